From an optimization exercise on the open Yosys and OpenROAD flow, aimed at small area and a short achievable clock period; shortcuts taken in it are not production practice. RTL that was checked went through simulation tests only; none was proved equivalent to the original. Order is by start time. A run may have started before the one above it ended, and the first run may already hold edits. The series may have gaps, and a smaller design here may also do less where the tests do not look. Only the layout flow was run in runs 2 to 4, 11, 12, 18 to 21, 23 and 25; the RTL was not checked for function there. No driver is modelled on the clock port, so clocking that relies on it looks cheaper here than on a real chip.

File: design/flow/config.mk
export PLATFORM = sky130hd
export DESIGN_NAME = sync_fifo
export DESIGN_NICKNAME = sync_fifo
export VERILOG_FILES = /design/flow/design.v
export SDC_FILE = /design/flow/constraint.sdc
export NUM_CORES = 4
export LEC_CHECK = 0
export CAP_MARGIN = 20
export CORE_MARGIN = 2
export CORE_UTILIZATION = 40
export SLEW_MARGIN = 20
File: design/flow/constraint.sdc
create_clock -name core_clock -period 4.2 [get_ports {clk}]
set_input_delay 0.8400 -clock core_clock [delete_from_list [all_inputs] [get_ports {clk}]]
set_output_delay 0.8400 -clock core_clock [all_outputs]
set_load 0.01 [all_outputs]
File: design/flow/design.v
module sync_fifo #(
    parameter DATA_WIDTH = 32,
    parameter ADDR_WIDTH = 4,    
    parameter FIFO_DEPTH = 16
) (
    input wire clk,
    input wire rst_n,
    input wire wr_en,
    input wire [DATA_WIDTH-1:0] data_in,
    output wire full,
    input wire rd_en,
    output wire [DATA_WIDTH-1:0] data_out,
    output wire empty
);
  reg [DATA_WIDTH-1:0] mem[0:FIFO_DEPTH-1];
  reg [ADDR_WIDTH:0] wr_ptr;   
  reg [ADDR_WIDTH:0] rd_ptr;
  wire [ADDR_WIDTH:0] wr_ptr_gray;
  wire [ADDR_WIDTH:0] rd_ptr_gray;
  assign empty = (wr_ptr == rd_ptr);
  assign full = ((wr_ptr[ADDR_WIDTH-1:0] == rd_ptr[ADDR_WIDTH-1:0]) &&
                   (wr_ptr[ADDR_WIDTH] != rd_ptr[ADDR_WIDTH]));
  assign data_out = mem[rd_ptr[ADDR_WIDTH-1:0]];
  always_ff @(posedge clk or negedge rst_n) begin
    if (!rst_n) begin
      wr_ptr <= 0;
    end else if (wr_en && !full) begin
      mem[wr_ptr[ADDR_WIDTH-1:0]] <= data_in;
      wr_ptr <= wr_ptr + 1;
    end
  end
  always_ff @(posedge clk or negedge rst_n) begin
    if (!rst_n) begin
      rd_ptr <= 0;
    end else if (rd_en && !empty) begin
      rd_ptr <= rd_ptr + 1;
    end
  end
  function [ADDR_WIDTH:0] binary_to_gray(input [ADDR_WIDTH:0] bin);
    binary_to_gray = bin ^ (bin >> 1);
  endfunction
  assign wr_ptr_gray = binary_to_gray(wr_ptr);
  assign rd_ptr_gray = binary_to_gray(rd_ptr);
endmodule
File: design/flow/run.sh
#!/bin/bash
# synth_recipe.tcl (not shown) runs the flow's synth.tcl, then flattens the netlist and writes it again
# the make line also repeats each setting of config.mk as NAME=value (left out here)
make -C /OpenROAD-flow-scripts/flow DESIGN_CONFIG=/design/flow/config.mk WORK_HOME=/design/flow/orfs CLKGATE_MAP_FILE= SYNTH_SCRIPT=/design/flow/synth_recipe.tcl finish
==> run_results.csv, run 1 <==
group,metric,value,unit
setup_path,cpMaxStageDelayCell,"dfrtp_4",
floorplan,die-area,52800,um2
floorplan,coreArea,50300,um2
sta,drv_slew,0,
layout,ff_latch_area,15600,um2
floorplan,io_pins,70,
layout,nets,1374,
cts,cts_tree,"built",
cts,path_clk_slew,0.06,ns
run_status,status,"finished clean",
setup_path,max_stage_delay,0.60,ns
global_route,grt_pass1_vias,12200,
worst_hold_path,hp-class,"reg -> reg",
setup_path,critPathMaxFanout,33,
cts,h-tree-depth,2,
setup_path,required,3.36,ns
yosys,synth_edf_count,512,
global_route,grt_max_degree,64,
floorplan,start_util,40.6,%
detailed_routing,drc,0,
global_route,grtUsageTotal,20.8,%
detailed_routing,num_vias,12100,
floorplan,chipWidth,230,um
yosys,yosysSeqAreaShare,76.6,%
setup_path,cp.buffers_inverters,4,
yosys,syn_area,20400,um2
yosys,syn_inst,1232,
detailed_routing,wl,55300,um
yosys,synth-seq-cells,522,
place,port_buffers,69,
layout,drive_gt1_share,14.5,%
yosys,synth.distinct_cells,65,
layout,layout_commonest_cell,"edfxtp_1",
sta,hold_viol,0,
setup_path,path_class,"reg -> out",
layout,n_antenna_cell,0,
setup_path,cp-start-kind,"flop",
layout,layout_common_cells,"edfxtp_1 (512), a22oi_1 (73), clkdlybuf4s50_1 (67)",
cts,cts_inserted_buffers,53,
setup_path,arrival,3.23,ns
sta,max_slew_margin,45.3,%
layout,fillers,4314,
sta,finalSetupViolations,0,
floorplan,rows,82,
yosys,async_flop_share,1.92,%
detailed_routing,first_pass_iters,5,
cts,cts_root_buffer,"clkbuf_16",
setup_path,end_kind,"output pin",
detailed_routing,ant_nets,0,
setup_path,path_cells,"buf_6 -> nor2_1 -> buf_4 -> nand2_2 -> buf_12 -> nand4_1 -> o32a_1 -> clkdlybuf4s50_1",
setup_path,cpLargestDelayFamily,"buffers and inverters",
global_route,grt.overflow.total,0,
sta,tightest_slew,0.821,ns
global_route,grt_pass1_wl,81400,um
sta,fmax,246,MHz
sta,finalSetupTns,0,ns
cts,cts_buffer_depth,3,
detailed_routing,routed_via_density,5.91,
sta,skew,0.0223,ns
cts,clk_latency,0.60,ns
place,gp_congestion,0.761,
detailed_routing,wire_per_inst,27.0,um
layout,multi_input_area,4360,um2
cts,cts_num_sinks,522,
flow_run,cap_violations,0,
yosys,synth_warnings,2,
global_route,antenna_found_initial,0,
place,dpl.hpwl,28100,um
sta,post-route-period-util,96.9,%
detailed_routing,drt_iter0_drc,1284,
yosys,syn_nets,1276,
sta,finalCriticalPeriod,4.07,ns
yosys,ys.flop_type,"edfxtp_1",
layout,area_delta_synth_final,17.5,%
floorplan,die_h,230,um
yosys,synth_area_per_cell,16.6,um2
per-stage QoR:
step | hold slack (ns) | instance area (um2) | setup slack (ns) | util, % | instances
after floorplan | 0.502 | 20400 | -0.386 | - | 1232
after global placement | 0.518 | 22100 | 0.394 | 44.0 | 1936
after detailed placement | 0.525 | 22100 | 0.430 | 44.0 | 1936
after CTS | 0.538 | 23900 | -0.00406 | 47.5 | 2042
after global routing | 0.564 | 24000 | -0.00154 | 47.7 | 2046
final | 0.534 | 24000 | 0.129 | 47.7 | 2046
worst paths after layout:
check / start / to / slack, ns / cells after the start
setup / recovery: rd_ptr[3] / data_out[20] / 0.13 / 8
hold / removal: wr_ptr[4] / wr_ptr[4] / 0.53 / 1
setup reg to reg: rd_ptr[3] / mem[14][0] / 1.40 / 6
hold reg to reg: wr_ptr[4] / wr_ptr[4] / 0.53 / 1
max in group asynchronous: rst_n / rd_ptr[2] / 3.43 / 2
min in group asynchronous: rst_n / wr_ptr[4] / 0.56 / 2
flip-flops by register name, indices dropped and copies added (netlist names):
register	count
mem	512
rd_ptr	5
wr_ptr	5
kinds of logic after synthesis:
kind of cell | after synthesis | share of synthesized area [%]
adder cells (fa/ha/maj) | 8 | 0.491
XOR/XNOR | 14 | 0.674
flip-flops | 522 | 76.6
multiplexers | 34 | 1.85
AND/OR/NAND/NOR | 212 | 5.11
buffers and inverters | 105 | 2.93
AO/OA/AOI/OAI | 337 | 12.4
Yosys cell counts (all sizes together) (4+ instances only):
library cell | number | area, um2
ha | 8 | 100
nor2b | 4 | 25.0
and3 | 6 | 37.5
nand3b | 9 | 67.6
a31oi | 28 | 175
mux2i | 23 | 230
o32a | 5 | 50.1
dfrtp | 10 | 250
mux2 | 9 | 101
a32o | 7 | 70.1
a221oi | 39 | 342
o211ai | 7 | 52.6
edfxtp | 512 | 15400
xnor2 | 13 | 129
buf | 86 | 526
nor3 | 19 | 111
a222oi | 24 | 240
nand3 | 55 | 275
a211oi | 13 | 97.6
nand4 | 4 | 40.0
clkbuf | 11 | 42.5
a21oi | 47 | 235
nand2b | 6 | 37.5
nor4 | 5 | 31.3
o21ai | 29 | 156
nor2 | 37 | 139
o22ai | 8 | 50.1
a22o | 12 | 105
a221o | 6 | 60.1
inv | 8 | 30.0
a22oi | 73 | 548
a311oi | 10 | 87.6
nand2 | 59 | 221
a32oi | 6 | 52.6
final cells by class:
| class | instances | share of cell area [%] |
|---|---|---|
| clock buffers | 72 | 6.09 |
| clock inverters | 27 | 0.757 |
| inverters | 8 | 0.125 |
| multi-input cells | 605 | 18.2 |
| flip-flops and latches | 522 | 65.2 |
| well taps | 672 | 3.51 |
| repair buffers | 140 | 6.07 |
routing by layer:
metal | wire, um | up-vias | GRT usage (%) | part of all wire (%)
li1 | - | 5269 | - | -
met1 | 22700 | 6239 | 27.5 | 41
met2 | 27400 | 495 | 35.2 | 50
met3 | 3760 | 87 | 2.99 | 6.8
met4 | 1400 | 0 | 7.14 | 2.5
met5 | 0 | - | 0 | 0
worst reg2reg max path, cell delays in order (launching register included):
cell and delay (ns):
dfrtp_4 0.60, buf_4 0.35, xnor2_2 0.18, nand4_4 0.22, o21ai_4 0.61, nor3_2 0.11
buf_4 0.39
timing repair:
action	CTS	global route
pin swaps	3	2
cloned	0	1
hold buffers	0	0
gates resized for setup	13	7
endpoints found under the setup margin	28	19
buffers inserted	7	3
Power of run 1 is not shown: the default activity estimate is doubtful for this run.
==> inputs of run 2 (changes only) <==
==> design/flow/design.v (replaced) <==
module sync_fifo (
    input wire clk,
    input wire rst_n,
    input wire wr_en,
    input wire [31:0] data_in,
    output wire full,
    input wire rd_en,
    output wire [31:0] data_out,
    output wire empty
);
  reg [31:0] mem[0:14];    
  reg [31:0] head;         
  reg [3:0] wp;            
  reg [3:0] rp;            
  reg [4:0] n;             
  reg empty_r;             
  reg full_r;              
  reg le1_r;               
  assign empty = empty_r;
  assign full = full_r;
  assign data_out = head;
  wire is1 = (n == 5'd1);
  wire is2 = (n == 5'd2);
  wire is15 = (n == 5'd15);
  wire do_w = wr_en & ~full_r;
  wire do_r = rd_en & ~empty_r;
  wire mem_we = wr_en & ~full_r & ~empty_r;
  wire wp_adv = mem_we & ~(rd_en & is1);
  wire rp_adv = rd_en & ~le1_r;
  wire [3:0] wp_inc = (wp == 4'd14) ? 4'd0 : wp + 4'd1;
  wire [3:0] rp_inc = (rp == 4'd14) ? 4'd0 : rp + 4'd1;
  wire [4:0] n_inc = n + 5'd1;
  wire [4:0] n_dec = n - 5'd1;
  wire [4:0] n_next = (do_w & ~do_r) ? n_inc : (do_r & ~do_w) ? n_dec : n;
  always_ff @(posedge clk or negedge rst_n) begin
    if (!rst_n) begin
      wp <= 4'd0;
      rp <= 4'd0;
      n <= 5'd0;
      empty_r <= 1'b1;
      full_r <= 1'b0;
      le1_r <= 1'b1;
    end else begin
      if (wp_adv) wp <= wp_inc;
      if (rp_adv) rp <= rp_inc;
      n <= n_next;
      empty_r <= empty_r ? ~wr_en : (is1 & rd_en & ~wr_en);
      full_r <= full_r ? ~rd_en : (is15 & wr_en & ~rd_en);
      le1_r <= empty_r | (is1 & ~(wr_en & ~rd_en)) | (is2 & rd_en & ~wr_en);
    end
  end
  always_ff @(posedge clk) begin
    if (mem_we) mem[wp] <= data_in;
  end
  always_ff @(posedge clk) begin
    if (empty_r | rd_en) head <= le1_r ? data_in : mem[rp];
  end
endmodule
==> run_results.csv, run 2 <==
group,metric,value,unit
detailed_routing,ant_nets,0,
global_route,grt.overflow.total,0,
detailed_routing,first_pass_iters,5,
global_route,grtUsageTotal,16.4,%
yosys,synthTopCellsByArea,"edfxtp_1 (74%), mux4_2 (8.4%), mux2i_1 (2.2%), dfrtp_1 (1.7%), mux2_2 (1.4%)",
detailed_routing,highest_layer,"met4",
layout,postLayoutCellArea,24200,um2
sta,tightest_slew,0.900,ns
global_route,antenna_found_initial,0,
place,gp_congestion,0.730,
run_status,status,"finished clean",
yosys,yosysSeqAreaShare,76.2,%
detailed_routing,wire_per_inst,22.9,um
global_route,grt_pass1_wl,65300,um
setup_path,regToRegStartpoint,"rp[0]",
yosys,synth.largest_area_cell,"edfxtp_1",
yosys,synth_top_family_by_area,"multiplexers",
setup_path,path_class,"in -> reg",
layout,largest_register_ffs,480,
layout,n_antenna_cell,0,
sta,finalCriticalPeriod,2.90,ns
place,dpl.hpwl,25800,um
yosys,synth_mux_area_share,12.8,%
global_route,grt_max_degree,65,
sta,post-route-period-util,69.0,%
yosys,synth_warnings,1,
yosys,synth-seq-cells,528,
yosys,synth_most_common_cell,"edfxtp_1",
floorplan,chipWidth,232,um
detailed_routing,num_vias,10100,
sta,skew,0.0279,ns
setup_path,critPathMaxFanout,16,
yosys,synth_top_area_share,74.2,%
setup_path,cp-start-kind,"input port",
detailed_routing,wl_met1,19000,um
layout,area_delta_synth_final,16.6,%
detailed_routing,met3_length,2190,um
detailed_routing,wl,43200,um
yosys,yosys.area_share.simple,3.53,%
sta,rsz0062_at_grt,"false",
yosys,async_flop_share,3.03,%
floorplan,coreArea,51200,um2
floorplan,die-area,53600,um2
place,place_inst,1782,
place,dpl-instance-area,22400,um2
sta,hold_viol,0,
floorplan,rows,83,
sta,fmax,345,MHz
detailed_routing,drc,0,
yosys,synth_area_per_cell,19.7,um2
sta,finalSetupTns,0,ns
floorplan,io_pins,70,
sta,drv_slew,0,
cts,h-tree-depth,2,
layout,layout_commonest_cell,"edfxtp_1",
cts,cts_root_buffer,"clkbuf_16",
yosys,synth_adder_area_share,0.363,%
detailed_routing,drt_iter0_drc,724,
floorplan,die_h,232,um
sta,max_slew_margin,40.0,%
worst_hold_path,hp-class,"reg -> reg",
sta,finalSetupViolations,0,
worst_hold_path,holdCritStartpoint,"n[3]",
setup_path,end_kind,"flop",
cts,cts_num_sinks,528,
yosys,yosys.area_share.xor_xnor,0.169,%
yosys,synth_common_cells,"edfxtp_1 (512), mux4_2 (77), nand2_1 (48), mux2i_1 (45), nor2_1 (39)",
detailed_routing,routed_via_density,5.37,
yosys,syn_nets,1095,
layout,instances_no_fill,1881,
yosys,syn_area,20700,um2
yosys,synth.distinct_cells,53,
detailed_routing,route.met2.wl,21100,um
cts,cts_inserted_buffers,54,
yosys,synth-compound-area-share,4.82,%
setup_path,arrival,3.18,ns
layout,layout_common_cells,"edfxtp_1 (512), mux4_2 (77), clkdlybuf4s50_1 (69)",
layout,drive_gt1_share,19.9,%
floorplan,start_util,40.4,%
cts,cts_setup_buffers,0,
layout,nets,1201,
place,port_buffers,69,
cts,cts_buffer_depth,3,
flow_run,cap_violations,0,
setup_path,cp-startpoint,"wr_en",
cts,cts_resized,0,
cts,clk_latency,0.60,ns
yosys,ys.flop_type,"edfxtp_1",
cts,path_clk_slew,0.06,ns
setup_path,required,4.48,ns
yosys,syn_inst,1053,
sta,whs,0.510,ns
cts,cts_hold_buffers,0,
yosys,synth_edf_count,512,
global_route,grt_pass1_vias,10500,
cts,cts_tree,"built",
## run 2: changes by cell type in the layout (fill, tap and decap cells not counted), sizes merged, moves of 24 or more
cell	before	now
a21oi	47	9
nand3	55	5
mux4	2	84
a22oi	73	7
buf	70	39
a222oi	24	0
a31oi	28	2
a221oi	39	0
## run 2: final cells by class
type | count | area, um2
timing repair buffer | 108 | 1100
tap | 680 | 851
clock buffer | 70 | 1410
fill | 4302 | 27000
inverter | 14 | 52.6
sequential | 528 | 15800
clock inverter | 28 | 344
multi-input combinational | 453 | 4600
## run 2: metrics by stage
| stage | worst slack [ns] | util, % |
|---|---|---|
| detailed placement | 0.647 | 43.7 |
| finish | 1.30 | 47.2 |
| CTS | 1.19 | 47.1 |
| floorplan | 0.166 | - |
| global placement | 0.662 | 43.7 |
| global route | 1.14 | 47.2 |
## run 2: worst max-delay path: stages
cell,delay (ns)
clkdlybuf4s50_1,0.53
nor2b_1,0.24
and2_1,0.28
nand3b_1,0.34
nor2_4,0.61
buf_4,0.33
## run 2: cell families (layout without fill, tap and decap cells)
kind of cell | Yosys count | in the layout
buffers and inverters | 72 | 220
xor gates and xnor gates | 4 | 4
and+or+nand+nor | 154 | 154
AOI/OAI and AO/OA | 135 | 135
DFF | 528 | 528
muxes | 154 | 154
adders and majority gates | 6 | 6
## run 2: metal layers
layer | GRT usage (%) | vias to the layer above
li1 | - | 4531
met1 | 22.1 | 5245
met2 | 27.4 | 250
met3 | 2.88 | 66
met4 | 4.82 | 0
met5 | 0 | -
## run 2: path summary, 6_finish.rpt
path,endpoint,slack [ns],cells after the start
max in group asynchronous,rp[1],2.80,1
min in group asynchronous,full_r,0.76,1
min reg2reg,n[3],0.51,1
min,n[3],0.51,1
max,mem[7][12],1.30,6
max reg2reg,head[13],1.48,6
Power of run 2 is not shown: the default activity estimate is doubtful for this run.
==> inputs of run 3 (changes only) <==
--- a/design/flow/config.mk
+++ b/design/flow/config.mk
@@ -8,4 +8,5 @@
 export CAP_MARGIN = 20
 export CORE_MARGIN = 2
 export CORE_UTILIZATION = 40
+export SETUP_SLACK_MARGIN = 2.3
 export SLEW_MARGIN = 20
==> run_results.csv, run 3 <==
group,metric,value,unit
run_status,status,"finished clean",
flow_run,cap_violations,0,
layout,area_delta_synth_final,32.1,%
worst_hold_path,holdCritStartpoint,"n[3]",
cts,h-tree-depth,2,
sta,skew,0.0286,ns
cts,clk_latency,0.62,ns
layout,layout_common_cells,"edfxtp_1 (512), mux4_2 (82), clkbuf_16 (77)",
global_route,grt_max_degree,28,
layout,largest_register_ffs,480,
global_route,grt_pass1_vias,11300,
cts,cts_tree,"built",
detailed_routing,drt_iter0_drc,1330,
cts,cts_buffer_depth,3,
yosys,synth-seq-cells,528,
place,dpl-instance-area,22400,um2
sta,tightest_slew,0.815,ns
global_route,antenna_found_initial,1,
yosys,syn_inst,1053,
detailed_routing,ant_nets,0,
yosys,synthTopCellsByArea,"edfxtp_1 (74%), mux4_2 (8.4%), mux2i_1 (2.2%), dfrtp_1 (1.7%), mux2_2 (1.4%)",
detailed_routing,first_pass_iters,5,
yosys,syn_nets,1095,
yosys,synth_most_common_cell,"edfxtp_1",
setup_path,critPathMaxFanout,5,
sta,finalSetupTns,0,ns
detailed_routing,routed_via_density,5.73,
yosys,synth_top_area_share,74.2,%
yosys,synth_warnings,1,
floorplan,die_h,232,um
global_route,grt.overflow.total,0,
sta,max_slew_margin,45.5,%
detailed_routing,num_vias,11700,
layout,drive_gt1_share,36.6,%
setup_path,ff2ff_setup_slack,1.99,ns
global_route,grtUsageTotal,20.4,%
cts,cts_root_buffer,"clkbuf_16",
floorplan,io_pins,70,
setup_path,end_kind,"flop",
sta,rsz0062_at_grt,"true",
yosys,synth.distinct_cells,53,
floorplan,chipWidth,232,um
yosys,synth_common_cells,"edfxtp_1 (512), mux4_2 (77), nand2_1 (48), mux2i_1 (45), nor2_1 (39)",
detailed_routing,drc,0,
worst_hold_path,worst_hold_path.endpoint,"n[3]",
layout,layout_commonest_cell,"edfxtp_1",
setup_path,regToRegStartpoint,"full_r",
cts,cts_hold_buffers,0,
setup_path,required,4.52,ns
setup_path,r2r_end,"mem[5][21]",
layout,nets,1360,
yosys,async_flop_share,3.03,%
cts,cts_num_sinks,528,
yosys,yosysSeqAreaShare,76.2,%
setup_path,arrival,2.54,ns
cts,cts_inserted_buffers,53,
place,gp_congestion,0.743,
setup_path,r2r_cells,10,
yosys,synth.largest_area_cell,"edfxtp_1",
yosys,ys.flop_type,"edfxtp_1",
floorplan,start_util,40.4,%
global_route,grt_pass1_wl,79100,um
floorplan,die-area,53600,um2
detailed_routing,wire_per_inst,29.2,um
yosys,synth_edf_count,512,
sta,drv_slew,0,
place,dpl.hpwl,27000,um
setup_path,path_class,"in -> reg",
sta,finalCriticalPeriod,2.23,ns
cts,path_clk_slew,0.06,ns
layout,n_antenna_cell,0,
sta,fmax,449,MHz
sta,hold_viol,0,
detailed_routing,wl,59700,um
floorplan,rows,83,
layout,fillers,3840,
worst_hold_path,hold_path_depth,1,
yosys,syn_area,20700,um2
layout,utilization,53.4,%
yosys,synth_area_per_cell,19.7,um2
layout,postLayoutCellArea,27400,um2
worst_hold_path,hp-class,"reg -> reg",
place,port_buffers,69,
sta,post-route-period-util,53.0,%
sta,finalSetupViolations,0,
floorplan,coreArea,51200,um2
setup_path,cp-start-kind,"input port",
==> run 3: per-stage QoR <==
step | instances | worst slack, ns | hold WS (ns)
6_report | 2042 | 1.97 | 0.503
5_1_grt | 2042 | 1.94 | 0.523
4_1_cts | 1988 | 2.05 | 0.505
3_5_place_dp | 1782 | 0.871 | 0.495
3_3_place_gp | 1782 | 0.880 | 0.495
2_1_floorplan | 1053 | 1.36 | 0.464
==> run 3: critical path: stages <==
cell,delay (ns)
clkdlybuf4s15_1,0.24
nor2b_4,0.19
and2_4,0.15
buf_6,0.10
buf_6,0.09
nand3b_1,0.18
buf_6,0.22
nor2_4,0.21
buf_6,0.17
clkbuf_16,0.15
==> run 3: how the worst max path moves through the flow <==
stage / from / to / slack, ns / cells after the start
after floorplan: wr_en / mem[0][0] / 1.36 / 4
after global placement: wr_en / mem[4][21] / 0.88 / 6
after detailed placement: wr_en / mem[4][21] / 0.87 / 6
after CTS: empty_r / empty / 2.05 / 1
after global routing: full_r / mem[5][30] / 1.94 / 10
final: wr_en / mem[5][21] / 1.97 / 10
==> run 3: per-layer routing <==
metal | up-vias | part of all wire (%) | track usage, % | wire length (um)
li1 | 4863 | - | - | -
met1 | 6148 | 40 | 28.2 | 23900
met2 | 577 | 49 | 33.4 | 29200
met3 | 117 | 7.8 | 3.57 | 4690
met4 | 2 | 3.2 | 5.71 | 1910
met5 | - | 0.022 | 0 | 13
==> run 3: cell type report <==
class,count,area [um2],share of cell area [%]
multi-input combinational,453,4950,18.1
tap,680,851,3.11
sequential,528,15800,57.7
inverter,14,55.1,0.201
clock buffer,61,1360,4.96
clock inverter,38,350,1.28
timing repair buffer,268,3990,14.6
==> run 3: timing repair <==
item                                   CTS  global route
pin swaps                               23            29
setup endpoints to repair              573           545
endpoints found under the hold margin    0             0
cloned                                  27            29
buffers inserted                        80            25
gates resized for setup                296            84
==> run 3: logic make-up (layout without fill, tap and decap cells) <==
logic type                 after synthesis  count (layout)  share of synthesized area [%]
AOI/OAI and AO/OA                      135             135                           4.82
xor gates and xnor gates                 4               4                          0.169
DFF                                    528             528                           76.2
adders and majority gates                6               6                          0.363
muxes                                  154             154                           12.8
and+or+nand+nor                        154             154                           3.53
buffers and inverters                   72             381                           2.12
Power of run 3 is not shown: the default activity estimate is doubtful for this run.
==> inputs of run 4 (changes only) <==
--- a/design/flow/config.mk
+++ b/design/flow/config.mk
@@ -7,6 +7,6 @@
 export LEC_CHECK = 0
 export CAP_MARGIN = 20
 export CORE_MARGIN = 2
-export CORE_UTILIZATION = 40
+export CORE_UTILIZATION = 65
 export SETUP_SLACK_MARGIN = 2.3
 export SLEW_MARGIN = 20
==> run_results.csv, run 4 <==
group,metric,value,unit
run_status,status,"finished clean",
place,dpl.hpwl,24300,um
cts,cts_tree,"built",
yosys,synth.distinct_cells,53,
yosys,yosysSeqAreaShare,76.2,%
layout,layout_commonest_cell,"edfxtp_1",
sta,finalCriticalPeriod,2.19,ns
detailed_routing,first_pass_iters,5,
yosys,syn_inst,1053,
yosys,synth_top_area_share,74.2,%
yosys,synth_area_per_cell,19.7,um2
cts,cts_root_buffer,"clkbuf_16",
sta,rsz0062_at_grt,"true",
global_route,grt_pass1_wl,73700,um
setup_path,critPathMaxFanout,8,
layout,instances_no_fill,1701,
place,gp_congestion,0.762,
setup_path,arrival,2.50,ns
setup_path,r2r_end,"head[19]",
detailed_routing,num_vias,11400,
detailed_routing,drt_iter0_drc,1624,
yosys,synth_most_common_cell,"edfxtp_1",
layout,drive_gt1_share,33.8,%
detailed_routing,wire_per_inst,30.9,um
worst_hold_path,hp-class,"in -> reg",
yosys,synth-seq-cells,528,
cts,path_clk_slew,0.06,ns
yosys,synth.largest_area_cell,"edfxtp_1",
floorplan,rows,65,
detailed_routing,routed_via_density,6.70,
floorplan,die-area,33300,um2
sta,skew,0.0171,ns
layout,nets,1302,
yosys,synthTopCellsByArea,"edfxtp_1 (74%), mux4_2 (8.4%), mux2i_1 (2.2%), dfrtp_1 (1.7%), mux2_2 (1.4%)",
setup_path,path_cells,"buf_6 -> buf_16 -> mux4_2 -> mux2_4 -> o22ai_2 -> nor2_1",
sta,tightest_slew,0.975,ns
layout,area_delta_synth_final,23.7,%
yosys,synth_edf_count,512,
setup_path,required,4.51,ns
setup_path,end_kind,"flop",
yosys,syn_nets,1095,
layout,layout_common_cells,"edfxtp_1 (512), mux4_2 (81), clkbuf_16 (59)",
setup_path,r2r_cells,6,
flow_run,cap_violations,0,
floorplan,chipWidth,182,um
place,place_inst,1498,
setup_path,regToRegStartpoint,"rp[0]",
cts,cts_hold_buffers,0,
cts,clk_latency,0.57,ns
floorplan,start_util,65.8,%
yosys,synth_warnings,1,
detailed_routing,wl,52600,um
layout,largest_register_ffs,480,
yosys,synth_common_cells,"edfxtp_1 (512), mux4_2 (77), nand2_1 (48), mux2i_1 (45), nor2_1 (39)",
global_route,antenna_found_initial,0,
sta,finalSetupViolations,0,
setup_path,cp-start-kind,"flop",
place,port_buffers,69,
global_route,grtUsageTotal,30.8,%
setup_path,ff2ff_setup_slack,2.01,ns
sta,hold_viol,0,
floorplan,die_h,182,um
floorplan,coreArea,31500,um2
global_route,grt.overflow.total,0,
layout,fillers,1508,
setup_path,max_stage_delay,0.55,ns
cts,cts_num_sinks,528,
detailed_routing,drc,0,
setup_path,cp-startpoint,"rp[0]",
setup_path,cpMaxStageDelayCell,"dfrtp_4",
sta,fmax,456,MHz
layout,n_antenna_cell,0,
global_route,grt_max_degree,55,
yosys,syn_area,20700,um2
setup_path,path_class,"reg -> reg",
cts,h-tree-depth,2,
floorplan,io_pins,70,
cts,cts_inserted_buffers,51,
yosys,ys.flop_type,"edfxtp_1",
sta,drv_slew,0,
sta,finalSetupTns,0,ns
setup_path,cpLargestDelayFamily,"multiplexers",
sta,max_slew_margin,34.8,%
cts,cts_buffer_depth,3,
global_route,grt_pass1_vias,11100,
setup_path,critical_path.endpoint,"head[19]",
detailed_routing,ant_nets,0,
yosys,async_flop_share,3.03,%
setup_path,cp.depth,6,
sta,post-route-period-util,52.2,%
setup_path,cp.buffers_inverters,2,
[run 4: cell counts after synthesis]
No cell type changed its count.
[run 4: final cells by class]
| type | instances | area, um2 | area share (%) |
|---|---|---|---|
| inverters | 14 | 55.1 | 0.215 |
| flip-flops and latches | 528 | 15800 | 61.7 |
| repair buffers | 212 | 2690 | 10.5 |
| clock buffers | 65 | 1380 | 5.39 |
| well taps | 402 | 503 | 1.96 |
| clock inverters | 27 | 208 | 0.811 |
| multi-input cells | 453 | 4980 | 19.5 |
[run 4: worst reg2reg max path, delay by kind of cell, from the launching register on]
family / cells / cell delay (ns)
mux: 2 / 0.87
flops: 1 / 0.55
buf+inv: 2 / 0.33
compound gates: 1 / 0.12
simple gates: 1 / 0.07
[run 4: worst min-delay path by stage]
stage	end	cells past startpoint	startpoint
global placement	n[3]	1	n[3]
finish	empty_r	2	wr_en
floorplan	n[3]	1	n[3]
CTS	empty_r	2	wr_en
detailed placement	n[3]	1	n[3]
global route	empty_r	2	wr_en
[run 4: cell families (layout without fill, tap and decap cells)]
group	count (synthesis)	count (layout)	share of synthesized area [%]
xor+xnor	4	4	0.169
compound gates	135	135	4.82
mux	154	154	12.8
flops	528	528	76.2
fa+ha+maj	6	6	0.363
buf+inv	72	318	2.12
simple gates	154	154	3.53
[run 4: timing repair]
action                     in CTS  in global routing
buffers inserted               69                 18
resized for setup             279                 51
pin swaps                      37                 16
cloned                         16                  8
setup endpoints to repair     584                384
[run 4: per-stage QoR]
stage	setup WS, ns	hold WS, ns	instance area (um2)	util, %
floorplan	1.36	0.464	20800	-
global placement	0.965	0.502	22000	69.9
detailed placement	0.920	0.511	22000	69.9
CTS	2.08	0.438	25100	79.7
global route	1.99	0.446	25600	81.4
finish	2.01	0.445	25600	81.4
[run 4: layer usage]
layer / part of all wire, % / vias to the layer above / global-route usage, % / routed length [um]
li1: - / 4737 / - / -
met1: 39 / 5954 / 45.2 / 20200
met2: 51 / 635 / 51.0 / 26800
met3: 8.6 / 65 / 3.85 / 4500
met4: 1.9 / 0 / 7.06 / 986
met5: 0 / - / 0 / 0
Power of run 4 is not shown: the default activity estimate is doubtful for this run.
==> inputs of run 5 (changes only) <==
==> design/flow/design.v (replaced) <==
module sync_fifo (
    input wire clk,
    input wire rst_n,
    input wire wr_en,
    input wire [31:0] data_in,
    output wire full,
    input wire rd_en,
    output wire [31:0] data_out,
    output wire empty
);
  reg [31:0] chain[0:14];  
  reg [31:0] head;         
  reg [15:0] pos;          
  reg empty_r;             
  assign empty = empty_r;
  assign full = pos[15];
  assign data_out = head;
  wire do_w = wr_en & ~pos[15];
  wire m_up = do_w & ~empty_r & ~rd_en;
  wire m_down = rd_en & ~pos[0] & ~do_w;
  always_ff @(posedge clk or negedge rst_n) begin
    if (!rst_n) begin
      pos <= 16'd1;
      empty_r <= 1'b1;
    end else begin
      if (m_up) pos <= {pos[14:0], 1'b0};
      else if (m_down) pos <= {1'b0, pos[15:1]};
      empty_r <= empty_r ? ~wr_en : (pos[0] & rd_en & ~wr_en);
    end
  end
  integer i;
  always_ff @(posedge clk) begin
    if (do_w) begin
      chain[0] <= data_in;
      for (i = 1; i < 15; i = i + 1) chain[i] <= chain[i-1];
    end
  end
  reg [31:0] next_head;
  always @* begin
    next_head = data_in & {32{pos[0]}};
    for (i = 0; i < 15; i = i + 1)
      next_head = next_head | (chain[i] & {32{pos[i+1]}});
  end
  always_ff @(posedge clk) begin
    if (empty_r | rd_en) head <= next_head;
  end
endmodule
--- a/design/flow/config.mk
+++ b/design/flow/config.mk
@@ -8,5 +8,7 @@
 export CAP_MARGIN = 20
 export CORE_MARGIN = 2
 export CORE_UTILIZATION = 65
+export CTS_CLUSTER_DIAMETER = 80
+export CTS_CLUSTER_SIZE = 30
 export SETUP_SLACK_MARGIN = 2.3
 export SLEW_MARGIN = 20
==> run_results.csv, run 5 <==
group,metric,value,unit
layout,drive_gt1_share,14.3,%
sta,post-route-period-util,49.0,%
cts,cts_inserted_buffers,21,
yosys,synth_warnings,2,
global_route,grt_pass1_vias,10200,
worst_hold_path,hp-class,"reg -> reg",
sta,hold_viol,0,
setup_path,path_cells,"buf_6",
detailed_routing,wire_per_inst,31.0,um
sta,finalCriticalPeriod,2.06,ns
yosys,ys.flop_type,"edfxtp_1",
floorplan,chipWidth,175,um
yosys,syn_area,18900,um2
setup_path,critPathMaxFanout,2,
yosys,synth_edf_count,512,
detailed_routing,drc,0,
yosys,syn_inst,934,
floorplan,rows,62,
cts,clk_latency,0.56,ns
cts,cts_tree,"built",
global_route,antenna_found_initial,0,
worst_hold_path,worst_hold_path.endpoint,"chain[14][8]",
floorplan,start_util,65.9,%
place,gp_congestion,0.797,
place,port_buffers,69,
layout,utilization,73.1,%
floorplan,die-area,30500,um2
sta,max_slew_margin,20.8,%
yosys,yosysSeqAreaShare,83.5,%
setup_path,cp-start-kind,"flop",
yosys,synth_top_area_share,81.3,%
worst_hold_path,hold_path_depth,0,
setup_path,required,3.36,ns
setup_path,r2r_end,"head[19]",
setup_path,ff2ff_setup_slack,2.32,ns
yosys,synth_most_common_cell,"edfxtp_1",
layout,postLayoutCellArea,21000,um2
setup_path,end_kind,"output pin",
setup_path,regToRegStartpoint,"pos[1]",
place,dpl-instance-area,20100,um2
layout,fillers,1676,
global_route,grt_max_degree,103,
layout,largest_register_ffs,480,
detailed_routing,ant_nets,0,
setup_path,cp.buffers_inverters,1,
layout,layout_commonest_cell,"edfxtp_1",
layout,layout_common_cells,"edfxtp_1 (512), a22o_1 (128), a221oi_1 (121)",
global_route,grt_pass1_wl,64100,um
detailed_routing,drt_iter0_drc,1387,
setup_path,arrival,1.22,ns
setup_path,cpMaxStageDelayCell,"dfstp_2",
sta,rsz0062_at_grt,"true",
cts,path_clk_slew,0.11,ns
yosys,syn_nets,970,
sta,skew,0.0206,ns
flow_run,cap_violations,0,
detailed_routing,first_pass_iters,5,
yosys,synth.distinct_cells,28,
global_route,grtUsageTotal,28.6,%
cts,h-tree-depth,1,
global_route,grt.overflow.total,0,
cts,cts_root_buffer,"clkbuf_16",
yosys,synth_common_cells,"edfxtp_1 (512), a22o_1 (129), a221oi_1 (128), clkbuf_1 (54), nand4_1 (32)",
run_status,status,"finished clean",
place,dpl.hpwl,21300,um
sta,fmax,486,MHz
detailed_routing,routed_via_density,7.21,
sta,drv_slew,0,
yosys,synth.largest_area_cell,"edfxtp_1",
yosys,synth-seq-cells,529,
yosys,async_flop_share,3.21,%
detailed_routing,wl,43100,um
sta,finalSetupTns,0,ns
layout,nets,1035,
yosys,synth_area_per_cell,20.3,um2
layout,n_antenna_cell,0,
setup_path,cpLargestDelayFamily,"flip-flops",
sta,finalSetupViolations,0,
sta,tightest_slew,1.19,ns
setup_path,max_stage_delay,0.57,ns
cts,cts_num_sinks,529,
cts,cts_buffer_depth,3,
setup_path,r2r_cells,4,
detailed_routing,num_vias,10000,
worst_hold_path,holdCritStartpoint,"chain[13][8]",
floorplan,io_pins,70,
floorplan,coreArea,28700,um2
floorplan,die_h,175,um
yosys,synthTopCellsByArea,"edfxtp_1 (81%), a22o_1 (6.0%), a221oi_1 (5.9%), dfrtp_1 (2.0%), clkbuf_1 (1.1%)",
setup_path,path_class,"reg -> out",
layout,area_delta_synth_final,10.9,%
[run 5: changes by cell type in the layout (fill, tap and decap cells not counted), moves of 31 or more]
| cell | previous run | this run |
|---|---|---|
| buf_6 | 38 | 7 |
| clkbuf_16 | 59 | 22 |
| mux4_2 | 81 | 0 |
| nand2_1 | 46 | 0 |
| nand4_1 | 1 | 32 |
| a221oi_1 | 0 | 121 |
| mux2i_1 | 41 | 1 |
| a22o_1 | 0 | 128 |
[run 5: metrics by stage]
step / std cells / setup slack [ns] / hold WS (ns)
after floorplan: 934 / 1.57 / 0.427
after global placement: 1335 / 1.07 / 0.429
after detailed placement: 1335 / 0.946 / 0.435
after CTS: 1383 / 2.13 / 0.461
after global routing: 1391 / 2.11 / 0.470
final: 1391 / 2.14 / 0.456
[run 5: cells by family after synthesis]
family / synth area share [%]
muxes: 0.0529
DFF: 83.5
buffers and inverters: 1.51
and+or+nand+nor: 1.89
AOI/OAI and AO/OA: 13.0
[run 5: what timing repair did]
| action | in CTS | in global routing |
|---|---|---|
| cloned | 6 | 1 |
| setup endpoints to repair | 576 | 50 |
| buffers inserted | 11 | 7 |
| hold buffers | 0 | 0 |
| resized for setup | 165 | 11 |
| pin swaps | 3 | 1 |
[run 5: how the worst max path moves through the flow]
| stage | to | cells past startpoint | start | slack (ns) |
|---|---|---|---|---|
| floorplan | pos[13] | 5 | wr_en | 1.57 |
| global placement | chain[0][29] | 4 | wr_en | 1.07 |
| detailed placement | chain[1][14] | 4 | wr_en | 0.95 |
| CTS | empty | 1 | empty_r | 2.13 |
| global route | empty | 1 | empty_r | 2.11 |
| finish | empty | 1 | empty_r | 2.14 |
[run 5: layout make-up]
class,instances,area (um2),area share (%)
clock buffer,27,548,2.61
clock inverter,4,25.0,0.119
inverter,2,33.8,0.161
multi-input combinational,335,2980,14.2
sequential,529,15800,75.5
tap,384,480,2.29
timing repair buffer,107,1030,4.89
timing repair inverter,3,48.8,0.233
[run 5: per-layer routing]
metal  up-vias  GRT usage [%]  wire, um
met5         -              0         0
met1      5230           41.3     17100
li1       4169              -         -
met3        67           4.66      3950
met4         0           9.20       901
met2       565           45.8     21200
Power of run 5 is not shown: the default activity estimate is doubtful for this run.
==> inputs of run 6 (changes only) <==
--- a/design/flow/design.v
+++ b/design/flow/design.v
@@ -11,21 +11,21 @@
   reg [31:0] chain[0:14];  
   reg [31:0] head;         
   reg [15:0] pos;          
-  reg empty_r;             
-  assign empty = empty_r;
+  reg ne_r;                
+  assign empty = ~ne_r;
   assign full = pos[15];
   assign data_out = head;
   wire do_w = wr_en & ~pos[15];
-  wire m_up = do_w & ~empty_r & ~rd_en;
+  wire m_up = do_w & ne_r & ~rd_en;
   wire m_down = rd_en & ~pos[0] & ~do_w;
   always_ff @(posedge clk or negedge rst_n) begin
     if (!rst_n) begin
       pos <= 16'd1;
-      empty_r <= 1'b1;
+      ne_r <= 1'b0;
     end else begin
       if (m_up) pos <= {pos[14:0], 1'b0};
       else if (m_down) pos <= {1'b0, pos[15:1]};
-      empty_r <= empty_r ? ~wr_en : (pos[0] & rd_en & ~wr_en);
+      ne_r <= ne_r ? ~(pos[0] & rd_en & ~wr_en) : wr_en;
     end
   end
   integer i;
@@ -42,6 +42,6 @@
       next_head = next_head | (chain[i] & {32{pos[i+1]}});
   end
   always_ff @(posedge clk) begin
-    if (empty_r | rd_en) head <= next_head;
+    if (~ne_r | rd_en) head <= next_head;
   end
 endmodule
==> run_results.csv, run 6 <==
group,metric,value,unit
run_status,status,"finished clean",
yosys,synth_warnings,2,
setup_path,cpMaxStageDelayCell,"dfrtp_4",
setup_path,cp.buffers_inverters,1,
floorplan,chipWidth,175,um
global_route,met2_usage,42.9,%
yosys,synth-seq-cells,529,
layout,nets,1038,
setup_path,path_class,"reg -> out",
cts,cts_buffer_depth,3,
layout,utilization,72.6,%
setup_path,cp-startpoint,"pos[15]",
yosys,synth_most_common_cell,"edfxtp_1",
setup_path,cp-start-kind,"flop",
yosys,synth_edf_count,512,
yosys,synth_common_cells,"edfxtp_1 (512), a22o_1 (129), a221oi_1 (128), nand4_1 (32), buf_2 (31)",
yosys,synthTopCellsByArea,"edfxtp_1 (81%), a22o_1 (5.9%), a221oi_1 (5.9%), dfrtp_1 (2.1%), nand4_1 (1.1%)",
layout,layout_commonest_cell,"edfxtp_1",
setup_path,r2r_end,"head[9]",
setup_path,required,3.36,ns
detailed_routing,num_vias,10200,
global_route,use_met1,43.7,%
floorplan,io_pins,70,
layout,n_antenna_cell,0,
sta,rsz0062_at_grt,"true",
detailed_routing,ant_nets,0,
global_route,grtUsageTotal,28.3,%
setup_path,critPathMaxFanout,2,
global_route,grt_use_met3,4.77,%
yosys,synth.distinct_cells,31,
setup_path,cpLargestDelayFamily,"flip-flops",
setup_path,path_cells,"buf_6",
yosys,ys.flop_type,"edfxtp_1",
sta,hold_viol,0,
setup_path,end_kind,"output pin",
worst_hold_path,hold_path_depth,0,
cts,cts_root_buffer,"clkbuf_16",
global_route,grt_pass1_vias,9924,
worst_hold_path,worst_hold_path.endpoint,"chain[6][25]",
place,dpl.hpwl,23000,um
cts,path_clk_slew,0.11,ns
detailed_routing,wire_per_inst,30.8,um
cts,cts_tree,"built",
setup_path,ff2ff_setup_slack,2.29,ns
sta,fmax,495,MHz
detailed_routing,routed_via_density,7.29,
yosys,syn_nets,971,
floorplan,start_util,66.0,%
floorplan,rows,62,
sta,finalCriticalPeriod,2.02,ns
detailed_routing,first_pass_iters,5,
floorplan,die-area,30600,um2
sta,drv_slew,0,
worst_hold_path,hp-class,"reg -> reg",
sta,tightest_slew,0.745,ns
cts,h-tree-depth,1,
setup_path,arrival,1.18,ns
global_route,grt.overflow.total,0,
sta,skew,0.0253,ns
worst_hold_path,holdCritStartpoint,"chain[5][25]",
yosys,synth.largest_area_cell,"edfxtp_1",
sta,finalSetupTns,0,ns
global_route,grt_pass1_wl,63500,um
global_route,antenna_found_initial,0,
flow_run,cap_violations,0,
floorplan,die_h,175,um
layout,drive_gt1_share,12.3,%
sta,finalSetupViolations,0,
yosys,async_flop_share,3.21,%
yosys,synth_area_per_cell,20.3,um2
setup_path,r2r_cells,4,
setup_path,max_stage_delay,0.50,ns
detailed_routing,drt_iter0_drc,1439,
floorplan,coreArea,28800,um2
yosys,syn_inst,935,
global_route,grt-busiest-layer,"met1",
place,port_buffers,69,
detailed_routing,wl,42900,um
cts,cts_num_sinks,529,
sta,max_slew_margin,50.2,%
layout,layout_common_cells,"edfxtp_1 (512), a22o_1 (129), a221oi_1 (125)",
sta,post-route-period-util,48.1,%
setup_path,regToRegStartpoint,"pos[0]",
layout,area_delta_synth_final,9.98,%
layout,largest_register_ffs,480,
yosys,syn_area,19000,um2
yosys,synth_top_area_share,80.9,%
global_route,grt_max_degree,75,
cts,clk_latency,0.56,ns
cts,cts_inserted_buffers,21,
place,gp_congestion,0.821,
yosys,yosysSeqAreaShare,83.2,%
detailed_routing,drc,0,
run 6: timing repair:
| action | 4_1_cts | 5_1_grt |
|---|---|---|
| hold buffers | 0 | 0 |
| buffers inserted | 5 | 7 |
| gates resized for setup | 169 | 21 |
| setup endpoints to repair | 594 | 56 |
| gates cloned | 6 | 0 |
| pin swaps | 1 | 0 |
| endpoints found under the hold margin | 0 | 0 |
run 6: area by class of cell:
| cell class | instances | area (um2) |
|---|---|---|
| Sequential cell | 529 | 15800 |
| Fill cell | 1711 | 7880 |
| Multi-Input combinational cell | 336 | 2880 |
| Timing Repair Buffer | 108 | 1040 |
| Clock buffer | 28 | 552 |
| Tap cell | 384 | 480 |
| Timing Repair inverter | 3 | 48.8 |
| Inverter | 3 | 37.5 |
| Clock inverter | 1 | 16.3 |
run 6: worst max path at each step:
| stage | to | slack [ns] | cells after the start |
|---|---|---|---|
| floorplan | pos[10] | 1.58 | 5 |
| global placement | chain[0][9] | 1.34 | 4 |
| detailed placement | chain[12][3] | 1.24 | 4 |
| CTS | data_out[12] | 2.16 | 1 |
| global route | data_out[12] | 2.16 | 1 |
| finish | full | 2.18 | 1 |
run 6: logic make-up (layout without fill, tap and decap cells):
group,Yosys count,count (layout),share of synthesized area [%]
muxes,1,1,0.0527
buffers and inverters,70,143,1.88
and+or+nand+nor,58,58,2.02
AOI/OAI and AO/OA,277,277,12.9
DFF,529,529,83.2
run 6: stage by stage:
| stage | area, um2 | hold slack (ns) | setup slack [ns] | std cells |
|---|---|---|---|---|
| after floorplan | 19000 | 0.427 | 1.58 | 935 |
| after global placement | 20100 | 0.428 | 1.34 | 1345 |
| after detailed placement | 20100 | 0.434 | 1.24 | 1345 |
| after CTS | 20800 | 0.449 | 2.16 | 1385 |
| after global routing | 20900 | 0.469 | 2.16 | 1392 |
| final | 20900 | 0.450 | 2.18 | 1392 |
run 6: metal layers:
metal	up-vias	share of wire, %
met4	0	2.3
met2	628	47
met1	5271	41
li1	4172	-
met5	-	0
met3	82	10
Power of run 6 is not shown: the default activity estimate is doubtful for this run.
==> inputs of run 7 (changes only) <==
==> design/flow/flow/run.sh (new file) <==
#!/bin/bash
# Standard layout, with one change after clock tree synthesis: the root
# buffer of the clock tree is removed and the clock port drives the next
# level of clock buffers directly (flow/post_cts.tcl).
set -e
cd "$(dirname "$0")/.."
cp standard.sh standard.sh.log.txt 2>/dev/null || true
export POST_CTS_TCL="$PWD/flow/post_cts.tcl"
bash standard.sh > standard.log 2>&1
==> design/flow/flow/post_cts.tcl (new file) <==
set block [ord::get_db_block]
set root [$block findInst clkbuf_0_clk]
if {$root != "NULL"} {
  set in_net [[$root findITerm A] getNet]
  set out_net [[$root findITerm X] getNet]
  set sinks {}
  foreach it [$out_net getITerms] {
    if {[$it getInst] != $root} { lappend sinks $it }
  }
  if {[llength $sinks] <= 4} {
    foreach it $sinks { $it disconnect; $it connect $in_net }
    odb::dbInst_destroy $root
    odb::dbNet_destroy $out_net
    puts "post_cts: removed clkbuf_0_clk, clock port drives [llength $sinks] buffers"
    estimate_parasitics -placement
    repair_timing_helper
    detailed_placement
  }
}
==> design/flow/standard.sh (new file) <==
#!/bin/bash
# synth_recipe.tcl (not shown) runs the flow's synth.tcl, then flattens the netlist and writes it again
# the make line also repeats each setting of config.mk as NAME=value (left out here)
make -C /OpenROAD-flow-scripts/flow DESIGN_CONFIG=/design/flow/config.mk WORK_HOME=/design/flow/orfs CLKGATE_MAP_FILE= SYNTH_SCRIPT=/design/flow/synth_recipe.tcl "${@:-finish}"
removed: design/flow/run.sh
==> run_results.csv, run 7 <==
group,metric,value,unit
setup_path,arrival,2.07,ns
yosys,syn_area,19000,um2
layout,n_antenna_cell,0,
sta,post-route-period-util,45.9,%
sta,finalSetupTns,0,ns
yosys,synth-seq-cells,529,
setup_path,cp-start-kind,"input port",
cts,cts_num_sinks,529,
sta,skew,0.0241,ns
place,port_buffers,69,
setup_path,r2r_cells,4,
detailed_routing,first_pass_iters,5,
sta,max_slew_margin,49.2,%
global_route,grt.overflow.total,0,
layout,postLayoutCellArea,20900,um2
global_route,antenna_found_initial,0,
setup_path,required,4.34,ns
global_route,grtUsageTotal,28.2,%
run_status,status,"finished clean",
flow_run,cap_violations,0,
yosys,async_flop_share,3.21,%
yosys,synth_most_common_cell,"edfxtp_1",
yosys,synth_top_area_share,80.9,%
floorplan,coreArea,28800,um2
place,gp_congestion,0.821,
floorplan,chipWidth,175,um
yosys,synth.distinct_cells,31,
setup_path,end_kind,"flop",
global_route,grt_max_degree,75,
yosys,synth.largest_area_cell,"edfxtp_1",
detailed_routing,wire_per_inst,30.8,um
layout,area_delta_synth_final,9.78,%
layout,fillers,1715,
worst_hold_path,hp-class,"reg -> reg",
sta,hold_viol,0,
detailed_routing,ant_nets,0,
place,place_inst,1345,
floorplan,rows,62,
detailed_routing,routed_via_density,7.30,
detailed_routing,wl,42800,um
sta,tightest_slew,0.760,ns
place,dpl.hpwl,23000,um
yosys,synth_warnings,2,
layout,nets,1037,
sta,finalSetupViolations,0,
floorplan,die_h,175,um
sta,drv_slew,0,
layout,largest_register_ffs,480,
sta,fmax,518,MHz
cts,path_clk_slew,0.11,ns
global_route,grt_pass1_wl,63500,um
floorplan,start_util,66.0,%
global_route,grt_pass1_vias,9905,
setup_path,critPathMaxFanout,2,
layout,instances_no_fill,1391,
setup_path,path_class,"in -> reg",
cts,clk_latency,0.42,ns
detailed_routing,num_vias,10200,
detailed_routing,drc,0,
yosys,syn_nets,971,
cts,cts_tree,"built",
setup_path,ff2ff_setup_slack,2.33,ns
setup_path,r2r_end,"head[2]",
layout,layout_common_cells,"edfxtp_1 (512), a22o_1 (129), a221oi_1 (125)",
setup_path,critical_path.endpoint,"head[2]",
yosys,synthTopCellsByArea,"edfxtp_1 (81%), a22o_1 (5.9%), a221oi_1 (5.9%), dfrtp_1 (2.1%), nand4_1 (1.1%)",
setup_path,cp-startpoint,"data_in[2]",
sta,rsz0062_at_grt,"true",
detailed_routing,drt_iter0_drc,1413,
floorplan,io_pins,70,
setup_path,regToRegStartpoint,"pos[4]",
layout,layout_commonest_cell,"edfxtp_1",
layout,drive_gt1_share,12.1,%
sta,finalCriticalPeriod,1.93,ns
yosys,syn_inst,935,
yosys,synth_area_per_cell,20.3,um2
yosys,synth_edf_count,512,
place,dpl-instance-area,20100,um2
yosys,ys.flop_type,"edfxtp_1",
yosys,synth_common_cells,"edfxtp_1 (512), a22o_1 (129), a221oi_1 (128), nand4_1 (32), buf_2 (31)",
yosys,yosysSeqAreaShare,83.2,%
floorplan,die-area,30600,um2
run 7: cell counts after synthesis:
Identical to the previous run, type by type.
run 7: how the worst min path moves through the flow:
stage	from	endpoint	slack (ns)	depth (start not counted)
final	chain[5][25]	chain[6][25]	0.45	0
after global routing	chain[0][15]	chain[1][15]	0.47	0
after detailed placement	chain[12][0]	chain[13][0]	0.43	0
after floorplan	chain[0][20]	chain[1][20]	0.43	0
after global placement	chain[12][19]	chain[13][19]	0.43	0
run 7: logic make-up (layout without fill, tap and decap cells):
family	count (synthesis)	after routing	synth area share (%)
flip-flops	529	529	83.2
buffers and inverters	70	142	1.88
multiplexers	1	1	0.0527
AND/OR/NAND/NOR	58	58	2.02
AO/OA/AOI/OAI	277	277	12.9
run 7: metrics by stage:
stage               hold WS (ns)  setup WS [ns]  utilization, %
global route               0.469           2.24            72.5
floorplan                  0.427           1.58               -
global placement           0.428           1.34            69.8
finish                     0.450           2.27            72.5
detailed placement         0.434           1.24            69.8
run 7: critical path, cell delays in order:
cell	delay (ns)
clkdlybuf4s50_1	0.46
a22o_1	0.25
a221oi_1	0.32
nand4_1	0.20
run 7: final cells by class:
| class | instances | area (um2) | area share [%] |
|---|---|---|---|
| Clock buffer | 27 | 527 | 2.53 |
| Inverter | 3 | 37.5 | 0.180 |
| Timing Repair Buffer | 108 | 1030 | 4.92 |
| Sequential cell | 529 | 15800 | 75.9 |
| Multi-Input combinational cell | 336 | 2880 | 13.8 |
| Clock inverter | 1 | 16.3 | 0.0780 |
| Timing Repair inverter | 3 | 52.6 | 0.252 |
| Tap cell | 384 | 480 | 2.30 |
run 7: metal layers:
metal	vias up	global-route usage [%]	wire, um
li1	4174	-	-
met1	5261	43.6	17500
met2	625	42.6	19900
met3	93	4.53	4320
met4	0	7.88	1130
met5	-	0	0
Power of run 7 is not shown: the default activity estimate is doubtful for this run.
==> inputs of run 8 (changes only) <==
==> design/flow/flow/run.sh (replaced) <==
#!/bin/bash
# Standard layout, with one change after clock tree synthesis: the root
# buffer of the clock tree is removed and the clock port drives the next
# level of clock buffers directly (flow/post_cts.tcl); and the port buffers
# are buf_2 cells, which the resizer can size, rather than delay cells.
set -e
cd "$(dirname "$0")/.."
cp standard.sh standard.sh.log.txt 2>/dev/null || true
export POST_CTS_TCL="$PWD/flow/post_cts.tcl"
export BUFFER_PORTS_ARGS="-buffer_cell sky130_fd_sc_hd__buf_2"
bash standard.sh > standard.log 2>&1
--- a/design/flow/config.mk
+++ b/design/flow/config.mk
@@ -10,5 +10,5 @@
 export CORE_UTILIZATION = 65
 export CTS_CLUSTER_DIAMETER = 80
 export CTS_CLUSTER_SIZE = 30
-export SETUP_SLACK_MARGIN = 2.3
+export SETUP_SLACK_MARGIN = 2.45
 export SLEW_MARGIN = 20
==> run_results.csv, run 8 <==
group,metric,value,unit
run_status,status,"finished clean",
yosys,ys.flop_type,"edfxtp_1",
sta,finalCriticalPeriod,1.94,ns
flow_run,cap_violations,0,
yosys,syn_nets,971,
yosys,syn_area,19000,um2
sta,finalSetupViolations,0,
worst_hold_path,hp-class,"in -> async",
cts,cts_tree,"built",
setup_path,arrival,1.10,ns
global_route,antenna_found_initial,1,
sta,skew,0.0134,ns
detailed_routing,drc,0,
setup_path,cp.depth,2,
setup_path,end_kind,"output pin",
setup_path,r2r_end,"head[16]",
yosys,syn_inst,935,
floorplan,chipWidth,175,um
detailed_routing,wire_per_inst,31.4,um
yosys,synth_area_per_cell,20.3,um2
yosys,synth_edf_count,512,
setup_path,cpMaxStageDelayCell,"dfrtp_2",
yosys,synth_top_area_share,80.9,%
setup_path,ff2ff_setup_slack,2.41,ns
yosys,synth.largest_area_cell,"edfxtp_1",
place,port_buffers,69,
sta,post-route-period-util,46.3,%
setup_path,regToRegStartpoint,"pos[15]",
setup_path,cpLargestDelayFamily,"flip-flops",
yosys,synth-seq-cells,529,
floorplan,die-area,30600,um2
sta,rsz0062_at_grt,"true",
cts,path_clk_slew,0.11,ns
sta,fmax,515,MHz
floorplan,io_pins,70,
floorplan,die_h,175,um
sta,whs,0.343,ns
yosys,synth_most_common_cell,"edfxtp_1",
global_route,grt.overflow.total,0,
floorplan,start_util,66.0,%
detailed_routing,ant_nets,0,
global_route,grtUsageTotal,29.2,%
yosys,synth.distinct_cells,31,
detailed_routing,wl,44400,um
setup_path,path_class,"reg -> out",
layout,drive_gt1_share,17.5,%
floorplan,rows,62,
yosys,synthTopCellsByArea,"edfxtp_1 (81%), a22o_1 (5.9%), a221oi_1 (5.9%), dfrtp_1 (2.1%), nand4_1 (1.1%)",
layout,largest_register_ffs,480,
global_route,grt_pass1_vias,10200,
setup_path,path_cells,"buf_12 -> buf_6",
layout,area_delta_synth_final,9.88,%
place,dpl-instance-area,19700,um2
detailed_routing,drt_iter0_drc,1379,
yosys,async_flop_share,3.21,%
setup_path,max_stage_delay,0.45,ns
sta,hold_viol,0,
yosys,yosysSeqAreaShare,83.2,%
sta,drv_slew,0,
setup_path,required,3.36,ns
yosys,synth_common_cells,"edfxtp_1 (512), a22o_1 (129), a221oi_1 (128), nand4_1 (32), buf_2 (31)",
cts,cts_num_sinks,529,
setup_path,critPathMaxFanout,2,
layout,layout_common_cells,"edfxtp_1 (512), a22o_1 (129), a221oi_1 (117)",
global_route,grt_pass1_wl,65700,um
layout,layout_commonest_cell,"edfxtp_1",
layout,postLayoutCellArea,20900,um2
setup_path,cp.buffers_inverters,2,
yosys,synth_warnings,2,
place,dpl.hpwl,23100,um
detailed_routing,routed_via_density,7.22,
layout,utilization,72.5,%
setup_path,r2r_cells,5,
sta,tightest_slew,0.542,ns
global_route,grt_max_degree,127,
detailed_routing,first_pass_iters,5,
sta,finalSetupTns,0,ns
layout,nets,1048,
place,gp_congestion,0.802,
detailed_routing,num_vias,10200,
sta,max_slew_margin,63.9,%
cts,clk_latency,0.42,ns
floorplan,coreArea,28800,um2
setup_path,cp-start-kind,"flop",
-- run 8: cells by family (layout without fill, tap and decap cells) --
kind of cell	after synthesis	count (layout)	synth area share, %
other	0	1	0
multiplexers	1	1	0.0527
flip-flops	529	529	83.2
AND/OR/NAND/NOR	58	58	2.02
AO/OA/AOI/OAI	277	277	12.9
buffers and inverters	70	161	1.88
-- run 8: how the worst max path moves through the flow --
stage,start,end,slack [ns]
2_1_floorplan,wr_en,pos[10],1.58
3_3_place_gp,wr_en,chain[11][12],1.61
3_5_place_dp,wr_en,pos[5],1.46
5_1_grt,pos[15],full,2.23
6_report,pos[15],full,2.26
-- run 8: layout make-up --
class                   count  area [um2]
well taps                 384         480
inverters                   3        37.5
fillers                  1703        7900
flip-flops and latches    529       15900
diodes                      1        2.50
multi-input cells         336        2930
repair inverters            4        63.8
repair buffers            118         933
clock buffers              35         557
clock inverters             1        16.3
-- run 8: routing by layer --
layer | vias to the layer above | track usage (%) | wire, um
li1 | 4210 | - | -
met1 | 5194 | 43.2 | 17400
met2 | 694 | 46.4 | 21300
met3 | 92 | 4.79 | 4590
met4 | 0 | 7.92 | 1060
met5 | - | 0 | 0
-- run 8: stage by stage --
| stage | cells | setup slack [ns] |
|---|---|---|
| 6_report | 1411 | 2.26 |
| 5_1_grt | 1411 | 2.23 |
| 3_5_place_dp | 1342 | 1.46 |
| 3_3_place_gp | 1342 | 1.61 |
| 2_1_floorplan | 935 | 1.58 |
Power of run 8 is not shown: the default activity estimate is doubtful for this run.
==> inputs of run 9 (changes only) <==
--- a/design/flow/design.v
+++ b/design/flow/design.v
@@ -12,20 +12,27 @@
   reg [31:0] head;         
   reg [15:0] pos;          
   reg ne_r;                
-  assign empty = ~ne_r;
-  assign full = pos[15];
+  reg ne_o;                
+  reg full_o;              
+  assign empty = ~ne_o;
+  assign full = full_o;
   assign data_out = head;
   wire do_w = wr_en & ~pos[15];
   wire m_up = do_w & ne_r & ~rd_en;
   wire m_down = rd_en & ~pos[0] & ~do_w;
+  wire [15:0] pos_next = m_up ? {pos[14:0], 1'b0} : m_down ? {1'b0, pos[15:1]} : pos;
+  wire ne_next = ne_r ? ~(pos[0] & rd_en & ~wr_en) : wr_en;
   always_ff @(posedge clk or negedge rst_n) begin
     if (!rst_n) begin
       pos <= 16'd1;
       ne_r <= 1'b0;
+      ne_o <= 1'b0;
+      full_o <= 1'b0;
     end else begin
-      if (m_up) pos <= {pos[14:0], 1'b0};
-      else if (m_down) pos <= {1'b0, pos[15:1]};
-      ne_r <= ne_r ? ~(pos[0] & rd_en & ~wr_en) : wr_en;
+      pos <= pos_next;
+      ne_r <= ne_next;
+      ne_o <= ne_o ? ~(pos[0] & rd_en & ~wr_en) : wr_en;
+      full_o <= full_o ? ~rd_en : (pos[14] & wr_en & ~rd_en);
     end
   end
   integer i;
--- a/design/flow/config.mk
+++ b/design/flow/config.mk
@@ -10,5 +10,5 @@
 export CORE_UTILIZATION = 65
 export CTS_CLUSTER_DIAMETER = 80
 export CTS_CLUSTER_SIZE = 30
-export SETUP_SLACK_MARGIN = 2.45
+export SETUP_SLACK_MARGIN = 2.3
 export SLEW_MARGIN = 20
==> run_results.csv, run 9 <==
group,metric,value,unit
yosys,syn_area,18900,um2
global_route,grt.overflow.total,0,
yosys,yosysSeqAreaShare,83.7,%
place,dpl.hpwl,20400,um
setup_path,required,4.27,ns
layout,area_delta_synth_final,7.36,%
place,place_ws,1.60,ns
sta,skew,0.0221,ns
sta,fmax,512,MHz
detailed_routing,first_pass_iters,5,
setup_path,ff2ff_setup_slack,2.30,ns
global_route,grtUsageTotal,26.8,%
place,port_buffers,69,
sta,hold_viol,0,
setup_path,regToRegStartpoint,"pos[15]",
detailed_routing,drt_iter0_drc,1296,
cts,clk_latency,0.43,ns
floorplan,die_h,175,um
sta,layout_setup_ws,2.25,ns
sta,drv_slew,0,
yosys,synth_most_common_cell,"edfxtp_1",
floorplan,chipWidth,175,um
floorplan,rows,62,
sta,rsz0062_at_grt,"true",
setup_path,r2r_end,"chain[5][27]",
sta,whs,0.330,ns
detailed_routing,wire_per_inst,30.7,um
yosys,ys.flop_type,"edfxtp_1",
setup_path,cp-start-kind,"input port",
sta,tightest_slew,1.13,ns
floorplan,die-area,30500,um2
cts,cts_num_sinks,531,
setup_path,arrival,2.02,ns
layout,n_antenna_cell,0,
sta,finalCriticalPeriod,1.95,ns
layout,instances_no_fill,1360,
cts,path_clk_slew,0.11,ns
setup_path,path_class,"in -> reg",
run_status,status,"finished clean",
global_route,grt_pass1_wl,61000,um
layout,drive_gt1_share,13.0,%
yosys,syn_inst,931,
place,place_inst,1324,
floorplan,coreArea,28700,um2
sta,finalSetupTns,0,ns
sta,max_slew_margin,24.5,%
floorplan,io_pins,70,
yosys,synthTopCellsByArea,"edfxtp_1 (81%), a22o_1 (6.0%), a221oi_1 (5.9%), dfrtp_1 (2.4%), nand4_1 (1.1%)",
yosys,synth.largest_area_cell,"edfxtp_1",
layout,largest_register_ffs,480,
setup_path,end_kind,"flop",
layout,layout_common_cells,"edfxtp_1 (512), a22o_1 (129), a221oi_1 (128)",
yosys,syn_nets,967,
sta,finalSetupViolations,0,
detailed_routing,routed_via_density,7.27,
detailed_routing,num_vias,9885,
global_route,grt_pass1_vias,9714,
yosys,synth_edf_count,512,
yosys,synth_area_per_cell,20.3,um2
cts,cts_tree,"built",
yosys,synth_top_area_share,81.2,%
layout,nets,1004,
setup_path,critPathMaxFanout,113,
detailed_routing,wl,41700,um
layout,layout_commonest_cell,"edfxtp_1",
global_route,grt_max_degree,113,
setup_path,r2r_cells,3,
yosys,synth-seq-cells,531,
yosys,async_flop_share,3.58,%
global_route,antenna_found_initial,0,
yosys,synth_common_cells,"edfxtp_1 (512), a22o_1 (129), a221oi_1 (128), clkbuf_1 (50), nand4_1 (32)",
worst_hold_path,hp-class,"in -> async",
detailed_routing,drc,0,
floorplan,start_util,66.0,%
flow_run,cap_violations,0,
yosys,synth_warnings,2,
detailed_routing,ant_nets,0,
place,gp_congestion,0.804,
sta,post-route-period-util,46.5,%
yosys,synth.distinct_cells,24,
layout,fillers,1757,
[run 9: cell types whose count changed after synthesis, moves of 3 or more]
cell	change
a221o_1	+14
and2_1	+14
buf_1	+3
buf_2	-20
buf_4	-4
clkbuf_1	+23
nand2_1	-3
nand2b_1	-10
o221a_1	-12
[run 9: area by class of cell]
| class | instances | area (um2) | area share [%] |
|---|---|---|---|
| timing repair buffer | 81 | 542 | 2.67 |
| sequential | 531 | 15900 | 78.2 |
| multi-input combinational | 331 | 2800 | 13.8 |
| tap | 384 | 480 | 2.36 |
| clock inverter | 3 | 22.5 | 0.111 |
| timing repair inverter | 1 | 16.3 | 0.0800 |
| inverter | 2 | 33.8 | 0.166 |
| clock buffer | 27 | 527 | 2.59 |
[run 9: cells by family after synthesis]
family          synth area share, %
compound gates                 12.9
flops                          83.7
buf+inv                        1.56
simple gates                   1.86
[run 9: how the worst max path moves through the flow]
stage | startpoint | to | slack, ns | cells past startpoint
5_1_grt | wr_en | chain[3][17] | 2.22 | 4
6_report | wr_en | chain[5][27] | 2.25 | 4
2_1_floorplan | wr_en | pos[10] | 1.58 | 5
3_3_place_gp | wr_en | chain[12][25] | 1.70 | 4
3_5_place_dp | wr_en | chain[10][27] | 1.60 | 4
[run 9: worst max-delay path: stages]
cell	delay, ns
buf_2	0.15
nand2b_4	0.17
clkinv_16	0.26
buf_16	0.44
[run 9: routing by layer]
layer	routed length, um	global-route usage [%]	vias up
li1	-	-	4090
met1	16600	40.1	5177
met2	20400	42.9	542
met3	3640	2.74	76
met4	1110	7.85	0
met5	0	0	-
[run 9: stage by stage]
stage                     utilization [%]  area [um2]
after detailed placement             68.3       19600
final                                70.8       20300
after global routing                 70.8       20300
after global placement               68.3       19600
after floorplan                         -       19000
Power of run 9 is not shown: the default activity estimate is doubtful for this run.
==> inputs of run 10 (changes only) <==
--- a/design/flow/config.mk
+++ b/design/flow/config.mk
@@ -10,5 +10,5 @@
 export CORE_UTILIZATION = 65
 export CTS_CLUSTER_DIAMETER = 80
 export CTS_CLUSTER_SIZE = 30
-export SETUP_SLACK_MARGIN = 2.3
+export SETUP_SLACK_MARGIN = 2.15
 export SLEW_MARGIN = 20
==> run_results.csv, run 10 <==
group,metric,value,unit
yosys,syn_area,18900,um2
detailed_routing,routed_via_density,7.27,
global_route,grt.overflow.total,0,
setup_path,required,4.47,ns
yosys,synth_common_cells,"edfxtp_1 (512), a22o_1 (129), a221oi_1 (128), clkbuf_1 (50), nand4_1 (32)",
sta,finalSetupTns,0,ns
floorplan,start_util,66.0,%
yosys,synth_area_per_cell,20.3,um2
cts,clk_latency,0.41,ns
detailed_routing,wl_met1,16500,um
sta,skew,0.0122,ns
setup_path,cp.buffers_inverters,1,
layout,postLayoutCellArea,20300,um2
yosys,synth_top_area_share,81.2,%
yosys,synth-seq-cells,531,
sta,rsz0062_at_grt,"false",
detailed_routing,wire_per_inst,29.9,um
place,dpl.hpwl,22000,um
run_status,status,"finished clean",
yosys,syn_nets,967,
layout,largest_register_ffs,480,
sta,finalCriticalPeriod,2.02,ns
global_route,grt_pass1_wl,61800,um
setup_path,cp-start-kind,"flop",
detailed_routing,route.met2.wl,19600,um
setup_path,end_kind,"flop",
sta,hold_viol,0,
sta,layout_setup_ws,2.18,ns
layout,drive_gt1_share,13.0,%
detailed_routing,highest_layer,"met4",
setup_path,path_cells,"buf_4 -> a22o_1 -> a221oi_1 -> nand4_1",
floorplan,die_h,175,um
sta,fmax,495,MHz
yosys,synth_warnings,2,
global_route,grtUsageTotal,27.0,%
layout,layout_commonest_cell,"edfxtp_1",
global_route,grt_max_degree,112,
cts,cts_num_sinks,531,
layout,nets,1013,
sta,finalSetupViolations,0,
floorplan,io_pins,70,
sta,tightest_slew,0.664,ns
floorplan,chipWidth,175,um
setup_path,r2r_end,"head[13]",
setup_path,cpMaxStageDelayCell,"dfstp_2",
yosys,synth.distinct_cells,24,
yosys,synthTopCellsByArea,"edfxtp_1 (81%), a22o_1 (6.0%), a221oi_1 (5.9%), dfrtp_1 (2.4%), nand4_1 (1.1%)",
setup_path,max_stage_delay,0.95,ns
sta,post-route-period-util,48.1,%
setup_path,r2r_cells,4,
detailed_routing,first_pass_iters,6,
floorplan,rows,62,
detailed_routing,drc,0,
setup_path,critPathMaxFanout,22,
global_route,grt_pass1_vias,9935,
worst_hold_path,hp-class,"in -> async",
yosys,synth.largest_area_cell,"edfxtp_1",
yosys,synth_edf_count,512,
global_route,antenna_found_initial,0,
floorplan,coreArea,28700,um2
yosys,syn_inst,931,
detailed_routing,ant_nets,0,
yosys,async_flop_share,3.58,%
floorplan,die-area,30500,um2
detailed_routing,drt_iter0_drc,1312,
cts,path_clk_slew,0.11,ns
yosys,ys.flop_type,"edfxtp_1",
layout,n_antenna_cell,0,
layout,area_delta_synth_final,7.00,%
detailed_routing,num_vias,9937,
detailed_routing,met3_length,3650,um
setup_path,path_class,"reg -> reg",
place,port_buffers,69,
detailed_routing,wl,40900,um
setup_path,arrival,2.30,ns
setup_path,cpLargestDelayFamily,"flip-flops",
place,place_ws,1.57,ns
setup_path,ff2ff_setup_slack,2.18,ns
cts,cts_tree,"built",
sta,drv_slew,0,
flow_run,cap_violations,0,
layout,fillers,1818,
yosys,synth_most_common_cell,"edfxtp_1",
place,gp_congestion,0.798,
place,dpl-instance-area,19700,um2
layout,layout_common_cells,"edfxtp_1 (512), a22o_1 (129), a221oi_1 (128)",
sta,max_slew_margin,55.7,%
setup_path,regToRegStartpoint,"pos[0]",
yosys,yosysSeqAreaShare,83.7,%
-- run 10: routing by layer --
metal  GRT usage [%]  vias up
met5               0        -
met3            4.40       93
met1            40.5     5184
li1                -     4103
met2            42.3      557
met4            7.57        0
-- run 10: kinds of logic (layout without fill, tap and decap cells) --
family	Yosys count	in the layout	synth area share [%]
compound gates	276	276	12.9
buf+inv	69	121	1.56
flops	531	531	83.7
simple gates	55	55	1.86
-- run 10: how the worst max path moves through the flow --
| stage | depth (start not counted) | from | slack (ns) | endpoint |
|---|---|---|---|---|
| final | 4 | pos[0] | 2.18 | head[13] |
| after floorplan | 5 | wr_en | 1.58 | pos[10] |
| after global routing | 4 | wr_en | 2.15 | chain[13][27] |
| after detailed placement | 4 | wr_en | 1.57 | chain[12][7] |
| after global placement | 4 | wr_en | 1.70 | chain[8][7] |
-- run 10: stage by stage --
stage | std cells | util (%) | hold slack, ns
global route | 1367 | 70.6 | 0.366
floorplan | 931 | - | 0.427
finish | 1367 | 70.6 | 0.347
global placement | 1338 | 68.6 | 0.428
detailed placement | 1338 | 68.6 | 0.434
-- run 10: layout make-up --
| type | instances | area [um2] | share of cell area (%) |
|---|---|---|---|
| clock buffer | 27 | 527 | 2.60 |
| tap | 384 | 480 | 2.37 |
| timing repair buffer | 90 | 532 | 2.62 |
| timing repair inverter | 1 | 16.3 | 0.0803 |
| multi-input combinational | 331 | 2800 | 13.8 |
| inverter | 2 | 33.8 | 0.167 |
| sequential | 531 | 15900 | 78.3 |
| clock inverter | 1 | 11.3 | 0.0556 |
Power of run 10 is not shown: the default activity estimate is doubtful for this run.
==> inputs of run 11 (changes only) <==
--- a/design/flow/design.v
+++ b/design/flow/design.v
@@ -11,6 +11,7 @@
   reg [31:0] chain[0:14];  
   reg [31:0] head;         
   reg [15:0] pos;          
+  reg [15:0] pos_b;        
   reg ne_r;                
   reg ne_o;                
   reg full_o;              
@@ -25,6 +26,7 @@
   always_ff @(posedge clk or negedge rst_n) begin
     if (!rst_n) begin
       pos <= 16'd1;
+      pos_b <= 16'd1;
       ne_r <= 1'b0;
       ne_o <= 1'b0;
       full_o <= 1'b0;
@@ -32,6 +34,8 @@
       pos <= pos_next;
       ne_r <= ne_next;
       ne_o <= ne_o ? ~(pos[0] & rd_en & ~wr_en) : wr_en;
+      if (m_up) pos_b <= {pos_b[14:0], 1'b0};
+      else if (m_down) pos_b <= {1'b0, pos_b[15:1]};
       full_o <= full_o ? ~rd_en : (pos[14] & wr_en & ~rd_en);
     end
   end
@@ -44,9 +48,9 @@
   end
   reg [31:0] next_head;
   always @* begin
-    next_head = data_in & {32{pos[0]}};
+    next_head = data_in & {32{pos_b[0]}};
     for (i = 0; i < 15; i = i + 1)
-      next_head = next_head | (chain[i] & {32{pos[i+1]}});
+      next_head = next_head | (chain[i] & {32{pos_b[i+1]}});
   end
   always_ff @(posedge clk) begin
     if (~ne_r | rd_en) head <= next_head;
--- a/design/flow/config.mk
+++ b/design/flow/config.mk
@@ -10,5 +10,5 @@
 export CORE_UTILIZATION = 65
 export CTS_CLUSTER_DIAMETER = 80
 export CTS_CLUSTER_SIZE = 30
-export SETUP_SLACK_MARGIN = 2.15
+export SETUP_SLACK_MARGIN = 2.3
 export SLEW_MARGIN = 20
==> run_results.csv, run 11 <==
group,metric,value,unit
detailed_routing,num_vias,10400,
setup_path,cpLargestDelayFamily,"flip-flops",
floorplan,io_pins,70,
detailed_routing,first_pass_iters,5,
yosys,synth_adder_area_share,0,%
yosys,syn_inst,1016,
setup_path,arrival,1.06,ns
place,port_buffers,69,
flow_run,cap_violations,0,
setup_path,cp-start-kind,"flop",
floorplan,die-area,31700,um2
detailed_routing,routed_via_density,7.13,
sta,finalCriticalPeriod,1.90,ns
worst_hold_path,hp-class,"reg -> reg",
setup_path,end_kind,"output pin",
yosys,syn_nets,1052,
setup_path,ff2ff_setup_slack,2.32,ns
sta,finalSetupTns,0,ns
setup_path,max_stage_delay,0.45,ns
yosys,yosys.area_share.simple,2.37,%
layout,layout_common_cells,"edfxtp_1 (512), a22o_1 (131), a221oi_1 (128)",
global_route,grt_pass1_wl,63000,um
sta,skew,0.0213,ns
setup_path,path_cells,"buf_2",
global_route,grt_pass1_vias,10100,
floorplan,die_h,178,um
global_route,grt_max_degree,93,
global_route,antenna_found_initial,1,
worst_hold_path,hold_path_depth,0,
yosys,yosysSeqAreaShare,82.6,%
place,dpl.hpwl,21900,um
yosys,synth_warnings,2,
yosys,syn_area,19700,um2
global_route,grt.overflow.total,0,
detailed_routing,ant_nets,0,
sta,drv_slew,0,
layout,largest_register_ffs,480,
floorplan,chipWidth,178,um
setup_path,cp.buffers_inverters,1,
worst_hold_path,holdCritStartpoint,"chain[9][28]",
setup_path,r2r_cells,4,
sta,max_slew_margin,21.6,%
layout,area_delta_synth_final,7.85,%
yosys,synth.distinct_cells,28,
yosys,yosys.area_share.xor_xnor,0,%
sta,hold_viol,0,
worst_hold_path,worst_hold_path.endpoint,"chain[10][28]",
detailed_routing,wire_per_inst,29.3,um
run_status,status,"finished clean",
yosys,synth-compound-area-share,13.3,%
yosys,synth_area_per_cell,19.4,um2
layout,drive_gt1_share,14.0,%
global_route,grtUsageTotal,27.3,%
yosys,synth.largest_area_cell,"edfxtp_1",
setup_path,regToRegStartpoint,"pos_b[11]",
setup_path,required,3.36,ns
floorplan,start_util,66.2,%
place,gp_congestion,0.751,
yosys,synth_common_cells,"edfxtp_1 (512), a22o_1 (131), a221oi_1 (128), clkbuf_1 (64), dfrtp_1 (33)",
sta,rsz0062_at_grt,"false",
cts,cts_tree,"built",
yosys,synth-seq-cells,547,
cts,clk_latency,0.44,ns
cts,path_clk_slew,0.12,ns
yosys,async_flop_share,6.40,%
layout,nets,1098,
floorplan,rows,63,
cts,cts_num_sinks,547,
sta,finalSetupViolations,0,
detailed_routing,drc,0,
setup_path,r2r_end,"head[21]",
detailed_routing,drt_iter0_drc,1433,
yosys,synth_edf_count,512,
sta,tightest_slew,1.18,ns
yosys,synth_mux_area_share,0,%
setup_path,path_class,"reg -> out",
yosys,synth_top_area_share,78.1,%
detailed_routing,wl,42800,um
floorplan,coreArea,29700,um2
yosys,synth_top_family_by_area,"compound AO/OA/AOI/OAI gates",
yosys,ys.flop_type,"edfxtp_1",
yosys,synthTopCellsByArea,"edfxtp_1 (78%), a22o_1 (5.8%), a221oi_1 (5.7%), dfrtp_1 (4.2%), clkbuf_1 (1.2%)",
layout,layout_commonest_cell,"edfxtp_1",
sta,fmax,527,MHz
sta,post-route-period-util,45.2,%
setup_path,cpMaxStageDelayCell,"edfxtp_1",
setup_path,critPathMaxFanout,1,
yosys,synth_most_common_cell,"edfxtp_1",
run 11: cell count changes after synthesis, sizes merged, moves of 2 or more:
cell / previous run / this run
dfrtp: 18 / 33
a31oi: 1 / 15
and2: 14 / 0
clkbuf: 50 / 64
nand3: 0 / 14
o21ai: 0 / 14
and3: 0 / 13
nor2: 3 / 16
buf: 17 / 14
a22o: 129 / 131
run 11: per-layer routing:
metal / share of wire, % / track usage (%) / vias up
met5: 0 / 0 / -
met4: 2.5 / 6.86 / 0
met3: 8.6 / 3.47 / 70
met2: 47 / 42.1 / 520
met1: 42 / 42.4 / 5391
li1: - / - / 4440
run 11: layout make-up:
cell class / instances / area [um2]
antenna: 1 / 2.50
tap: 390 / 488
clock buffer: 29 / 587
timing repair buffer: 98 / 643
sequential: 547 / 16300
multi-input combinational: 390 / 3120
clock inverter: 2 / 23.8
fill: 1821 / 8490
timing repair inverter: 2 / 20.0
inverter: 2 / 33.8
run 11: worst max path at each step:
stage                         from            to  cells after the start
after floorplan              wr_en   chain[0][0]                      3
after detailed placement     wr_en  chain[0][21]                      4
after global routing      head[16]  data_out[16]                      1
after global placement       wr_en  chain[6][21]                      4
final                     head[16]  data_out[16]                      1
run 11: per-stage QoR:
stage / cells / hold slack (ns) / setup WS, ns / util [%] / area, um2
after floorplan: 1016 / 0.427 / 1.57 / - / 19700
after global placement: 1415 / 0.429 / 1.55 / 68.7 / 20400
after detailed placement: 1415 / 0.433 / 1.51 / 68.7 / 20400
after global routing: 1460 / 0.468 / 2.30 / 71.4 / 21200
final: 1461 / 0.453 / 2.30 / 71.4 / 21200
run 11: cells by family after synthesis:
| logic type | count (synthesis) |
|---|---|
| compound gates | 307 |
| buf+inv | 80 |
| simple gates | 82 |
| flops | 547 |
Power of run 11 is not shown: the default activity estimate is doubtful for this run.
==> inputs of run 12 (changes only) <==
--- a/design/flow/design.v
+++ b/design/flow/design.v
@@ -46,13 +46,15 @@
       for (i = 1; i < 15; i = i + 1) chain[i] <= chain[i-1];
     end
   end
+  wire take = ~ne_r | rd_en;
+  wire keep = ne_r & ~rd_en;
   reg [31:0] next_head;
   always @* begin
-    next_head = data_in & {32{pos_b[0]}};
+    next_head = (data_in & {32{pos_b[0] & take}}) | (head & {32{keep}});
     for (i = 0; i < 15; i = i + 1)
-      next_head = next_head | (chain[i] & {32{pos_b[i+1]}});
+      next_head = next_head | (chain[i] & {32{pos_b[i+1] & take}});
   end
   always_ff @(posedge clk) begin
-    if (~ne_r | rd_en) head <= next_head;
+    head <= next_head;
   end
 endmodule
==> run_results.csv, run 12 <==
group,metric,value,unit
sta,finalCriticalPeriod,1.85,ns
setup_path,regToRegStartpoint,"pos_b[9]",
yosys,synthTopCellsByArea,"edfxtp_1 (72%), dfrtp_1 (4.1%), a22o_1 (3.8%), a22oi_1 (3.6%), a221oi_1 (3.3%)",
global_route,antenna_found_initial,1,
place,port_buffers,69,
yosys,syn_inst,1091,
flow_run,cap_violations,0,
yosys,synth_warnings,2,
worst_hold_path,holdCritStartpoint,"chain[1][8]",
worst_hold_path,hp-class,"reg -> reg",
yosys,synth_top_area_share,72.4,%
yosys,syn_area,19900,um2
sta,skew,0.0220,ns
layout,postLayoutCellArea,21500,um2
yosys,synth_edf_count,480,
cts,cts_num_sinks,547,
setup_path,path_class,"reg -> reg",
setup_path,required,4.55,ns
yosys,yosysSeqAreaShare,80.1,%
global_route,grt_pass1_vias,10400,
layout,nets,1174,
detailed_routing,wl,43600,um
yosys,ys.flop_type,"edfxtp_1",
layout,layout_common_cells,"edfxtp_1 (480), a22o_1 (87), a22oi_1 (85)",
detailed_routing,first_pass_iters,5,
floorplan,die_h,179,um
cts,path_clk_slew,0.11,ns
global_route,grtUsageTotal,27.2,%
sta,tightest_slew,1.10,ns
setup_path,ff2ff_setup_slack,2.35,ns
detailed_routing,routed_via_density,6.97,
place,place_inst,1489,
yosys,synth_area_per_cell,18.2,um2
place,dpl.hpwl,21500,um
sta,post-route-period-util,44.0,%
yosys,synth.distinct_cells,35,
global_route,grt_pass1_wl,63900,um
setup_path,r2r_end,"head[28]",
worst_hold_path,worst_hold_path.endpoint,"chain[2][8]",
place,gp_congestion,0.758,
layout,utilization,70.9,%
floorplan,io_pins,70,
sta,finalSetupViolations,0,
layout,area_delta_synth_final,8.17,%
layout,drive_gt1_share,16.9,%
setup_path,cp-startpoint,"pos_b[9]",
floorplan,rows,64,
detailed_routing,drc,0,
sta,hold_viol,0,
setup_path,critPathMaxFanout,35,
global_route,grt.overflow.total,0,
floorplan,start_util,65.6,%
layout,instances_no_fill,1548,
setup_path,end_kind,"flop",
layout,layout_commonest_cell,"edfxtp_1",
run_status,status,"finished clean",
floorplan,chipWidth,179,um
layout,fillers,1960,
detailed_routing,ant_nets,0,
detailed_routing,drt_iter0_drc,1331,
sta,fmax,541,MHz
yosys,synth_common_cells,"edfxtp_1 (480), a22oi_1 (95), a22o_1 (87), a221oi_1 (74), buf_2 (49)",
yosys,syn_nets,1127,
sta,max_slew_margin,26.8,%
cts,clk_latency,0.45,ns
yosys,async_flop_share,6.40,%
floorplan,die-area,32000,um2
yosys,synth-seq-cells,547,
floorplan,coreArea,30300,um2
setup_path,cp-start-kind,"flop",
worst_hold_path,hold_path_depth,0,
yosys,synth_most_common_cell,"edfxtp_1",
layout,largest_register_ffs,480,
detailed_routing,wire_per_inst,28.2,um
sta,rsz0062_at_grt,"true",
cts,cts_tree,"built",
setup_path,arrival,2.20,ns
detailed_routing,num_vias,10800,
sta,finalSetupTns,0,ns
sta,drv_slew,0,
layout,n_antenna_cell,0,
yosys,synth.largest_area_cell,"edfxtp_1",
global_route,grt_max_degree,95,
place,dpl-instance-area,20500,um2
setup_path,r2r_cells,4,
[run 12: cell types whose count changed after synthesis, moves of 20 or more]
cell / change
a22oi_1: +95
clkbuf_1: -55
a221oi_1: -54
a22o_1: -44
nand2_1: +42
buf_2: +41
dfxtp_1: +32
edfxtp_1: -32
a41oi_1: +26
nand4_1: -20
[run 12: metrics by stage]
step / worst slack, ns / hold slack [ns]
2_1_floorplan: 1.58 / 0.427
3_3_place_gp: 1.46 / 0.428
3_5_place_dp: 1.43 / 0.434
5_1_grt: 2.29 / 0.467
6_report: 2.35 / 0.451
[run 12: metal layers]
layer | GRT usage, % | wire length (um)
met5 | 0 | 13
met3 | 3.50 | 3340
met1 | 41.7 | 18700
met2 | 42.6 | 20800
met4 | 6.03 | 775
[run 12: cell families (layout without fill, tap and decap cells)]
kind of cell | count (synthesis) | count (layout) | share of synthesized area [%]
mux | 15 | 15 | 0.817
buf+inv | 82 | 141 | 2.60
simple gates | 123 | 125 | 3.01
flops | 547 | 547 | 80.1
compound gates | 324 | 324 | 13.5
[run 12: layout make-up]
cell class	instances	area [um2]	area share [%]
Timing Repair inverter	2	27.5	0.128
Clock inverter	5	47.5	0.221
Timing Repair Buffer	100	811	3.77
Tap cell	396	495	2.30
Sequential cell	547	16000	74.4
Multi-Input combinational cell	464	3530	16.4
Clock buffer	32	567	2.63
Inverter	2	33.8	0.157
[run 12: worst max-delay path by stage]
stage,endpoint,cells after the start,slack [ns]
2_1_floorplan,pos[10],7,1.58
3_3_place_gp,pos[11],7,1.46
3_5_place_dp,pos[11],7,1.43
5_1_grt,head[18],5,2.29
6_report,head[28],4,2.35
[run 12: worst max-delay path, cell delays in order (launching register included)]
cell and delay (ns):
dfrtp_2 1.11, a22o_1 0.26, a221oi_2 0.04, and3_1 0.18, a41oi_1 0.17
Power of run 12 is not shown: the default activity estimate is doubtful for this run.
==> inputs of run 13 (changes only) <==
==> design/flow/design.v (replaced) <==
module sync_fifo (
    input wire clk,
    input wire rst_n,
    input wire wr_en,
    input wire [31:0] data_in,
    output wire full,
    input wire rd_en,
    output wire [31:0] data_out,
    output wire empty
);
  reg [31:0] chain[0:14];  
  reg [31:0] head;         
  reg [15:0] pos;          
  reg ne_r;                
  assign empty = ~ne_r;
  assign full = pos[15];
  assign data_out = head;
  wire do_w = wr_en & ~pos[15];
  wire m_up = do_w & ne_r & ~rd_en;
  wire m_down = rd_en & ~pos[0] & ~do_w;
  always_ff @(posedge clk or negedge rst_n) begin
    if (!rst_n) begin
      pos <= 16'd1;
      ne_r <= 1'b0;
    end else begin
      if (m_up) pos <= {pos[14:0], 1'b0};
      else if (m_down) pos <= {1'b0, pos[15:1]};
      ne_r <= ne_r ? ~(pos[0] & rd_en & ~wr_en) : wr_en;
    end
  end
  integer i;
  always_ff @(posedge clk) begin
    if (do_w) begin
      chain[0] <= data_in;
      for (i = 1; i < 15; i = i + 1) chain[i] <= chain[i-1];
    end
  end
  reg [31:0] next_head;
  always @* begin
    next_head = data_in & {32{pos[0]}};
    for (i = 0; i < 15; i = i + 1)
      next_head = next_head | (chain[i] & {32{pos[i+1]}});
  end
  always_ff @(posedge clk) begin
    if (~ne_r | rd_en) head <= next_head;
  end
endmodule
==> run_results.csv, run 13 <==
group,metric,value,unit
place,dpl-instance-area,19700,um2
setup_path,required,3.36,ns
place,gp_congestion,0.802,
yosys,synth.largest_area_cell,"edfxtp_1",
yosys,synth.distinct_cells,31,
floorplan,rows,62,
layout,largest_register_ffs,480,
layout,layout_common_cells,"edfxtp_1 (512), a22o_1 (129), a221oi_1 (127)",
detailed_routing,drc,0,
detailed_routing,first_pass_iters,5,
global_route,antenna_found_initial,1,
detailed_routing,routed_via_density,7.24,
yosys,synth_top_area_share,80.9,%
detailed_routing,wl,43600,um
yosys,synth_edf_count,512,
floorplan,io_pins,70,
layout,area_delta_synth_final,8.78,%
yosys,synthTopCellsByArea,"edfxtp_1 (81%), a22o_1 (5.9%), a221oi_1 (5.9%), dfrtp_1 (2.1%), nand4_1 (1.1%)",
yosys,syn_area,19000,um2
floorplan,coreArea,28800,um2
yosys,syn_inst,935,
sta,rsz0062_at_grt,"true",
cts,cts_tree,"built",
sta,finalCriticalPeriod,1.93,ns
yosys,ys.flop_type,"edfxtp_1",
setup_path,arrival,1.09,ns
floorplan,die_h,175,um
global_route,grt_pass1_wl,64900,um
yosys,yosysSeqAreaShare,83.2,%
layout,instances_no_fill,1400,
setup_path,path_cells,"buf_12 -> buf_6",
detailed_routing,num_vias,10100,
cts,path_clk_slew,0.12,ns
sta,tightest_slew,0.604,ns
setup_path,regToRegStartpoint,"pos[2]",
detailed_routing,ant_nets,0,
cts,clk_latency,0.42,ns
sta,drv_slew,0,
setup_path,cpLargestDelayFamily,"flip-flops",
sta,finalSetupViolations,0,
place,place_inst,1342,
worst_hold_path,hp-class,"in -> async",
setup_path,max_stage_delay,0.44,ns
setup_path,cp-start-kind,"flop",
global_route,grt_max_degree,127,
floorplan,die-area,30600,um2
floorplan,chipWidth,175,um
global_route,grt_pass1_vias,10100,
detailed_routing,drt_iter0_drc,1231,
sta,fmax,517,MHz
global_route,grtUsageTotal,28.8,%
layout,drive_gt1_share,15.5,%
sta,post-route-period-util,46.0,%
detailed_routing,wire_per_inst,31.2,um
setup_path,critPathMaxFanout,2,
floorplan,start_util,66.0,%
sta,finalSetupTns,0,ns
run_status,status,"finished clean",
yosys,synth_most_common_cell,"edfxtp_1",
yosys,syn_nets,971,
sta,max_slew_margin,59.7,%
place,port_buffers,69,
setup_path,end_kind,"output pin",
setup_path,cp.buffers_inverters,2,
yosys,synth_common_cells,"edfxtp_1 (512), a22o_1 (129), a221oi_1 (128), nand4_1 (32), buf_2 (31)",
layout,nets,1037,
cts,cts_num_sinks,529,
sta,skew,0.0151,ns
flow_run,cap_violations,0,
place,dpl.hpwl,23100,um
sta,hold_viol,0,
yosys,synth-seq-cells,529,
yosys,synth_warnings,2,
layout,layout_commonest_cell,"edfxtp_1",
yosys,async_flop_share,3.21,%
setup_path,path_class,"reg -> out",
layout,postLayoutCellArea,20700,um2
layout,fillers,1732,
setup_path,cpMaxStageDelayCell,"dfrtp_2",
setup_path,cp-startpoint,"pos[15]",
global_route,grt.overflow.total,0,
yosys,synth_area_per_cell,20.3,um2
==> run 13: cell types whose count changed in the layout (fill, tap and decap cells not counted), moves of 20 or more <==
cell,previous run,this run
a41oi_1,26,0
edfxtp_1,480,512
a221oi_1,74,127
nand2_1,43,3
a22o_1,87,129
nor2_1,28,1
and3_1,26,0
dfxtp_2,22,0
a22oi_1,85,0
nand4_1,12,32
==> run 13: kinds of logic after synthesis <==
| logic type | Yosys count | synth area share, % |
|---|---|---|
| buffers and inverters | 70 | 1.88 |
| multiplexers | 1 | 0.0527 |
| flip-flops | 529 | 83.2 |
| AND/OR/NAND/NOR | 58 | 2.02 |
| AO/OA/AOI/OAI | 277 | 12.9 |
==> run 13: final cells by class <==
cell class / instances / area [um2] / share of cell area, %
diodes: 1 / 2.50 / 0.0121
clock buffers: 35 / 557 / 2.69
inverters: 3 / 37.5 / 0.182
well taps: 384 / 480 / 2.32
multi-input cells: 336 / 2860 / 13.8
flip-flops and latches: 529 / 15800 / 76.7
repair inverters: 3 / 52.6 / 0.254
clock inverters: 1 / 16.3 / 0.0787
repair buffers: 108 / 820 / 3.96
==> run 13: final timing paths <==
check / to / slack, ns / depth (start not counted)
max in group asynchronous: pos[5] / 3.52 / 1
max reg2reg: head[22] / 2.34 / 4
min: pos[13] / 0.34 / 1
min in group core_clock: chain[2][0] / 0.46 / 0
min reg2reg: chain[2][0] / 0.46 / 0
max: full / 2.27 / 2
==> run 13: metal layers <==
metal | global-route usage (%) | up-vias | share of wire (%)
li1 | - | 4181 | -
met1 | 42.4 | 5214 | 39
met2 | 45.9 | 654 | 48
met3 | 4.53 | 84 | 10
met4 | 7.78 | 0 | 2.4
met5 | 0 | - | 0
==> run 13: metrics by stage <==
stage,hold slack [ns],worst slack (ns),util (%)
2_1_floorplan,0.427,1.58,-
3_3_place_gp,0.429,1.61,68.4
3_5_place_dp,0.434,1.46,68.4
5_1_grt,0.360,2.24,71.8
6_report,0.343,2.27,71.8
Power of run 13 is not shown: the default activity estimate is doubtful for this run.
==> inputs of run 14 (changes only) <==
--- a/design/flow/design.v
+++ b/design/flow/design.v
@@ -12,20 +12,27 @@
   reg [31:0] head;         
   reg [15:0] pos;          
   reg ne_r;                
-  assign empty = ~ne_r;
-  assign full = pos[15];
+  reg ne_o;                
+  reg full_o;              
+  assign empty = ~ne_o;
+  assign full = full_o;
   assign data_out = head;
   wire do_w = wr_en & ~pos[15];
   wire m_up = do_w & ne_r & ~rd_en;
   wire m_down = rd_en & ~pos[0] & ~do_w;
+  wire [15:0] pos_next = m_up ? {pos[14:0], 1'b0} : m_down ? {1'b0, pos[15:1]} : pos;
+  wire ne_next = ne_r ? ~(pos[0] & rd_en & ~wr_en) : wr_en;
   always_ff @(posedge clk or negedge rst_n) begin
     if (!rst_n) begin
       pos <= 16'd1;
       ne_r <= 1'b0;
+      ne_o <= 1'b0;
+      full_o <= 1'b0;
     end else begin
-      if (m_up) pos <= {pos[14:0], 1'b0};
-      else if (m_down) pos <= {1'b0, pos[15:1]};
-      ne_r <= ne_r ? ~(pos[0] & rd_en & ~wr_en) : wr_en;
+      pos <= pos_next;
+      ne_r <= ne_next;
+      ne_o <= ne_o ? ~(pos[0] & rd_en & ~wr_en) : wr_en;
+      full_o <= full_o ? ~rd_en : (pos[14] & wr_en & ~rd_en);
     end
   end
   integer i;
--- a/design/flow/config.mk
+++ b/design/flow/config.mk
@@ -7,8 +7,9 @@
 export LEC_CHECK = 0
 export CAP_MARGIN = 20
 export CORE_MARGIN = 2
-export CORE_UTILIZATION = 65
+export CORE_UTILIZATION = 70
 export CTS_CLUSTER_DIAMETER = 80
 export CTS_CLUSTER_SIZE = 30
+export PLACE_DENSITY = 0.85
 export SETUP_SLACK_MARGIN = 2.3
 export SLEW_MARGIN = 20
==> run_results.csv, run 14 <==
group,metric,value,unit
run_status,status,"finished clean",
floorplan,coreArea,26700,um2
cts,cts_tree,"built",
sta,rsz0062_at_grt,"true",
yosys,synth_most_common_cell,"edfxtp_1",
cts,clk_latency,0.42,ns
yosys,synth.largest_area_cell,"edfxtp_1",
sta,max_slew_margin,65.5,%
global_route,grtUsageTotal,28.9,%
sta,finalSetupTns,0,ns
yosys,synth-seq-cells,531,
yosys,synth-compound-area-share,12.9,%
floorplan,start_util,70.8,%
place,gp_congestion,0.804,
layout,drive_gt1_share,15.1,%
global_route,use_met1,41.9,%
sta,drv_slew,0,
detailed_routing,routed_via_density,7.40,
place,port_buffers,69,
yosys,synth_common_cells,"edfxtp_1 (512), a22o_1 (129), a221oi_1 (128), clkbuf_1 (50), nand4_1 (32)",
detailed_routing,drc,0,
global_route,antenna_found_initial,1,
place,place_ws,1.39,ns
global_route,grt_use_met3,4.84,%
yosys,syn_nets,967,
yosys,synth_area_per_cell,20.3,um2
detailed_routing,first_pass_iters,5,
detailed_routing,wire_per_inst,30.8,um
yosys,synthTopCellsByArea,"edfxtp_1 (81%), a22o_1 (6.0%), a221oi_1 (5.9%), dfrtp_1 (2.4%), nand4_1 (1.1%)",
cts,path_clk_slew,0.11,ns
yosys,synth_mux_area_share,0,%
layout,layout_commonest_cell,"edfxtp_1",
sta,finalSetupViolations,0,
global_route,met2_usage,46.7,%
sta,whs,0.361,ns
layout,nets,1031,
floorplan,io_pins,70,
yosys,ys.flop_type,"edfxtp_1",
global_route,grt.overflow.total,0,
place,dpl.hpwl,23100,um
floorplan,rows,60,
layout,layout_common_cells,"edfxtp_1 (512), a22o_1 (129), a221oi_1 (127)",
global_route,grt_pass1_wl,60200,um
setup_path,end_kind,"flop",
yosys,syn_area,18900,um2
detailed_routing,num_vias,9992,
yosys,yosys.area_share.simple,1.86,%
layout,area_delta_synth_final,8.32,%
floorplan,die-area,28400,um2
yosys,syn_inst,931,
cts,cts_num_sinks,531,
setup_path,path_class,"reg -> reg",
sta,skew,0.0190,ns
yosys,async_flop_share,3.58,%
detailed_routing,wl,41600,um
global_route,grt-busiest-layer,"met2",
layout,largest_register_ffs,480,
detailed_routing,ant_nets,0,
setup_path,arrival,2.01,ns
global_route,grt_max_degree,103,
setup_path,critPathMaxFanout,25,
detailed_routing,drt_iter0_drc,1336,
yosys,synth_adder_area_share,0,%
yosys,synth_top_area_share,81.2,%
sta,fmax,533,MHz
floorplan,die_h,168,um
sta,hold_viol,0,
yosys,yosysSeqAreaShare,83.7,%
floorplan,chipWidth,168,um
global_route,grt_pass1_vias,9865,
yosys,synth_top_family_by_area,"compound AO/OA/AOI/OAI gates",
yosys,synth_edf_count,512,
sta,tightest_slew,0.518,ns
yosys,synth.distinct_cells,24,
sta,finalCriticalPeriod,1.88,ns
setup_path,cp-start-kind,"flop",
sta,post-route-period-util,44.6,%
worst_hold_path,hp-class,"in -> async",
flow_run,cap_violations,0,
setup_path,required,4.33,ns
yosys,yosys.area_share.xor_xnor,0,%
sta,layout_setup_ws,2.32,ns
yosys,synth_warnings,2,
[run 14: cell types whose count changed after synthesis, sizes merged, moves of 3 or more]
cell,change
a221o,+14
and2,+14
buf,-23
clkbuf,+23
nand2,-3
nand2b,-11
o221a,-12
[run 14: final timing paths]
kind	end	slack, ns	startpoint	cells after the start
max	head[18]	2.32	pos[12]	4
min	pos[6]	0.36	rst_n	1
max reg2reg	head[18]	2.32	pos[12]	4
min reg2reg	chain[2][18]	0.45	chain[1][18]	0
max in group asynchronous	pos[5]	3.47	rst_n	1
min in group core_clock	chain[2][18]	0.45	chain[1][18]	0
[run 14: cell type report]
cell class / instances / area [um2]
Tap cell: 341 / 427
Timing Repair inverter: 1 / 16.3
Fill cell: 1386 / 6220
Clock inverter: 1 / 8.76
Antenna cell: 1 / 2.50
Inverter: 2 / 33.8
Timing Repair Buffer: 108 / 753
Clock buffer: 35 / 557
Multi-Input combinational cell: 331 / 2810
Sequential cell: 531 / 15900
[run 14: per-stage QoR]
stage          area, um2  utilization, %  cells
2_1_floorplan      19000               -    931
3_3_place_gp       19600            73.5   1296
3_5_place_dp       19600            73.5   1296
5_1_grt            20500            76.7   1351
6_report           20500            76.7   1351
[run 14: worst max-delay path: stages, from the launching register on]
cell and delay (ns):
dfrtp_2 0.56, buf_4 0.34, a22o_1 0.27, a221oi_1 0.23
nand4_1 0.17
[run 14: cell families (layout without fill, tap and decap cells)]
group                  after synthesis  after routing
other                                0              1
AND/OR/NAND/NOR                     55             55
flip-flops                         531            531
AO/OA/AOI/OAI                      276            276
buffers and inverters               69            147
[run 14: metal layers]
layer,up-vias,wire (um)
met5,-,0
met4,0,947
met3,67,4640
met2,691,20400
li1,4153,-
met1,5081,15600
Power of run 14 is not shown: the default activity estimate is doubtful for this run.
==> inputs of run 15 (changes only) <==
--- a/design/flow/config.mk
+++ b/design/flow/config.mk
@@ -7,9 +7,9 @@
 export LEC_CHECK = 0
 export CAP_MARGIN = 20
 export CORE_MARGIN = 2
-export CORE_UTILIZATION = 70
+export CORE_UTILIZATION = 78
 export CTS_CLUSTER_DIAMETER = 80
 export CTS_CLUSTER_SIZE = 30
-export PLACE_DENSITY = 0.85
+export PLACE_DENSITY = 0.9
 export SETUP_SLACK_MARGIN = 2.3
 export SLEW_MARGIN = 20
==> run_results.csv, run 15 <==
group,metric,value,unit
setup_path,cpMaxStageDelayCell,"dfrtp_2",
layout,fillers,970,
yosys,synth_area_per_cell,20.3,um2
sta,drv_slew,0,
layout,utilization,85.0,%
sta,finalCriticalPeriod,1.98,ns
flow_run,cap_violations,0,
place,gp_congestion,0.785,
floorplan,coreArea,24100,um2
detailed_routing,drt_iter0_drc,1745,
global_route,grt_pass1_wl,63000,um
detailed_routing,ant_nets,0,
place,dpl.hpwl,23500,um
layout,area_delta_synth_final,8.17,%
sta,finalSetupTns,0,ns
detailed_routing,routed_via_density,7.86,
yosys,syn_nets,967,
cts,path_clk_slew,0.12,ns
sta,finalSetupViolations,0,
sta,rsz0062_at_grt,"true",
yosys,synth_top_area_share,81.2,%
global_route,grt_max_degree,131,
sta,layout_setup_ws,2.22,ns
global_route,grt.overflow.total,0,
setup_path,path_cells,"buf_6 -> a22o_1 -> a221oi_1 -> nand4_1",
global_route,grt_pass1_vias,10300,
detailed_routing,wl,44900,um
layout,layout_commonest_cell,"edfxtp_1",
yosys,async_flop_share,3.58,%
sta,max_slew_margin,55.6,%
sta,skew,0.0155,ns
floorplan,die-area,25500,um2
worst_hold_path,hp-class,"in -> async",
run_status,status,"finished clean",
place,place_ws,1.53,ns
yosys,synthTopCellsByArea,"edfxtp_1 (81%), a22o_1 (6.0%), a221oi_1 (5.9%), dfrtp_1 (2.4%), nand4_1 (1.1%)",
setup_path,end_kind,"flop",
setup_path,max_stage_delay,0.59,ns
layout,layout_common_cells,"edfxtp_1 (512), a22o_1 (129), a221oi_1 (125)",
detailed_routing,drc,0,
detailed_routing,wire_per_inst,33.7,um
global_route,grtUsageTotal,33.7,%
setup_path,cp-start-kind,"flop",
setup_path,required,4.32,ns
sta,hold_viol,0,
yosys,syn_area,18900,um2
layout,drive_gt1_share,15.2,%
setup_path,path_class,"reg -> reg",
floorplan,rows,57,
floorplan,die_h,160,um
global_route,antenna_found_initial,1,
place,port_buffers,69,
sta,post-route-period-util,47.1,%
yosys,syn_inst,931,
yosys,synth-seq-cells,531,
floorplan,start_util,78.5,%
yosys,yosysSeqAreaShare,83.7,%
yosys,synth_warnings,2,
yosys,synth_most_common_cell,"edfxtp_1",
cts,cts_num_sinks,531,
yosys,synth.largest_area_cell,"edfxtp_1",
cts,clk_latency,0.42,ns
yosys,synth_common_cells,"edfxtp_1 (512), a22o_1 (129), a221oi_1 (128), clkbuf_1 (50), nand4_1 (32)",
layout,largest_register_ffs,480,
cts,cts_tree,"built",
setup_path,critPathMaxFanout,24,
sta,tightest_slew,0.667,ns
layout,ff_latch_area,15900,um2
yosys,ys.flop_type,"edfxtp_1",
floorplan,io_pins,70,
detailed_routing,first_pass_iters,5,
sta,fmax,506,MHz
layout,nets,1031,
yosys,synth.distinct_cells,24,
setup_path,arrival,2.10,ns
yosys,synth_edf_count,512,
floorplan,chipWidth,160,um
layout,multi_input_area,2820,um2
detailed_routing,num_vias,10500,
==> run 15: critical path, delay by kind of cell (launching register included) <==
kind / cells / cell delay, ns
simple gates: 1 / 0.25
flops: 1 / 0.59
compound gates: 2 / 0.54
buf+inv: 1 / 0.29
==> run 15: routing by layer <==
metal | part of all wire (%) | GRT usage [%]
met4 | 5.0 | 15.6
met3 | 12 | 4.65
met1 | 34 | 47.4
met5 | 0 | 0
met2 | 49 | 54.5
==> run 15: cells by family after synthesis <==
kind of cell | share of synthesized area [%]
compound gates | 12.9
buf+inv | 1.56
flops | 83.7
simple gates | 1.86
==> run 15: final timing paths <==
path / from / to / slack (ns) / cells past startpoint
worst max-delay path: pos[11] / head[22] / 2.22 / 4
max in group asynchronous: rst_n / pos[13] / 3.45 / 1
min in group core_clock: chain[3][21] / chain[4][21] / 0.46 / 0
worst max register to register: pos[11] / head[22] / 2.22 / 4
worst min register to register: chain[3][21] / chain[4][21] / 0.46 / 0
worst min-delay path: rst_n / pos[10] / 0.37 / 1
==> run 15: cell type report <==
class / instances / area share, %
timing repair inverter: 2 / 0.134
timing repair buffer: 107 / 3.55
tap: 324 / 1.98
antenna: 1 / 0.0122
sequential: 531 / 77.6
inverter: 2 / 0.165
clock buffer: 35 / 2.72
multi-input combinational: 331 / 13.8
clock inverter: 1 / 0.0550
==> run 15: stage by stage <==
| step | cell area (um2) | std cells | hold slack, ns |
|---|---|---|---|
| 5_1_grt | 20500 | 1334 | 0.389 |
| 3_5_place_dp | 19600 | 1279 | 0.434 |
| 3_3_place_gp | 19600 | 1279 | 0.429 |
| 2_1_floorplan | 19000 | 931 | 0.427 |
| 6_report | 20500 | 1334 | 0.369 |
Power of run 15 is not shown: the default activity estimate is doubtful for this run.
==> inputs of run 16 (changes only) <==
--- a/design/flow/config.mk
+++ b/design/flow/config.mk
@@ -7,9 +7,9 @@
 export LEC_CHECK = 0
 export CAP_MARGIN = 20
 export CORE_MARGIN = 2
-export CORE_UTILIZATION = 78
+export CORE_UTILIZATION = 65
 export CTS_CLUSTER_DIAMETER = 80
 export CTS_CLUSTER_SIZE = 30
-export PLACE_DENSITY = 0.9
+export PLACE_DENSITY = 0.75
 export SETUP_SLACK_MARGIN = 2.3
 export SLEW_MARGIN = 20
==> run_results.csv, run 16 <==
group,metric,value,unit
setup_path,arrival,1.03,ns
sta,layout_setup_ws,2.33,ns
yosys,synth-seq-cells,531,
yosys,synth_most_common_cell,"edfxtp_1",
sta,post-route-period-util,44.5,%
detailed_routing,num_vias,9800,
floorplan,io_pins,70,
setup_path,r2r_cells,4,
setup_path,path_cells,"buf_2",
worst_hold_path,hp-class,"in -> async",
floorplan,die-area,30500,um2
global_route,grt_pass1_wl,60000,um
layout,largest_register_ffs,480,
place,gp_congestion,0.766,
place,port_buffers,69,
floorplan,start_util,66.0,%
yosys,ys.flop_type,"edfxtp_1",
global_route,antenna_found_initial,1,
detailed_routing,wl,40300,um
sta,drv_slew,0,
setup_path,cpLargestDelayFamily,"flip-flops",
floorplan,chipWidth,175,um
cts,cts_num_sinks,531,
sta,finalCriticalPeriod,1.87,ns
sta,rsz0062_at_grt,"true",
sta,finalSetupViolations,0,
flow_run,cap_violations,0,
setup_path,cp-start-kind,"flop",
layout,multi_input_area,2800,um2
floorplan,die_h,175,um
sta,tightest_slew,0.689,ns
layout,nets,1020,
layout,n_antenna_cell,0,
yosys,synth_edf_count,512,
setup_path,cpMaxStageDelayCell,"edfxtp_1",
setup_path,required,3.36,ns
layout,area_delta_synth_final,7.63,%
floorplan,rows,62,
setup_path,ff2ff_setup_slack,2.38,ns
layout,fillers,1759,
setup_path,r2r_end,"head[30]",
setup_path,regToRegStartpoint,"pos[12]",
sta,skew,0.0108,ns
setup_path,end_kind,"output pin",
detailed_routing,wire_per_inst,29.3,um
place,dpl.hpwl,21200,um
layout,ff_latch_area,15900,um2
global_route,grt.overflow.total,0,
sta,hold_viol,0,
setup_path,cp.buffers_inverters,1,
global_route,grt_pass1_vias,9732,
yosys,syn_area,18900,um2
detailed_routing,drc,0,
sta,fmax,535,MHz
cts,path_clk_slew,0.11,ns
layout,utilization,71.0,%
setup_path,critPathMaxFanout,1,
sta,finalSetupTns,0,ns
cts,clk_latency,0.41,ns
layout,layout_common_cells,"edfxtp_1 (512), a22o_1 (129), a221oi_1 (128)",
detailed_routing,drt_iter0_drc,1265,
global_route,grt_max_degree,114,
layout,layout_commonest_cell,"edfxtp_1",
yosys,synth_common_cells,"edfxtp_1 (512), a22o_1 (129), a221oi_1 (128), clkbuf_1 (50), nand4_1 (32)",
yosys,yosysSeqAreaShare,83.7,%
detailed_routing,ant_nets,0,
yosys,synthTopCellsByArea,"edfxtp_1 (81%), a22o_1 (6.0%), a221oi_1 (5.9%), dfrtp_1 (2.4%), nand4_1 (1.1%)",
detailed_routing,routed_via_density,7.13,
place,place_ws,1.66,ns
layout,drive_gt1_share,14.0,%
yosys,syn_inst,931,
detailed_routing,first_pass_iters,7,
yosys,synth_top_area_share,81.2,%
yosys,synth.largest_area_cell,"edfxtp_1",
sta,max_slew_margin,54.0,%
run_status,status,"finished clean",
yosys,synth_area_per_cell,20.3,um2
yosys,synth_warnings,2,
yosys,syn_nets,967,
yosys,async_flop_share,3.58,%
floorplan,coreArea,28700,um2
global_route,grtUsageTotal,26.4,%
cts,cts_tree,"built",
setup_path,max_stage_delay,0.45,ns
setup_path,path_class,"reg -> out",
yosys,synth.distinct_cells,24,
run 16: cell count changes in the layout (fill, tap and decap cells not counted), moves of 2 or more:
cell	before	now
a221oi_1	125	128
a221oi_2	3	0
buf_4	26	18
buf_6	7	11
inv_8	2	0
buf_2	69	67
clkbuf_1	15	7
run 16: cell families (layout without fill, tap and decap cells):
| kind of cell | Yosys count | count (layout) | synth area share, % |
|---|---|---|---|
| flip-flops | 531 | 531 | 83.7 |
| AO/OA/AOI/OAI | 276 | 276 | 12.9 |
| buffers and inverters | 69 | 129 | 1.56 |
| AND/OR/NAND/NOR | 55 | 55 | 1.86 |
run 16: metal layers:
metal	up-vias	GRT usage, %	share of wire (%)
met5	-	0	0.040
met4	2	5.94	1.8
met3	54	3.55	8.9
met2	540	42.6	49
met1	5072	39.7	40
li1	4132	-	-
run 16: per-stage QoR:
step	hold WS, ns	std cells	area (um2)
5_1_grt	0.382	1375	20400
3_3_place_gp	0.430	1337	19700
6_report	0.359	1375	20400
2_1_floorplan	0.427	931	19000
3_5_place_dp	0.434	1337	19700
run 16: final cells by class:
cell class                 count  share of cell area [%]
inverter                       2                   0.166
sequential                   531                    78.0
timing repair inverter         1                  0.0798
multi-input combinational    331                    13.7
timing repair buffer          97                    3.01
clock buffer                  27                    2.59
tap                          384                    2.36
clock inverter                 2                  0.0553
run 16: worst max-delay path by stage:
stage	end	from	slack, ns	cells after the start
after floorplan	pos[10]	wr_en	1.58	5
after global placement	chain[9][5]	wr_en	1.70	4
after detailed placement	chain[3][28]	wr_en	1.66	4
after global routing	head[29]	pos[12]	2.27	4
final	data_out[22]	head[22]	2.33	1
Power of run 16 is not shown: the default activity estimate is doubtful for this run.
==> inputs of run 17 (changes only) <==
--- a/design/flow/config.mk
+++ b/design/flow/config.mk
@@ -8,8 +8,8 @@
 export CAP_MARGIN = 20
 export CORE_MARGIN = 2
 export CORE_UTILIZATION = 65
-export CTS_CLUSTER_DIAMETER = 80
-export CTS_CLUSTER_SIZE = 30
+export CTS_CLUSTER_DIAMETER = 60
+export CTS_CLUSTER_SIZE = 20
 export PLACE_DENSITY = 0.75
-export SETUP_SLACK_MARGIN = 2.3
+export SETUP_SLACK_MARGIN = 2.35
 export SLEW_MARGIN = 20
==> run_results.csv, run 17 <==
group,metric,value,unit
setup_path,end_kind,"flop",
cts,cts_num_sinks,531,
setup_path,required,4.31,ns
layout,utilization,73.1,%
layout,area_delta_synth_final,10.8,%
yosys,synth_top_area_share,81.2,%
layout,fillers,1700,
setup_path,r2r_cells,4,
place,gp_congestion,0.766,
sta,tightest_slew,0.682,ns
floorplan,io_pins,70,
global_route,grtUsageTotal,27.0,%
sta,max_slew_margin,54.5,%
sta,finalCriticalPeriod,1.87,ns
place,port_buffers,69,
cts,clk_latency,0.37,ns
setup_path,critPathMaxFanout,113,
detailed_routing,routed_via_density,7.08,
sta,rsz0062_at_grt,"true",
detailed_routing,first_pass_iters,7,
yosys,syn_area,18900,um2
setup_path,arrival,1.97,ns
yosys,synth_edf_count,512,
sta,post-route-period-util,44.4,%
layout,instances_no_fill,1408,
detailed_routing,wire_per_inst,29.5,um
detailed_routing,drt_iter0_drc,1476,
layout,layout_commonest_cell,"edfxtp_1",
detailed_routing,wl,41500,um
place,place_ws,1.66,ns
floorplan,die-area,30500,um2
place,dpl.hpwl,21200,um
yosys,synth.distinct_cells,24,
sta,drv_slew,0,
setup_path,path_class,"in -> reg",
setup_path,cp-start-kind,"input port",
flow_run,cap_violations,0,
yosys,synth_warnings,2,
sta,fmax,536,MHz
yosys,synth_area_per_cell,20.3,um2
sta,hold_viol,0,
detailed_routing,drc,0,
global_route,antenna_found_initial,2,
yosys,yosysSeqAreaShare,83.7,%
sta,finalSetupViolations,0,
layout,layout_common_cells,"edfxtp_1 (512), a22o_1 (129), a221oi_1 (128)",
floorplan,start_util,66.0,%
yosys,synth_common_cells,"edfxtp_1 (512), a22o_1 (129), a221oi_1 (128), clkbuf_1 (50), nand4_1 (32)",
run_status,status,"finished clean",
global_route,grt_pass1_wl,61000,um
yosys,synth.largest_area_cell,"edfxtp_1",
yosys,synthTopCellsByArea,"edfxtp_1 (81%), a22o_1 (6.0%), a221oi_1 (5.9%), dfrtp_1 (2.4%), nand4_1 (1.1%)",
global_route,grt_max_degree,114,
floorplan,coreArea,28700,um2
layout,largest_register_ffs,480,
sta,finalSetupTns,0,ns
cts,path_clk_slew,0.08,ns
floorplan,rows,62,
yosys,synth-seq-cells,531,
yosys,ys.flop_type,"edfxtp_1",
detailed_routing,ant_nets,0,
layout,drive_gt1_share,16.1,%
floorplan,chipWidth,175,um
global_route,grt.overflow.total,0,
floorplan,die_h,175,um
yosys,syn_inst,931,
layout,nets,1039,
yosys,async_flop_share,3.58,%
sta,skew,0.0197,ns
global_route,grt_pass1_vias,9927,
sta,layout_setup_ws,2.33,ns
yosys,synth_most_common_cell,"edfxtp_1",
cts,cts_tree,"built",
worst_hold_path,hp-class,"in -> async",
yosys,syn_nets,967,
detailed_routing,num_vias,9975,
place,place_inst,1337,
[run 17: cell counts after synthesis]
Identical to the previous run, type by type.
[run 17: final timing paths]
| check | slack [ns] | end | startpoint |
|---|---|---|---|
| max | 2.33 | chain[9][8] | wr_en |
| max reg2reg | 2.38 | head[8] | pos[6] |
| min reg2reg | 0.45 | chain[13][31] | chain[12][31] |
| max in group asynchronous | 3.45 | pos[12] | rst_n |
| min in group core_clock | 0.45 | chain[13][31] | chain[12][31] |
| min | 0.40 | pos[8] | rst_n |
[run 17: area by class of cell]
cell class	instances	area (um2)	area share, %
Antenna cell	2	5.00	0.0239
Clock buffer	47	942	4.49
Clock inverter	7	86.3	0.411
Inverter	2	33.8	0.161
Multi-Input combinational cell	331	2800	13.4
Sequential cell	531	15900	75.8
Tap cell	384	480	2.29
Timing Repair Buffer	103	722	3.44
Timing Repair inverter	1	16.3	0.0775
[run 17: worst max-delay path, stage by stage]
cell and delay (ns):
buf_2 0.14, nand2b_4 0.23, clkinv_16 0.27, buf_6 0.35
[run 17: metal layers]
metal	wire, um	track usage, %	up-vias
li1	-	-	4180
met1	16600	39.6	5132
met4	936	8.30	0
met5	0	0	-
met3	3760	4.53	80
met2	20200	42.7	583
[run 17: kinds of logic (layout without fill, tap and decap cells)]
group,Yosys count,count (layout),share of synthesized area (%)
AO/OA/AOI/OAI,276,276,12.9
buffers and inverters,69,160,1.56
flip-flops,531,531,83.7
other,0,2,0
AND/OR/NAND/NOR,55,55,1.86
[run 17: through the flow]
step,hold slack (ns),instance area [um2]
3_5_place_dp,0.434,19700
3_3_place_gp,0.430,19700
5_1_grt,0.432,21000
2_1_floorplan,0.427,19000
6_report,0.402,21000
Power of run 17 is not shown: the default activity estimate is doubtful for this run.
==> inputs of run 18 (changes only) <==
--- a/design/flow/design.v
+++ b/design/flow/design.v
@@ -11,6 +11,7 @@
   reg [31:0] chain[0:14];  
   reg [31:0] head;         
   reg [15:0] pos;          
+  reg [15:0] pos_b;        
   reg ne_r;                
   reg ne_o;                
   reg full_o;              
@@ -25,6 +26,7 @@
   always_ff @(posedge clk or negedge rst_n) begin
     if (!rst_n) begin
       pos <= 16'd1;
+      pos_b <= 16'd1;
       ne_r <= 1'b0;
       ne_o <= 1'b0;
       full_o <= 1'b0;
@@ -33,6 +35,8 @@
       ne_r <= ne_next;
       ne_o <= ne_o ? ~(pos[0] & rd_en & ~wr_en) : wr_en;
       full_o <= full_o ? ~rd_en : (pos[14] & wr_en & ~rd_en);
+      if (m_up) pos_b <= {pos_b[14:0], 1'b0};
+      else if (m_down) pos_b <= {1'b0, pos_b[15:1]};
     end
   end
   integer i;
@@ -44,11 +48,16 @@
   end
   reg [31:0] next_head;
   always @* begin
-    next_head = data_in & {32{pos[0]}};
-    for (i = 0; i < 15; i = i + 1)
-      next_head = next_head | (chain[i] & {32{pos[i+1]}});
+    next_head[15:0] = data_in[15:0] & {16{pos[0]}};
+    next_head[31:16] = data_in[31:16] & {16{pos_b[0]}};
+    for (i = 0; i < 15; i = i + 1) begin
+      next_head[15:0] = next_head[15:0] | (chain[i][15:0] & {16{pos[i+1]}});
+      next_head[31:16] = next_head[31:16] | (chain[i][31:16] & {16{pos_b[i+1]}});
+    end
   end
+  wire take = ~ne_r | rd_en;
+  wire keep = ne_o & ~rd_en;
   always_ff @(posedge clk) begin
-    if (~ne_r | rd_en) head <= next_head;
+    head <= (next_head & {32{take}}) | (head & {32{keep}});
   end
 endmodule
--- a/design/flow/config.mk
+++ b/design/flow/config.mk
@@ -8,8 +8,8 @@
 export CAP_MARGIN = 20
 export CORE_MARGIN = 2
 export CORE_UTILIZATION = 65
-export CTS_CLUSTER_DIAMETER = 60
-export CTS_CLUSTER_SIZE = 20
+export CTS_CLUSTER_DIAMETER = 80
+export CTS_CLUSTER_SIZE = 30
 export PLACE_DENSITY = 0.75
-export SETUP_SLACK_MARGIN = 2.35
+export SETUP_SLACK_MARGIN = 2.3
 export SLEW_MARGIN = 20
==> run_results.csv, run 18 <==
group,metric,value,unit
setup_path,r2r_cells,4,
setup_path,path_cells,"inv_2 -> buf_6",
sta,rsz0062_at_grt,"true",
layout,drive_gt1_share,14.1,%
sta,whs,0.453,ns
detailed_routing,ant_nets,0,
yosys,ys.flop_type,"edfxtp_1",
yosys,synthTopCellsByArea,"edfxtp_1 (73%), a22o_1 (7.2%), a221oi_1 (5.7%), dfrtp_1 (4.2%), dfxtp_1 (3.2%)",
sta,tightest_slew,1.14,ns
setup_path,max_stage_delay,0.43,ns
layout,layout_common_cells,"edfxtp_1 (480), a22o_1 (163), a221oi_1 (128)",
place,port_buffers,69,
place,dpl.hpwl,22500,um
floorplan,coreArea,29800,um2
yosys,synth.largest_area_cell,"edfxtp_1",
global_route,antenna_found_initial,2,
layout,area_delta_synth_final,7.35,%
yosys,synth_warnings,2,
sta,hold_viol,0,
cts,path_clk_slew,0.11,ns
setup_path,cpLargestDelayFamily,"flip-flops",
yosys,synth_most_common_cell,"edfxtp_1",
yosys,syn_nets,1086,
global_route,grt_pass1_wl,63500,um
place,dpl-instance-area,20200,um2
setup_path,arrival,1.05,ns
setup_path,cpMaxStageDelayCell,"dfrtp_1",
sta,finalSetupViolations,0,
detailed_routing,first_pass_iters,6,
yosys,synth.distinct_cells,31,
setup_path,required,3.36,ns
yosys,synth_top_area_share,73.0,%
worst_hold_path,hold_path_depth,0,
sta,post-route-period-util,45.0,%
layout,fillers,1812,
detailed_routing,routed_via_density,7.11,
flow_run,cap_violations,0,
layout,nets,1126,
yosys,synth_area_per_cell,18.8,um2
sta,skew,0.0150,ns
cts,clk_latency,0.42,ns
cts,cts_num_sinks,547,
layout,layout_commonest_cell,"edfxtp_1",
global_route,grt.overflow.total,0,
yosys,async_flop_share,6.40,%
setup_path,critPathMaxFanout,2,
sta,finalCriticalPeriod,1.89,ns
setup_path,end_kind,"output pin",
layout,postLayoutCellArea,21200,um2
sta,fmax,529,MHz
yosys,yosysSeqAreaShare,80.7,%
detailed_routing,wire_per_inst,28.7,um
cts,cts_tree,"built",
setup_path,path_class,"reg -> out",
layout,utilization,71.2,%
yosys,syn_inst,1050,
run_status,status,"finished clean",
detailed_routing,drc,0,
floorplan,rows,63,
global_route,grt_max_degree,99,
yosys,syn_area,19800,um2
place,gp_congestion,0.769,
detailed_routing,num_vias,10600,
floorplan,start_util,66.3,%
worst_hold_path,hp-class,"reg -> reg",
layout,largest_register_ffs,480,
global_route,grt_pass1_vias,10500,
floorplan,chipWidth,178,um
detailed_routing,drt_iter0_drc,1310,
yosys,synth_common_cells,"edfxtp_1 (480), a22o_1 (163), a221oi_1 (128), nand2_1 (42), dfrtp_1 (33)",
floorplan,die_h,178,um
layout,n_antenna_cell,0,
yosys,synth-seq-cells,547,
setup_path,cp.depth,2,
setup_path,cp.buffers_inverters,2,
detailed_routing,wl,42900,um
sta,max_slew_margin,24.1,%
sta,drv_slew,0,
floorplan,die-area,31800,um2
yosys,synth_edf_count,480,
global_route,grtUsageTotal,27.2,%
setup_path,cp-start-kind,"flop",
floorplan,io_pins,70,
-- run 18: worst paths after layout --
kind                                endpoint          from  slack [ns]
worst max-delay path                   empty          ne_o        2.31
worst min-delay path            chain[14][3]  chain[13][3]        0.45
worst max register to register      head[30]      pos_b[2]        2.33
worst min register to register  chain[14][3]  chain[13][3]        0.45
max in group asynchronous           pos_b[5]         rst_n        3.17
min in group asynchronous          pos_b[13]         rst_n        0.48
-- run 18: logic make-up after synthesis --
logic type / after synthesis / share of synthesized area, %
buf+inv: 80 / 2.42
mux: 15 / 0.766
compound gates: 325 / 14.0
simple gates: 83 / 2.17
flops: 547 / 80.7
-- run 18: layout make-up --
class	instances	area [um2]	area share [%]
Clock buffer	35	609	2.87
Clock inverter	4	30.0	0.142
Inverter	1	3.75	0.0177
Multi-Input combinational cell	426	3390	16.0
Sequential cell	547	16000	75.3
Tap cell	390	488	2.30
Timing Repair Buffer	93	722	3.40
-- run 18: through the flow --
step	cells	worst slack (ns)	TNS, ns
after floorplan	1050	-1.46	-468.52
after global placement	1437	1.35	0
after detailed placement	1437	1.29	0
after global routing	1496	2.29	0
final	1496	2.31	0
-- run 18: per-layer routing --
| metal | wire, um | global-route usage [%] | up-vias |
|---|---|---|---|
| li1 | - | - | 4518 |
| met1 | 16800 | 38.9 | 5418 |
| met2 | 21000 | 44.6 | 597 |
| met3 | 3950 | 4.20 | 106 |
| met4 | 1210 | 7.32 | 4 |
| met5 | 19 | 0 | - |
Power of run 18 is not shown: the default activity estimate is doubtful for this run.
==> inputs of run 19 (changes only) <==
--- a/design/flow/design.v
+++ b/design/flow/design.v
@@ -11,7 +11,6 @@
   reg [31:0] chain[0:14];  
   reg [31:0] head;         
   reg [15:0] pos;          
-  reg [15:0] pos_b;        
   reg ne_r;                
   reg ne_o;                
   reg full_o;              
@@ -26,7 +25,6 @@
   always_ff @(posedge clk or negedge rst_n) begin
     if (!rst_n) begin
       pos <= 16'd1;
-      pos_b <= 16'd1;
       ne_r <= 1'b0;
       ne_o <= 1'b0;
       full_o <= 1'b0;
@@ -35,8 +33,6 @@
       ne_r <= ne_next;
       ne_o <= ne_o ? ~(pos[0] & rd_en & ~wr_en) : wr_en;
       full_o <= full_o ? ~rd_en : (pos[14] & wr_en & ~rd_en);
-      if (m_up) pos_b <= {pos_b[14:0], 1'b0};
-      else if (m_down) pos_b <= {1'b0, pos_b[15:1]};
     end
   end
   integer i;
@@ -48,12 +44,9 @@
   end
   reg [31:0] next_head;
   always @* begin
-    next_head[15:0] = data_in[15:0] & {16{pos[0]}};
-    next_head[31:16] = data_in[31:16] & {16{pos_b[0]}};
-    for (i = 0; i < 15; i = i + 1) begin
-      next_head[15:0] = next_head[15:0] | (chain[i][15:0] & {16{pos[i+1]}});
-      next_head[31:16] = next_head[31:16] | (chain[i][31:16] & {16{pos_b[i+1]}});
-    end
+    next_head = data_in & {32{pos[0]}};
+    for (i = 0; i < 15; i = i + 1)
+      next_head = next_head | (chain[i] & {32{pos[i+1]}});
   end
   wire take = ~ne_r | rd_en;
   wire keep = ne_o & ~rd_en;
==> run_results.csv, run 19 <==
group,metric,value,unit
cts,cts_num_sinks,531,
layout,n_antenna_cell,0,
floorplan,chipWidth,175,um
place,dpl.hpwl,21900,um
global_route,grt_pass1_vias,9941,
sta,max_slew_margin,54.2,%
yosys,synth_area_per_cell,19.3,um2
global_route,grt_pass1_wl,61500,um
sta,rsz0062_at_grt,"true",
layout,layout_commonest_cell,"edfxtp_1",
yosys,syn_inst,987,
place,place_ws,1.56,ns
sta,finalCriticalPeriod,1.88,ns
setup_path,cp.buffers_inverters,1,
floorplan,coreArea,28800,um2
global_route,grt.overflow.total,0,
layout,instances_no_fill,1444,
yosys,synth.largest_area_cell,"edfxtp_1",
setup_path,cpMostUsedCell,"a22o_1",
setup_path,critPathMaxFanout,19,
setup_path,arrival,2.18,ns
layout,largest_register_ffs,480,
floorplan,die_h,175,um
sta,finalSetupTns,0,ns
setup_path,path_class,"reg -> reg",
setup_path,cp-start-kind,"flop",
layout,drive_gt1_share,15.5,%
cts,path_clk_slew,0.11,ns
setup_path,r2r_cells,5,
run_status,status,"finished clean",
sta,skew,0.0129,ns
sta,hold_viol,0,
sta,tightest_slew,0.686,ns
global_route,grtUsageTotal,27.0,%
yosys,yosysSeqAreaShare,81.5,%
cts,clk_latency,0.42,ns
sta,finalSetupViolations,0,
yosys,synth_edf_count,480,
layout,nets,1082,
detailed_routing,ant_nets,0,
flow_run,cap_violations,0,
yosys,synth-seq-cells,531,
sta,fmax,532,MHz
place,port_buffers,69,
worst_hold_path,hp-class,"in -> async",
place,place_inst,1384,
floorplan,start_util,66.2,%
layout,layout_common_cells,"edfxtp_1 (480), a22o_1 (160), a221oi_1 (128)",
detailed_routing,drc,0,
global_route,grt_max_degree,89,
floorplan,rows,62,
setup_path,required,4.51,ns
layout,fillers,1714,
setup_path,cpMaxStageDelayCell,"dfrtp_4",
yosys,synth_most_common_cell,"edfxtp_1",
sta,post-route-period-util,44.7,%
yosys,syn_nets,1023,
detailed_routing,drt_iter0_drc,1258,
yosys,ys.flop_type,"edfxtp_1",
setup_path,r2r_end,"head[18]",
place,gp_congestion,0.764,
setup_path,ff2ff_setup_slack,2.32,ns
detailed_routing,wire_per_inst,28.9,um
setup_path,end_kind,"flop",
detailed_routing,routed_via_density,7.07,
detailed_routing,first_pass_iters,5,
sta,layout_setup_ws,2.32,ns
setup_path,regToRegStartpoint,"pos[13]",
detailed_routing,wl,41700,um
yosys,synth_warnings,2,
setup_path,cpLargestDelayFamily,"flip-flops",
setup_path,path_cells,"buf_12 -> a22o_1 -> a221oi_1 -> nand4_1 -> a22o_1",
yosys,synth_top_area_share,75.6,%
yosys,synthTopCellsByArea,"edfxtp_1 (76%), a22o_1 (7.4%), a221oi_1 (5.9%), dfxtp_1 (3.4%), dfrtp_1 (2.4%)",
floorplan,die-area,30700,um2
yosys,syn_area,19100,um2
sta,drv_slew,0,
yosys,async_flop_share,3.58,%
layout,area_delta_synth_final,8.15,%
detailed_routing,num_vias,10200,
setup_path,cp-startpoint,"pos[13]",
floorplan,io_pins,70,
yosys,synth.distinct_cells,27,
global_route,antenna_found_initial,1,
setup_path,max_stage_delay,0.69,ns
cts,cts_tree,"built",
yosys,synth_common_cells,"edfxtp_1 (480), a22o_1 (160), a221oi_1 (128), clkbuf_1 (36)",
## run 19: how the worst max path moves through the flow
stage                   end  slack [ns]  cells after the start
6_report           head[18]        2.32                      5
5_1_grt            head[24]        2.28                      5
3_5_place_dp   chain[1][15]        1.56                      4
3_3_place_gp   chain[9][15]        1.58                      4
2_1_floorplan       pos[14]        1.36                      6
## run 19: worst register-to-register path: cells and delay by family, from the launching register on
kind	cells	cell delay (ns)
compound gates	3	0.67
buf+inv	1	0.27
flops	1	0.69
simple gates	1	0.15
## run 19: logic make-up after synthesis
logic type,Yosys count,share of synthesized area [%]
DFF,531,81.5
AOI/OAI and AO/OA,309,13.9
buffers and inverters,80,2.41
and+or+nand+nor,55,1.63
muxes,12,0.630
## run 19: per-layer routing
layer,track usage [%],part of all wire (%)
met4,8.30,3.3
met2,43.0,47
met3,3.94,9.5
met5,0,0.038
met1,39.8,40
## run 19: through the flow
| step | hold WS (ns) | util, % | area (um2) |
|---|---|---|---|
| after floorplan | 0.427 | - | 19100 |
| after global routing | 0.389 | 71.6 | 20600 |
| after global placement | 0.428 | 68.3 | 19700 |
| final | 0.370 | 71.6 | 20600 |
| after detailed placement | 0.435 | 68.3 | 19700 |
## run 19: area by class of cell
class | count | area (um2) | area share [%]
clock buffer | 36 | 603 | 2.92
sequential | 531 | 15600 | 75.6
timing repair inverter | 2 | 32.5 | 0.158
tap | 384 | 480 | 2.33
multi-input combinational | 376 | 3080 | 15.0
inverter | 4 | 41.3 | 0.200
timing repair buffer | 111 | 790 | 3.83
Power of run 19 is not shown: the default activity estimate is doubtful for this run.
==> inputs of run 20 (changes only) <==
--- a/design/flow/design.v
+++ b/design/flow/design.v
@@ -35,12 +35,16 @@
       full_o <= full_o ? ~rd_en : (pos[14] & wr_en & ~rd_en);
     end
   end
+  reg [14:0] ge;           
   integer i;
+  always @* begin
+    ge[14] = pos[15] | pos[14];
+    for (i = 13; i >= 0; i = i - 1) ge[i] = ge[i+1] | pos[i];
+  end
   always_ff @(posedge clk) begin
-    if (do_w) begin
-      chain[0] <= data_in;
-      for (i = 1; i < 15; i = i + 1) chain[i] <= chain[i-1];
-    end
+    if (do_w) chain[0] <= data_in;
+    for (i = 1; i < 15; i = i + 1)
+      if (do_w & ge[i]) chain[i] <= chain[i-1];
   end
   reg [31:0] next_head;
   always @* begin
==> design/flow/flow/run.sh (replaced) <==
#!/bin/bash
# Standard layout, with three changes:
# - before the resizer runs, each read-select register's loads are split
#   into groups of nearby loads behind buffers of their own
#   (flow/pre_resize.tcl);
# - after clock tree synthesis the root buffer of the clock tree is removed
#   and the clock port drives the next level of clock buffers directly
#   (flow/post_cts.tcl);
# - the port buffers are buf_2 cells, which the resizer can size, rather
#   than delay cells.
set -e
cd "$(dirname "$0")/.."
export PRE_RESIZE_TCL="$PWD/flow/pre_resize.tcl"
export POST_CTS_TCL="$PWD/flow/post_cts.tcl"
export BUFFER_PORTS_ARGS="-buffer_cell sky130_fd_sc_hd__buf_2"
bash standard.sh > standard.log 2>&1
==> design/flow/flow/pre_resize.tcl (new file) <==
# Split the loads of each read-select register (pos[*]) into groups of
# nearby loads, each group behind its own buffer placed at its centre, so
# that the register drives only a few buffer inputs.
proc my_split_net {block net master per_group tag} {
  set drv ""
  set sinks {}
  foreach it [$net getITerms] {
    if {[$it isOutputSignal]} { set drv $it } else { lappend sinks $it }
  }
  set n [llength $sinks]
  if {$drv eq "" || $n <= $per_group} { return 0 }
  set ngroups [expr {($n + $per_group - 1) / $per_group}]
  # order the loads along x, then cut into groups
  set pts {}
  foreach it $sinks {
    set loc [[$it getInst] getLocation]
    lappend pts [list [lindex $loc 0] [lindex $loc 1] $it]
  }
  set pts [lsort -integer -index 0 $pts]
  set size [expr {($n + $ngroups - 1) / $ngroups}]
  for {set g 0} {$g < $ngroups} {incr g} {
    set grp [lrange $pts [expr {$g * $size}] [expr {($g + 1) * $size - 1}]]
    if {[llength $grp] == 0} { continue }
    set sx 0; set sy 0
    foreach p $grp { incr sx [lindex $p 0]; incr sy [lindex $p 1] }
    set cx [expr {$sx / [llength $grp]}]
    set cy [expr {$sy / [llength $grp]}]
    set newnet [odb::dbNet_create $block "${tag}_n$g"]
    set buf [odb::dbInst_create $block $master "${tag}_b$g"]
    $buf setLocation $cx $cy
    $buf setPlacementStatus PLACED
    [$buf findITerm A] connect $net
    [$buf findITerm X] connect $newnet
    foreach p $grp {
      set it [lindex $p 2]
      $it disconnect
      $it connect $newnet
    }
  }
  return $ngroups
}

set block [ord::get_db_block]
set master [[ord::get_db] findMaster sky130_fd_sc_hd__buf_4]
set k 0
foreach inst [$block getInsts] {
  set name [$inst getName]
  if {![regexp {^pos\\\[} $name]} { continue }
  set q [$inst findITerm Q]
  if {$q eq "NULL"} { continue }
  set net [$q getNet]
  if {$net eq "NULL"} { continue }
  # the register's net, and the nets of any buffers synthesis put behind it
  set nets [list $net]
  foreach it [$net getITerms] {
    set m [[$it getInst] getMaster]
    if {[$it isInputSignal] && [string match *__buf_* [$m getName]]} {
      set o [[$it getInst] findITerm X]
      if {$o ne "NULL" && [$o getNet] ne "NULL"} { lappend nets [$o getNet] }
    }
  }
  set j 0
  foreach nt $nets {
    set g [my_split_net $block $nt $master 9 "possplit${k}_$j"]
    puts "pre_resize: $name [$nt getName]: $g buffers"
    incr j
  }
  incr k
}
==> run_results.csv, run 20 <==
group,metric,value,unit
setup_path,cp-startpoint,"pos[13]",
sta,whs,0.351,ns
flow_run,cap_violations,0,
yosys,synth-compound-area-share,14.1,%
sta,finalSetupTns,0,ns
setup_path,r2r_cells,5,
detailed_routing,drc,0,
layout,multi_input_area,3810,um2
sta,drv_slew,0,
yosys,synth.distinct_cells,31,
floorplan,die-area,30800,um2
global_route,grt_pass1_vias,11800,
sta,finalCriticalPeriod,1.97,ns
yosys,async_flop_share,3.58,%
yosys,synth-seq-cells,531,
setup_path,ff2ff_setup_slack,2.23,ns
sta,rsz0062_at_grt,"true",
sta,layout_setup_ws,2.23,ns
layout,n_antenna_cell,0,
yosys,synthTopCellsByArea,"edfxtp_1 (75%), a22o_1 (7.3%), a221oi_1 (5.9%), dfxtp_1 (3.4%), dfrtp_1 (2.4%)",
setup_path,critPathMaxFanout,19,
detailed_routing,wire_per_inst,36.8,um
setup_path,path_class,"reg -> reg",
cts,path_clk_slew,0.12,ns
place,port_buffers,69,
floorplan,die_h,175,um
layout,fillers,1550,
sta,fmax,509,MHz
global_route,grt.overflow.total,0,
floorplan,rows,62,
global_route,grt_max_degree,43,
yosys,synth_area_per_cell,18.8,um2
yosys,syn_nets,1052,
cts,clk_latency,0.43,ns
yosys,synth_adder_area_share,0,%
yosys,synth_top_area_share,75.4,%
yosys,synth_mux_area_share,0.629,%
global_route,antenna_found_initial,1,
global_route,grtUsageTotal,36.8,%
layout,utilization,76.4,%
yosys,synth_warnings,2,
place,gp_congestion,0.826,
yosys,yosysSeqAreaShare,81.3,%
global_route,grt_pass1_wl,80400,um
place,place_ws,1.09,ns
yosys,synth.largest_area_cell,"edfxtp_1",
yosys,synth_common_cells,"edfxtp_1 (480), a22o_1 (160), a221oi_1 (128), clkbuf_1 (53)",
detailed_routing,drt_iter0_drc,2066,
cts,cts_num_sinks,531,
layout,area_delta_synth_final,15.4,%
setup_path,required,4.30,ns
yosys,synth_edf_count,480,
setup_path,end_kind,"flop",
layout,largest_register_ffs,480,
setup_path,critical_path.endpoint,"chain[13][22]",
sta,tightest_slew,1.09,ns
yosys,synth_top_family_by_area,"compound AO/OA/AOI/OAI gates",
setup_path,r2r_end,"chain[13][22]",
yosys,synth_most_common_cell,"edfxtp_1",
yosys,yosys.area_share.xor_xnor,0,%
sta,post-route-period-util,46.8,%
setup_path,arrival,2.07,ns
detailed_routing,ant_nets,0,
floorplan,coreArea,28900,um2
cts,cts_tree,"built",
sta,hold_viol,0,
layout,nets,1212,
run_status,status,"finished clean",
sta,finalSetupViolations,0,
worst_hold_path,hp-class,"in -> async",
layout,ff_latch_area,15500,um2
detailed_routing,first_pass_iters,6,
layout,layout_common_cells,"edfxtp_1 (480), a22o_1 (159), buf_4 (113)",
setup_path,regToRegStartpoint,"pos[13]",
yosys,syn_inst,1016,
setup_path,cp-start-kind,"flop",
floorplan,chipWidth,175,um
sta,skew,0.0137,ns
layout,layout_commonest_cell,"edfxtp_1",
yosys,ys.flop_type,"edfxtp_1",
detailed_routing,wl,58000,um
detailed_routing,routed_via_density,7.72,
layout,drive_gt1_share,26.3,%
yosys,yosys.area_share.simple,2.06,%
place,dpl.hpwl,35300,um
floorplan,io_pins,70,
detailed_routing,num_vias,12200,
sta,max_slew_margin,27.4,%
floorplan,start_util,66.2,%
yosys,syn_area,19100,um2
==> run 20: cell families after synthesis <==
| logic type | after synthesis |
|---|---|
| muxes | 12 |
| buffers and inverters | 83 |
| DFF | 531 |
| and+or+nand+nor | 74 |
| AOI/OAI and AO/OA | 316 |
==> run 20: final cells by class, clock buffers not listed <==
class,count,share of cell area [%]
Tap cell,384,2.18
Timing Repair Buffer,137,4.77
Inverter,7,0.244
Multi-Input combinational cell,410,17.3
Sequential cell,531,70.5
Clock inverter,1,0.0511
Buffer,69,2.49
==> run 20: metal layers <==
layer / vias up / GRT usage (%) / part of all wire (%)
met3: 264 / 8.38 / 14
met1: 6004 / 47.6 / 33
met4: 2 / 20.0 / 6.9
met2: 1233 / 58.9 / 47
li1: 4651 / - / -
met5: - / 0 / 0.022
==> run 20: how the worst min path moves through the flow <==
| stage | to | slack (ns) | depth (start not counted) |
|---|---|---|---|
| floorplan | chain[1][24] | 0.43 | 0 |
| global placement | chain[12][30] | 0.43 | 0 |
| detailed placement | chain[9][25] | 0.43 | 0 |
| global route | full_o | 0.38 | 1 |
| finish | pos[11] | 0.35 | 1 |
==> run 20: stage by stage <==
| step | area (um2) | cells |
|---|---|---|
| 2_1_floorplan | 19200 | 1016 |
| 3_3_place_gp | 19900 | 1416 |
| 3_5_place_dp | 20500 | 1486 |
| 5_1_grt | 22100 | 1574 |
| 6_report | 22100 | 1574 |
==> run 20: critical path: stages, from the launching register on <==
cell and delay, ns:
dfrtp_1 0.42, buf_4 0.23, buf_4 0.28, nor2_1 0.12, nor2_4 0.26, buf_6 0.34
Power of run 20 is not shown: the default activity estimate is doubtful for this run.
==> inputs of run 21 (changes only) <==
==> design/flow/flow/run.sh (replaced) <==
#!/bin/bash
# Standard layout, with one change after clock tree synthesis: the root
# buffer of the clock tree is removed and the clock port drives the next
# level of clock buffers directly (flow/post_cts.tcl); and the port buffers
# are buf_2 cells, which the resizer can size, rather than delay cells.
set -e
cd "$(dirname "$0")/.."
cp standard.sh standard.sh.log.txt 2>/dev/null || true
export POST_CTS_TCL="$PWD/flow/post_cts.tcl"
export BUFFER_PORTS_ARGS="-buffer_cell sky130_fd_sc_hd__buf_2"
bash standard.sh > standard.log 2>&1
removed: design/flow/flow/pre_resize.tcl
==> run_results.csv, run 21 <==
group,metric,value,unit
yosys,synth_most_common_cell,"edfxtp_1",
layout,nets,1132,
detailed_routing,wire_per_inst,34.4,um
setup_path,path_cells,"buf_6 -> inv_1 -> nand2_1 -> o21ai_2 -> nand2_4",
floorplan,start_util,66.2,%
place,place_inst,1417,
sta,post-route-period-util,46.1,%
yosys,synth_warnings,2,
yosys,synth_top_area_share,75.4,%
place,dpl.hpwl,26900,um
detailed_routing,routed_via_density,7.53,
sta,finalSetupViolations,0,
setup_path,cp-startpoint,"pos[2]",
sta,finalSetupTns,0,ns
yosys,synth.largest_area_cell,"edfxtp_1",
cts,path_clk_slew,0.11,ns
floorplan,die_h,175,um
setup_path,r2r_cells,5,
global_route,grt_pass1_vias,11400,
layout,layout_common_cells,"edfxtp_1 (480), a22o_1 (160), a221oi_1 (122)",
yosys,yosysSeqAreaShare,81.3,%
global_route,grt.overflow.total,0,
detailed_routing,drc,0,
global_route,antenna_found_initial,0,
sta,skew,0.0190,ns
detailed_routing,drt_iter0_drc,1673,
sta,drv_slew,0,
setup_path,regToRegStartpoint,"pos[2]",
setup_path,max_stage_delay,0.39,ns
global_route,grt_pass1_wl,74800,um
sta,hold_viol,0,
yosys,synth_edf_count,480,
setup_path,path_class,"reg -> reg",
floorplan,coreArea,28900,um2
setup_path,r2r_end,"chain[1][10]",
yosys,synth_common_cells,"edfxtp_1 (480), a22o_1 (160), a221oi_1 (128), clkbuf_1 (53)",
setup_path,cp.buffers_inverters,2,
setup_path,critPathMaxFanout,35,
detailed_routing,wl,51300,um
layout,drive_gt1_share,18.5,%
worst_hold_path,hp-class,"in -> async",
setup_path,cpLargestDelayFamily,"simple AND/OR/NAND/NOR gates",
floorplan,chipWidth,175,um
run_status,status,"finished clean",
yosys,syn_area,19100,um2
setup_path,arrival,2.02,ns
yosys,syn_nets,1052,
yosys,synth.distinct_cells,31,
yosys,synth-seq-cells,531,
layout,layout_commonest_cell,"edfxtp_1",
sta,tightest_slew,1.07,ns
floorplan,die-area,30800,um2
place,gp_congestion,0.826,
layout,area_delta_synth_final,11.1,%
sta,rsz0062_at_grt,"true",
setup_path,required,4.28,ns
yosys,synthTopCellsByArea,"edfxtp_1 (75%), a22o_1 (7.3%), a221oi_1 (5.9%), dfxtp_1 (3.4%), dfrtp_1 (2.4%)",
detailed_routing,first_pass_iters,7,
floorplan,io_pins,70,
global_route,grt_max_degree,40,
flow_run,cap_violations,0,
layout,n_antenna_cell,0,
place,port_buffers,69,
yosys,async_flop_share,3.58,%
cts,cts_num_sinks,531,
setup_path,end_kind,"flop",
detailed_routing,ant_nets,0,
detailed_routing,num_vias,11200,
sta,max_slew_margin,28.6,%
layout,largest_register_ffs,480,
yosys,syn_inst,1016,
layout,instances_no_fill,1494,
sta,finalCriticalPeriod,1.94,ns
setup_path,ff2ff_setup_slack,2.26,ns
cts,clk_latency,0.42,ns
setup_path,cpMaxStageDelayCell,"dfrtp_1",
yosys,ys.flop_type,"edfxtp_1",
layout,fillers,1700,
global_route,grtUsageTotal,33.8,%
setup_path,cp-start-kind,"flop",
cts,cts_tree,"built",
floorplan,rows,62,
yosys,synth_area_per_cell,18.8,um2
sta,fmax,517,MHz
-- run 21: per-layer routing --
layer  global-route usage [%]  vias to the layer above  wire length (um)
met3                     4.72                      165              5410
met2                     53.4                      866             24100
met4                     14.7                        0              2630
met5                        0                        -                 0
met1                     48.3                     5726             19200
li1                         -                     4490                 -
-- run 21: worst max path at each step --
stage / cells after the start / slack [ns] / endpoint
detailed placement: 6 / 1.05 / chain[3][29]
finish: 5 / 2.26 / chain[1][10]
global placement: 6 / 1.14 / chain[3][25]
floorplan: 5 / 1.53 / chain[6][0]
global route: 7 / 2.27 / chain[1][10]
-- run 21: layout make-up --
cell class                      instances  area (um2)  area share, %
Sequential cell                       531       15500           73.3
Multi-Input combinational cell        410        3590           16.9
Timing Repair Buffer                  125         951           4.48
Clock buffer                           34         553           2.61
Tap cell                              384         480           2.26
Inverter                                7        50.0          0.236
Clock inverter                          2        36.3          0.171
Timing Repair inverter                  1        8.76         0.0413
-- run 21: per-stage QoR --
stage	util (%)	hold WS [ns]	instance area, um2	setup slack (ns)
detailed placement	69.2	0.435	20000	1.05
finish	73.5	0.341	21200	2.26
global placement	69.1	0.428	19900	1.14
floorplan	-	0.427	19200	1.53
global route	73.5	0.366	21200	2.27
-- run 21: logic make-up (layout without fill, tap and decap cells) --
family                 after synthesis  after routing  synth area share [%]
DFF                                531            531                  81.3
AOI/OAI and AO/OA                  316            317                  14.1
buffers and inverters               83            169                  1.88
and+or+nand+nor                     74             81                  2.06
muxes                               12             12                 0.629
Power of run 21 is not shown: the default activity estimate is doubtful for this run.
==> inputs of run 22 (changes only) <==
--- a/design/flow/design.v
+++ b/design/flow/design.v
@@ -35,16 +35,12 @@
       full_o <= full_o ? ~rd_en : (pos[14] & wr_en & ~rd_en);
     end
   end
-  reg [14:0] ge;           
   integer i;
-  always @* begin
-    ge[14] = pos[15] | pos[14];
-    for (i = 13; i >= 0; i = i - 1) ge[i] = ge[i+1] | pos[i];
-  end
   always_ff @(posedge clk) begin
-    if (do_w) chain[0] <= data_in;
-    for (i = 1; i < 15; i = i + 1)
-      if (do_w & ge[i]) chain[i] <= chain[i-1];
+    if (do_w) begin
+      chain[0] <= data_in;
+      for (i = 1; i < 15; i = i + 1) chain[i] <= chain[i-1];
+    end
   end
   reg [31:0] next_head;
   always @* begin
@@ -52,9 +48,7 @@
     for (i = 0; i < 15; i = i + 1)
       next_head = next_head | (chain[i] & {32{pos[i+1]}});
   end
-  wire take = ~ne_r | rd_en;
-  wire keep = ne_o & ~rd_en;
   always_ff @(posedge clk) begin
-    head <= (next_head & {32{take}}) | (head & {32{keep}});
+    if (~ne_r | rd_en) head <= next_head;
   end
 endmodule
--- a/design/flow/config.mk
+++ b/design/flow/config.mk
@@ -13,3 +13,4 @@
 export PLACE_DENSITY = 0.75
 export SETUP_SLACK_MARGIN = 2.3
 export SLEW_MARGIN = 20
+export TNS_END_PERCENT = 10
==> run_results.csv, run 22 <==
group,metric,value,unit
run_status,status,"finished clean",
global_route,grt_max_degree,100,
place,dpl.hpwl,20300,um
cts,cts_tree,"built",
yosys,async_flop_share,3.58,%
yosys,synth_top_family_by_area,"compound AO/OA/AOI/OAI gates",
yosys,syn_area,18900,um2
yosys,synth_most_common_cell,"edfxtp_1",
cts,path_clk_slew,0.11,ns
setup_path,end_kind,"flop",
layout,utilization,70.8,%
layout,n_antenna_cell,0,
floorplan,rows,62,
sta,skew,0.0161,ns
yosys,synth_mux_area_share,0,%
setup_path,max_stage_delay,0.83,ns
global_route,grtUsageTotal,25.9,%
floorplan,start_util,66.0,%
layout,layout_commonest_cell,"edfxtp_1",
floorplan,chipWidth,175,um
setup_path,arrival,2.10,ns
floorplan,coreArea,28700,um2
yosys,synth.distinct_cells,24,
layout,area_delta_synth_final,7.28,%
detailed_routing,routed_via_density,7.09,
sta,fmax,510,MHz
cts,clk_latency,0.41,ns
yosys,synth-seq-cells,531,
flow_run,cap_violations,0,
sta,rsz0062_at_grt,"true",
yosys,yosysSeqAreaShare,83.7,%
floorplan,die_h,175,um
sta,finalCriticalPeriod,1.96,ns
detailed_routing,wl,39300,um
cts,cts_num_sinks,531,
yosys,synth_top_area_share,81.2,%
yosys,synth_common_cells,"edfxtp_1 (512), a22o_1 (129), a221oi_1 (128), clkbuf_1 (50), nand4_1 (32)",
sta,finalSetupTns,0,ns
floorplan,die-area,30500,um2
worst_hold_path,hp-class,"in -> async",
setup_path,cp-start-kind,"flop",
sta,finalSetupViolations,0,
yosys,synthTopCellsByArea,"edfxtp_1 (81%), a22o_1 (6.0%), a221oi_1 (5.9%), dfrtp_1 (2.4%), nand4_1 (1.1%)",
sta,hold_viol,0,
detailed_routing,num_vias,9682,
layout,drive_gt1_share,13.3,%
detailed_routing,ant_nets,0,
place,gp_congestion,0.764,
global_route,grt.overflow.total,0,
yosys,synth_edf_count,512,
global_route,grt_pass1_vias,9595,
global_route,grt_pass1_wl,59100,um
setup_path,path_cells,"a22o_1 -> a221oi_1 -> nand4_1",
yosys,ys.flop_type,"edfxtp_1",
layout,layout_common_cells,"edfxtp_1 (512), a22o_1 (129), a221oi_1 (128)",
yosys,syn_inst,931,
global_route,antenna_found_initial,1,
layout,largest_register_ffs,480,
setup_path,cpMaxStageDelayCell,"dfrtp_2",
yosys,synth_area_per_cell,20.3,um2
setup_path,required,4.34,ns
sta,tightest_slew,1.10,ns
sta,drv_slew,0,
yosys,yosys.area_share.simple,1.86,%
detailed_routing,wire_per_inst,28.8,um
yosys,yosys.area_share.xor_xnor,0,%
yosys,synth.largest_area_cell,"edfxtp_1",
detailed_routing,first_pass_iters,6,
place,port_buffers,69,
yosys,syn_nets,967,
detailed_routing,drt_iter0_drc,1359,
setup_path,path_class,"reg -> reg",
setup_path,critPathMaxFanout,35,
yosys,synth-compound-area-share,12.9,%
layout,nets,1010,
sta,post-route-period-util,46.7,%
yosys,synth_adder_area_share,0,%
floorplan,io_pins,70,
yosys,synth_warnings,2,
detailed_routing,drc,0,
sta,max_slew_margin,27.0,%
[run 22: cell types whose count changed after synthesis, sizes merged, moves of 5 or more]
cell	change
mux2i	-12
edfxtp	+32
dfxtp	-32
nand2	-24
o21ai	-18
buf	-6
a221o	+13
inv	-5
nor2	-6
and2	+13
a22o	-31
[run 22: worst paths after layout]
path	start	endpoint	slack, ns	cells after the start
min reg2reg	chain[11][20]	chain[12][20]	0.45	0
max reg2reg	pos[3]	head[30]	2.24	3
max	pos[3]	head[30]	2.24	3
min	rst_n	full_o	0.36	1
max in group asynchronous	rst_n	pos[5]	3.49	1
min in group core_clock	chain[11][20]	chain[12][20]	0.45	0
[run 22: final cells by class]
cell class                 instances  area [um2]
clock buffer                      28         531
clock inverter                     1        8.76
fill                            1770        8390
inverter                           2        33.8
multi-input combinational        331        2800
sequential                       531       15900
tap                              384         480
timing repair buffer              87         553
timing repair inverter             1        16.3
[run 22: through the flow]
stage	cells	cell area [um2]	hold WS (ns)	setup slack, ns
after detailed placement	1329	19600	0.434	1.33
after global placement	1329	19600	0.429	1.38
after global routing	1365	20300	0.379	2.21
final	1365	20300	0.358	2.24
after floorplan	931	19000	0.427	1.58
[run 22: cell families after synthesis]
group / after synthesis
DFF: 531
AOI/OAI and AO/OA: 276
buffers and inverters: 69
and+or+nand+nor: 55
[run 22: layer usage]
metal,share of wire [%],wire [um],GRT usage (%),up-vias
li1,-,-,-,4111
met3,9.1,3590,3.85,93
met2,47,18400,40.2,510
met4,2.8,1100,7.15,2
met1,41,16200,39.4,4966
met5,0.018,7,0,-
[run 22: critical path: cells and delay by family (launching register included)]
kind	cells	cell delay, ns
AO/OA/AOI/OAI	2	0.64
AND/OR/NAND/NOR	1	0.20
flip-flops	1	0.83
Power of run 22 is not shown: the default activity estimate is doubtful for this run.
==> inputs of run 23 (changes only) <==
--- a/design/flow/design.v
+++ b/design/flow/design.v
@@ -48,7 +48,9 @@
     for (i = 0; i < 15; i = i + 1)
       next_head = next_head | (chain[i] & {32{pos[i+1]}});
   end
+  wire take = ~ne_r | rd_en;
+  wire keep = ne_o & ~rd_en;
   always_ff @(posedge clk) begin
-    if (~ne_r | rd_en) head <= next_head;
+    head <= (next_head & {32{take}}) | (head & {32{keep}});
   end
 endmodule
==> run_results.csv, run 23 <==
group,metric,value,unit
detailed_routing,wl,42500,um
layout,nets,1077,
setup_path,arrival,1.08,ns
setup_path,required,3.36,ns
setup_path,path_cells,"inv_2 -> buf_6",
layout,layout_commonest_cell,"edfxtp_1",
cts,path_clk_slew,0.11,ns
setup_path,cp.buffers_inverters,2,
yosys,synth_edf_count,480,
run_status,status,"finished clean",
yosys,async_flop_share,3.58,%
detailed_routing,ant_nets,0,
setup_path,cp-startpoint,"ne_o",
layout,instances_no_fill,1438,
yosys,yosysSeqAreaShare,81.5,%
setup_path,regToRegStartpoint,"pos[1]",
flow_run,cap_violations,0,
sta,rsz0062_at_grt,"true",
floorplan,coreArea,28800,um2
place,gp_congestion,0.765,
yosys,synthTopCellsByArea,"edfxtp_1 (76%), a22o_1 (7.4%), a221oi_1 (5.9%), dfxtp_1 (3.4%), dfrtp_1 (2.4%)",
place,place_inst,1381,
detailed_routing,routed_via_density,7.20,
layout,area_delta_synth_final,8.09,%
floorplan,chipWidth,175,um
setup_path,cp-start-kind,"flop",
yosys,synth.distinct_cells,27,
detailed_routing,drc,0,
setup_path,path_class,"reg -> out",
yosys,ys.flop_type,"edfxtp_1",
yosys,syn_area,19100,um2
yosys,synth_area_per_cell,19.3,um2
cts,clk_latency,0.42,ns
yosys,synth.largest_area_cell,"edfxtp_1",
setup_path,cpMaxStageDelayCell,"dfrtp_1",
detailed_routing,num_vias,10400,
global_route,grt_max_degree,109,
floorplan,die_h,175,um
cts,cts_num_sinks,531,
setup_path,ff2ff_setup_slack,2.31,ns
layout,utilization,71.6,%
setup_path,critPathMaxFanout,2,
yosys,synth_most_common_cell,"edfxtp_1",
yosys,syn_inst,987,
place,port_buffers,69,
place,dpl.hpwl,21700,um
setup_path,r2r_end,"head[27]",
sta,drv_slew,0,
global_route,antenna_found_initial,0,
setup_path,critical_path.endpoint,"empty",
sta,finalCriticalPeriod,1.92,ns
yosys,synth_warnings,2,
global_route,grt_pass1_wl,61900,um
sta,hold_viol,0,
sta,tightest_slew,0.722,ns
layout,layout_common_cells,"edfxtp_1 (480), a22o_1 (160), a221oi_1 (126)",
yosys,synth_top_area_share,75.6,%
layout,drive_gt1_share,14.6,%
global_route,grt.overflow.total,0,
sta,max_slew_margin,51.9,%
detailed_routing,drt_iter0_drc,1543,
floorplan,start_util,66.2,%
layout,largest_register_ffs,480,
detailed_routing,wire_per_inst,29.5,um
worst_hold_path,hp-class,"in -> async",
floorplan,io_pins,70,
yosys,synth_common_cells,"edfxtp_1 (480), a22o_1 (160), a221oi_1 (128), clkbuf_1 (36)",
global_route,grt_pass1_vias,9992,
place,dpl-instance-area,19700,um2
cts,cts_tree,"built",
sta,post-route-period-util,45.6,%
setup_path,max_stage_delay,0.42,ns
floorplan,rows,62,
floorplan,die-area,30700,um2
sta,fmax,522,MHz
yosys,synth-seq-cells,531,
sta,finalSetupViolations,0,
global_route,grtUsageTotal,27.2,%
sta,skew,0.0156,ns
setup_path,cpLargestDelayFamily,"flip-flops",
setup_path,r2r_cells,5,
setup_path,cp.depth,2,
layout,n_antenna_cell,0,
layout,postLayoutCellArea,20600,um2
sta,finalSetupTns,0,ns
yosys,syn_nets,1023,
detailed_routing,first_pass_iters,5,
layout,fillers,1722,
setup_path,end_kind,"output pin",
-- run 23: cell count changes in the layout (fill, tap and decap cells not counted), sizes merged, moves of 5 or more --
cell / change
and2: -14
mux2i: +12
a22o: +31
dfxtp: +32
o21ai: +13
nand2: +14
buf: +19
clkbuf: +5
a221o: -13
edfxtp: -32
-- run 23: area by class of cell --
cell class	instances	area, um2	share of cell area (%)
flip-flops and latches	531	15600	75.6
clock inverters	2	36.3	0.176
clock buffers	33	549	2.67
repair buffers	106	795	3.86
repair inverters	2	32.5	0.158
multi-input cells	376	3100	15.0
well taps	384	480	2.33
inverters	4	41.3	0.200
-- run 23: how the worst min path moves through the flow --
stage | start | to | slack (ns) | cells past startpoint
finish | rst_n | full_o | 0.36 | 1
global route | rst_n | ne_r | 0.40 | 1
detailed placement | chain[6][8] | chain[7][8] | 0.43 | 0
global placement | chain[5][30] | chain[6][30] | 0.43 | 0
floorplan | chain[9][30] | chain[10][30] | 0.43 | 0
-- run 23: worst reg2reg max path: stages, from the launching register on --
cell and delay [ns]:
dfrtp_4 0.70, buf_12 0.26, a22o_1 0.22, a221oi_1 0.27, nand4_1 0.13, a22o_1 0.21
-- run 23: per-stage QoR --
step,setup WS (ns),hold slack (ns)
floorplan,1.36,0.427
global placement,1.37,0.429
detailed placement,1.31,0.432
global route,2.27,0.397
finish,2.28,0.355
-- run 23: cells by family (layout without fill, tap and decap cells) --
| kind of cell | count (synthesis) | in the layout | share of synthesized area (%) |
|---|---|---|---|
| flops | 531 | 531 | 81.5 |
| compound gates | 309 | 309 | 13.9 |
| mux | 12 | 12 | 0.630 |
| simple gates | 55 | 55 | 1.63 |
| buf+inv | 80 | 147 | 2.41 |
-- run 23: layer usage --
metal	wire [um]	GRT usage [%]	vias up
li1	-	-	4316
met1	17000	42.3	5282
met2	19500	41.3	674
met3	4750	4.05	86
met4	1160	7.29	0
met5	0	0	-
Power of run 23 is not shown: the default activity estimate is doubtful for this run.
==> inputs of run 24 (changes only) <==
--- a/design/flow/design.v
+++ b/design/flow/design.v
@@ -48,9 +48,7 @@
     for (i = 0; i < 15; i = i + 1)
       next_head = next_head | (chain[i] & {32{pos[i+1]}});
   end
-  wire take = ~ne_r | rd_en;
-  wire keep = ne_o & ~rd_en;
   always_ff @(posedge clk) begin
-    head <= (next_head & {32{take}}) | (head & {32{keep}});
+    if (~ne_r | rd_en) head <= next_head;
   end
 endmodule
--- a/design/flow/flow/post_cts.tcl
+++ b/design/flow/flow/post_cts.tcl
@@ -12,6 +12,47 @@
     odb::dbInst_destroy $root
     odb::dbNet_destroy $out_net
     puts "post_cts: removed clkbuf_0_clk, clock port drives [llength $sinks] buffers"
+    if {[llength $sinks] <= 2} {
+      set k 0
+      foreach it $sinks {
+        set buf [$it getInst]
+        set bnet [[$buf findITerm X] getNet]
+        set pts {}
+        foreach s [$bnet getITerms] {
+          if {[$s getInst] == $buf} { continue }
+          set loc [[$s getInst] getLocation]
+          lappend pts [list [lindex $loc 0] [lindex $loc 1] $s]
+        }
+        set n [llength $pts]
+        if {$n < 4} { continue }
+        # cut along the wider spread
+        set xs [lsort -integer [lmap p $pts {lindex $p 0}]]
+        set ys [lsort -integer [lmap p $pts {lindex $p 1}]]
+        set idx [expr {([lindex $xs end] - [lindex $xs 0]) >= ([lindex $ys end] - [lindex $ys 0]) ? 0 : 1}]
+        set pts [lsort -integer -index $idx $pts]
+        set half [expr {$n / 2}]
+        set moved [lrange $pts $half end]
+        set sx 0; set sy 0
+        foreach p $moved { incr sx [lindex $p 0]; incr sy [lindex $p 1] }
+        set cx [expr {$sx / [llength $moved]}]
+        set cy [expr {$sy / [llength $moved]}]
+        set nb [odb::dbInst_create $block [$buf getMaster] "clkbuf_split_$k"]
+        set nn [odb::dbNet_create $block "clknet_split_$k"]
+        $nn setSigType CLOCK
+        $nb setLocation $cx $cy
+        $nb setPlacementStatus PLACED
+        [$nb findITerm A] connect $in_net
+        [$nb findITerm X] connect $nn
+        foreach p $moved { set s [lindex $p 2]; $s disconnect; $s connect $nn }
+        # the original buffer moves to the centre of the loads it keeps
+        set sx 0; set sy 0
+        set kept [lrange $pts 0 [expr {$half - 1}]]
+        foreach p $kept { incr sx [lindex $p 0]; incr sy [lindex $p 1] }
+        $buf setLocation [expr {$sx / [llength $kept]}] [expr {$sy / [llength $kept]}]
+        puts "post_cts: split [$buf getName]: [llength $kept] + [llength $moved] loads"
+        incr k
+      }
+    }
     estimate_parasitics -placement
     repair_timing_helper
     detailed_placement
--- a/design/flow/config.mk
+++ b/design/flow/config.mk
@@ -13,4 +13,3 @@
 export PLACE_DENSITY = 0.75
 export SETUP_SLACK_MARGIN = 2.3
 export SLEW_MARGIN = 20
-export TNS_END_PERCENT = 10
==> run_results.csv, run 24 <==
group,metric,value,unit
yosys,synth_most_common_cell,"edfxtp_1",
sta,finalSetupViolations,0,
floorplan,coreArea,28700,um2
detailed_routing,first_pass_iters,5,
global_route,antenna_found_initial,2,
worst_hold_path,hp-class,"in -> async",
setup_path,path_class,"in -> reg",
yosys,synth_area_per_cell,20.3,um2
flow_run,cap_violations,0,
setup_path,cp-start-kind,"input port",
yosys,syn_nets,967,
yosys,synth_top_area_share,81.2,%
yosys,syn_area,18900,um2
layout,nets,1021,
floorplan,io_pins,70,
yosys,ys.flop_type,"edfxtp_1",
setup_path,end_kind,"flop",
yosys,synth_warnings,2,
global_route,grt.overflow.total,0,
floorplan,chipWidth,175,um
setup_path,arrival,2.02,ns
sta,fmax,514,MHz
place,gp_congestion,0.766,
layout,largest_register_ffs,480,
sta,skew,0.0275,ns
place,place_inst,1337,
layout,utilization,71.2,%
floorplan,die_h,175,um
yosys,synthTopCellsByArea,"edfxtp_1 (81%), a22o_1 (6.0%), a221oi_1 (5.9%), dfrtp_1 (2.4%), nand4_1 (1.1%)",
sta,post-route-period-util,46.3,%
detailed_routing,num_vias,9809,
sta,drv_slew,0,
sta,max_slew_margin,54.8,%
place,dpl.hpwl,21200,um
sta,rsz0062_at_grt,"true",
sta,finalSetupTns,0,ns
yosys,async_flop_share,3.58,%
layout,layout_common_cells,"edfxtp_1 (512), a22o_1 (129), a221oi_1 (128)",
sta,finalCriticalPeriod,1.94,ns
setup_path,critPathMaxFanout,113,
yosys,synth_edf_count,512,
run_status,status,"finished clean",
cts,cts_num_sinks,531,
global_route,grt_pass1_vias,9781,
yosys,yosysSeqAreaShare,83.7,%
global_route,grt_max_degree,114,
yosys,synth.distinct_cells,24,
layout,area_delta_synth_final,7.88,%
cts,path_clk_slew,0.11,ns
detailed_routing,drc,0,
global_route,grt_pass1_wl,60000,um
yosys,synth.largest_area_cell,"edfxtp_1",
floorplan,rows,62,
yosys,syn_inst,931,
place,port_buffers,69,
floorplan,start_util,66.0,%
global_route,grtUsageTotal,26.7,%
yosys,synth-seq-cells,531,
detailed_routing,wire_per_inst,29.2,um
setup_path,required,4.27,ns
floorplan,die-area,30500,um2
detailed_routing,ant_nets,0,
cts,cts_tree,"built",
layout,layout_commonest_cell,"edfxtp_1",
yosys,synth_common_cells,"edfxtp_1 (512), a22o_1 (129), a221oi_1 (128), clkbuf_1 (50), nand4_1 (32)",
detailed_routing,drt_iter0_drc,1331,
cts,clk_latency,0.35,ns
detailed_routing,routed_via_density,7.12,
sta,tightest_slew,0.679,ns
sta,hold_viol,0,
layout,drive_gt1_share,14.1,%
layout,instances_no_fill,1377,
detailed_routing,wl,40200,um
## run 24: changes by cell type after synthesis, moves of 13 or more
cell	delta
a221o_1	+13
a22o_1	-31
and2_1	+14
clkbuf_1	+14
dfxtp_1	-32
edfxtp_1	+32
nand2_1	-14
o21ai_1	-13
## run 24: area by class of cell, clock buffers not listed
| type | instances | area (um2) |
|---|---|---|
| inverters | 2 | 33.8 |
| clock inverters | 2 | 11.3 |
| repair buffers | 96 | 611 |
| fillers | 1751 | 8280 |
| multi-input cells | 331 | 2800 |
| diodes | 1 | 2.50 |
| repair inverters | 1 | 16.3 |
| flip-flops and latches | 531 | 15900 |
| well taps | 384 | 480 |
| plain buffers | 2 | 50.0 |
## run 24: logic make-up after synthesis
| logic type | after synthesis | synth area share, % |
|---|---|---|
| AOI/OAI and AO/OA | 276 | 12.9 |
| and+or+nand+nor | 55 | 1.86 |
| DFF | 531 | 83.7 |
| buffers and inverters | 69 | 1.56 |
## run 24: path summary, 6_finish.rpt
path | from | to | slack (ns) | depth (start not counted)
worst max-delay path | wr_en | chain[9][17] | 2.26 | 4
worst min-delay path | rst_n | pos[13] | 0.42 | 1
worst max register to register | pos[12] | head[30] | 2.37 | 4
worst min register to register | chain[7][20] | chain[8][20] | 0.44 | 0
max in group asynchronous | rst_n | pos[14] | 3.44 | 1
min in group core_clock | chain[7][20] | chain[8][20] | 0.44 | 0
## run 24: per-layer routing
metal  vias to the layer above  wire (um)  GRT usage (%)
li1                       4132          -              -
met5                         -         12              0
met1                      5071      16200           39.0
met3                        62       3790           5.31
met2                       542      19400           42.2
met4                         2        780           7.33
## run 24: worst max-delay path, stage by stage
cell	delay (ns)
buf_2	0.14
nand2b_4	0.22
clkinv_16	0.21
buf_6	0.40
## run 24: stage by stage
stage          hold WS, ns  area, um2  setup slack, ns
6_report             0.417      20400             2.26
2_1_floorplan        0.427      19000             1.58
3_5_place_dp         0.434      19700             1.66
3_3_place_gp         0.430      19700             1.70
5_1_grt              0.450      20400             2.27
Power of run 24 is not shown: the default activity estimate is doubtful for this run.
==> inputs of run 25 (changes only) <==
--- a/design/flow/design.v
+++ b/design/flow/design.v
@@ -48,7 +48,9 @@
     for (i = 0; i < 15; i = i + 1)
       next_head = next_head | (chain[i] & {32{pos[i+1]}});
   end
+  wire take = ~ne_r | rd_en;
+  wire keep = ne_o & ~rd_en;
   always_ff @(posedge clk) begin
-    if (~ne_r | rd_en) head <= next_head;
+    head <= (next_head & {32{take}}) | (head & {32{keep}});
   end
 endmodule
==> run_results.csv, run 25 <==
group,metric,value,unit
detailed_routing,num_vias,10300,
sta,rsz0062_at_grt,"true",
setup_path,required,4.45,ns
setup_path,critPathMaxFanout,29,
floorplan,coreArea,28800,um2
layout,drive_gt1_share,16.0,%
cts,cts_tree,"built",
detailed_routing,ant_nets,0,
setup_path,cpMostUsedCell,"buf_4",
floorplan,io_pins,70,
layout,n_antenna_cell,0,
yosys,synth_warnings,2,
yosys,synth.distinct_cells,27,
setup_path,r2r_cells,4,
layout,postLayoutCellArea,20700,um2
flow_run,cap_violations,0,
floorplan,die_h,175,um
setup_path,cpMaxStageDelayCell,"buf_4",
detailed_routing,drc,0,
sta,skew,0.0332,ns
global_route,grt_pass1_wl,62000,um
floorplan,chipWidth,175,um
detailed_routing,wire_per_inst,28.9,um
sta,fmax,542,MHz
yosys,yosysSeqAreaShare,81.5,%
layout,fillers,1689,
yosys,syn_nets,1023,
yosys,synth_edf_count,480,
floorplan,die-area,30700,um2
sta,post-route-period-util,44.0,%
layout,layout_common_cells,"edfxtp_1 (480), a22o_1 (160), a221oi_1 (128)",
cts,clk_latency,0.35,ns
setup_path,path_class,"in -> reg",
setup_path,max_stage_delay,0.31,ns
sta,tightest_slew,0.706,ns
place,port_buffers,69,
yosys,synth-seq-cells,531,
yosys,synth.largest_area_cell,"edfxtp_1",
floorplan,rows,62,
layout,area_delta_synth_final,8.80,%
setup_path,regToRegStartpoint,"pos[5]",
sta,drv_slew,0,
yosys,synth_common_cells,"edfxtp_1 (480), a22o_1 (160), a221oi_1 (128), clkbuf_1 (36)",
yosys,syn_inst,987,
run_status,status,"finished clean",
place,dpl-instance-area,19700,um2
detailed_routing,wl,41900,um
cts,cts_num_sinks,531,
place,gp_congestion,0.764,
yosys,synth_most_common_cell,"edfxtp_1",
sta,hold_viol,0,
yosys,synthTopCellsByArea,"edfxtp_1 (76%), a22o_1 (7.4%), a221oi_1 (5.9%), dfxtp_1 (3.4%), dfrtp_1 (2.4%)",
yosys,synth_top_area_share,75.6,%
sta,finalSetupTns,0,ns
global_route,grtUsageTotal,27.5,%
yosys,synth_area_per_cell,19.3,um2
yosys,async_flop_share,3.58,%
floorplan,start_util,66.2,%
setup_path,cpLargestDelayFamily,"buffers and inverters",
setup_path,cp-start-kind,"input port",
setup_path,arrival,2.10,ns
yosys,syn_area,19100,um2
detailed_routing,first_pass_iters,5,
layout,layout_commonest_cell,"edfxtp_1",
layout,largest_register_ffs,480,
setup_path,end_kind,"flop",
worst_hold_path,hp-class,"in -> async",
detailed_routing,routed_via_density,7.08,
yosys,ys.flop_type,"edfxtp_1",
global_route,grt_pass1_vias,9975,
sta,max_slew_margin,52.9,%
setup_path,path_cells,"buf_2 -> nand2b_4 -> buf_4 -> nor2_1 -> buf_4 -> nor3b_1 -> a221o_1",
global_route,grt.overflow.total,0,
global_route,grt_max_degree,89,
global_route,antenna_found_initial,1,
sta,finalSetupViolations,0,
setup_path,r2r_end,"head[3]",
sta,finalCriticalPeriod,1.85,ns
layout,utilization,72.1,%
setup_path,cp.buffers_inverters,3,
cts,path_clk_slew,0.11,ns
setup_path,ff2ff_setup_slack,2.38,ns
detailed_routing,drt_iter0_drc,1238,
place,dpl.hpwl,21900,um
layout,nets,1089,
-- run 25: cell types whose count changed after synthesis, sizes merged, moves of 14 or more --
cell,change
a22o,+31
and2,-14
buf,+22
dfxtp,+32
edfxtp,-32
nand2,+14
-- run 25: final cells by class, clock buffers not listed --
cell class / instances / area (um2) / share of cell area (%)
sequential: 531 / 15600 / 75.1
multi-input combinational: 376 / 3080 / 14.9
tap: 384 / 480 / 2.32
timing repair buffer: 116 / 863 / 4.16
timing repair inverter: 2 / 32.5 / 0.157
inverter: 4 / 41.3 / 0.199
buffer: 2 / 50.0 / 0.241
-- run 25: worst max-delay path by stage --
stage	start	to	cells past startpoint
after global placement	wr_en	chain[9][15]	4
after global routing	pos[10]	head[13]	5
after detailed placement	wr_en	chain[1][15]	4
final	wr_en	pos[14]	7
after floorplan	wr_en	pos[14]	6
-- run 25: cell families after synthesis --
kind of cell | share of synthesized area [%]
AOI/OAI and AO/OA | 13.9
buffers and inverters | 2.41
muxes | 0.630
DFF | 81.5
and+or+nand+nor | 1.63
-- run 25: metal layers --
metal / vias to the layer above / part of all wire, % / global-route usage, %
li1: 4337 / - / -
met1: 5255 / 40 / 40.2
met2: 583 / 48 / 43.3
met3: 94 / 9.0 / 4.61
met4: 2 / 3.1 / 9.06
met5: - / 0.038 / 0
-- run 25: metrics by stage --
stage               hold WS [ns]  setup WS (ns)  instances
floorplan                  0.427           1.36        987
global placement           0.428           1.58       1384
detailed placement         0.435           1.56       1384
global route               0.446           2.29       1451
finish                     0.429           2.35       1451
Power of run 25 is not shown: the default activity estimate is doubtful for this run.

## port drivers added, routing unchanged
Ports are ideal in the flow. The routed layouts listed here were re-timed in OpenROAD.
Step 1 assumes that a clkbuf_16 drives the clock port and a buf_2 every other input.
Step 2 also shifts input and output timing later by t, the mid clock arrival at the registers, as if the neighbouring blocks saw the same clock.
Slacks: ideal ports / drivers / drivers and shift; pairs: ideal ports / drivers.
run	t (ns)	setup WS [ns]	worst setup path after step 2	worst register clock-pin slew, ns
run 1	0.641	0.129 / 0.075 / 0.716	register to output	0.07 / 0.07
run 2	0.639	1.300 / 1.332 / 0.692	input to register	0.06 / 0.06
run 3	0.665	1.974 / 1.964 / 1.299	input to register	0.07 / 0.07
run 4	0.616	2.008 / 2.008 / 1.476	input to register	0.07 / 0.07
run 5	0.597	2.143 / 2.090 / 1.814	input to register	0.12 / 0.12
run 6	0.598	2.179 / 2.125 / 1.822	input to register	0.11 / 0.11
run 7	0.477	2.271 / 2.233 / 1.831	input to register	0.12 / 0.12
run 8	0.475	2.257 / 2.190 / 2.019	input to register	0.11 / 0.11
run 9	0.483	2.245 / 2.235 / 1.794	input to register	0.12 / 0.12
run 10	0.471	2.178 / 2.178 / 1.770	input to register	0.11 / 0.11
run 11	0.494	2.303 / 2.234 / 1.978	input to register	0.12 / 0.12
run 12	0.499	2.353 / 2.303 / 2.010	input to register	0.12 / 0.12
run 13	0.474	2.267 / 2.200 / 1.957	input to register	0.12 / 0.12
run 14	0.479	2.325 / 2.276 / 1.927	input to register	0.12 / 0.12
run 15	0.480	2.224 / 2.224 / 1.876	input to register	0.12 / 0.12
run 16	0.471	2.332 / 2.265 / 1.958	input to register	0.11 / 0.11
run 17	0.451	2.335 / 2.286 / 1.958	input to register	0.08 / 0.08
run 18	0.479	2.309 / 2.244 / 1.896	input to register	0.11 / 0.11
run 19	0.474	2.321 / 2.308 / 1.953	input to register	0.12 / 0.12
run 20	0.488	2.234 / 2.234 / 1.805	input to register	0.12 / 0.12
run 21	0.481	2.265 / 2.265 / 1.853	input to register	0.11 / 0.11
run 22	0.472	2.240 / 2.235 / 1.803	input to register	0.11 / 0.11
run 23	0.482	2.284 / 2.218 / 1.888	input to register	0.12 / 0.12
run 24	0.446	2.255 / 2.286 / 1.900	input to register	0.11 / 0.11
run 25	0.451	2.354 / 2.320 / 1.981	input to register	0.12 / 0.12
After both steps every run listed still meets setup and hold. For run 3, which loses most, drivers alone change the setup slack by -0.010 ns; drivers and shift together by -0.675 ns.
